What follows belongs to an exercise in optimizing a design on an open flow for a short achievable clock period and few clock cycles; a production flow would make more cautious choices. RTL that was checked went through simulation tests only; none was proved equivalent to the original. The runs stand in the order in which they began. Some may have run side by side, so a run need not build on the results above it, and the first need not be the original design. The series may have gaps, and a smaller design here may also do less where the tests do not look. For runs 2 and 3, only the layout was checked, not whether the RTL still works. The clock port is modelled as an ideal driver; clocking choices that lean on that would not hold on a real chip. Power and IR drop assume default switching activity.

==> design.v <==
module mux4x1_4bit (
    input  wire [3:0] in0,
    input  wire [3:0] in1,
    input  wire [3:0] in2,
    input  wire [3:0] in3,
    input  wire [1:0] sel,
    output reg  [3:0] out
);
    always @(*) begin
        case (sel)
            2'b00: out = in0;
            2'b01: out = in1;
            2'b10: out = in2;
            2'b11: out = in3;
        endcase
    end
endmodule 
module mux4x1_32bit (
    input  [31:0] in0,
    input  [31:0] in1,
    input  [31:0] in2,
    input  [31:0] in3,
    input  [1:0]  sel,
    output reg [31:0] out
);
    always @(*) begin
        case (sel)
            2'b00: out = in0;
            2'b01: out = in1;
            2'b10: out = in2;
            2'b11: out = in3;
            default: out = 32'b0;
        endcase
    end
endmodule
module ALU(
    input [31:0] A, B,
    input [2:0] ALUOp, 
    output reg signed [31:0] ALU_result,
    output reg Zero, Negative, Positive    
);
    always @(*) begin
        case(ALUOp)
            3'b000: ALU_result = A | B;     
            3'b001: ALU_result = A + B;     
            3'b010: ALU_result = A - B;     
            3'b011: begin              
                if (A == B) ALU_result = 0;
                else if (A < B) ALU_result = -1;
                else ALU_result = 1;
            end
            default: ALU_result = 0;
        endcase
        Zero = (ALU_result == 0);  
    	Negative = (ALU_result < 0);
        Positive = (ALU_result > 0);
    end
endmodule    
module Comparator (
    input  [31:0] A,
    input  [31:0] B,
    output reg zero,
    output reg positive,
    output reg negative
);	
	always @(*) begin  
        if (A == B) begin
            zero     = 1;
            positive = 0;
            negative = 0;
        end
        else if ($signed(A) > $signed(B)) begin
            zero     = 0;
            positive = 1;
            negative = 0;
        end
        else begin
            zero     = 0;
            positive = 0;
            negative = 1;
        end
    end
endmodule
module Exception(
	input [5:0]opcode,
	input [3:0] IF_ID_RegDest,
	output reg exception
	);
always @ (*) 
	begin
		  exception =1'b0 ;
		if ((opcode == 6'd8 || opcode == 6'd9) && IF_ID_RegDest[0] == 1'b1) begin   
			exception = 1'b1;
		end
	end
endmodule
module control_unit( 
    input [5:0] opcode,
	input load_use,
	input second,
	input Exception,
    output reg  RegWr, ExtOp,
    output reg [2:0] ALUOp,
    output reg MemRd, MemWr,
    output reg WBdata ,
	output reg  [1:0]RegDst,
	output reg  [1:0]RegReadB,
	output reg Data_write,
	output reg [1:0]ALUSrc
);
always @(*)
begin
		RegReadB = 0;
		if (Exception == 0) begin
			if (opcode == 6'd7)
				RegReadB = 1;
			else if (opcode == 6'd9)
				RegReadB = second ? 2'd2 : 2'd1;
		end
end
always @(*)
begin
		ExtOp = !(opcode == 6'd0 || opcode == 6'd1 || opcode == 6'd2 ||
		          opcode == 6'd3 || opcode == 6'd4);
end
always @(*) 
begin
        RegDst = 0; RegWr = 0;
        ALUOp = 3'b000; ALUSrc = 0;
        MemRd = 0; MemWr = 0; WBdata = 0; Data_write=0;
		if (Exception == 1 || load_use == 1)
			begin
			end
		else if ((opcode == 6'd8) && !second) begin  
				    RegDst = 0;
		            ALUSrc = 1;
		            WBdata = 1;
		            RegWr = 1;
		            MemRd = 1;
		            ALUOp = 3'b001;
		end		
		else if ((opcode == 6'd9) && !second) begin
				    RegDst = 1;
		            ALUSrc = 1;
		            MemWr = 1;
		            ALUOp = 3'b001;
		end		
		else 
		begin
	        case (opcode) 
	            6'd0: 
				begin  
	                RegDst = 0; RegWr = 1; ALUOp = 3'b000;
	            end
	            6'd1: 
				begin  
	                RegDst = 0; RegWr = 1; ALUOp = 3'b001;
	            end
	            6'd2: 
				begin  
	                RegDst = 0; RegWr = 1; ALUOp = 3'b010;
	            end
	            6'd3: 
				begin  
	                RegDst = 0; RegWr = 1; ALUOp = 3'b011;
	            end
	            6'd4: 
				begin  
	                ALUSrc = 1; RegWr = 1; ALUOp = 3'b000;
	            end
	            6'd5: 
				begin  
	                ALUSrc = 1; RegWr = 1; ALUOp = 3'b001;
	            end
	            6'd6: 
				begin  
	                RegDst = 0; ALUSrc = 1; WBdata = 1; RegWr = 1; MemRd = 1; ALUOp = 3'b001;
	            end
	            6'd7: 
				begin  
	                 ALUSrc = 1; MemWr = 1; ALUOp = 3'b001;
	            end
				6'd8:   
				begin  
		            RegDst = 1;
		            ALUSrc = 2;
		            WBdata = 1;
		            RegWr = 1;
		            MemRd = 1;
		            ALUOp = 3'b001;
		        end	 
	            6'd9: 
				begin  
		            RegDst = 2;
		            ALUSrc = 2;
		            MemWr = 1;
		            ALUOp = 3'b001;
	            end	
	            6'd10,6'd11, 6'd12: 
				begin  
	            end
	            6'd13, 6'd14:
				begin  
	            end
				6'd15: 
				begin  
	                RegDst = 2; RegWr = 1; Data_write=1;
	            end
	            default: ;
	        endcase
			end
    end
endmodule    
module immediate_extender(
    input [13:0] imm_input,
    input Mostbit,
    output [31:0] imm_output
);
assign imm_output = (Mostbit == 1'b0) ? {18'b0, imm_input} :
                        {{18{imm_input[13]}}, imm_input};
endmodule
module forwarding_unit(	
	input ID_EX_MemRd,
    input [3:0] ID_EX_Rs,
    input [3:0] ID_EX_Rt,
	input [3:0] ID_EX_RegRd,
    input [3:0] EX_MEM_RegRd,
    input [3:0] MEM_WB_RegRd,
	input ID_EX_RegWrite,
    input EX_MEM_RegWrite,
    input MEM_WB_RegWrite,
    output reg [1:0] ForwardA,
    output reg [1:0] ForwardB,
	output reg load_use
);
    always @(*) begin
        ForwardA = 2'b00;
        ForwardB = 2'b00; 
		load_use = 1'b0;
        if (ID_EX_RegWrite && (ID_EX_RegRd != 0) && (ID_EX_RegRd == ID_EX_Rs) )
            ForwardA = 2'b01; 			
		else if (EX_MEM_RegWrite && (EX_MEM_RegRd != 0) &&(EX_MEM_RegRd == ID_EX_Rs))
            ForwardA = 2'b10;
		else if (MEM_WB_RegWrite && (MEM_WB_RegRd != 0) &&(MEM_WB_RegRd == ID_EX_Rs))
            ForwardA = 2'b11;
		else  
			ForwardA = 2'b00;
        if (ID_EX_RegWrite && (ID_EX_RegRd != 0) && (ID_EX_RegRd == ID_EX_Rt))
            ForwardB = 2'b01;
		else if(EX_MEM_RegWrite && (EX_MEM_RegRd != 0) &&(EX_MEM_RegRd  == ID_EX_Rt))
			ForwardB = 2'b10;
		else if (MEM_WB_RegWrite && (MEM_WB_RegRd != 0) &&(MEM_WB_RegRd == ID_EX_Rt))
            ForwardB = 2'b11;
		else  
			ForwardB = 2'b00;
		if ((ID_EX_MemRd == 1) && (ForwardA==1 || ForwardB==1))	begin
			load_use = 1'b1;											
			end
    end
endmodule
module RegisterFile(
    input clk,
    input RegWrite, RegWrite2,
    input [3:0] Rd, Rs, Rt,
    input [31:0] BusW, BusW2,
    output reg [31:0] BusA, BusB
);
    reg signed [31:0] Registers[1:15];
    always @(posedge clk) begin
        if (RegWrite2)
            Registers[15] <= BusW2;
        if (RegWrite && Rd != 4'd15 && Rd != 4'd0)
            Registers[Rd] <= BusW;
    end
	always @(*) begin
	    if (Rs == 4'd0)
	        BusA = 32'd0;
	    else if (RegWrite && Rs == Rd)     
	        BusA = BusW;          
	    else
	        BusA = Registers[Rs];      
	    if (Rt == 4'd0)
	        BusB = 32'd0;
	    else if (RegWrite && Rt == Rd)         
	        BusB = BusW;
	    else
	        BusB = Registers[Rt];
	end	 
endmodule
module PC_ctrl (
    input [5:0] OPcode,
    input zero,
    input positive,
    input negative,
	output reg kill1,
    output reg [1:0] PCSrc
);
    always @(*) begin
        kill1 = 0; 	   
		PCSrc = 2'b00;  
        case (OPcode)
            6'b001010: if (zero)   begin  PCSrc = 2'b10; kill1 =1; end  
            6'b001011: if (positive) begin PCSrc = 2'b10; kill1 =1; end 
            6'b001100: if (negative) begin PCSrc = 2'b10; kill1=1; end 
            6'b001101:            begin  PCSrc = 2'b01; kill1=1; end 
            6'b001110:            begin  PCSrc = 2'b10; kill1=1; end  
            6'b001111:            begin  PCSrc = 2'b10; kill1=1; end  
            default: PCSrc = 2'b00;
        endcase
    end
endmodule	  
module Program_Counter ( 
	input [31:0] IF_ID_PC,
	input [31:0] BTA,
    input clk, 
	input stall,
    input reset,
    input [1:0] PCSrc,
    input signed [31:0] imm_ext,
    input [31:0] reg_addr,
    output reg [31:0] PC
);
    always @(posedge clk or posedge reset) begin
        if (reset) begin
            PC <= 0;
        end 
	else if (!stall) begin
            case (PCSrc)
                2'b00: PC <= PC + 4;
                2'b01: PC <= reg_addr;
                2'b10: PC <= IF_ID_PC +(imm_ext <<2);
                2'b11: PC <= PC;  
            endcase
	end
    end
endmodule
module IF_ID (
    input clk,
    input reset,
	input stall,
	input kill1,
    input [31:0] PC_in,
    input [31:0] instruction_in,
    output reg [31:0] PC_out,
    output reg [31:0] instruction_out
);	
	parameter NOP = 32'b0;   
    always @(posedge clk or posedge reset) begin
        if (reset) begin
            PC_out <= 32'hFFFFFFFF;
            instruction_out <= NOP;
        end 
		else if (!stall) begin	 
            PC_out <= PC_in;  
			if (kill1)	  
            	instruction_out <=NOP;	
			else
				instruction_out <= instruction_in;	
        end	
    end	
endmodule
module ID_EX (
    input clk,
    input reset,
    input [2:0] ALUOp_in,
    input [1:0] ALUSrc_in,
    input       MemRead_in,
    input       MemWrite_in,
    input       WBdata_in,
    input       RegWrite_in,
    input       Data_write_in,
    input [31:0] BusA_in,
    input [31:0] BusB_in,
    input [31:0] imm_ext_in,
    input [3:0] Rd_in,
	input [31:0] PC,
	input [31:0] BTA_in,
    output reg [1:0] RegDst_out,
    output reg [2:0] ALUOp_out,
    output reg [1:0] ALUSrc_out,
    output reg       MemRead_out,
    output reg       MemWrite_out,
    output reg       WBdata_out,
    output reg       RegWrite_out,
    output reg       Data_write_out,
    output reg [31:0] BusA_out,
    output reg [31:0] BusB_out,
    output reg [31:0] imm_ext_out,
    output reg [3:0] Rd_out,
	output reg [31:0] PC_out,
	output reg [31:0] BTA_out
);
    always @(posedge clk or posedge reset) begin
        if (reset) begin
            {RegDst_out, ALUOp_out, ALUSrc_out, MemRead_out, MemWrite_out,
             WBdata_out, RegWrite_out, Data_write_out} <= 0;
            {BusA_out, BusB_out, imm_ext_out} <= 0;
            {Rd_out,BTA_out} <= 0; 
			PC_out <= 32'hFFFFFFFF;
        end else begin
            ALUOp_out      <= ALUOp_in;
            ALUSrc_out     <= ALUSrc_in;
            MemRead_out    <= MemRead_in;
            MemWrite_out   <= MemWrite_in;
            WBdata_out     <= WBdata_in;
            RegWrite_out   <= RegWrite_in;
            Data_write_out <= Data_write_in;
            BusA_out <= BusA_in;
            BusB_out <= BusB_in;
            imm_ext_out <= imm_ext_in;
            Rd_out <= Rd_in;
			PC_out <= PC ;
			BTA_out<=BTA_in; 
        end
    end
endmodule
module EX_MEM (
    input clk,
    input reset,
    input MemRead_in,
    input MemWrite_in,
    input WBdata_in,
    input RegWrite_in,
    input Data_write_in,
    input [31:0] ALU_result_in,
    input [31:0] BusB_in,
    input [3:0] dest_reg_in,
	input [31:0] PC,
    output reg MemRead_out,
    output reg MemWrite_out,
    output reg WBdata_out,
    output reg RegWrite_out,
    output reg Data_write_out,
    output reg [31:0] ALU_result_out,
    output reg [31:0] BusB_out,
    output reg [3:0] dest_reg_out,
	output reg [31:0] PC_out
);
    always @(posedge clk or posedge reset) begin
        if (reset) begin
            {MemRead_out, MemWrite_out, WBdata_out, RegWrite_out, Data_write_out} <= 0;
            ALU_result_out <= 0;
            BusB_out <= 0;
            dest_reg_out <= 0;
			PC_out <=32'hFFFFFFFF ;
        end else begin
            MemRead_out <= MemRead_in;
            MemWrite_out <= MemWrite_in;
            WBdata_out <= WBdata_in;
            RegWrite_out <= RegWrite_in;
            Data_write_out <= Data_write_in;
            ALU_result_out <= ALU_result_in;
            BusB_out <= BusB_in;
            dest_reg_out <= dest_reg_in;
			PC_out <= PC ;
        end
    end
endmodule
module MEM_WB (
    input clk,
    input reset,
    input RegWrite_in,
    input Data_write_in,
    input [31:0] Data_in,
    input [3:0] dest_reg_in,
	input [31:0] PC,
    output reg RegWrite_out,
    output reg Data_write_out,
    output reg [31:0] Data_out,
    output reg [3:0] dest_reg_out,
	output reg [31:0] PC_out
);
    always @(posedge clk or posedge reset) begin
        if (reset) begin
            {RegWrite_out, Data_write_out} <= 0;
            Data_out <= 0;
            dest_reg_out <= 0;
			PC_out<=32'hFFFFFFFF;
        end else begin
            RegWrite_out <= RegWrite_in;
            Data_write_out <= Data_write_in;
            Data_out <= Data_in;
            dest_reg_out <= dest_reg_in;
			PC_out<=PC;
        end
    end
endmodule
module pipline(    
    input clk,
    input reset,
    output [31:0] imem_addr,
    input  [31:0] imem_data,
    output [31:0] dmem_addr,
    output [31:0] dmem_wdata,
    output        dmem_we,
    input  [31:0] dmem_rdata
);
	wire stall;
	wire load_use;
	reg second;
    wire [31:0] PC;
    wire [31:0] instruction;
    assign imem_addr = PC;
    assign instruction = imem_data;
	wire [31:0] IF_ID_PC;
    wire [31:0] IF_ID_instruction ;
	IF_ID if_id ( 
	.kill1(kill1),
	.clk(clk),
	.reset(reset),
	.stall(stall),
	.PC_in(PC),
	.instruction_in(instruction),
	.PC_out(IF_ID_PC),
	.instruction_out(IF_ID_instruction)
	);
    wire [5:0] opcode = IF_ID_instruction[31:26];
    wire [3:0] Rd     = IF_ID_instruction[25:22];
    wire [3:0] Rs     = IF_ID_instruction[21:18];
    wire [3:0] Rt     = IF_ID_instruction[17:14];
    wire [13:0] imm   = IF_ID_instruction[13:0];
    wire ExtOp;
    wire [31:0] imm_ext;
    immediate_extender IMEXT (
        .imm_input(imm),
        .Mostbit(ExtOp),
        .imm_output(imm_ext)
    );
    wire RegWr, MemRd, MemWr, WBdata, Data_write;
    wire [1:0] RegDst, ALUSrc, PCSrc,RegReadB;  
	wire kill1;
    wire [2:0] ALUOp;
    control_unit CU (  
		.load_use(load_use),
		.second(second),
        .opcode(opcode),
        .RegDst(RegDst),
        .RegWr(RegWr),
        .ExtOp(ExtOp),
        .ALUOp(ALUOp),
        .ALUSrc(ALUSrc),
        .MemRd(MemRd),
        .MemWr(MemWr),
        .WBdata(WBdata),
        .Data_write(Data_write),
        .RegReadB(RegReadB),
		.Exception(Exception)
    );
    wire [3:0] real_Rt;
    wire [3:0] write_reg;
	mux4x1_4bit my_muxRB (
        .in0(Rt),
        .in1(Rd),
        .in2(Rd + 1),
        .in3(Rt),
        .sel(RegReadB),
        .out(real_Rt)
    	);
    mux4x1_4bit my_mux (
        .in0(Rd),
        .in1(Rd + 1),
        .in2(4'd14),
        .in3(Rt),
        .sel(RegDst),
        .out(write_reg)
    );
    wire [31:0] BusA, BusB;
	wire signed [31:0] BusW, BusW_temp;
	wire [31:0] R14_debug;
    RegisterFile RF (
        .clk(clk),
        .RegWrite(MEM_WB_RegWr),
        .Rd(MEM_WB_dest_reg),
        .Rs(Rs),
        .Rt(real_Rt),
        .BusW(BusW),
        .BusA(BusA),
        .BusB(BusB),
		.BusW2(BusW2),
		.RegWrite2(MEM_WB_RegWr || 1)
    );
	wire [31:0] BTA_in ; 
	assign BTA_in = IF_ID_PC + (imm_ext<< 2);
	wire zero, positive , negative;
Comparator comparator (
    .A(outForwardA),
    .B(outForwardB),
    .zero(zero),
    .positive(positive),
    .negative(negative)
);
	wire [31:0] ID_EX_PC;
	wire [31:0] BTA_out;
    wire [31:0] ID_EX_BusA, ID_EX_BusB;
    wire [31:0] ID_EX_imm_ext;
    wire [3:0] ID_EX_Rd;
    wire [1:0] ID_EX_RegDst, ID_EX_ALUSrc;
    wire ID_EX_RegWr, ID_EX_MemRd, ID_EX_MemWr, ID_EX_WBdata;
    wire [2:0] ID_EX_ALUOp;
    wire ID_EX_Data_write ; 
ID_EX id_ex(
    .clk(clk),
    .reset(reset),
    .ALUOp_in(ALUOp),
    .ALUSrc_in(ALUSrc),
    .MemRead_in(MemRd),
    .MemWrite_in(MemWr),
    .WBdata_in(WBdata),
    .RegWrite_in(RegWr),
    .Data_write_in(Data_write),
.PC(IF_ID_PC),
.BTA_in(BTA_in),
    .BusA_in(outForwardA),
    .BusB_in(outForwardB),
    .imm_ext_in(imm_ext),
    .Rd_in(write_reg),
.PC_out(ID_EX_PC),
.BTA_out(BTA_out),
    .RegDst_out(ID_EX_RegDst),
    .ALUOp_out(ID_EX_ALUOp),
    .ALUSrc_out(ID_EX_ALUSrc),
    .MemRead_out(ID_EX_MemRd),
    .MemWrite_out(ID_EX_MemWr),
    .WBdata_out(ID_EX_WBdata),
    .RegWrite_out(ID_EX_RegWr),
    .Data_write_out(ID_EX_Data_write),
    .BusA_out(ID_EX_BusA),
    .BusB_out(ID_EX_BusB),
    .imm_ext_out(ID_EX_imm_ext),
    .Rd_out(ID_EX_Rd)
);
    wire [31:0] ALU_inputB;
	wire [31:0] outForwardA;
	wire [31:0] outForwardB;
    mux4x1_32bit my_mux2 (
        .in0(ID_EX_BusB),
        .in1(ID_EX_imm_ext),
        .in2(ID_EX_imm_ext + 1),
        .in3(ID_EX_BusB),
        .sel(ID_EX_ALUSrc),
        .out(ALU_inputB)
    );
    wire signed [31:0] ALU_result;
    wire Zero, Negative, Positive;
    wire [31:0] EX_result = ID_EX_Data_write ? ID_EX_PC + 4 : ALU_result;
mux4x1_32bit my_mux4 (
    .in0(BusA),
    .in1(EX_result),
    .in2(BusW_temp),
    .in3(BusW),
    .sel(ForwardA),
    .out(outForwardA)
);
mux4x1_32bit my_mux3 (
    .in0(BusB),
    .in1(EX_result),
    .in2(BusW_temp),
    .in3(BusW),
    .sel(ForwardB),
    .out(outForwardB)
);
    ALU alu (
        .A(ID_EX_BusA),
        .B(ALU_inputB),
        .ALUOp(ID_EX_ALUOp),
        .ALU_result(ALU_result),
        .Zero(Zero),   
        .Negative(Negative),
        .Positive(Positive)
    );
	wire [1:0] ForwardA, ForwardB;
	wire Exception;
	forwarding_unit forward_unit ( 
		.ID_EX_MemRd(ID_EX_MemRd), 
		.ID_EX_Rs(Rs),
		.ID_EX_Rt(real_Rt),
		.ID_EX_RegRd(ID_EX_Rd),
		.EX_MEM_RegRd(EX_MEM_write_reg),
		.MEM_WB_RegRd(MEM_WB_dest_reg),
		.ID_EX_RegWrite(ID_EX_RegWr),
		.EX_MEM_RegWrite(EX_MEM_RegWr),
		.MEM_WB_RegWrite(MEM_WB_RegWr),
		.ForwardA(ForwardA),
		.ForwardB(ForwardB),
		.load_use(load_use)
		); 
	wire is_dw = (opcode == 6'd8 || opcode == 6'd9) && !Exception;
	assign stall = load_use || (is_dw && !second);
	always @(posedge clk or posedge reset) begin
		if (reset)
			second <= 1'b0;
		else if (!load_use)
			second <= is_dw && !second;
	end
	Exception try(
		.opcode(opcode),
		.IF_ID_RegDest(IF_ID_instruction[25:22]),
		.exception(Exception)
		);
    wire [31:0] EX_MEM_ALU_result;
    wire [31:0] EX_MEM_BusB;
    wire [3:0] EX_MEM_write_reg;
    wire EX_MEM_RegWr, EX_MEM_MemRd, EX_MEM_MemWr, EX_MEM_WBdata;
    wire EX_MEM_Data_write;
    wire [31:0] EX_MEM_PC ;
EX_MEM ex_mem(
    .clk(clk),
    .reset(reset),
    .MemRead_in(ID_EX_MemRd),
    .MemWrite_in(ID_EX_MemWr),
    .WBdata_in(ID_EX_WBdata),
    .RegWrite_in(ID_EX_RegWr),
    .Data_write_in(ID_EX_Data_write),
    .ALU_result_in(EX_result),
    .BusB_in(ID_EX_BusB),
    .dest_reg_in(ID_EX_Rd),
.PC(ID_EX_PC),
    .MemRead_out(EX_MEM_MemRd),
    .MemWrite_out(EX_MEM_MemWr),
    .WBdata_out(EX_MEM_WBdata),
    .RegWrite_out(EX_MEM_RegWr),
    .Data_write_out(EX_MEM_Data_write),
    .ALU_result_out(EX_MEM_ALU_result),
    .BusB_out(EX_MEM_BusB),
    .dest_reg_out(EX_MEM_write_reg),
.PC_out(EX_MEM_PC)
);
    wire [31:0] MemDataOut;
    assign dmem_addr  = EX_MEM_ALU_result;
    assign dmem_wdata = EX_MEM_BusB;
    assign dmem_we    = EX_MEM_MemWr;
    assign MemDataOut = dmem_rdata;
	assign BusW_temp = (EX_MEM_WBdata) ? MemDataOut : EX_MEM_ALU_result;
    wire [31:0] MEM_WB_DataOut;
    wire [3:0] MEM_WB_dest_reg;
    wire MEM_WB_RegWr, MEM_WB_WBdata;
    wire MEM_WB_Data_write;
    wire [31:0] MEM_WB_PC ;
MEM_WB mem_wb (
    .clk(clk),
    .reset(reset),
    .RegWrite_in(EX_MEM_RegWr),
    .Data_write_in(EX_MEM_Data_write),
    .Data_in(BusW_temp),
    .dest_reg_in(EX_MEM_write_reg),
.PC(EX_MEM_PC),
    .RegWrite_out(MEM_WB_RegWr),
    .Data_write_out(MEM_WB_Data_write),
    .Data_out(MEM_WB_DataOut),
    .dest_reg_out(MEM_WB_dest_reg),
.PC_out(MEM_WB_PC)
);
	assign BusW  = (MEM_WB_Data_write) ? MEM_WB_PC + 4 : MEM_WB_DataOut;
	wire [31:0] BusW2; 
	assign BusW2  = MEM_WB_PC; 
    PC_ctrl pc_control (
        .OPcode(opcode),
        .zero(zero),
        .positive(positive),
        .negative(negative),
        .PCSrc(PCSrc),
		.kill1(kill1)
    );
    Program_Counter pc (
		.IF_ID_PC(IF_ID_PC),
		.BTA(BTA_in),
		.stall(stall),
        .clk(clk),
        .reset(reset),
        .PCSrc(PCSrc),
        .imm_ext(imm_ext),
        .reg_addr(outForwardA),
        .PC(PC));
endmodule
==> run.sh <==
#!/bin/bash
# synth_recipe.tcl (not shown) runs the flow's synth.tcl, then flattens the netlist and writes it again
# the make line also repeats each setting of config.mk as NAME=value (left out here)
make -C /OpenROAD-flow-scripts/flow DESIGN_CONFIG=/design/flow/config.mk WORK_HOME=/design/flow/orfs CLKGATE_MAP_FILE= SYNTH_SCRIPT=/design/flow/synth_recipe.tcl finish
==> config.mk <==
export PLATFORM = sky130hd
export DESIGN_NAME = pipline
export DESIGN_NICKNAME = pipline
export VERILOG_FILES = /design/flow/design.v
export SDC_FILE = /design/flow/constraint.sdc
export NUM_CORES = 4
export LEC_CHECK = 0
export CAP_MARGIN = 20
export CORE_MARGIN = 2
export CORE_UTILIZATION = 40
export PLACE_DENSITY = 0.6
export SLEW_MARGIN = 20
==> constraint.sdc <==
create_clock -name core_clock -period 9.2 [get_ports {clk}]
set_input_delay 1.8400 -clock core_clock [delete_from_list [all_inputs] [get_ports {clk}]]
set_output_delay 1.8400 -clock core_clock [all_outputs]
set_load 0.01 [all_outputs]
==> results of run 1 <==
==> critical path, delay by kind of cell (launching register included) <==
kind	cells	cell delay [ns]
fa+ha+maj	4	0.94
buf+inv	4	0.53
flops	1	0.39
simple gates	18	4.06
compound gates	11	2.81
==> worst max-delay path by stage <==
stage | endpoint
global placement | pc.PC[22]
finish | pc.PC[31]
global route | pc.PC[30]
detailed placement | pc.PC[31]
floorplan | pc.PC[22]
CTS | pc.PC[31]
==> cell type report <==
| type | instances | area [µm²] |
|---|---|---|
| fill | 10614 | 62200 |
| clock buffer | 123 | 2610 |
| sequential | 874 | 24100 |
| antenna | 2 | 5.00 |
| clock inverter | 54 | 593 |
| inverter | 183 | 694 |
| multi-input combinational | 2711 | 21800 |
| tap | 1536 | 1920 |
| timing repair buffer | 396 | 3560 |
==> metrics by stage <==
step	power, mW	cell area [µm²]	hold WS, ns	util (%)
after floorplan	12.5	47300	0.331	-
after global placement	17.6	51700	0.336	44.0
after detailed placement	17.5	51700	0.347	44.0
after CTS	21.5	55000	0.343	46.7
after global routing	22.8	55400	0.357	47.1
final	21.9	55400	0.345	47.1
==> registers in the layout (all words and copies together), names as in the netlist, 2 cells and up <==
name and count:
RF.Registers 480, ex_mem.ALU_result_out 32, ex_mem.BusB_out 32, ex_mem.PC_out 32
ex_mem.dest_reg_out 4, id_ex.ALUOp_out 2, id_ex.ALUSrc_out 2, id_ex.BusA_out 32
id_ex.BusB_out 32, id_ex.PC_out 32, id_ex.Rd_out 4, id_ex.imm_ext_out 15
if_id.PC_out 32, if_id.instruction_out 32, mem_wb.Data_out 32, mem_wb.PC_out 32
mem_wb.dest_reg_out 4, pc.PC 32
==> power groups by stage <==
stage               clock network, mW  registers [mW]  logic [mW]
floorplan                           0            6.20        6.26
global placement                    0            6.78        10.8
detailed placement                  0            6.79        10.7
CTS                              3.96            6.72        10.8
global route                     4.13            6.81        11.9
finish                           3.92            6.74        11.3
==> cells by family after synthesis <==
logic type / count (synthesis)
adders and majority gates: 175
xor gates and xnor gates: 115
AOI/OAI and AO/OA: 1007
buffers and inverters: 462
DFF: 874
muxes: 353
and+or+nand+nor: 1061
==> per-layer routing <==
layer | vias up | wire (µm)
met5 | - | 88
met4 | 14 | 6240
met3 | 310 | 18500
met2 | 2028 | 77200
met1 | 18537 | 76600
li1 | 15628 | -
==> layout by cell type, fill, tap and decap left out, types with 50 or more instances in the layout <==
cell,count
sky130_fd_sc_hd__inv_1,180
sky130_fd_sc_hd__mux2i_1,93
sky130_fd_sc_hd__dfrtp_1,260
sky130_fd_sc_hd__buf_4,219
sky130_fd_sc_hd__xor2_1,50
sky130_fd_sc_hd__nand2_1,397
sky130_fd_sc_hd__nor2_1,242
sky130_fd_sc_hd__edfxtp_1,448
sky130_fd_sc_hd__nand3_1,102
sky130_fd_sc_hd__dfstp_2,128
sky130_fd_sc_hd__clkbuf_16,96
sky130_fd_sc_hd__clkdlybuf4s50_1,162
sky130_fd_sc_hd__a21o_1,68
sky130_fd_sc_hd__xnor2_1,65
sky130_fd_sc_hd__mux4_2,230
sky130_fd_sc_hd__o21ai_0,177
sky130_fd_sc_hd__ha_1,168
sky130_fd_sc_hd__a21oi_1,312
==> repair_timing <==
| action | 4_1_cts | 5_1_grt |
|---|---|---|
| endpoints found under the setup margin | 32 | 32 |
| pin swaps | 0 | 28 |
| setup buffers | 0 | 14 |
| hold endpoints to repair | 0 | 0 |
| gates resized for setup | 8 | 52 |
| gates cloned | 0 | 1 |
| hold buffers | 0 | 0 |
==> summary.txt, run 1 <==
=================================================================================
Compound-gate portion of the synthesized area                               14.2%
RR Startpoint                                                        id_ex.imm_ext_out[0]
Share of Yosys cell area claimed by the top area cell type                  28.5%
Post-synthesis simple-gate area fraction                                    10.4%
Worst slack after detailed placement                                    -0.327 ns
Crit share post-route                                                       96.2%
Number of remaining DRC errors                                                  0
Routability cong.                                                            1.01
Run status                                                           complete, no violations
Via count of the first global-routing pass                                 34,625
EDFF count, synth                                                             448
Max Cap Viol                                                                    0
Unique masters post-synth                                                     104
Arrival @ worst endpoint                                                  9.40 ns
Leading area contributor after synthesis                             sky130_fd_sc_hd__edfxtp_1
Router iterations before antenna repair                                         8
Half-perimeter wire length of the detailed placement result            131,000 µm
Clock tree from TritonCTS                                                   built
Horiz. Die Dim                                                             348 µm
Area Growth Syn to Fin                                                      17.1%
Buffer cell driving the clock tree root                              sky130_fd_sc_hd__clkbuf_16
Tmin final                                                                8.85 ns
Clock Power Share                                                           17.9%
Total of warnings raised by yosys                                              17
Setup TNS                                                                    0 ns
H-Tree Level Count                                                              3
Routing usage on met2                                                       42.5%
Seq/Total Area, Yosys                                                       51.0%
Required time reported for the critical path endpoint                     9.75 ns
Met3 track utilization from global routing                                  6.88%
Most Frequent Cell on Critical Path                                  sky130_fd_sc_hd__and3_1
Internal Power                                                            12.0 mW
Initial Utilization                                                         40.2%
Hold Crit Class                                                      flip-flop to flip-flop
Worst Clk Skew                                                          0.0663 ns
All-layer global routing usage                                              29.0%
Async set or reset register ratio after synthesis                           45.1%
Endpoint of the worst-slack reg-to-reg timing path                      pc.PC[31]
Count of antenna-violating nets left after detailed routing                     0
Main flop type after synthesis                                       sky130_fd_sc_hd__edfxtp_1
Largest vdd supply drop                                                0.000204 V
Dominant combinational cell family by area after synthesis           compound AO/OA/AOI/OAI gates
Final setup viols                                                               0
Leading post-synthesis cells by cell area                            sky130_fd_sc_hd__edfxtp_1 28%, sky130_fd_sc_hd__dfrtp_1 14%, sky130_fd_sc_hd__mux4_2 11%, sky130_fd_sc_hd__dfstp_2 7.1%, sky130_fd_sc_hd__ha_1 4.6%
Clock transition at the registers of the reported paths                   0.07 ns
Standard cell core area                                               118,000 µm²
Global-route wire length before repair                                 254,000 µm
Reported leakage power                                                    21.1 nW
FMAX                                                                      113 MHz
Cell Rows                                                                     126
Sort of element at the start of the critical path                       flip-flop
Adder-Cell Fraction of Synth Area                                           4.68%
Net Sw Power                                                              9.90 mW
Number of clock sinks seen by CTS                                             874
Power density relative to cell area                                    396 nW/µm²
Residual overflow from global routing                                           0
Normalized max-slew margin                                                  25.8%
Fin worst setup slack                                                    0.350 ns
Met1 Resource Use GR                                                        42.4%
Worst Setup End Kind                                                    flip-flop
Slowest cell delay on critical path                                       0.72 ns
Synth cell count leaders                                             448 x sky130_fd_sc_hd__edfxtp_1, 397 x sky130_fd_sc_hd__nand2_1, 324 x sky130_fd_sc_hd__a21oi_1, 266 x sky130_fd_sc_hd__dfrtp_1, 258 x sky130_fd_sc_hd__nor2_1
Routed via count divided by cell count                                       6.21
Max Transition Viols Final                                                      0
I/O Pins                                                                      163
Detail-routed net length per standard cell                                30.4 µm
Share of power burned in registers                                          30.7%
Start point of the critical path                                     id_ex.imm_ext_out[0]
Initial antenna violation count                                                14
Netlist Area Pre-Place                                                 47,300 µm²
Cell count after synthesis                                                  4,047
Number of clock buffers inserted by TritonCTS                                  94
Maximum root-to-sink buffer count                                               3
Wire length after detailed routing                                     179,000 µm
Count of final hold-check violations                                            0
Minimum setup slack among reg-to-reg paths                                0.35 ns
Least-Margin Pin Slew                                                     1.11 ns
Cell with the biggest individual delay on the critical path          sky130_fd_sc_hd__o41ai_4
Hold depth                                                                      0
Category of the critical setup timing path                           flip-flop to flip-flop
Most common cell in the synthesized netlist                          sky130_fd_sc_hd__edfxtp_1
Flip-flop and latch count after synthesis                                     874
Total number of vias                                                       36,517
Worst min-delay path endpoint                                        mem_wb.PC_out[13]
Cells after DPL                                                             5,685
Post-Synthesis Mean Instance Area                                        11.7 µm²
Clock latency of the later-clocked register in the worst-skew pair        0.72 ns
Gr busiest metal                                                             met2
Layout cell share with drive strength beyond 1                              21.0%
Worst R2R Path Depth                                                           37
Total Die Area                                                        121,000 µm²
Vertical die dimension                                                     348 µm
Port Buffer Count                                                             162
Total number of nets in the final design                                    4,501
Worst hold start                                                     ex_mem.PC_out[13]
Maximum number of pins on one net before global-route repair                  142
Initial detailed-routing violation count                                    4,755
Part of the power in combinational logic                                    51.4%
Share of cell area taken by muxes after synthesis                           13.6%
CP max FO                                                                      10
Post-synthesis xor/xnor area fraction                                       2.13%
Switching power share of the total                                          45.2%
Cell Count, Final, Fillers Out                                              5,879
=================================================================================
Testbench counts, summed over its fixed seeds: cycles 60,385.
==> inputs of run 2 (changes only) <==
==> design.v (replaced) <==
module pipline(
    input clk,
    input reset,
    output [31:0] imem_addr,
    input  [31:0] imem_data,
    output [31:0] dmem_addr,
    output [31:0] dmem_wdata,
    output        dmem_we,
    input  [31:0] dmem_rdata
);
    reg  [31:0] pc;
    reg         d_valid;
    reg  [31:0] d_ir;
    reg  [31:0] d_pc;
    reg         second;           
    reg         e_valid;
    reg  [31:0] e_a, e_b, e_imm, e_pc4, e_target;
    reg         e_fa_m, e_fa_w, e_fb_m, e_fb_w;
    reg         e_use_imm;
    reg         e_op_or, e_op_add, e_op_sub, e_op_cmp, e_op_link;
    reg         e_regwr, e_load, e_store;
    reg  [3:0]  e_dst;
    reg         e_bz, e_bgz, e_blz, e_jr;
    reg         e_pred_taken;     
    reg         e_ras_ok;         
    reg  [31:0] e_ras_pc;
    reg         m_regwr, m_load, m_we;
    reg  [3:0]  m_dst;
    reg  [31:0] m_res, m_wdata;
    reg         w_regwr;
    reg  [3:0]  w_dst;
    reg  [31:0] w_data;
    reg  [31:0] rf [1:14];
    assign imem_addr  = pc;
    assign dmem_addr  = m_res;
    assign dmem_wdata = m_wdata;
    assign dmem_we    = m_we;
    wire [5:0]  op  = d_ir[31:26];
    wire [3:0]  rd  = d_ir[25:22];
    wire [3:0]  rs  = d_ir[21:18];
    wire [3:0]  rt  = d_ir[17:14];
    wire [13:0] imm = d_ir[13:0];
    wire op_or   = op == 6'd0;
    wire op_add  = op == 6'd1;
    wire op_sub  = op == 6'd2;
    wire op_cmp  = op == 6'd3;
    wire op_ori  = op == 6'd4;
    wire op_addi = op == 6'd5;
    wire op_lw   = op == 6'd6;
    wire op_sw   = op == 6'd7;
    wire op_ldw  = op == 6'd8 && !rd[0];
    wire op_sdw  = op == 6'd9 && !rd[0];
    wire op_bz   = op == 6'd10;
    wire op_bgz  = op == 6'd11;
    wire op_blz  = op == 6'd12;
    wire op_jr   = op == 6'd13;
    wire op_j    = op == 6'd14;
    wire op_cll  = op == 6'd15;
    wire is_rtype = op_or | op_add | op_sub | op_cmp;
    wire is_cond  = op_bz | op_bgz | op_blz;
    wire is_dw    = op_ldw | op_sdw;
    wire use_a = is_rtype | op_ori | op_addi | op_lw | op_sw | op_ldw | op_sdw | is_cond | op_jr;
    wire use_b = is_rtype | op_sw | op_sdw | is_cond;
    wire [3:0] rb = (op_sw | op_sdw) ? {rd[3:1], rd[0] | second} : rt;
    wire       regwr = is_rtype | op_ori | op_addi | op_lw | op_ldw | op_cll;
    wire [3:0] dst   = op_cll ? 4'd14 : {rd[3:1], rd[0] | (op_ldw & second)};
    wire [31:0] sext  = {{18{imm[13]}}, imm};
    wire [31:0] imm_x = op_ori ? {18'd0, imm} : (second ? sext + 32'd1 : sext);
    wire [31:0] d_pc4    = d_pc + 32'd4;
    wire [31:0] d_target = d_pc + {sext[29:0], 2'b00};
    wire [31:0] rf_a = (rs == 4'd0 || rs == 4'd15) ? 32'd0 :
                       (w_regwr && w_dst == rs) ? w_data : rf[rs];
    wire [31:0] rf_b = (rb == 4'd0 || rb == 4'd15) ? 32'd0 :
                       (w_regwr && w_dst == rb) ? w_data : rf[rb];
    wire load_use = e_valid && e_load && (
                        (use_a && rs != 4'd0 && rs == e_dst) ||
                        (use_b && rb != 4'd0 && rb == e_dst));
    reg  [31:0] ras [0:3];
    reg  [1:0]  ras_sp;           
    reg  [2:0]  ras_cnt;
    wire [31:0] ras_top = ras[ras_sp];
    wire        e_mis;
    wire [31:0] e_redirect;
    wire issue    = d_valid && !load_use && !e_mis;
    wire dw_first = is_dw && !second;
    wire d_stall  = d_valid && (load_use || dw_first);
    wire pred_cond  = is_cond && imm[13];
    wire ras_hit    = op_jr && ras_cnt != 3'd0;
    wire d_redirect = issue && !dw_first && (op_j || op_cll || pred_cond || ras_hit);
    wire [31:0] d_redirect_pc = ras_hit ? ras_top : d_target;
    always @(posedge clk or posedge reset) begin
        if (reset) begin
            pc      <= 32'd0;
            d_valid <= 1'b0;
            d_ir    <= 32'd0;
            d_pc    <= 32'd0;
            second  <= 1'b0;
        end else begin
            if (e_mis) begin
                pc      <= e_redirect;
                d_valid <= 1'b0;
            end else if (d_stall) begin
                pc      <= pc;
            end else if (d_redirect) begin
                pc      <= d_redirect_pc;
                d_valid <= 1'b0;
            end else begin
                pc      <= pc + 32'd4;
                d_valid <= 1'b1;
                d_ir    <= imem_data;
                d_pc    <= pc;
            end
            if (e_mis)
                second <= 1'b0;
            else if (issue && is_dw)
                second <= !second;
        end
    end
    always @(posedge clk or posedge reset) begin
        if (reset) begin
            ras_sp  <= 2'd0;
            ras_cnt <= 3'd0;
        end else if (issue && op_cll) begin
            ras_sp  <= ras_sp + 2'd1;
            if (ras_cnt != 3'd4) ras_cnt <= ras_cnt + 3'd1;
        end else if (issue && op_jr && ras_cnt != 3'd0) begin
            ras_sp  <= ras_sp - 2'd1;
            ras_cnt <= ras_cnt - 3'd1;
        end
    end
    always @(posedge clk) begin
        if (issue && op_cll)
            ras[ras_sp + 2'd1] <= d_pc4;
    end
    always @(posedge clk or posedge reset) begin
        if (reset) begin
            e_valid <= 1'b0;
        end else begin
            e_valid <= issue;
        end
    end
    always @(posedge clk) begin
        e_a       <= rf_a;
        e_b       <= rf_b;
        e_imm     <= imm_x;
        e_pc4     <= d_pc4;
        e_target  <= d_target;
        e_fa_m    <= e_valid && e_regwr && e_dst == rs && rs != 4'd0;
        e_fa_w    <= m_regwr && m_dst == rs && rs != 4'd0;
        e_fb_m    <= e_valid && e_regwr && e_dst == rb && rb != 4'd0;
        e_fb_w    <= m_regwr && m_dst == rb && rb != 4'd0;
        e_use_imm <= !(is_rtype || is_cond);
        e_op_or   <= op_or | op_ori;
        e_op_add  <= op_add | op_addi | op_lw | op_sw | op_ldw | op_sdw;
        e_op_sub  <= op_sub;
        e_op_cmp  <= op_cmp;
        e_op_link <= op_cll;
        e_regwr   <= regwr;
        e_load    <= op_lw | op_ldw;
        e_store   <= op_sw | op_sdw;
        e_dst     <= dst;
        e_bz      <= op_bz;
        e_bgz     <= op_bgz;
        e_blz     <= op_blz;
        e_jr      <= op_jr;
        e_pred_taken <= pred_cond;
        e_ras_ok  <= ras_hit;
        e_ras_pc  <= ras_top;
    end
    wire [31:0] fa = e_fa_m ? m_res : e_fa_w ? w_data : e_a;
    wire [31:0] fb = e_fb_m ? m_res : e_fb_w ? w_data : e_b;
    wire [31:0] bop = e_use_imm ? e_imm : fb;
    wire [31:0] sum  = fa + bop;
    wire [31:0] diff = fa - fb;
    wire        eq   = fa == fb;
    wire        ltu  = fa < fb;
    wire        lts  = $signed(fa) < $signed(fb);
    wire        gts  = $signed(fa) > $signed(fb);
    wire [31:0] cmpv = eq ? 32'd0 : ltu ? 32'hFFFFFFFF : 32'd1;
    wire [31:0] result = ({32{e_op_or}}   & (fa | bop)) |
                         ({32{e_op_add}}  & sum) |
                         ({32{e_op_sub}}  & diff) |
                         ({32{e_op_cmp}}  & cmpv) |
                         ({32{e_op_link}} & e_pc4);
    wire taken   = (e_bz & eq) | (e_bgz & gts) | (e_blz & lts);
    wire cond_mis = (e_bz | e_bgz | e_blz) & (taken ^ e_pred_taken);
    wire jr_mis   = e_jr & !(e_ras_ok && fa == e_ras_pc);
    assign e_mis      = e_valid && (cond_mis || jr_mis);
    assign e_redirect = e_jr ? fa : e_pred_taken ? e_pc4 : e_target;
    always @(posedge clk or posedge reset) begin
        if (reset) begin
            m_regwr <= 1'b0;
            m_load  <= 1'b0;
            m_we    <= 1'b0;
        end else begin
            m_regwr <= e_valid && e_regwr;
            m_load  <= e_valid && e_load;
            m_we    <= e_valid && e_store;
        end
    end
    always @(posedge clk) begin
        m_dst   <= e_dst;
        m_res   <= result;
        m_wdata <= fb;
    end
    always @(posedge clk or posedge reset) begin
        if (reset)
            w_regwr <= 1'b0;
        else
            w_regwr <= m_regwr && m_dst != 4'd0 && m_dst != 4'd15;
    end
    always @(posedge clk) begin
        w_dst  <= m_dst;
        w_data <= m_load ? dmem_rdata : m_res;
    end
    always @(posedge clk) begin
        if (w_regwr)
            rf[w_dst] <= w_data;
    end
endmodule
--- a/config.mk
+++ b/config.mk
@@ -6,7 +6,9 @@
 export NUM_CORES = 4
 export LEC_CHECK = 0
+export ABC_CLOCK_PERIOD_IN_PS = 2500
 export CAP_MARGIN = 20
 export CORE_MARGIN = 2
 export CORE_UTILIZATION = 40
 export PLACE_DENSITY = 0.6
+export SETUP_SLACK_MARGIN = 5
 export SLEW_MARGIN = 20
==> run 2 against run 1 <==
Wire length fell by 3.7%. Cell area rose by 5.2%. Sequential share of layout area rose by 1.2 points. Die area rose by 3.6%. Clock-buffer cell count rose by 19. Worst setup slack improved by 4.2 ns. First-iteration DRC count fell by 1.8%. Clock skew fell by 0.0064 ns. Fmax rose by 90%. Global-route usage fell by 2.9 points. Final cell count rose by 8.5%. Non-clock buffer count fell by 67. Highest routed layer unchanged.
==> summary.txt, run 2 <==
=====================================================================================
Worst Clk Skew                                                              0.0599 ns
Power density relative to cell area                                        296 nW/µm²
Cell type group with the largest total delay on the critical path        compound AO/OA/AOI/OAI gates
Setup TNS                                                                        0 ns
Met1 Resource Use GR                                                            36.1%
H-Tree Level Count                                                                  3
Standard cell core area                                                   122,000 µm²
Slowest cell delay on critical path                                           0.41 ns
Required time reported for the critical path endpoint                         9.57 ns
Crit share post-route                                                           50.7%
Adder-Cell Fraction of Synth Area                                               3.51%
Max Transition Viols Final                                                          0
Routed via count divided by cell count                                           5.97
PnR Total Power                                                               17.2 mW
Least-Margin Pin Slew                                                         1.22 ns
Critical-path cell list                                                  buf_12, buf_16, mux2_4, nor2_1, a21o_1, inv_2, ha_4, a211o_1, a21oi_4, a21boi_4, o211ai_1, a21oi_2, mux2i_2, mux2i_4, buf_12, buf_4, nand2_4, nor2_4, buf_6, and3_4, buf_12
FMAX                                                                          214 MHz
Post-route standard cell area excluding fillers                            58,200 µm²
Seq/Total Area, Yosys                                                           53.1%
Layout cell share with drive strength beyond 1                                  16.4%
Max Cap Viol                                                                        0
Main flop type after synthesis                                           sky130_fd_sc_hd__edfxtp_1
DP Area                                                                    52,300 µm²
Buffer cell driving the clock tree root                                  sky130_fd_sc_hd__clkbuf_16
Post-Synthesis Mean Instance Area                                            10.9 µm²
Port Buffer Count                                                                 162
Cell Rows                                                                         128
Sort of element at the start of the critical path                           flip-flop
Router iterations before antenna repair                                             8
Post-synthesis simple-gate area fraction                                        12.5%
Cells after DPL                                                                 6,071
Met3 track utilization from global routing                                      4.69%
Cell Count, Final, Fillers Out                                                  6,380
Cell with the biggest individual delay on the critical path              sky130_fd_sc_hd__dfxtp_4
Final Util                                                                      47.8%
Initial antenna violation count                                                     9
Hold Crit Class                                                          flip-flop to flip-flop
Initial detailed-routing violation count                                        4,668
Normalized max-slew margin                                                      18.4%
Count of antenna-violating nets left after detailed routing                         0
Gr busiest metal                                                                 met2
Cell count after synthesis                                                      4,497
Routability cong.                                                               0.925
Run status                                                               complete, no violations
Via count of the first global-routing pass                                     36,469
Share of cell area taken by muxes after synthesis                               10.5%
Maximum number of pins on one net before global-route repair                      141
Detail-routed net length per standard cell                                    27.0 µm
EDFF count, synth                                                                 576
Clock latency of the later-clocked register in the worst-skew pair            0.72 ns
Horiz. Die Dim                                                                 354 µm
Share of Yosys cell area claimed by the top area cell type                      35.3%
Reported leakage power                                                        21.5 nW
Area Growth Syn to Fin                                                          18.9%
Most common cell in the synthesized netlist                              sky130_fd_sc_hd__nand2_1
Number of clock buffers inserted by TritonCTS                                     107
Routing usage on met2                                                           41.2%
Synth cell count leaders                                                 677 x sky130_fd_sc_hd__nand2_1, 576 x sky130_fd_sc_hd__edfxtp_1, 310 x sky130_fd_sc_hd__nor2_1, 300 x sky130_fd_sc_hd__dfxtp_1, 235 x sky130_fd_sc_hd__a21oi_1
Clock transition at the registers of the reported paths                       0.06 ns
Leading area contributor after synthesis                                 sky130_fd_sc_hd__edfxtp_1
Compound-gate portion of the synthesized area                                   13.9%
I/O Pins                                                                          163
Number of remaining DRC errors                                                      0
Maximum root-to-sink buffer count                                                   3
Unique masters post-synth                                                          92
Vertical die dimension                                                         354 µm
Most frequent standard cell in the layout excluding fill and tap cells   sky130_fd_sc_hd__nand2_1
Residual overflow from global routing                                               0
Post-synthesis xor/xnor area fraction                                           2.97%
Global-route wire length before repair                                     245,000 µm
Largest vdd supply drop                                                    0.000174 V
Total number of vias                                                           38,113
Tmin final                                                                    4.66 ns
Dominant combinational cell family by area after synthesis               compound AO/OA/AOI/OAI gates
Worst Setup End Kind                                                        flip-flop
Count of final hold-check violations                                                0
Total Die Area                                                            125,000 µm²
CP max FO                                                                           8
Unrepaired setup endpoints after global routing                                   yes
Total number of nets in the final design                                        4,861
Number of clock sinks seen by CTS                                                 984
Number of hold buffers added after CTS                                              0
All-layer global routing usage                                                  26.2%
Critical path buffers and inverters                                                 7
Category of the critical setup timing path                               flip-flop to flip-flop
Flip-flop and latch count after synthesis                                         984
Half-perimeter wire length of the detailed placement result                107,000 µm
Leading post-synthesis cells by cell area                                sky130_fd_sc_hd__edfxtp_1 35%, sky130_fd_sc_hd__dfxtp_1 12%, sky130_fd_sc_hd__dfrtp_1 5.5%, sky130_fd_sc_hd__nand2_1 5.2%, sky130_fd_sc_hd__mux4_2 4.4%
Netlist Area Pre-Place                                                     49,000 µm²
Total of warnings raised by yosys                                                   1
Arrival @ worst endpoint                                                      5.04 ns
Wire length after detailed routing                                         172,000 µm
Initial Utilization                                                             40.2%
Final setup viols                                                                   0
Clock tree from TritonCTS                                                       built
Max reg flops                                                                     448
Async set or reset register ratio after synthesis                               11.0%
Leading cell types in the layout, fill and taps excluded                 670 x sky130_fd_sc_hd__nand2_1, 576 x sky130_fd_sc_hd__edfxtp_1, 294 x sky130_fd_sc_hd__nor2_1
Most Frequent Cell on Critical Path                                      sky130_fd_sc_hd__buf_12
=====================================================================================
run 2: cell count changes after synthesis, moves of 52 or more:
cell	change
sky130_fd_sc_hd__a211oi_1	+89
sky130_fd_sc_hd__mux4_2	-134
sky130_fd_sc_hd__mux2_2	+60
sky130_fd_sc_hd__dfxtp_1	+268
sky130_fd_sc_hd__dfstp_2	-128
sky130_fd_sc_hd__nor2_1	+52
sky130_fd_sc_hd__a21oi_1	-89
sky130_fd_sc_hd__mux2i_1	+79
sky130_fd_sc_hd__dfrtp_1	-158
sky130_fd_sc_hd__edfxtp_1	+128
sky130_fd_sc_hd__nand2_1	+280
sky130_fd_sc_hd__a311oi_1	+98
run 2: routing by layer:
| metal | up-vias | wire, µm |
|---|---|---|
| met5 | - | 13 |
| met2 | 1929 | 78200 |
| li1 | 16949 | - |
| met3 | 350 | 16500 |
| met4 | 2 | 6740 |
| met1 | 18883 | 70500 |
run 2: cell families (layout without fill, tap and decap cells):
kind of cell	count (synthesis)	count (layout)
AOI/OAI and AO/OA	1007	1009
adders and majority gates	135	135
DFF	984	984
other	0	2
xor gates and xnor gates	166	166
and+or+nand+nor	1392	1398
muxes	374	374
buffers and inverters	439	687
run 2: timing repair:
item | 4_1_cts | 5_1_grt
pin swaps | 22 | 31
gates resized for setup | 132 | 112
setup endpoints to repair | 295 | 272
cloned | 9 | 14
setup buffers | 53 | 29
run 2: final timing paths:
kind | from | to | slack [ns] | depth (start not counted)
max reg2reg | e_fa_w | ras[1][27] | 4.54 | 21
max | e_fa_w | ras[1][27] | 4.54 | 21
min | m_dst[3] | w_dst[3] | 0.43 | 0
min in group asynchronous | reset | d_ir[1] | 1.70 | 2
min reg2reg | m_dst[3] | w_dst[3] | 0.43 | 0
max in group asynchronous | reset | d_ir[21] | 5.84 | 3
run 2: report_power, final:
group          switching, mW  internal, mW
Sequential             0.977          5.58
Combinational           3.60          2.59
Clock                   1.88          2.62
run 2: metrics by stage:
| stage | setup slack, ns | hold WS, ns |
|---|---|---|
| 2_1_floorplan | 5.00 | 0.329 |
| 3_3_place_gp | 3.37 | 0.417 |
| 3_5_place_dp | 3.31 | 0.418 |
| 4_1_cts | 4.68 | 0.427 |
| 5_1_grt | 4.43 | 0.439 |
| 6_report | 4.54 | 0.431 |
run 2: layout make-up:
| type | instances | area [µm²] |
|---|---|---|
| flip-flops and latches | 984 | 26100 |
| well taps | 1625 | 2030 |
| repair buffers | 329 | 3540 |
| multi-input cells | 3082 | 22300 |
| clock buffers | 142 | 3040 |
| inverters | 156 | 599 |
| fillers | 10932 | 63500 |
| clock inverters | 60 | 643 |
| diodes | 2 | 5.00 |
run 2: worst register-to-register path, cell delays in order (launching register included):
cell                       delay (ns)
sky130_fd_sc_hd__dfxtp_4         0.41
sky130_fd_sc_hd__buf_12          0.14
sky130_fd_sc_hd__buf_16          0.14
sky130_fd_sc_hd__mux2_4          0.32
sky130_fd_sc_hd__nor2_1          0.09
sky130_fd_sc_hd__a21o_1          0.16
sky130_fd_sc_hd__inv_2           0.07
sky130_fd_sc_hd__ha_4            0.24
sky130_fd_sc_hd__a211o_1         0.30
sky130_fd_sc_hd__a21oi_4         0.21
sky130_fd_sc_hd__a21boi_4        0.09
sky130_fd_sc_hd__o211ai_1        0.30
sky130_fd_sc_hd__a21oi_2         0.11
sky130_fd_sc_hd__mux2i_2         0.30
sky130_fd_sc_hd__mux2i_4         0.31
sky130_fd_sc_hd__buf_12          0.14
sky130_fd_sc_hd__buf_4           0.11
sky130_fd_sc_hd__nand2_4         0.13
sky130_fd_sc_hd__nor2_4          0.20
sky130_fd_sc_hd__buf_6           0.13
sky130_fd_sc_hd__and3_4          0.27
sky130_fd_sc_hd__buf_12          0.17
==> inputs of run 3 (changes only) <==
==> design.v (replaced) <==
module pipline(
    input clk,
    input reset,
    output [31:0] imem_addr,
    input  [31:0] imem_data,
    output [31:0] dmem_addr,
    output [31:0] dmem_wdata,
    output        dmem_we,
    input  [31:0] dmem_rdata
);
    reg  [31:0] pc;
    reg         d_valid;
    reg  [31:0] d_ir;
    reg  [31:0] d_pc;
    reg         second;           
    reg         d_fhit;           
    reg         d_fp;             
    reg  [31:0] d_fpc;            
    reg         e_valid;
    reg  [31:0] e_a, e_b, e_bop, e_pc4, e_target, e_alt;
    reg         e_op_or, e_op_add, e_op_sub, e_op_cmp, e_op_link;
    reg         e_regwr, e_load, e_store;
    reg  [3:0]  e_dst;
    reg         e_bz, e_bgz, e_blz, e_jr, e_j;
    reg         e_pred_taken;     
    reg         e_ras_ok;         
    reg  [31:0] e_ras_pc;
    reg  [9:0]  e_pcidx;          
    reg         m_regwr, m_load, m_we;
    reg  [3:0]  m_dst;
    reg  [31:0] m_res, m_wdata;
    reg         w_regwr;
    reg  [3:0]  w_dst;
    reg  [31:0] w_data;
    reg  [31:0] rf [1:14];
    assign imem_addr  = pc;
    assign dmem_addr  = m_res;
    assign dmem_wdata = m_wdata;
    assign dmem_we    = m_we;
    wire [5:0]  op  = d_ir[31:26];
    wire [3:0]  rd  = d_ir[25:22];
    wire [3:0]  rs  = d_ir[21:18];
    wire [3:0]  rt  = d_ir[17:14];
    wire [13:0] imm = d_ir[13:0];
    wire op_or   = op == 6'd0;
    wire op_add  = op == 6'd1;
    wire op_sub  = op == 6'd2;
    wire op_cmp  = op == 6'd3;
    wire op_ori  = op == 6'd4;
    wire op_addi = op == 6'd5;
    wire op_lw   = op == 6'd6;
    wire op_sw   = op == 6'd7;
    wire op_ldw  = op == 6'd8 && !rd[0];
    wire op_sdw  = op == 6'd9 && !rd[0];
    wire op_bz   = op == 6'd10;
    wire op_bgz  = op == 6'd11;
    wire op_blz  = op == 6'd12;
    wire op_jr   = op == 6'd13;
    wire op_j    = op == 6'd14;
    wire op_cll  = op == 6'd15;
    wire is_rtype = op_or | op_add | op_sub | op_cmp;
    wire is_cond  = op_bz | op_bgz | op_blz;
    wire is_dw    = op_ldw | op_sdw;
    wire is_ctrl  = is_cond | op_jr | op_j | op_cll;
    wire use_a = is_rtype | op_ori | op_addi | op_lw | op_sw | op_ldw | op_sdw | is_cond | op_jr;
    wire use_b = is_rtype | op_sw | op_sdw | is_cond;
    wire [3:0] rb = (op_sw | op_sdw) ? {rd[3:1], rd[0] | second} : rt;
    wire       regwr = is_rtype | op_ori | op_addi | op_lw | op_ldw | op_cll;
    wire [3:0] dst   = op_cll ? 4'd14 : {rd[3:1], rd[0] | (op_ldw & second)};
    wire [31:0] sext  = {{18{imm[13]}}, imm};
    wire [31:0] imm_x = op_ori ? {18'd0, imm} : (second ? sext + 32'd1 : sext);
    wire [31:0] d_pc4    = d_pc + 32'd4;
    wire [31:0] d_target = d_pc + {sext[29:0], 2'b00};
    wire [31:0] e_result;
    wire [31:0] m_value = m_load ? dmem_rdata : m_res;
    wire a_e = e_valid && e_regwr && e_dst == rs;
    wire a_m = m_regwr && m_dst == rs;
    wire a_w = w_regwr && w_dst == rs;
    wire b_e = e_valid && e_regwr && e_dst == rb;
    wire b_m = m_regwr && m_dst == rb;
    wire b_w = w_regwr && w_dst == rb;
    wire [31:0] rf_a = (rs == 4'd0 || rs == 4'd15) ? 32'd0 : rf[rs];
    wire [31:0] rf_b = (rb == 4'd0 || rb == 4'd15) ? 32'd0 : rf[rb];
    wire a_z = rs == 4'd0;
    wire b_z = rb == 4'd0;
    wire [31:0] opa = a_z ? 32'd0 : a_e ? e_result : a_m ? m_value : a_w ? w_data : rf_a;
    wire [31:0] opb = b_z ? 32'd0 : b_e ? e_result : b_m ? m_value : b_w ? w_data : rf_b;
    wire load_use = e_valid && e_load && (
                        (use_a && !a_z && rs == e_dst) ||
                        (use_b && !b_z && rb == e_dst));
    reg  [31:0] ras [0:3];
    reg  [1:0]  ras_sp;           
    reg  [2:0]  ras_cnt;
    wire [31:0] ras_top = ras[ras_sp];
    wire        e_mis;
    wire [31:0] e_redirect;
    wire dw_first = is_dw && !second;
    wire d_stall  = d_valid && (load_use || dw_first);
    wire d_go     = d_valid && !load_use;
    wire pred_cond  = is_cond && (d_fhit ? d_fp : imm[13]);
    wire ras_hit    = op_jr && !d_fp && ras_cnt != 3'd0;
    wire need_tgt   = ((op_j || op_cll) && !d_fp) || (is_cond && !d_fhit && imm[13]);
    wire d_redirect = d_go && !dw_first && (need_tgt || ras_hit || (!is_ctrl && d_fp));
    wire [31:0] d_redirect_pc = ras_hit ? ras_top : is_ctrl ? d_target : d_pc4;
    reg  [15:0] btb_v;
    reg  [5:0]  btb_tag [0:15];
    reg  [29:0] btb_tgt [0:15];
    reg         btb_tk  [0:15];
    reg         btb_jr  [0:15];
    wire [3:0]  f_idx  = pc[5:2];
    wire        f_hit  = btb_v[f_idx] && btb_tag[f_idx] == pc[11:6] && pc[31:12] == 20'd0;
    wire        f_jr   = btb_jr[f_idx];
    wire        f_pred = f_hit && btb_tk[f_idx] && (!f_jr || ras_cnt != 3'd0);
    wire [31:0] f_pc   = f_jr ? ras_top : {btb_tgt[f_idx], 2'b00};
    wire        e_btb_we = e_valid && (e_bz || e_bgz || e_blz || e_jr || e_j);
    wire        e_taken;
    always @(posedge clk or posedge reset) begin
        if (reset)
            btb_v <= 16'd0;
        else if (e_btb_we)
            btb_v[e_pcidx[3:0]] <= 1'b1;
    end
    always @(posedge clk) begin
        if (e_btb_we) begin
            btb_tag[e_pcidx[3:0]] <= e_pcidx[9:4];
            btb_tgt[e_pcidx[3:0]] <= e_target[31:2];
            btb_tk[e_pcidx[3:0]]  <= e_taken;
            btb_jr[e_pcidx[3:0]]  <= e_jr;
        end
    end
    wire [31:0] f_next = d_stall ? pc : d_redirect ? d_redirect_pc : f_pred ? f_pc : pc + 32'd4;
    always @(posedge clk or posedge reset) begin
        if (reset) begin
            pc      <= 32'd0;
            d_valid <= 1'b0;
        end else begin
            pc      <= e_mis ? e_redirect : f_next;
            d_valid <= !e_mis && (d_stall ? d_valid : !d_redirect);
        end
    end
    always @(posedge clk or posedge reset) begin
        if (reset) begin
            d_ir    <= 32'd0;
            d_pc    <= 32'd0;
            d_fhit  <= 1'b0;
            d_fp    <= 1'b0;
            d_fpc   <= 32'd0;
        end else if (!d_stall) begin
            d_ir    <= imem_data;
            d_pc    <= pc;
            d_fhit  <= f_hit;
            d_fp    <= f_pred;
            d_fpc   <= f_pc;
        end
    end
    always @(posedge clk or posedge reset) begin
        if (reset)
            second <= 1'b0;
        else if (e_mis)
            second <= 1'b0;
        else if (d_go && is_dw)
            second <= !second;
    end
    always @(posedge clk or posedge reset) begin
        if (reset) begin
            ras_sp  <= 2'd0;
            ras_cnt <= 3'd0;
        end else if (e_valid && e_op_link) begin
            ras_sp  <= ras_sp + 2'd1;
            if (ras_cnt != 3'd4) ras_cnt <= ras_cnt + 3'd1;
        end else if (e_valid && e_jr && ras_cnt != 3'd0) begin
            ras_sp  <= ras_sp - 2'd1;
            ras_cnt <= ras_cnt - 3'd1;
        end
    end
    always @(posedge clk) begin
        if (e_valid && e_op_link)
            ras[ras_sp + 2'd1] <= e_pc4;
    end
    always @(posedge clk or posedge reset) begin
        if (reset)
            e_valid <= 1'b0;
        else
            e_valid <= d_go && !e_mis;
    end
    always @(posedge clk) begin
        e_a       <= opa;
        e_b       <= opb;
        e_bop     <= (is_rtype || is_cond) ? opb : imm_x;
        e_pc4     <= d_pc4;
        e_target  <= d_target;
        e_alt     <= pred_cond ? d_pc4 : d_target;
        e_op_or   <= op_or | op_ori;
        e_op_add  <= op_add | op_addi | op_lw | op_sw | op_ldw | op_sdw;
        e_op_sub  <= op_sub;
        e_op_cmp  <= op_cmp;
        e_op_link <= op_cll;
        e_regwr   <= regwr;
        e_load    <= op_lw | op_ldw;
        e_store   <= op_sw | op_sdw;
        e_dst     <= dst;
        e_bz      <= op_bz;
        e_bgz     <= op_bgz;
        e_blz     <= op_blz;
        e_jr      <= op_jr;
        e_j       <= op_j | op_cll;
        e_pred_taken <= pred_cond;
        e_ras_ok  <= ras_hit || (op_jr && d_fp);
        e_ras_pc  <= d_fp ? d_fpc : ras_top;
        e_pcidx   <= d_pc[11:2];
    end
    wire [31:0] sum  = e_a + e_bop;
    wire [31:0] diff = e_a - e_b;
    wire        eq   = e_a == e_b;
    wire        ltu  = e_a < e_b;
    wire        lts  = $signed(e_a) < $signed(e_b);
    wire        gts  = $signed(e_a) > $signed(e_b);
    wire [31:0] cmpv = eq ? 32'd0 : ltu ? 32'hFFFFFFFF : 32'd1;
    assign e_result = ({32{e_op_or}}   & (e_a | e_bop)) |
                      ({32{e_op_add}}  & sum) |
                      ({32{e_op_sub}}  & diff) |
                      ({32{e_op_cmp}}  & cmpv) |
                      ({32{e_op_link}} & e_pc4);
    wire taken    = (e_bz & eq) | (e_bgz & gts) | (e_blz & lts);
    assign e_taken = taken | e_jr | e_j;
    wire cond_mis = (e_bz | e_bgz | e_blz) & (taken ^ e_pred_taken);
    wire jr_mis   = e_jr & !(e_ras_ok && e_a == e_ras_pc);
    assign e_mis      = e_valid && (cond_mis || jr_mis);
    assign e_redirect = e_jr ? e_a : e_alt;
    always @(posedge clk or posedge reset) begin
        if (reset) begin
            m_regwr <= 1'b0;
            m_load  <= 1'b0;
            m_we    <= 1'b0;
        end else begin
            m_regwr <= e_valid && e_regwr && e_dst != 4'd0 && e_dst != 4'd15;
            m_load  <= e_valid && e_load;
            m_we    <= e_valid && e_store;
        end
    end
    always @(posedge clk) begin
        m_dst   <= e_dst;
        m_res   <= e_result;
        m_wdata <= e_b;
    end
    always @(posedge clk or posedge reset) begin
        if (reset)
            w_regwr <= 1'b0;
        else
            w_regwr <= m_regwr;
    end
    always @(posedge clk) begin
        w_dst  <= m_dst;
        w_data <= m_value;
    end
    always @(posedge clk) begin
        if (w_regwr)
            rf[w_dst] <= w_data;
    end
endmodule
--- a/config.mk
+++ b/config.mk
@@ -6,5 +6,5 @@
 export NUM_CORES = 4
 export LEC_CHECK = 0
-export ABC_CLOCK_PERIOD_IN_PS = 2500
+export ABC_CLOCK_PERIOD_IN_PS = 2000
 export CAP_MARGIN = 20
 export CORE_MARGIN = 2
@@ -13,2 +13,3 @@
 export SETUP_SLACK_MARGIN = 5
 export SLEW_MARGIN = 20
+export TNS_END_PERCENT = 100
==> run 3 against run 2 <==
Final cell count is 40% higher. Core utilization is 1.6 points lower. Critical path depth is 12 lower. Sequential power is 65% higher. Global-route usage is 0.46 points higher. Via count is 43% higher. Synthesized cell count is 37% higher. Die area is 57% higher. Critical path type unchanged. Critical endpoint is now e_a[26]. Largest cell class unchanged.
==> summary.txt, run 3 <==
=====================================================================================
Run status                                                               complete, no violations
Maximum root-to-sink buffer count                                                   3
Fin worst setup slack                                                         5.01 ns
Final Util                                                                      46.2%
Global-route wire length before repair                                     380,000 µm
Tmin final                                                                    4.19 ns
Hold Crit Class                                                          flip-flop to flip-flop
Clock latency of the later-clocked register in the worst-skew pair            0.87 ns
Number of clock buffers inserted by TritonCTS                                     178
Netlist Area Pre-Place                                                     77,100 µm²
Number of remaining DRC errors                                                      0
Crit share post-route                                                           45.5%
Layout cell share with drive strength beyond 1                                  14.1%
Maximum number of pins on one net before global-route repair                      141
PnR Total Power                                                               25.3 mW
I/O Pins                                                                          163
Async set or reset register ratio after synthesis                               9.32%
EDFF count, synth                                                               1,184
Max reg flops                                                                     480
Total number of nets in the final design                                        6,458
Power density relative to cell area                                        285 nW/µm²
Share of power burned in registers                                              42.5%
Clock tree from TritonCTS                                                       built
Leading area contributor after synthesis                                 sky130_fd_sc_hd__edfxtp_1
Post-Synthesis Mean Instance Area                                            12.5 µm²
Slowest cell delay on critical path                                           1.07 ns
Detail-routed net length per standard cell                                    29.9 µm
Half-perimeter wire length of the detailed placement result                170,000 µm
Critical-path cell list                                                  buf_4, xnor2_1, nand3_1, nor3_2, buf_4, nor2_4, buf_4, a221oi_1, o31ai_1
Leading post-synthesis cells by cell area                                sky130_fd_sc_hd__edfxtp_1 46%, sky130_fd_sc_hd__dfxtp_1 9.2%, sky130_fd_sc_hd__mux4_2 8.0%, sky130_fd_sc_hd__dfrtp_1 5.1%, sky130_fd_sc_hd__nand2_1 4.4%
Initial detailed-routing violation count                                        7,273
Worst slack after detailed placement                                          4.14 ns
Routability cong.                                                               0.933
Internal Power                                                                16.6 mW
Cell count after synthesis                                                      6,147
FMAX                                                                          239 MHz
Horiz. Die Dim                                                                 443 µm
Required time reported for the critical path endpoint                         9.88 ns
Normalized max-slew margin                                                      14.1%
Most Frequent Cell on Critical Path                                      sky130_fd_sc_hd__buf_4
Router iterations before antenna repair                                             8
Total number of vias                                                           54,498
Routed via count divided by cell count                                           6.09
Least-Margin Pin Slew                                                         1.28 ns
Vertical die dimension                                                         443 µm
Largest vdd supply drop                                                    0.000227 V
Seq/Total Area, Yosys                                                           60.4%
Number of clock sinks seen by CTS                                               1,695
Count of final hold-check violations                                                0
Residual overflow from global routing                                               0
Clock transition at the registers of the reported paths                       0.06 ns
Reported leakage power                                                        32.2 nW
Standard cell core area                                                   192,000 µm²
Switching power share of the total                                              34.6%
Unique masters post-synth                                                         103
Worst Setup End Kind                                                        flip-flop
Cell Rows                                                                         161
All-layer global routing usage                                                  26.6%
WHS                                                                          0.352 ns
Buffer cell driving the clock tree root                                  sky130_fd_sc_hd__clkbuf_16
Final setup viols                                                                   0
Via count of the first global-routing pass                                     52,097
Share of Yosys cell area claimed by the top area cell type                      46.1%
Count of antenna-violating nets left after detailed routing                         0
Category of the critical setup timing path                               flip-flop to flip-flop
Unrepaired setup endpoints after global routing                                    no
CP max FO                                                                          44
Setup TNS                                                                        0 ns
Area Growth Syn to Fin                                                          15.1%
Minimum setup slack among reg-to-reg paths                                    5.01 ns
Synth cell count leaders                                                 1,184 x sky130_fd_sc_hd__edfxtp_1, 907 x sky130_fd_sc_hd__nand2_1, 379 x sky130_fd_sc_hd__nor2_1, 353 x sky130_fd_sc_hd__dfxtp_1, 274 x sky130_fd_sc_hd__mux4_2
Port Buffer Count                                                                 162
Sort of element at the start of the critical path                           flip-flop
Net Sw Power                                                                  8.75 mW
Main flop type after synthesis                                           sky130_fd_sc_hd__edfxtp_1
H-Tree Level Count                                                                  4
Most frequent standard cell in the layout excluding fill and tap cells   sky130_fd_sc_hd__edfxtp_1
Max Transition Viols Final                                                          0
Total of warnings raised by yosys                                                   1
Clock Power Share                                                               29.9%
Max Cap Viol                                                                        0
Flip-flop and latch count after synthesis                                       1,695
Initial Utilization                                                             40.1%
Most common cell in the synthesized netlist                              sky130_fd_sc_hd__edfxtp_1
Cell with the biggest individual delay on the critical path              sky130_fd_sc_hd__a221oi_1
Wire length after detailed routing                                         267,000 µm
Part of the power in combinational logic                                        27.5%
Total Die Area                                                            196,000 µm²
Arrival @ worst endpoint                                                      4.87 ns
Initial antenna violation count                                                    20
Worst Clk Skew                                                              0.0677 ns
Leading cell types in the layout, fill and taps excluded                 1,184 x sky130_fd_sc_hd__edfxtp_1, 907 x sky130_fd_sc_hd__nand2_1, 352 x sky130_fd_sc_hd__nor2_1
=====================================================================================
[run 3: cells by family after synthesis]
kind of cell | count (synthesis) | share of synthesized area, %
simple gates | 1833 | 10.4
mux | 505 | 11.1
compound gates | 1192 | 10.3
flops | 1695 | 60.4
fa+ha+maj | 140 | 2.31
xor+xnor | 196 | 2.23
buf+inv | 586 | 3.22
[run 3: path summary, 6_finish.rpt]
path,startpoint,to,cells after the start
min in group asynchronous,reset,d_ir[24],2
max reg2reg,d_ir[20],e_a[26],9
max,d_ir[20],e_a[26],9
min,e_b[29],m_wdata[29],0
min reg2reg,e_b[29],m_wdata[29],0
max in group asynchronous,reset,ras_sp[0],3
[run 3: area by class of cell]
| class | instances | area (µm²) |
|---|---|---|
| fillers | 16948 | 103000 |
| flip-flops and latches | 1695 | 46600 |
| multi-input cells | 3870 | 28700 |
| clock buffers | 249 | 5130 |
| repair buffers | 313 | 3240 |
| well taps | 2526 | 3160 |
| clock inverters | 87 | 1140 |
| inverters | 194 | 734 |
| diodes | 8 | 20.0 |
[run 3: power by group through the flow]
| stage | logic (mW) | registers (mW) | clock network [mW] |
|---|---|---|---|
| final | 6.97 | 10.8 | 7.57 |
| after global routing | 7.35 | 10.9 | 7.95 |
| after CTS | 6.85 | 10.7 | 7.63 |
| after detailed placement | 6.57 | 11.0 | 0 |
| after global placement | 6.56 | 10.9 | 0 |
| after floorplan | 4.25 | 10.2 | 0 |
[run 3: metrics by stage]
step           std cells  cell area (µm²)
2_1_floorplan       6147            77100
3_3_place_gp        8563            81500
3_5_place_dp        8563            81500
4_1_cts             8926            88500
5_1_grt             8935            88700
6_report            8942            88700
[run 3: layer usage]
metal	up-vias	part of all wire, %	wire, µm	track usage, %
li1	23283	-	-	-
met1	27563	40	107000	36.4
met2	3076	45	120000	40.8
met3	568	9.4	25100	4.74
met4	8	5.7	15300	13.3
met5	-	0.019	50	0
[run 3: repair_timing]
action	CTS	global route
hold buffers	0	0
cloned	11	2
pin swaps	5	2
resized for setup	61	22
buffers inserted	16	6
endpoints found under the setup margin	120	83
[run 3: worst max-delay path: cells and delay by family (launching register included)]
kind	cells	cell delay (ns)
DFF	1	0.73
and+or+nand+nor	3	0.40
xor gates and xnor gates	1	0.19
buffers and inverters	3	1.44
AOI/OAI and AO/OA	2	1.22
==> inputs of run 4 (changes only) <==
--- a/design.v
+++ b/design.v
@@ -53,7 +53,8 @@
     wire op_ldw  = op == 6'd8 && !rd[0];
     wire op_sdw  = op == 6'd9 && !rd[0];
-    wire op_bz   = op == 6'd10;
-    wire op_bgz  = op == 6'd11;
-    wire op_blz  = op == 6'd12;
+    wire br_far  = imm != 14'd1;
+    wire op_bz   = op == 6'd10 && br_far;
+    wire op_bgz  = op == 6'd11 && br_far;
+    wire op_blz  = op == 6'd12 && br_far;
     wire op_jr   = op == 6'd13;
     wire op_j    = op == 6'd14;
==> flow/run.sh (new file) <==
#!/bin/bash
# Standard ORFS layout (standard.sh) with a larger setup margin for
# timing repair, so the resizer keeps optimising below the design's period.
# The design, constraints and clock period are the design's, unchanged.
set -euo pipefail
MARGIN=$(cat flow/margin.txt)
bash standard.sh SETUP_SLACK_MARGIN=$MARGIN TNS_END_PERCENT=100 finish > flow_make.log 2>&1
==> flow/margin.txt (new file) <==
6.2
==> standard.sh (new file) <==
#!/bin/bash
# synth_recipe.tcl (not shown) runs the flow's synth.tcl, then flattens the netlist and writes it again
# the make line also repeats each setting of config.mk as NAME=value (left out here)
make -C /OpenROAD-flow-scripts/flow DESIGN_CONFIG=/design/flow/config.mk WORK_HOME=/design/flow/orfs CLKGATE_MAP_FILE= SYNTH_SCRIPT=/design/flow/synth_recipe.tcl "${@:-finish}"
removed: run.sh
==> run 4 against run 3 <==
Still clean. Total power up 6.8%. Global-route usage grew 1.5 points. Area after synthesis hardly changed. Combinational power rose by 28%. Core utilization is 4.4 points higher. Register-to-register slack improved by 0.49 ns. Cell area rose by 9.5%. Fmax is 13% higher. Via count grew 5.3%. Non-clock buffer count is 376 higher. Critical path depth grew 6. Largest cell class unchanged. Largest power group unchanged. Highest routed layer unchanged.
==> summary.txt, run 4 <==
=====================================================================================
Total number of nets in the final design                                        6,763
Max reg flops                                                                     480
Port Buffer Count                                                                 162
Leading area contributor after synthesis                                 sky130_fd_sc_hd__edfxtp_1
Global-route wire length before repair                                     400,000 µm
I/O Pins                                                                          163
H-Tree Level Count                                                                  4
Worst slack after detailed placement                                          4.47 ns
Max Transition Viols Final                                                          0
Largest vdd supply drop                                                    0.000215 V
Cell Rows                                                                         161
Synth cell count leaders                                                 1,184 x sky130_fd_sc_hd__edfxtp_1, 885 x sky130_fd_sc_hd__nand2_1, 401 x sky130_fd_sc_hd__nor2_1, 353 x sky130_fd_sc_hd__dfxtp_1, 279 x sky130_fd_sc_hd__mux4_2
Via count of the first global-routing pass                                     55,063
Async set or reset register ratio after synthesis                               9.32%
Total of warnings raised by yosys                                                   1
Residual overflow from global routing                                               0
Tmin final                                                                    3.70 ns
Clock latency of the later-clocked register in the worst-skew pair            0.85 ns
Flip-flop and latch count after synthesis                                       1,695
Routed via count divided by cell count                                           6.21
Main flop type after synthesis                                           sky130_fd_sc_hd__edfxtp_1
Unrepaired setup endpoints after global routing                                   yes
Area Growth Syn to Fin                                                          26.0%
Post-Synthesis Mean Instance Area                                            12.7 µm²
Layout cell share with drive strength beyond 1                                  29.3%
Number of clock buffers inserted by TritonCTS                                     172
Fin worst setup slack                                                         5.50 ns
Clock transition at the registers of the reported paths                       0.06 ns
Required time reported for the critical path endpoint                         9.93 ns
Sequential cell area                                                       46,900 µm²
PnR Total Power                                                               27.0 mW
Cells after DPL                                                                 8,485
WHS                                                                          0.343 ns
Buffer cell driving the clock tree root                                  sky130_fd_sc_hd__clkbuf_16
Power density relative to cell area                                        278 nW/µm²
Filler Cell Count                                                              16,031
Vertical die dimension                                                         443 µm
Hold Crit Class                                                          flip-flop to flip-flop
Worst Clk Skew                                                              0.0288 ns
All-layer global routing usage                                                  28.1%
FMAX                                                                          270 MHz
Wire length after detailed routing                                         286,000 µm
Crit share post-route                                                           40.2%
Most common cell in the synthesized netlist                              sky130_fd_sc_hd__edfxtp_1
EDFF count, synth                                                               1,184
CP max FO                                                                           6
Share of Yosys cell area claimed by the top area cell type                      46.1%
Total number of vias                                                           57,368
Reported leakage power                                                        35.8 nW
Run status                                                               complete, no violations
Most frequent standard cell in the layout excluding fill and tap cells   sky130_fd_sc_hd__edfxtp_1
Detail-routed net length per standard cell                                    31.0 µm
Normalized max-slew margin                                                      24.7%
Netlist Area Pre-Place                                                     77,100 µm²
Standard cell core area                                                   192,000 µm²
Initial Utilization                                                             40.1%
Number of hold buffers added after CTS                                              0
Count of final hold-check violations                                                0
Minimum setup slack among reg-to-reg paths                                    5.50 ns
Sort of element at the start of the critical path                           flip-flop
Number of clock sinks seen by CTS                                               1,695
Number of remaining DRC errors                                                      0
Count of antenna-violating nets left after detailed routing                         0
Horiz. Die Dim                                                                 443 µm
Initial antenna violation count                                                    15
Half-perimeter wire length of the detailed placement result                160,000 µm
Leading cell types in the layout, fill and taps excluded                 1,184 x sky130_fd_sc_hd__edfxtp_1, 845 x sky130_fd_sc_hd__nand2_1, 318 x sky130_fd_sc_hd__nor2_1
Seq/Total Area, Yosys                                                           60.4%
Cell Count, Final, Fillers Out                                                  9,235
Area taken by multi-input logic gates                                      31,900 µm²
Maximum number of pins on one net before global-route repair                       73
Arrival @ worst endpoint                                                      4.44 ns
Maximum root-to-sink buffer count                                                   3
Category of the critical setup timing path                               flip-flop to flip-flop
Leading post-synthesis cells by cell area                                sky130_fd_sc_hd__edfxtp_1 46%, sky130_fd_sc_hd__dfxtp_1 9.2%, sky130_fd_sc_hd__mux4_2 8.2%, sky130_fd_sc_hd__dfrtp_1 5.1%, sky130_fd_sc_hd__nand2_1 4.3%
Max Cap Viol                                                                        0
Initial detailed-routing violation count                                        7,708
Routability cong.                                                               0.904
Total Die Area                                                            196,000 µm²
Worst Setup End Kind                                                        flip-flop
Clock tree from TritonCTS                                                       built
Router iterations before antenna repair                                             6
Setup TNS                                                                        0 ns
Cell count after synthesis                                                      6,064
Final setup viols                                                                   0
Least-Margin Pin Slew                                                         1.13 ns
Unique masters post-synth                                                          93
=====================================================================================
==> run 4: cell count changes after synthesis, sizes merged, moves of 23 or more <==
cell | before | now
a21oi | 269 | 233
buf | 194 | 114
clkbuf | 198 | 266
mux2i | 180 | 224
nand2 | 909 | 886
o21ai | 251 | 180
==> run 4: layout make-up <==
| type | instances | share of cell area, % |
|---|---|---|
| sequential | 1695 | 48.3 |
| multi-input combinational | 3809 | 32.9 |
| timing repair buffer | 689 | 8.61 |
| clock buffer | 235 | 5.17 |
| tap | 2526 | 3.25 |
| clock inverter | 90 | 1.00 |
| inverter | 189 | 0.755 |
| antenna | 2 | 0.00515 |
==> run 4: cells by family after synthesis <==
group | synth area share [%]
simple gates | 10.2
flops | 60.4
compound gates | 9.74
mux | 12.1
buf+inv | 2.92
xor+xnor | 2.23
fa+ha+maj | 2.33
==> run 4: what timing repair did <==
item,4_1_cts,5_1_grt
endpoints found under the hold margin,0,0
setup buffers,271,87
pin swaps,157,147
cloned,47,18
setup endpoints to repair,550,412
gates resized for setup,1302,324
==> run 4: critical path, cell delays in order, from the launching register on <==
cell and delay [ns]:
sky130_fd_sc_hd__dfrtp_2 0.46, sky130_fd_sc_hd__or4b_4 0.61, sky130_fd_sc_hd__a211oi_4 0.30, sky130_fd_sc_hd__buf_6 0.14
sky130_fd_sc_hd__a21oi_4 0.03, sky130_fd_sc_hd__clkbuf_16 0.17, sky130_fd_sc_hd__xnor2_4 0.14, sky130_fd_sc_hd__or4_4 0.46
sky130_fd_sc_hd__buf_6 0.15, sky130_fd_sc_hd__nand3_4 0.11, sky130_fd_sc_hd__buf_12 0.14, sky130_fd_sc_hd__buf_16 0.16
sky130_fd_sc_hd__nor2_4 0.05, sky130_fd_sc_hd__a2111oi_4 0.31, sky130_fd_sc_hd__nor4_2 0.09, sky130_fd_sc_hd__mux2_4 0.29
==> run 4: through the flow <==
step | cell area, µm² | util, %
after floorplan | 77500 | -
after global placement | 81900 | 42.7
after detailed placement | 81900 | 42.7
after CTS | 94800 | 49.4
after global routing | 97100 | 50.6
final | 97100 | 50.6
==> run 4: path summary, 6_finish.rpt <==
path	startpoint	end	depth (start not counted)
worst max-delay path	d_ir[28]	e_bop[3]	15
worst min-delay path	e_b[22]	m_wdata[22]	0
worst max register to register	d_ir[28]	e_bop[3]	15
worst min register to register	e_b[22]	m_wdata[22]	0
max in group asynchronous	reset	d_ir[19]	3
min in group asynchronous	reset	d_pc[30]	2
==> run 4: power breakdown <==
part | switching [mW] | internal [mW] | leakage, nW
Clock | 3.12 | 4.25 | 2.93
Combinational | 4.94 | 3.95 | 17.3
Sequential | 1.25 | 9.53 | 15.6
Total | 9.31 | 17.7 | 35.8
==> run 4: layer usage <==
metal	track usage, %	vias up	part of all wire (%)
li1	-	23825	-
met1	37.7	29195	39
met2	42.8	3501	44
met3	5.77	837	10
met4	15.3	10	6.4
met5	0	-	0.018
Testbench counts for the RTL of run 4, summed over its fixed seeds: cycles 60,274.
==> inputs of run 5 (changes only) <==
==> design.v (replaced) <==
module pipline(
    input clk,
    input reset,
    output [31:0] imem_addr,
    input  [31:0] imem_data,
    output [31:0] dmem_addr,
    output [31:0] dmem_wdata,
    output        dmem_we,
    input  [31:0] dmem_rdata
);
    function [15:0] onehot;
        input [3:0] r;
        begin
            onehot = 16'd1 << r;
            onehot[0]  = 1'b0;
            onehot[15] = 1'b0;
        end
    endfunction
    function [32:0] ksadd;
        input [31:0] a, b;
        input        cin;
        reg   [31:0] p, g, pp, gg;
        integer      n, d;
        begin
            p  = a ^ b;
            g  = a & b;
            pp = p;
            gg = g;
            gg[0] = g[0] | (p[0] & cin);
            for (d = 1; d < 32; d = d * 2)
                for (n = 31; n >= d; n = n - 1) begin
                    gg[n] = gg[n] | (pp[n] & gg[n - d]);
                    pp[n] = pp[n] & pp[n - d];
                end
            ksadd[0] = p[0] ^ cin;
            for (n = 1; n < 32; n = n + 1)
                ksadd[n] = p[n] ^ gg[n - 1];
            ksadd[32] = gg[31];
        end
    endfunction
    reg  [9:0]  pc;               
    reg         second;           
    reg         e_valid;
    reg  [31:0] e_a, e_b, e_imm;
    reg         e_fa_m, e_fa_w, e_fa_r;       
    reg         e_fb_m, e_fb_w, e_fb_r;       
    reg         e_bi_m, e_bi_w, e_bi_r, e_bi_i;  
    reg  [9:0]  e_pc1;            
    reg  [9:0]  e_alt;            
    reg         e_op_or, e_op_add, e_op_sub, e_op_cmp, e_op_link;
    reg         e_regwr, e_load, e_store;
    reg  [15:0] e_dst_oh;
    reg  [15:0] e_ld_oh;          
    reg         e_st_ld;          
    reg         e_bz, e_bgz, e_blz, e_jr, e_cll;
    reg         e_pred_taken;     
    reg         e_ras_ok;         
    reg  [9:0]  e_ras_pc;
    reg         m_load, m_we;
    reg  [15:0] m_dst_oh;
    reg  [31:0] m_res, m_wdata;
    reg  [15:0] w_dst_oh;
    reg  [31:0] w_data;
    reg  [31:0] rf [1:14];
    reg  [9:0]  ras [0:3];
    reg  [1:0]  ras_sp;           
    reg  [2:0]  ras_cnt;
    assign imem_addr  = {20'd0, pc, 2'b00};
    assign dmem_addr  = m_res;
    assign dmem_wdata = m_wdata;
    assign dmem_we    = m_we;
    wire [5:0]  op  = imem_data[31:26];
    wire [3:0]  rd  = imem_data[25:22];
    wire [3:0]  rs  = imem_data[21:18];
    wire [3:0]  rt  = imem_data[17:14];
    wire [13:0] imm = imem_data[13:0];
    wire op_or   = op == 6'd0;
    wire op_add  = op == 6'd1;
    wire op_sub  = op == 6'd2;
    wire op_cmp  = op == 6'd3;
    wire op_ori  = op == 6'd4;
    wire op_addi = op == 6'd5;
    wire op_lw   = op == 6'd6;
    wire op_sw   = op == 6'd7;
    wire op_ldw  = op == 6'd8 && !rd[0];
    wire op_sdw  = op == 6'd9 && !rd[0];
    wire br_far  = imm != 14'd1;
    wire op_bz   = op == 6'd10 && br_far;
    wire op_bgz  = op == 6'd11 && br_far;
    wire op_blz  = op == 6'd12 && br_far;
    wire op_jr   = op == 6'd13;
    wire op_j    = op == 6'd14;
    wire op_cll  = op == 6'd15;
    wire is_rtype = op_or | op_add | op_sub | op_cmp;
    wire is_cond  = op_bz | op_bgz | op_blz;
    wire is_dw    = op_ldw | op_sdw;
    wire is_st = op_sw | op_sdw;
    wire use_a = is_rtype | op_ori | op_addi | op_lw | op_sw | op_ldw | op_sdw | is_cond | op_jr;
    wire use_t = is_rtype | is_cond;
    wire [15:0] rs_oh  = onehot(rs);
    wire [15:0] rt_oh  = onehot(rt);
    wire [15:0] rx_oh  = onehot({rd[3:1], rd[0] | second});
    wire        regwr  = is_rtype | op_ori | op_addi | op_lw | op_ldw | op_cll;
    wire [15:0] dst_oh = regwr ? onehot(op_cll ? 4'd14 : {rd[3:1], rd[0] | (op_ldw & second)})
                               : 16'd0;
    wire [31:0] sext  = {{18{imm[13]}}, imm};
    wire [31:0] imm_x = op_ori ? {18'd0, imm} : (second ? sext + 32'd1 : sext);
    reg  [31:0] rf_s, rf_t, rf_x;
    integer i;
    always @(*) begin
        rf_s = 32'd0;
        rf_t = 32'd0;
        rf_x = 32'd0;
        for (i = 1; i <= 14; i = i + 1) begin
            rf_s = rf_s | ({32{rs_oh[i]}} & rf[i]);
            rf_t = rf_t | ({32{rt_oh[i]}} & rf[i]);
            rf_x = rf_x | ({32{rx_oh[i]}} & rf[i]);
        end
    end
    wire s_w = |(rs_oh & w_dst_oh);
    wire t_w = |(rt_oh & w_dst_oh);
    wire x_w = |(rx_oh & w_dst_oh);
    wire [31:0] rd_a = s_w ? w_data : rf_s;
    wire [31:0] rd_t = t_w ? w_data : rf_t;
    wire [31:0] rd_x = x_w ? w_data : rf_x;
    wire [31:0] rd_b = is_st ? rd_x : rd_t;
    wire [15:0] e_wr = e_valid ? e_dst_oh : 16'd0;
    wire a_e = |(rs_oh & e_wr);
    wire a_m = |(rs_oh & m_dst_oh);
    wire t_e = |(rt_oh & e_wr);
    wire t_m = |(rt_oh & m_dst_oh);
    wire x_e = |(rx_oh & e_wr);
    wire x_m = |(rx_oh & m_dst_oh);
    wire b_e = is_st ? x_e : t_e;
    wire b_m = is_st ? x_m : t_m;
    wire [15:0] e_ld = e_valid ? e_ld_oh : 16'd0;
    wire load_use = (use_a && |(rs_oh & e_ld)) || (use_t && |(rt_oh & e_ld));
    wire st_ld    = is_st && |(rx_oh & e_ld);
    wire        e_mis;
    wire [9:0]  e_redirect;
    wire [9:0]  ras_top;
    wire [9:0]  pc1     = pc + 10'd1;
    wire [9:0]  ftarget = pc + imm[9:0];
    wire        pred_cond = (op == 6'd10 || op == 6'd11 || op == 6'd12) && imm[13];
    wire        ras_hit   = op_jr && ras_cnt != 3'd0;
    wire        dw_first  = is_dw && !second;
    wire        f_hold    = load_use || dw_first;
    wire        take      = op_j || op_cll || pred_cond;
    wire        s_tgt     = !f_hold && take;
    wire        s_ras     = !f_hold && !take && ras_hit;
    wire        s_pc1     = !f_hold && !take && !ras_hit;
    wire [9:0]  f_next = ({10{f_hold}} & pc) | ({10{s_tgt}} & ftarget) |
                         ({10{s_ras}} & ras_top) | ({10{s_pc1}} & pc1);
    always @(posedge clk or posedge reset) begin
        if (reset) begin
            pc     <= 10'd0;
            second <= 1'b0;
        end else begin
            pc     <= e_mis ? e_redirect : f_next;
            if (e_mis)
                second <= 1'b0;
            else if (!load_use && is_dw)
                second <= !second;
        end
    end
    always @(posedge clk or posedge reset) begin
        if (reset)
            e_valid <= 1'b0;
        else
            e_valid <= !load_use && !e_mis;
    end
    wire ub = use_t;
    always @(posedge clk) begin
        e_a       <= rd_a;
        e_b       <= rd_b;
        e_imm     <= imm_x;
        e_fa_m    <= a_e;
        e_fa_w    <= !a_e && a_m;
        e_fa_r    <= !a_e && !a_m;
        e_fb_m    <= b_e;
        e_fb_w    <= !b_e && b_m;
        e_fb_r    <= !b_e && !b_m;
        e_bi_m    <= ub && b_e;
        e_bi_w    <= ub && !b_e && b_m;
        e_bi_r    <= ub && !b_e && !b_m;
        e_bi_i    <= !ub;
        e_pc1     <= pc1;
        e_alt     <= pred_cond ? pc1 : ftarget;
        e_op_or   <= op_or | op_ori;
        e_op_add  <= op_add | op_addi | op_lw | op_sw | op_ldw | op_sdw;
        e_op_sub  <= op_sub;
        e_op_cmp  <= op_cmp;
        e_op_link <= op_cll;
        e_regwr   <= regwr;
        e_load    <= op_lw | op_ldw;
        e_store   <= op_sw | op_sdw;
        e_dst_oh  <= dst_oh;
        e_ld_oh   <= (op_lw | op_ldw) ? dst_oh : 16'd0;
        e_st_ld   <= st_ld;
        e_bz      <= op_bz;
        e_bgz     <= op_bgz;
        e_blz     <= op_blz;
        e_jr      <= op_jr;
        e_cll     <= op_cll;
        e_pred_taken <= pred_cond;
        e_ras_ok  <= ras_hit;
        e_ras_pc  <= ras_top;
    end
    wire [31:0] fa  = ({32{e_fa_m}} & m_res) | ({32{e_fa_w}} & w_data) | ({32{e_fa_r}} & e_a);
    wire [31:0] fb  = ({32{e_fb_m}} & m_res) | ({32{e_fb_w}} & w_data) | ({32{e_fb_r}} & e_b);
    wire [31:0] bop = ({32{e_bi_m}} & m_res) | ({32{e_bi_w}} & w_data) | ({32{e_bi_r}} & e_b) |
                      ({32{e_bi_i}} & e_imm);
    wire [32:0] sum33  = ksadd(fa, bop, 1'b0);
    wire [32:0] diff33 = ksadd(fa, ~fb, 1'b1);
    wire [31:0] sum  = sum33[31:0];
    wire [31:0] diff = diff33[31:0];
    wire [31:0] ca0 = m_res, ca1 = w_data, ca2 = e_a;
    wire [31:0] cb0 = m_res, cb1 = w_data, cb2 = e_b;
    wire [2:0]  csa = {e_fa_r, e_fa_w, e_fa_m};
    wire [2:0]  csb = {e_fb_r, e_fb_w, e_fb_m};
    wire [8:0]  ceq = {ca2 == cb2, ca2 == cb1, ca2 == cb0,
                       ca1 == cb2, 1'b1,       ca1 == cb0,
                       ca0 == cb2, ca0 == cb1, 1'b1};
    wire [8:0]  clt = {ca2 < cb2,  ca2 < cb1,  ca2 < cb0,
                       ca1 < cb2,  1'b0,       ca1 < cb0,
                       ca0 < cb2,  ca0 < cb1,  1'b0};
    wire [8:0]  cpair = {csa[2] & csb[2], csa[2] & csb[1], csa[2] & csb[0],
                         csa[1] & csb[2], csa[1] & csb[1], csa[1] & csb[0],
                         csa[0] & csb[2], csa[0] & csb[1], csa[0] & csb[0]};
    wire        eq   = |(cpair & ceq);
    wire        ltu  = |(cpair & clt);
    wire        lts  = (fa[31] ^ fb[31]) ? fa[31] : ltu;
    wire [2:0]  cjr  = {ca2[11:2] == e_ras_pc, ca1[11:2] == e_ras_pc, ca0[11:2] == e_ras_pc};
    wire        jr_ok = |(csa & cjr);
    wire        gts  = !lts && !eq;
    wire [31:0] cmpv = {{31{ltu}}, !eq};
    wire [31:0] link = {19'd0, e_pc1 == 10'd0 && e_cll, e_pc1, 2'b00};
    wire [31:0] result = ({32{e_op_or}}   & (fa | bop)) |
                         ({32{e_op_add}}  & sum) |
                         ({32{e_op_sub}}  & diff) |
                         ({32{e_op_cmp}}  & cmpv) |
                         ({32{e_op_link}} & link);
    wire taken    = (e_bz & eq) | (e_bgz & gts) | (e_blz & lts);
    wire cond_mis = (e_bz | e_bgz | e_blz) & (taken ^ e_pred_taken);
    wire jr_mis   = e_jr & !(e_ras_ok && jr_ok);
    assign e_mis      = e_valid && (cond_mis || jr_mis);
    assign e_redirect = e_jr ? fa[11:2] : e_alt;
    assign ras_top = ras[ras_sp];
    always @(posedge clk or posedge reset) begin
        if (reset) begin
            ras_sp  <= 2'd0;
            ras_cnt <= 3'd0;
        end else if (e_valid && e_cll) begin
            ras_sp  <= ras_sp + 2'd1;
            if (ras_cnt != 3'd4) ras_cnt <= ras_cnt + 3'd1;
        end else if (e_valid && e_jr && ras_cnt != 3'd0) begin
            ras_sp  <= ras_sp - 2'd1;
            ras_cnt <= ras_cnt - 3'd1;
        end
    end
    always @(posedge clk) begin
        if (e_valid && e_cll)
            ras[ras_sp + 2'd1] <= e_pc1;
    end
    always @(posedge clk or posedge reset) begin
        if (reset) begin
            m_dst_oh <= 16'd0;
            m_load   <= 1'b0;
            m_we     <= 1'b0;
        end else begin
            m_dst_oh <= e_wr;
            m_load   <= e_valid && e_load;
            m_we     <= e_valid && e_store;
        end
    end
    always @(posedge clk) begin
        m_res   <= result;
        m_wdata <= e_st_ld ? dmem_rdata : fb;
    end
    always @(posedge clk or posedge reset) begin
        if (reset)
            w_dst_oh <= 16'd0;
        else
            w_dst_oh <= m_dst_oh;
    end
    always @(posedge clk) begin
        w_data <= m_load ? dmem_rdata : m_res;
    end
    integer k;
    always @(posedge clk) begin
        for (k = 1; k <= 14; k = k + 1)
            if (w_dst_oh[k])
                rf[k] <= w_data;
    end
endmodule
==> flow/run.sh (replaced) <==
#!/bin/bash
# Standard ORFS layout (standard.sh), run in two parts:
#  1. the standard synthesis, unchanged;
#  2. floorplan to finish with a larger setup margin for timing repair, sizing
#     not limited to same-footprint cells, and the delay cells kept out of
#     port buffering and repair (added to the platform's don't-use list).
# The design, constraints and clock period are the design's, unchanged.
set -euo pipefail
MARGIN=$(cat flow/margin.txt)
DU=" sky130_fd_sc_hd__probe_p_8 sky130_fd_sc_hd__probec_p_8 sky130_fd_sc_hd__lpflow_bleeder_1 sky130_fd_sc_hd__lpflow_clkbufkapwr_1 sky130_fd_sc_hd__lpflow_clkbufkapwr_16 sky130_fd_sc_hd__lpflow_clkbufkapwr_2 sky130_fd_sc_hd__lpflow_clkbufkapwr_4 sky130_fd_sc_hd__lpflow_clkbufkapwr_8 sky130_fd_sc_hd__lpflow_clkinvkapwr_1 sky130_fd_sc_hd__lpflow_clkinvkapwr_16 sky130_fd_sc_hd__lpflow_clkinvkapwr_2 sky130_fd_sc_hd__lpflow_clkinvkapwr_4 sky130_fd_sc_hd__lpflow_clkinvkapwr_8 sky130_fd_sc_hd__lpflow_decapkapwr_12 sky130_fd_sc_hd__lpflow_decapkapwr_3 sky130_fd_sc_hd__lpflow_decapkapwr_4 sky130_fd_sc_hd__lpflow_decapkapwr_6 sky130_fd_sc_hd__lpflow_decapkapwr_8 sky130_fd_sc_hd__lpflow_inputiso0n_1 sky130_fd_sc_hd__lpflow_inputiso0p_1 sky130_fd_sc_hd__lpflow_inputiso1n_1 sky130_fd_sc_hd__lpflow_inputiso1p_1 sky130_fd_sc_hd__lpflow_inputisolatch_1 sky130_fd_sc_hd__lpflow_isobufsrc_1 sky130_fd_sc_hd__lpflow_isobufsrc_16 sky130_fd_sc_hd__lpflow_isobufsrc_2 sky130_fd_sc_hd__lpflow_isobufsrc_4 sky130_fd_sc_hd__lpflow_isobufsrc_8 sky130_fd_sc_hd__lpflow_isobufsrckapwr_16 sky130_fd_sc_hd__lpflow_lsbuf_lh_hl_isowell_tap_1 sky130_fd_sc_hd__lpflow_lsbuf_lh_hl_isowell_tap_2 sky130_fd_sc_hd__lpflow_lsbuf_lh_hl_isowell_tap_4 sky130_fd_sc_hd__lpflow_lsbuf_lh_isowell_4 sky130_fd_sc_hd__lpflow_lsbuf_lh_isowell_tap_1 sky130_fd_sc_hd__lpflow_lsbuf_lh_isowell_tap_2 sky130_fd_sc_hd__lpflow_lsbuf_lh_isowell_tap_4  sky130_fd_sc_hd__clkdlybuf4s* sky130_fd_sc_hd__dlygate4sd* sky130_fd_sc_hd__dlymetal6s*"
bash standard.sh synth > flow_synth.log 2>&1
bash standard.sh "DONT_USE_CELLS=$DU" MATCH_CELL_FOOTPRINT=0 SETUP_SLACK_MARGIN=$MARGIN TNS_END_PERCENT=100 finish > flow_make.log 2>&1
--- a/config.mk
+++ b/config.mk
@@ -9,6 +9,6 @@
 export CAP_MARGIN = 20
 export CORE_MARGIN = 2
-export CORE_UTILIZATION = 40
-export PLACE_DENSITY = 0.6
+export CORE_UTILIZATION = 45
+export PLACE_DENSITY = 0.62
 export SETUP_SLACK_MARGIN = 5
 export SLEW_MARGIN = 20
==> run 5 against run 4 <==
Still clean on timing, DRC and antenna. Via count down 21%. Fmax fell by 4.4%. Synthesized cell count down 31%. Worst setup slack got worse by 0.17 ns. Clock skew decreased by 0.011 ns. Final cell count down 33%. Cell area decreased by 41%. Clock power is 51% lower. Largest power group unchanged.
==> summary.txt, run 5 <==
=====================================================================================
Most common cell in the synthesized netlist                              sky130_fd_sc_hd__a22oi_1
Normalized max-slew margin                                                      14.9%
FMAX                                                                          258 MHz
Highest metal layer used by the detailed router                                  met5
Number of clock buffers inserted by TritonCTS                                      86
Maximum number of pins on one net before global-route repair                       44
Most frequent standard cell in the layout excluding fill and tap cells   sky130_fd_sc_hd__edfxtp_1
EDFF count, synth                                                                 488
Synth cell count leaders                                                 491 x sky130_fd_sc_hd__a22oi_1, 488 x sky130_fd_sc_hd__edfxtp_1, 302 x sky130_fd_sc_hd__ha_1, 297 x sky130_fd_sc_hd__nand2_1, 257 x sky130_fd_sc_hd__dfxtp_1
Area taken by multi-input logic gates                                      24,000 µm²
Port Buffer Count                                                                 140
Switching power share of the total                                              33.8%
Main flop type after synthesis                                           sky130_fd_sc_hd__edfxtp_1
Hold depth                                                                          1
Share of power burned in registers                                              39.5%
Total number of nets in the final design                                        5,253
Max reg flops                                                                     448
Max Transition Viols Final                                                          0
Count of antenna-violating nets left after detailed routing                         0
Clock tree from TritonCTS                                                       built
I/O Pins                                                                          163
Routed via count divided by cell count                                           7.27
Part of the power in combinational logic                                        28.5%
Wire length after detailed routing                                         222,000 µm
Count of final hold-check violations                                                0
Global-route wire length before repair                                     306,000 µm
Run status                                                               complete, no violations
DP Area                                                                    46,500 µm²
Area Growth Syn to Fin                                                          29.6%
Met2 routed WL                                                              89,800 µm
Leading post-synthesis cells by cell area                                sky130_fd_sc_hd__edfxtp_1 33%, sky130_fd_sc_hd__dfxtp_1 12%, sky130_fd_sc_hd__ha_1 8.6%, sky130_fd_sc_hd__a22oi_1 8.4%, sky130_fd_sc_hd__a221oi_1 3.2%
Detail-routed net length per standard cell                                    35.6 µm
Clock Power Share                                                               32.0%
Setup TNS                                                                        0 ns
Final setup viols                                                                   0
Sort of element at the start of the critical path                           flip-flop
H-Tree Level Count                                                                  3
Worst Setup End Kind                                                        flip-flop
Largest vdd supply drop                                                    0.000180 V
Reported leakage power                                                        21.8 nW
Half-perimeter wire length of the detailed placement result                123,000 µm
Cell Rows                                                                         114
Number of hold buffers added after CTS                                              0
Worst R2R Path Depth                                                               18
Vertical die dimension                                                         317 µm
Buffer cell driving the clock tree root                                  sky130_fd_sc_hd__clkbuf_16
Seq/Total Area, Yosys                                                           47.6%
Number of remaining DRC errors                                                      0
CP max FO                                                                           6
Total Die Area                                                            100,000 µm²
Share of Yosys cell area claimed by the top area cell type                      33.2%
Worst Clk Skew                                                              0.0175 ns
Filler Cell Count                                                               7,750
Crit share post-route                                                           42.1%
Least-Margin Pin Slew                                                         1.28 ns
Post-Synthesis Mean Instance Area                                            10.5 µm²
Category of the critical setup timing path                               flip-flop to flip-flop
Leading cell types in the layout, fill and taps excluded                 488 x sky130_fd_sc_hd__edfxtp_1, 477 x sky130_fd_sc_hd__a22oi_1, 279 x sky130_fd_sc_hd__nand2_1
Cell count after synthesis                                                      4,202
Routed length on met1                                                       75,300 µm
Internal Power                                                                7.45 mW
Layout cell share with drive strength beyond 1                                  25.7%
Unrepaired setup endpoints after global routing                                   yes
Initial antenna violation count                                                    10
Power density relative to cell area                                        197 nW/µm²
Router iterations before antenna repair                                            15
Clock transition at the registers of the reported paths                       0.06 ns
All-layer global routing usage                                                  42.6%
Async set or reset register ratio after synthesis                               5.93%
Sequential cell area                                                       21,300 µm²
Standard cell core area                                                    96,900 µm²
Flip-flop and latch count after synthesis                                         792
Residual overflow from global routing                                               0
Required time reported for the critical path endpoint                         9.75 ns
Netlist Area Pre-Place                                                     44,100 µm²
Post-route standard cell area excluding fillers                            57,100 µm²
Hold Crit Class                                                          flip-flop to flip-flop
Total of warnings raised by yosys                                                   2
Tmin final                                                                    3.87 ns
Clock latency of the later-clocked register in the worst-skew pair            0.68 ns
Max Cap Viol                                                                        0
WL met3                                                                     36,100 µm
Initial detailed-routing violation count                                        9,872
Leading area contributor after synthesis                                 sky130_fd_sc_hd__edfxtp_1
Maximum root-to-sink buffer count                                                   3
Via count of the first global-routing pass                                     42,458
Initial Utilization                                                             45.5%
Routability cong.                                                               0.995
Total number of vias                                                           45,327
Horiz. Die Dim                                                                 317 µm
Number of clock sinks seen by CTS                                                 792
Net Sw Power                                                                  3.80 mW
Arrival @ worst endpoint                                                      4.42 ns
Unique masters post-synth                                                          84
=====================================================================================
[run 5: changes by cell type in the layout (fill, tap and decap cells not counted), moves of 83 or more]
cell and delta:
sky130_fd_sc_hd__mux4_2 -269, sky130_fd_sc_hd__mux2i_1 -155, sky130_fd_sc_hd__nor2_1 -208, sky130_fd_sc_hd__clkbuf_16 -93
sky130_fd_sc_hd__dfxtp_1 -83, sky130_fd_sc_hd__a22oi_1 +470, sky130_fd_sc_hd__buf_1 +271, sky130_fd_sc_hd__ha_1 +175
sky130_fd_sc_hd__edfxtp_1 -696, sky130_fd_sc_hd__buf_4 -215, sky130_fd_sc_hd__a221oi_1 +104, sky130_fd_sc_hd__a22o_1 +110
sky130_fd_sc_hd__buf_2 +159, sky130_fd_sc_hd__nand2_1 -566
[run 5: worst paths after layout]
kind                         start            to  slack [ns]
max                         e_fa_m     m_res[30]        5.33
min                        e_store          m_we        0.44
max reg2reg                 e_fa_m     m_res[30]        5.33
min reg2reg                e_store          m_we        0.44
max in group asynchronous    reset         pc[7]        6.91
min in group asynchronous    reset  m_dst_oh[13]        1.29
[run 5: repair_timing]
action,4_1_cts,5_1_grt
pin swaps,166,129
endpoints found under the setup margin,179,180
gates cloned,34,4
setup buffers,430,127
gates resized for setup,1022,424
[run 5: kinds of logic after synthesis]
group | share of synthesized area, %
flops | 47.6
mux | 1.84
xor+xnor | 2.42
other cells | 0.00851
buf+inv | 4.56
fa+ha+maj | 8.75
compound gates | 24.6
simple gates | 10.2
[run 5: per-layer routing]
layer,vias up,GRT usage [%]
met5,-,0.568
met4,21,27.7
met3,1471,18.1
met2,4603,61.5
met1,21266,52.2
li1,17966,-
[run 5: metrics by stage]
stage / hold WS, ns / total power, mW / instances / setup WS [ns] / util [%]
floorplan: 0.395 / 6.02 / 4223 / 5.39 / -
global placement: 0.429 / 6.80 / 5467 / 2.98 / 47.9
detailed placement: 0.422 / 6.83 / 5474 / 2.85 / 48.0
CTS: 0.444 / 10.9 / 6099 / 5.39 / 56.8
global route: 0.453 / 11.6 / 6230 / 5.20 / 59.0
finish: 0.442 / 11.3 / 6232 / 5.33 / 59.0
[run 5: layout make-up]
class | count | share of cell area (%)
clock buffers | 102 | 3.96
diodes | 2 | 0.00876
clock inverters | 59 | 1.11
well taps | 1276 | 2.79
flip-flops and latches | 792 | 37.3
multi-input cells | 2940 | 42.1
inverters | 228 | 1.51
repair buffers | 833 | 11.3
[run 5: power groups by stage]
stage	clock network [mW]	logic, mW	registers (mW)
floorplan	0	1.68	4.34
global placement	0	2.28	4.52
detailed placement	0	2.32	4.51
CTS	3.60	2.84	4.42
global route	3.73	3.42	4.45
finish	3.60	3.21	4.44
[run 5: worst max-delay path, stage by stage, from the launching register on]
cell                       delay (ns)
sky130_fd_sc_hd__dfxtp_4         0.39
sky130_fd_sc_hd__buf_1           0.12
sky130_fd_sc_hd__a222oi_1        0.31
sky130_fd_sc_hd__buf_2           0.20
sky130_fd_sc_hd__buf_1           0.12
sky130_fd_sc_hd__buf_6           0.11
sky130_fd_sc_hd__ha_4            0.15
sky130_fd_sc_hd__fa_2            0.21
sky130_fd_sc_hd__nor2b_1         0.05
sky130_fd_sc_hd__o21a_1          0.21
sky130_fd_sc_hd__o21ai_2         0.17
sky130_fd_sc_hd__a21oi_2         0.09
sky130_fd_sc_hd__o31ai_4         0.38
sky130_fd_sc_hd__a31oi_4         0.20
sky130_fd_sc_hd__o21ai_0         0.31
sky130_fd_sc_hd__a21oi_2         0.16
sky130_fd_sc_hd__a21oi_1         0.21
sky130_fd_sc_hd__mux2i_1         0.11
sky130_fd_sc_hd__a211o_1         0.24
Testbench counts for the RTL of run 5, summed over its fixed seeds: cycles 55,664.
==> inputs of run 6 (changes only) <==
--- a/design.v
+++ b/design.v
@@ -42,7 +42,9 @@
     reg         second;           
     reg         e_valid;
-    reg  [31:0] e_a, e_b, e_imm;
+    reg  [31:0] e_a, e_b, e_imm;   
+    reg  [15:0] e_rx_oh;          
     reg         e_fa_m, e_fa_w, e_fa_r;       
     reg         e_fb_m, e_fb_w, e_fb_r;       
+    reg         e_fx_m, e_fx_w, e_fx_r;       
     reg         e_bi_m, e_bi_w, e_bi_r, e_bi_i;  
     reg  [9:0]  e_pc1;            
@@ -106,23 +108,18 @@
     wire [31:0] sext  = {{18{imm[13]}}, imm};
     wire [31:0] imm_x = op_ori ? {18'd0, imm} : (second ? sext + 32'd1 : sext);
-    reg  [31:0] rf_s, rf_t, rf_x;
+    reg  [31:0] rf_s, rf_t;
     integer i;
     always @(*) begin
         rf_s = 32'd0;
         rf_t = 32'd0;
-        rf_x = 32'd0;
         for (i = 1; i <= 14; i = i + 1) begin
             rf_s = rf_s | ({32{rs_oh[i]}} & rf[i]);
             rf_t = rf_t | ({32{rt_oh[i]}} & rf[i]);
-            rf_x = rf_x | ({32{rx_oh[i]}} & rf[i]);
         end
     end
     wire s_w = |(rs_oh & w_dst_oh);
     wire t_w = |(rt_oh & w_dst_oh);
-    wire x_w = |(rx_oh & w_dst_oh);
     wire [31:0] rd_a = s_w ? w_data : rf_s;
     wire [31:0] rd_t = t_w ? w_data : rf_t;
-    wire [31:0] rd_x = x_w ? w_data : rf_x;
-    wire [31:0] rd_b = is_st ? rd_x : rd_t;
     wire [15:0] e_wr = e_valid ? e_dst_oh : 16'd0;
     wire a_e = |(rs_oh & e_wr);
@@ -132,6 +129,4 @@
     wire x_e = |(rx_oh & e_wr);
     wire x_m = |(rx_oh & m_dst_oh);
-    wire b_e = is_st ? x_e : t_e;
-    wire b_m = is_st ? x_m : t_m;
     wire [15:0] e_ld = e_valid ? e_ld_oh : 16'd0;
     wire load_use = (use_a && |(rs_oh & e_ld)) || (use_t && |(rt_oh & e_ld));
@@ -173,15 +168,19 @@
     always @(posedge clk) begin
         e_a       <= rd_a;
-        e_b       <= rd_b;
+        e_b       <= rd_t;
+        e_rx_oh   <= rx_oh;
         e_imm     <= imm_x;
         e_fa_m    <= a_e;
         e_fa_w    <= !a_e && a_m;
         e_fa_r    <= !a_e && !a_m;
-        e_fb_m    <= b_e;
-        e_fb_w    <= !b_e && b_m;
-        e_fb_r    <= !b_e && !b_m;
-        e_bi_m    <= ub && b_e;
-        e_bi_w    <= ub && !b_e && b_m;
-        e_bi_r    <= ub && !b_e && !b_m;
+        e_fb_m    <= t_e;
+        e_fb_w    <= !t_e && t_m;
+        e_fb_r    <= !t_e && !t_m;
+        e_fx_m    <= x_e;
+        e_fx_w    <= !x_e && x_m;
+        e_fx_r    <= !x_e && !x_m;
+        e_bi_m    <= ub && t_e;
+        e_bi_w    <= ub && !t_e && t_m;
+        e_bi_r    <= ub && !t_e && !t_m;
         e_bi_i    <= !ub;
         e_pc1     <= pc1;
@@ -209,4 +208,12 @@
     wire [31:0] fa  = ({32{e_fa_m}} & m_res) | ({32{e_fa_w}} & w_data) | ({32{e_fa_r}} & e_a);
     wire [31:0] fb  = ({32{e_fb_m}} & m_res) | ({32{e_fb_w}} & w_data) | ({32{e_fb_r}} & e_b);
+    reg  [31:0] rf_xe;
+    integer j;
+    always @(*) begin
+        rf_xe = 32'd0;
+        for (j = 1; j <= 14; j = j + 1)
+            rf_xe = rf_xe | ({32{e_rx_oh[j]}} & rf[j]);
+    end
+    wire [31:0] fx  = ({32{e_fx_m}} & m_res) | ({32{e_fx_w}} & w_data) | ({32{e_fx_r}} & rf_xe);
     wire [31:0] bop = ({32{e_bi_m}} & m_res) | ({32{e_bi_w}} & w_data) | ({32{e_bi_r}} & e_b) |
                       ({32{e_bi_i}} & e_imm);
@@ -276,5 +283,5 @@
     always @(posedge clk) begin
         m_res   <= result;
-        m_wdata <= e_st_ld ? dmem_rdata : fb;
+        m_wdata <= e_st_ld ? dmem_rdata : fx;
     end
     always @(posedge clk or posedge reset) begin
==> run 6 against run 5 <==
Still clean. Final cell count shrank 0.47%. Fmax shrank 2.1%. Area after synthesis grew 0.45%. Non-clock buffer count shrank 116. Core utilization shrank 1.9 points. Critical path depth shrank 4. Wire length shrank 1.1%. Cell area shrank 2.1%. Die area grew 0.44%. Register-to-register slack lost 0.08 ns. Largest power group unchanged.
==> summary.txt, run 6 <==
=====================================================================================
Run status                                                               complete, no violations
Post-route standard cell area excluding fillers                            56,000 µm²
Sort of element at the start of the critical path                           flip-flop
Buffer cell driving the clock tree root                                  sky130_fd_sc_hd__clkbuf_16
Cells after DPL                                                                 5,552
Power density relative to cell area                                        203 nW/µm²
Layout cell share with drive strength beyond 1                                  22.7%
Total Die Area                                                            101,000 µm²
Initial antenna violation count                                                     5
Synth cell count leaders                                                 577 x sky130_fd_sc_hd__a22oi_1, 488 x sky130_fd_sc_hd__edfxtp_1, 303 x sky130_fd_sc_hd__o21ai_0, 302 x sky130_fd_sc_hd__ha_1, 279 x sky130_fd_sc_hd__nand2_1
Share of Yosys cell area claimed by the top area cell type                      33.1%
Worst R2R Path Depth                                                               14
Leading post-synthesis cells by cell area                                sky130_fd_sc_hd__edfxtp_1 33%, sky130_fd_sc_hd__dfxtp_1 12%, sky130_fd_sc_hd__a22oi_1 9.8%, sky130_fd_sc_hd__ha_1 8.5%, sky130_fd_sc_hd__o21ai_0 3.4%
Minimum setup slack among reg-to-reg paths                                    5.24 ns
Unrepaired setup endpoints after global routing                                   yes
Number of hold buffers added after CTS                                              0
Clock transition at the registers of the reported paths                       0.06 ns
Via count of the first global-routing pass                                     41,356
Routability cong.                                                                1.00
Max Transition Viols Final                                                          0
Tmin final                                                                    3.96 ns
Number of remaining DRC errors                                                      0
H-Tree Level Count                                                                  3
Netlist Area Pre-Place                                                     44,300 µm²
Most frequent standard cell in the layout excluding fill and tap cells   sky130_fd_sc_hd__a22oi_1
Final setup viols                                                                   0
Main flop type after synthesis                                           sky130_fd_sc_hd__edfxtp_1
Reported leakage power                                                        21.0 nW
Count of final hold-check violations                                                0
Initial Utilization                                                             45.2%
FMAX                                                                          253 MHz
Router iterations before antenna repair                                            13
Vertical die dimension                                                         318 µm
Residual overflow from global routing                                               0
Most Frequent Cell on Critical Path                                      sky130_fd_sc_hd__a21o_1
Routed via count divided by cell count                                           7.29
All-layer global routing usage                                                  41.0%
Worst Setup End Kind                                                        flip-flop
Global-route wire length before repair                                     300,000 µm
Fin worst setup slack                                                         5.24 ns
Area Growth Syn to Fin                                                          26.4%
Most common cell in the synthesized netlist                              sky130_fd_sc_hd__a22oi_1
Capture point of the worst path                                             m_res[30]
Seq/Total Area, Yosys                                                           48.1%
I/O Pins                                                                          163
Count of antenna-violating nets left after detailed routing                         0
Max reg flops                                                                     448
Total of warnings raised by yosys                                                   2
Slowest cell delay on critical path                                           0.50 ns
Cell Count, Final, Fillers Out                                                  6,203
Port Buffer Count                                                                 140
Cell Rows                                                                         115
Cell with the biggest individual delay on the critical path              sky130_fd_sc_hd__a222oi_1
Critical-path cell list                                                  buf_12, a222oi_1, ha_1, a21o_1, a21o_1, a221oi_2, o21ai_4, a31oi_4, o21ai_2, o41a_1, a221o_1, a2111oi_2, a21oi_1, nand2_1
Start point of the critical path                                               e_fb_m
Flip-flop and latch count after synthesis                                         809
Horiz. Die Dim                                                                 318 µm
Clock latency of the later-clocked register in the worst-skew pair            0.68 ns
WHS                                                                          0.455 ns
Worst slack after detailed placement                                          3.48 ns
Number of clock buffers inserted by TritonCTS                                      85
Hold Crit Class                                                          flip-flop to flip-flop
Leading cell types in the layout, fill and taps excluded                 571 x sky130_fd_sc_hd__a22oi_1, 488 x sky130_fd_sc_hd__edfxtp_1, 275 x sky130_fd_sc_hd__buf_1
Arrival @ worst endpoint                                                      4.55 ns
Least-Margin Pin Slew                                                         1.24 ns
Detail-routed net length per standard cell                                    35.4 µm
Maximum root-to-sink buffer count                                                   3
Maximum number of pins on one net before global-route repair                       37
Worst Clk Skew                                                              0.0289 ns
Wire length after detailed routing                                         220,000 µm
Leading area contributor after synthesis                                 sky130_fd_sc_hd__edfxtp_1
Total number of nets in the final design                                        5,210
Normalized max-slew margin                                                      16.5%
Max Cap Viol                                                                        0
Category of the critical setup timing path                               flip-flop to flip-flop
Post-Synthesis Mean Instance Area                                            10.4 µm²
Half-perimeter wire length of the detailed placement result                128,000 µm
Unique masters post-synth                                                          81
Cell count after synthesis                                                      4,266
Required time reported for the critical path endpoint                         9.80 ns
DP Area                                                                    46,400 µm²
EDFF count, synth                                                                 488
Final Util                                                                      57.1%
Initial detailed-routing violation count                                        9,618
Largest vdd supply drop                                                    0.000182 V
RR Startpoint                                                                  e_fb_m
Endpoint of the worst-slack reg-to-reg timing path                          m_res[30]
Clock tree from TritonCTS                                                       built
Number of clock sinks seen by CTS                                                 809
Async set or reset register ratio after synthesis                               5.81%
Standard cell core area                                                    98,000 µm²
Total number of vias                                                           45,205
PnR Total Power                                                               11.4 mW
Setup TNS                                                                        0 ns
Crit share post-route                                                           43.0%
CP max FO                                                                          18
=====================================================================================
-- run 6: cell count changes in the layout (fill, tap and decap cells not counted), moves of 26 or more --
| cell | before | now |
|---|---|---|
| sky130_fd_sc_hd__nor2b_1 | 23 | 57 |
| sky130_fd_sc_hd__o21ai_0 | 102 | 136 |
| sky130_fd_sc_hd__o21ai_1 | 52 | 99 |
| sky130_fd_sc_hd__buf_4 | 62 | 35 |
| sky130_fd_sc_hd__buf_2 | 160 | 128 |
| sky130_fd_sc_hd__a31oi_1 | 33 | 7 |
| sky130_fd_sc_hd__a22oi_1 | 477 | 571 |
| sky130_fd_sc_hd__a21oi_1 | 117 | 156 |
| sky130_fd_sc_hd__nand3_1 | 135 | 238 |
| sky130_fd_sc_hd__buf_6 | 137 | 104 |
| sky130_fd_sc_hd__inv_1 | 203 | 175 |
| sky130_fd_sc_hd__nand4_1 | 114 | 84 |
| sky130_fd_sc_hd__mux2i_1 | 55 | 24 |
| sky130_fd_sc_hd__a22o_1 | 123 | 95 |
-- run 6: logic make-up after synthesis --
kind of cell	Yosys count	synth area share (%)
xor+xnor	118	2.33
flops	809	48.1
other cells	1	0.00847
compound gates	1532	24.4
simple gates	1001	11.0
buf+inv	459	4.16
mux	40	1.20
fa+ha+maj	306	8.71
-- run 6: worst min-delay path by stage --
stage / slack [ns] / endpoint / from / depth (start not counted)
after floorplan: 0.40 / w_dst_oh[13] / m_dst_oh[13] / 0
after global placement: 0.43 / m_we / e_store / 1
after detailed placement: 0.44 / m_load / e_load / 1
after CTS: 0.45 / m_load / e_load / 1
after global routing: 0.47 / m_load / e_load / 1
final: 0.46 / m_load / e_load / 1
-- run 6: area by class of cell --
type,instances,area (µm²)
Antenna cell,6,15.0
Sequential cell,809,21600
Fill cell,8088,42000
Clock inverter,43,551
Tap cell,1287,1610
Timing Repair Buffer,717,5230
Inverter,190,729
Multi-Input combinational cell,3035,23800
Clock buffer,116,2420
-- run 6: power breakdown --
| group | total (mW) | internal (mW) | switching [mW] |
|---|---|---|---|
| combinational | 3.03 | 1.25 | 1.77 |
| sequential | 4.60 | 4.14 | 0.463 |
| clock | 3.73 | 2.16 | 1.57 |
| total | 11.4 | 7.56 | 3.80 |
-- run 6: critical path, delay by kind of cell, from the launching register on --
kind / cells / cell delay, ns
compound gates: 11 / 2.95
fa+ha+maj: 1 / 0.34
buf+inv: 1 / 0.15
flops: 1 / 0.35
simple gates: 1 / 0.07
-- run 6: what timing repair did --
| action | 4_1_cts | 5_1_grt |
|---|---|---|
| setup endpoints to repair | 188 | 214 |
| setup buffers | 307 | 138 |
| pin swaps | 136 | 140 |
| gates cloned | 33 | 7 |
| resized for setup | 841 | 413 |
-- run 6: metal layers --
layer,wire (µm),up-vias,global-route usage (%)
li1,-,17893,-
met1,74300,21334,50.2
met2,87600,4527,58.5
met3,35900,1447,16.8
met4,21800,4,28.8
met5,18,-,0.236
Testbench counts for the RTL of run 6, summed over its fixed seeds: cycles 55,664.
==> inputs of run 7 (changes only) <==
--- a/design.v
+++ b/design.v
@@ -39,4 +39,23 @@
         end
     endfunction
+    function [9:0] ksadd10;
+        input [9:0] a, b;
+        reg   [9:0] p, g, pp, gg;
+        integer     n, d;
+        begin
+            p  = a ^ b;
+            g  = a & b;
+            pp = p;
+            gg = g;
+            for (d = 1; d < 10; d = d * 2)
+                for (n = 9; n >= d; n = n - 1) begin
+                    gg[n] = gg[n] | (pp[n] & gg[n - d]);
+                    pp[n] = pp[n] & pp[n - d];
+                end
+            ksadd10[0] = p[0];
+            for (n = 1; n < 10; n = n + 1)
+                ksadd10[n] = p[n] ^ gg[n - 1];
+        end
+    endfunction
     reg  [9:0]  pc;               
     reg         second;           
@@ -44,22 +63,28 @@
     reg  [31:0] e_a, e_b, e_imm;   
     reg  [15:0] e_rx_oh;          
+    reg  [15:0] e_ry_oh;          
     reg         e_fa_m, e_fa_w, e_fa_r;       
     reg         e_fb_m, e_fb_w, e_fb_r;       
     reg         e_fx_m, e_fx_w, e_fx_r;       
+    reg         e_fy_m, e_fy_w, e_fy_r;       
     reg         e_bi_m, e_bi_w, e_bi_r, e_bi_i;  
     reg  [9:0]  e_pc1;            
     reg  [9:0]  e_alt;            
     reg         e_op_or, e_op_add, e_op_sub, e_op_cmp, e_op_link;
-    reg         e_regwr, e_load, e_store;
+    reg         e_regwr, e_load, e_store, e_sdw;
     reg  [15:0] e_dst_oh;
     reg  [15:0] e_ld_oh;          
     reg         e_st_ld;          
+    reg         e_st_ld2;         
     reg         e_bz, e_bgz, e_blz, e_jr, e_cll;
     reg         e_pred_taken;     
+    reg  [5:0]  e_bidx;           
     reg         e_ras_ok;         
     reg  [9:0]  e_ras_pc;
-    reg         m_load, m_we;
+    reg         m_load;
+    reg  [31:0] o_addr, o_wdata, p_data;
+    reg         o_we, pend;
     reg  [15:0] m_dst_oh;
-    reg  [31:0] m_res, m_wdata;
+    reg  [31:0] m_res;
     reg  [15:0] w_dst_oh;
     reg  [31:0] w_data;
@@ -69,7 +94,7 @@
     reg  [2:0]  ras_cnt;
     assign imem_addr  = {20'd0, pc, 2'b00};
-    assign dmem_addr  = m_res;
-    assign dmem_wdata = m_wdata;
-    assign dmem_we    = m_we;
+    assign dmem_addr  = o_addr;
+    assign dmem_wdata = o_wdata;
+    assign dmem_we    = o_we;
     wire [5:0]  op  = imem_data[31:26];
     wire [3:0]  rd  = imem_data[25:22];
@@ -96,5 +121,6 @@
     wire is_rtype = op_or | op_add | op_sub | op_cmp;
     wire is_cond  = op_bz | op_bgz | op_blz;
-    wire is_dw    = op_ldw | op_sdw;
+    wire is_dw    = op_ldw;         
+    wire is_mem   = op_lw | op_sw | op_ldw | op_sdw;
     wire is_st = op_sw | op_sdw;
     wire use_a = is_rtype | op_ori | op_addi | op_lw | op_sw | op_ldw | op_sdw | is_cond | op_jr;
@@ -102,5 +128,6 @@
     wire [15:0] rs_oh  = onehot(rs);
     wire [15:0] rt_oh  = onehot(rt);
-    wire [15:0] rx_oh  = onehot({rd[3:1], rd[0] | second});
+    wire [15:0] rx_oh  = onehot(rd);
+    wire [15:0] ry_oh  = onehot({rd[3:1], 1'b1});
     wire        regwr  = is_rtype | op_ori | op_addi | op_lw | op_ldw | op_cll;
     wire [15:0] dst_oh = regwr ? onehot(op_cll ? 4'd14 : {rd[3:1], rd[0] | (op_ldw & second)})
@@ -129,16 +156,25 @@
     wire x_e = |(rx_oh & e_wr);
     wire x_m = |(rx_oh & m_dst_oh);
+    wire y_e = |(ry_oh & e_wr);
+    wire y_m = |(ry_oh & m_dst_oh);
     wire [15:0] e_ld = e_valid ? e_ld_oh : 16'd0;
     wire load_use = (use_a && |(rs_oh & e_ld)) || (use_t && |(rt_oh & e_ld));
     wire st_ld    = is_st && |(rx_oh & e_ld);
+    wire st_ld2   = op_sdw && |(ry_oh & e_ld);
+    wire mem_hold = e_valid && e_sdw && is_mem;
     wire        e_mis;
     wire [9:0]  e_redirect;
     wire [9:0]  ras_top;
     wire [9:0]  pc1     = pc + 10'd1;
-    wire [9:0]  ftarget = pc + imm[9:0];
-    wire        pred_cond = (op == 6'd10 || op == 6'd11 || op == 6'd12) && imm[13];
+    wire [9:0]  ftarget = ksadd10(pc, imm[9:0]);
+    reg  [63:0] bh_v, bh_t;       
+    wire        bh_hit    = bh_v[pc[5:0]];
+    wire        bh_tk     = bh_t[pc[5:0]];
+    wire        pred_cond = (op == 6'd10 || op == 6'd11 || op == 6'd12) &&
+                            (bh_hit ? bh_tk : imm[13]);
     wire        ras_hit   = op_jr && ras_cnt != 3'd0;
     wire        dw_first  = is_dw && !second;
-    wire        f_hold    = load_use || dw_first;
+    wire        f_stall   = load_use || mem_hold;
+    wire        f_hold    = f_stall || dw_first;
     wire        take      = op_j || op_cll || pred_cond;
     wire        s_tgt     = !f_hold && take;
@@ -155,5 +191,5 @@
             if (e_mis)
                 second <= 1'b0;
-            else if (!load_use && is_dw)
+            else if (!f_stall && is_dw)
                 second <= !second;
         end
@@ -163,5 +199,5 @@
             e_valid <= 1'b0;
         else
-            e_valid <= !load_use && !e_mis;
+            e_valid <= !f_stall && !e_mis;
     end
     wire ub = use_t;
@@ -170,4 +206,5 @@
         e_b       <= rd_t;
         e_rx_oh   <= rx_oh;
+        e_ry_oh   <= ry_oh;
         e_imm     <= imm_x;
         e_fa_m    <= a_e;
@@ -180,4 +217,7 @@
         e_fx_w    <= !x_e && x_m;
         e_fx_r    <= !x_e && !x_m;
+        e_fy_m    <= y_e;
+        e_fy_w    <= !y_e && y_m;
+        e_fy_r    <= !y_e && !y_m;
         e_bi_m    <= ub && t_e;
         e_bi_w    <= ub && !t_e && t_m;
@@ -194,7 +234,9 @@
         e_load    <= op_lw | op_ldw;
         e_store   <= op_sw | op_sdw;
+        e_sdw     <= op_sdw;
         e_dst_oh  <= dst_oh;
         e_ld_oh   <= (op_lw | op_ldw) ? dst_oh : 16'd0;
         e_st_ld   <= st_ld;
+        e_st_ld2  <= st_ld2;
         e_bz      <= op_bz;
         e_bgz     <= op_bgz;
@@ -203,4 +245,5 @@
         e_cll     <= op_cll;
         e_pred_taken <= pred_cond;
+        e_bidx    <= pc[5:0];
         e_ras_ok  <= ras_hit;
         e_ras_pc  <= ras_top;
@@ -208,11 +251,15 @@
     wire [31:0] fa  = ({32{e_fa_m}} & m_res) | ({32{e_fa_w}} & w_data) | ({32{e_fa_r}} & e_a);
     wire [31:0] fb  = ({32{e_fb_m}} & m_res) | ({32{e_fb_w}} & w_data) | ({32{e_fb_r}} & e_b);
-    reg  [31:0] rf_xe;
+    reg  [31:0] rf_xe, rf_ye;
     integer j;
     always @(*) begin
         rf_xe = 32'd0;
-        for (j = 1; j <= 14; j = j + 1)
+        rf_ye = 32'd0;
+        for (j = 1; j <= 14; j = j + 1) begin
             rf_xe = rf_xe | ({32{e_rx_oh[j]}} & rf[j]);
+            rf_ye = rf_ye | ({32{e_ry_oh[j]}} & rf[j]);
+        end
     end
+    wire [31:0] fy  = ({32{e_fy_m}} & m_res) | ({32{e_fy_w}} & w_data) | ({32{e_fy_r}} & rf_ye);
     wire [31:0] fx  = ({32{e_fx_m}} & m_res) | ({32{e_fx_w}} & w_data) | ({32{e_fx_r}} & rf_xe);
     wire [31:0] bop = ({32{e_bi_m}} & m_res) | ({32{e_bi_w}} & w_data) | ({32{e_bi_r}} & e_b) |
@@ -250,4 +297,14 @@
     wire taken    = (e_bz & eq) | (e_bgz & gts) | (e_blz & lts);
     wire cond_mis = (e_bz | e_bgz | e_blz) & (taken ^ e_pred_taken);
+    always @(posedge clk or posedge reset) begin
+        if (reset)
+            bh_v <= 64'd0;
+        else if (e_valid && (e_bz || e_bgz || e_blz))
+            bh_v[e_bidx] <= 1'b1;
+    end
+    always @(posedge clk) begin
+        if (e_valid && (e_bz || e_bgz || e_blz))
+            bh_t[e_bidx] <= taken;
+    end
     wire jr_mis   = e_jr & !(e_ras_ok && jr_ok);
     assign e_mis      = e_valid && (cond_mis || jr_mis);
@@ -274,14 +331,18 @@
             m_dst_oh <= 16'd0;
             m_load   <= 1'b0;
-            m_we     <= 1'b0;
+            o_we     <= 1'b0;
+            pend     <= 1'b0;
         end else begin
             m_dst_oh <= e_wr;
             m_load   <= e_valid && e_load;
-            m_we     <= e_valid && e_store;
+            o_we     <= pend || (e_valid && e_store);
+            pend     <= e_valid && e_sdw;
         end
     end
     always @(posedge clk) begin
         m_res   <= result;
-        m_wdata <= e_st_ld ? dmem_rdata : fx;
+        o_addr  <= pend ? o_addr + 32'd1 : result;
+        o_wdata <= pend ? p_data : e_st_ld ? dmem_rdata : fx;
+        p_data  <= e_st_ld2 ? dmem_rdata : fy;
     end
     always @(posedge clk or posedge reset) begin
--- a/config.mk
+++ b/config.mk
@@ -9,6 +9,6 @@
 export CAP_MARGIN = 20
 export CORE_MARGIN = 2
-export CORE_UTILIZATION = 45
-export PLACE_DENSITY = 0.62
+export CORE_UTILIZATION = 40
+export PLACE_DENSITY = 0.6
 export SETUP_SLACK_MARGIN = 5
 export SLEW_MARGIN = 20
==> run 7 against run 6 <==
Sequential power increased by 24%. Sequential share of layout area decreased by 0.97 points. Total power increased by 32%. Global-route usage decreased by 3.4 points. Critical path depth increased by 16. Core utilization decreased by 5.8 points. Cell area increased by 28%. Non-clock buffer count increased by 256. Worst setup slack got worse by 0.30 ns. Synthesized cell count increased by 27%. Critical endpoint is now o_addr[6]. Largest power group unchanged.
==> summary.txt, run 7 <==
=====================================================================================
Run status                                                               complete, no violations
Cell count after synthesis                                                      5,404
Count of antenna-violating nets left after detailed routing                         0
Global-route wire length before repair                                     388,000 µm
Power density relative to cell area                                        210 nW/µm²
Sequential cell area                                                       26,900 µm²
Total of warnings raised by yosys                                                   2
Total number of vias                                                           57,716
Routed length on met1                                                       97,500 µm
Net Sw Power                                                                  5.38 mW
WL met3                                                                     45,100 µm
Leading area contributor after synthesis                                 sky130_fd_sc_hd__edfxtp_1
Highest metal layer used by the detailed router                                  met5
Synth cell count leaders                                                 648 x sky130_fd_sc_hd__a22oi_1, 552 x sky130_fd_sc_hd__edfxtp_1, 372 x sky130_fd_sc_hd__nand2_1, 356 x sky130_fd_sc_hd__dfxtp_1, 325 x sky130_fd_sc_hd__clkbuf_1
Most frequent standard cell in the layout excluding fill and tap cells   sky130_fd_sc_hd__a22oi_1
Adder-Cell Fraction of Synth Area                                               7.01%
Unrepaired setup endpoints after global routing                                   yes
Share of cell area taken by muxes after synthesis                               3.08%
Horiz. Die Dim                                                                 378 µm
Number of clock sinks seen by CTS                                               1,020
Standard cell core area                                                   139,000 µm²
Cell with the biggest individual delay on the critical path              sky130_fd_sc_hd__dfxtp_4
Max Cap Viol                                                                        0
Total number of nets in the final design                                        6,518
Compound-gate portion of the synthesized area                                   25.2%
Vertical die dimension                                                         378 µm
Async set or reset register ratio after synthesis                               11.0%
Worst Setup End Kind                                                        flip-flop
All-layer global routing usage                                                  37.6%
Initial antenna violation count                                                    28
Slowest cell delay on critical path                                           0.39 ns
Category of the critical setup timing path                               flip-flop to flip-flop
Cell type group with the largest total delay on the critical path        buffers and inverters
CP max FO                                                                           4
Normalized max-slew margin                                                      6.13%
Switching power share of the total                                              35.9%
Share of power burned in registers                                              38.1%
Number of hold buffers added after CTS                                              0
Hold Crit Class                                                          flip-flop to flip-flop
Count of final hold-check violations                                                0
Port Buffer Count                                                                 140
Sort of element at the start of the critical path                           flip-flop
Arrival @ worst endpoint                                                      4.86 ns
Routed via count divided by cell count                                           7.10
Dominant combinational cell family by area after synthesis               compound AO/OA/AOI/OAI gates
Tmin final                                                                    4.25 ns
PnR Total Power                                                               15.0 mW
Main flop type after synthesis                                           sky130_fd_sc_hd__edfxtp_1
Post-synthesis simple-gate area fraction                                        10.4%
Most common cell in the synthesized netlist                              sky130_fd_sc_hd__a22oi_1
Netlist Area Pre-Place                                                     55,900 µm²
Number of clock buffers inserted by TritonCTS                                     110
Half-perimeter wire length of the detailed placement result                163,000 µm
H-Tree Level Count                                                                  3
Clock latency of the later-clocked register in the worst-skew pair            0.80 ns
Met2 routed WL                                                             113,000 µm
Buffer cell driving the clock tree root                                  sky130_fd_sc_hd__clkbuf_16
Max Transition Viols Final                                                          0
Clock Power Share                                                               30.8%
Initial Utilization                                                             40.2%
Seq/Total Area, Yosys                                                           47.4%
Final Util                                                                      51.3%
Max reg flops                                                                     448
Detail-routed net length per standard cell                                    34.8 µm
Maximum root-to-sink buffer count                                                   3
Total Die Area                                                            143,000 µm²
I/O Pins                                                                          163
Leading post-synthesis cells by cell area                                sky130_fd_sc_hd__edfxtp_1 30%, sky130_fd_sc_hd__dfxtp_1 13%, sky130_fd_sc_hd__a22oi_1 8.7%, sky130_fd_sc_hd__ha_1 6.9%, sky130_fd_sc_hd__dfrtp_1 5.0%
Leading cell types in the layout, fill and taps excluded                 632 x sky130_fd_sc_hd__a22oi_1, 552 x sky130_fd_sc_hd__edfxtp_1, 369 x sky130_fd_sc_hd__buf_1
Final setup viols                                                                   0
EDFF count, synth                                                                 552
Share of Yosys cell area claimed by the top area cell type                      29.6%
Reported leakage power                                                        27.1 nW
Routability cong.                                                                1.02
Critical path buffers and inverters                                                23
Wire length after detailed routing                                         283,000 µm
Number of remaining DRC errors                                                      0
Router iterations before antenna repair                                            22
Post-Synthesis Mean Instance Area                                            10.3 µm²
Area taken by multi-input logic gates                                      30,300 µm²
Flip-flop and latch count after synthesis                                       1,020
Post-synthesis xor/xnor area fraction                                           2.47%
Least-Margin Pin Slew                                                         1.41 ns
Area Growth Syn to Fin                                                          27.7%
Largest vdd supply drop                                                    0.000292 V
Initial detailed-routing violation count                                       13,016
Clock transition at the registers of the reported paths                       0.06 ns
Internal Power                                                                9.61 mW
Worst Clk Skew                                                              0.0754 ns
Most Frequent Cell on Critical Path                                      sky130_fd_sc_hd__buf_1
Layout cell share with drive strength beyond 1                                  25.3%
Maximum number of pins on one net before global-route repair                       99
Residual overflow from global routing                                               0
Crit share post-route                                                           46.2%
Cell Rows                                                                         137
Required time reported for the critical path endpoint                         9.81 ns
Clock tree from TritonCTS                                                       built
Via count of the first global-routing pass                                     53,623
Setup TNS                                                                        0 ns
FMAX                                                                          235 MHz
Part of the power in combinational logic                                        31.1%
Filler Cell Count                                                              12,260
Unique masters post-synth                                                          82
=====================================================================================
## run 7: cell types whose count changed after synthesis, sizes merged, moves of 49 or more
cell | before | now
clkbuf | 216 | 325
nand2 | 279 | 372
dfxtp | 274 | 356
a22oi | 577 | 648
nor2 | 150 | 219
dfrtp | 47 | 112
edfxtp | 488 | 552
a21oi | 188 | 251
inv | 190 | 245
a31o | 2 | 51
## run 7: through the flow
step / cells / setup WS (ns) / hold WS [ns] / cell area, µm²
final: 8130 / 4.95 / 0.438 / 71400
after global routing: 8118 / 4.89 / 0.459 / 71400
after CTS: 7921 / 5.46 / 0.436 / 68500
after detailed placement: 7164 / 3.29 / 0.422 / 58900
after global placement: 7160 / 3.42 / 0.418 / 58800
after floorplan: 5425 / 5.44 / 0.391 / 57400
## run 7: layout make-up
class | count | area share, %
antenna | 16 | 0.0561
clock buffer | 147 | 4.32
clock inverter | 62 | 0.857
inverter | 248 | 1.35
multi-input combinational | 3788 | 42.5
sequential | 1020 | 37.7
tap | 1876 | 3.29
timing repair buffer | 973 | 9.96
## run 7: repair_timing
| item | CTS | global route |
|---|---|---|
| cloned | 37 | 14 |
| buffers inserted | 511 | 177 |
| endpoints found under the setup margin | 403 | 380 |
| pin swaps | 155 | 152 |
| gates resized for setup | 1017 | 476 |
## run 7: power groups by stage
stage | logic [mW] | registers (mW) | clock network (mW)
2_1_floorplan | 2.47 | 5.59 | 0
3_3_place_gp | 3.35 | 5.84 | 0
3_5_place_dp | 3.40 | 5.86 | 0
4_1_cts | 4.19 | 5.68 | 4.61
5_1_grt | 4.92 | 5.73 | 4.81
6_report | 4.66 | 5.71 | 4.62
## run 7: path summary, 6_finish.rpt
check	startpoint	end	slack, ns	cells after the start
worst max-delay path	e_fa_m	o_addr[6]	4.95	30
worst min-delay path	p_data[29]	o_wdata[29]	0.44	1
worst max register to register	e_fa_m	o_addr[6]	4.95	30
worst min register to register	p_data[29]	o_wdata[29]	0.44	1
max in group asynchronous	reset	pend	6.73	3
min in group asynchronous	reset	bh_v[25]	1.04	2
## run 7: logic make-up (layout without fill, tap and decap cells)
group / Yosys count / count (layout)
mux: 121 / 121
other cells: 1 / 38
fa+ha+maj: 311 / 311
simple gates: 1215 / 1234
compound gates: 1941 / 1942
xor+xnor: 158 / 158
buf+inv: 637 / 1430
flops: 1020 / 1020
## run 7: layer usage
| layer | GRT usage [%] | up-vias |
|---|---|---|
| met5 | 0.206 | - |
| li1 | - | 22719 |
| met2 | 53.1 | 5559 |
| met3 | 16.8 | 1793 |
| met4 | 25.7 | 36 |
| met1 | 45.7 | 27609 |
Testbench counts for the RTL of run 7, summed over its fixed seeds: cycles 54,113.
==> inputs of run 8 (changes only) <==
==> flow/run.sh (replaced) <==
#!/bin/bash
# Standard ORFS layout (standard.sh), run in parts:
#  1. the standard synthesis, unchanged;
#  2. floorplan to clock tree synthesis, with a larger setup margin for
#     timing repair, sizing not limited to same-footprint cells, and the delay
#     cells kept out of port buffering and repair (added to the platform's
#     don't-use list);
#  3. flow/fix_chains.tcl on the clock-tree result: bypasses repair buffers
#     that only drive another repair buffer (chains the setup repair leaves on
#     critical paths), then resizes gates for setup and legalizes;
#  4. global routing to finish, with the same settings.
# The design, constraints and clock period are the design's, unchanged.
set -euo pipefail
MARGIN=$(cat flow/margin.txt)
DU=" sky130_fd_sc_hd__probe_p_8 sky130_fd_sc_hd__probec_p_8 sky130_fd_sc_hd__lpflow_bleeder_1 sky130_fd_sc_hd__lpflow_clkbufkapwr_1 sky130_fd_sc_hd__lpflow_clkbufkapwr_16 sky130_fd_sc_hd__lpflow_clkbufkapwr_2 sky130_fd_sc_hd__lpflow_clkbufkapwr_4 sky130_fd_sc_hd__lpflow_clkbufkapwr_8 sky130_fd_sc_hd__lpflow_clkinvkapwr_1 sky130_fd_sc_hd__lpflow_clkinvkapwr_16 sky130_fd_sc_hd__lpflow_clkinvkapwr_2 sky130_fd_sc_hd__lpflow_clkinvkapwr_4 sky130_fd_sc_hd__lpflow_clkinvkapwr_8 sky130_fd_sc_hd__lpflow_decapkapwr_12 sky130_fd_sc_hd__lpflow_decapkapwr_3 sky130_fd_sc_hd__lpflow_decapkapwr_4 sky130_fd_sc_hd__lpflow_decapkapwr_6 sky130_fd_sc_hd__lpflow_decapkapwr_8 sky130_fd_sc_hd__lpflow_inputiso0n_1 sky130_fd_sc_hd__lpflow_inputiso0p_1 sky130_fd_sc_hd__lpflow_inputiso1n_1 sky130_fd_sc_hd__lpflow_inputiso1p_1 sky130_fd_sc_hd__lpflow_inputisolatch_1 sky130_fd_sc_hd__lpflow_isobufsrc_1 sky130_fd_sc_hd__lpflow_isobufsrc_16 sky130_fd_sc_hd__lpflow_isobufsrc_2 sky130_fd_sc_hd__lpflow_isobufsrc_4 sky130_fd_sc_hd__lpflow_isobufsrc_8 sky130_fd_sc_hd__lpflow_isobufsrckapwr_16 sky130_fd_sc_hd__lpflow_lsbuf_lh_hl_isowell_tap_1 sky130_fd_sc_hd__lpflow_lsbuf_lh_hl_isowell_tap_2 sky130_fd_sc_hd__lpflow_lsbuf_lh_hl_isowell_tap_4 sky130_fd_sc_hd__lpflow_lsbuf_lh_isowell_4 sky130_fd_sc_hd__lpflow_lsbuf_lh_isowell_tap_1 sky130_fd_sc_hd__lpflow_lsbuf_lh_isowell_tap_2 sky130_fd_sc_hd__lpflow_lsbuf_lh_isowell_tap_4  sky130_fd_sc_hd__clkdlybuf4s* sky130_fd_sc_hd__dlygate4sd* sky130_fd_sc_hd__dlymetal6s*"
R=orfs/results/$FLOW_PLATFORM/pipline/base
bash standard.sh synth > flow_synth.log 2>&1
bash standard.sh "DONT_USE_CELLS=$DU" MATCH_CELL_FOOTPRINT=0 SETUP_SLACK_MARGIN=$MARGIN TNS_END_PERCENT=100 cts > flow_cts.log 2>&1
PLATFORM_DIR=$FLOW_HOME/platforms/$FLOW_PLATFORM IN_ODB=$R/4_cts.odb IN_SDC=$R/4_cts.sdc OUT_ODB=$R/4_cts.odb \
  DONT_USE_CELLS="$DU" MARGIN=$MARGIN openroad -no_init -exit flow/fix_chains.tcl > flow_fix_chains.log 2>&1
bash standard.sh "DONT_USE_CELLS=$DU" MATCH_CELL_FOOTPRINT=0 SETUP_SLACK_MARGIN=$MARGIN TNS_END_PERCENT=100 finish > flow_make.log 2>&1
==> flow/fix_chains.tcl (new file) <==
# remove chains of repair buffers (a buffer driving only another buffer),
# then resize for setup
set P $::env(PLATFORM_DIR)
read_db $::env(IN_ODB)
read_liberty $P/lib/sky130_fd_sc_hd__tt_025C_1v80.lib
read_sdc $::env(IN_SDC)
source $P/setRC.tcl
set_propagated_clock [all_clocks]
set_dont_use $::env(DONT_USE_CELLS)
estimate_parasitics -placement
puts "FIX before WS [worst_slack -max]"
set block [ord::get_db_block]
set removed 0
set changed 1
while {$changed} {
  set changed 0
  foreach inst [$block getInsts] {
    set name [$inst getName]
    if {![string match rebuffer* $name]} continue
    set in [$inst findITerm A]
    set out [$inst findITerm X]
    if {$in eq "NULL" || $out eq "NULL"} continue
    set innet [$in getNet]
    set net [$out getNet]
    if {$net eq "NULL" || $innet eq "NULL"} continue
    if {[llength [$net getBTerms]] > 0} continue
    set loads {}
    foreach it [$net getITerms] {
      if {[$it isOutputSignal]} continue
      lappend loads $it
    }
    if {[llength $loads] != 1} continue
    set li [[lindex $loads 0] getInst]
    if {![string match rebuffer* [$li getName]]} continue
    # bypass this buffer: its load takes the buffer's input net
    set ld [lindex $loads 0]
    $ld disconnect
    $in disconnect
    $out disconnect
    $ld connect $innet
    odb::dbInst_destroy $inst
    odb::dbNet_destroy $net
    incr removed
    set changed 1
  }
}
puts "FIX removed $removed chained buffers"
estimate_parasitics -placement
puts "FIX after removal WS [worst_slack -max]"
repair_timing -setup -setup_margin $::env(MARGIN) -sequence "sizeup,swap" -repair_tns 100 -skip_last_gasp
detailed_placement
estimate_parasitics -placement
puts "FIX after repair WS [worst_slack -max] hold [worst_slack -min]"
if {[info exists ::env(OUT_ODB)]} { write_db $::env(OUT_ODB) }
==> run 8 against run 7 <==
Cell area decreased by 0.64%. Fmax grew 9.9%. Worst setup slack gained 0.38 ns. Total power shrank 0.48%. Synthesized cell count is the same. Area after synthesis stayed put. Final cell count down 1.9%. Global-route usage down 0.12 points. Clock-buffer cell count did not move. Critical path type unchanged.
==> summary.txt, run 8 <==
=====================================================================================
Run status                                                               complete, no violations
Total number of vias                                                           56,497
Area taken by multi-input logic gates                                      30,500 µm²
Seq/Total Area, Yosys                                                           47.4%
Residual overflow from global routing                                               0
Least-Margin Pin Slew                                                         1.45 ns
Total Die Area                                                            143,000 µm²
Arrival @ worst endpoint                                                      4.45 ns
Sort of element at the start of the critical path                           flip-flop
Horiz. Die Dim                                                                 378 µm
Maximum root-to-sink buffer count                                                   3
CP max FO                                                                           4
Initial antenna violation count                                                    26
Leading cell types in the layout, fill and taps excluded                 637 x sky130_fd_sc_hd__a22oi_1, 552 x sky130_fd_sc_hd__edfxtp_1, 354 x sky130_fd_sc_hd__nand2_1
Category of the critical setup timing path                               flip-flop to flip-flop
Routability cong.                                                                1.02
Max reg flops                                                                     448
Largest vdd supply drop                                                    0.000288 V
Reported leakage power                                                        26.8 nW
PnR Total Power                                                               14.9 mW
Global-route wire length before repair                                     386,000 µm
Unrepaired setup endpoints after global routing                                   yes
Netlist Area Pre-Place                                                     55,900 µm²
Final setup viols                                                                   0
Slowest cell delay on critical path                                           0.53 ns
Critical-path cell list                                                  inv_1, ha_1, nand4_1, or4_1, a21oi_2, a211o_1, a211oi_2, a211oi_4, buf_6, a31oi_4, a211o_4, a21oi_4, nand3b_4, clkbuf_16, o31ai_2
Initial Utilization                                                             40.2%
Port Buffer Count                                                                 140
H-Tree Level Count                                                                  3
Standard cell core area                                                   139,000 µm²
Worst Clk Skew                                                              0.0725 ns
Number of remaining DRC errors                                                      0
Total of warnings raised by yosys                                                   2
Max Transition Viols Final                                                          0
Crit share post-route                                                           42.0%
Max Cap Viol                                                                        0
Clock latency of the later-clocked register in the worst-skew pair            0.78 ns
Detail-routed net length per standard cell                                    35.0 µm
Most frequent standard cell in the layout excluding fill and tap cells   sky130_fd_sc_hd__a22oi_1
Initial detailed-routing violation count                                       12,609
Required time reported for the critical path endpoint                         9.79 ns
Number of clock sinks seen by CTS                                               1,020
Async set or reset register ratio after synthesis                               11.0%
Hold Crit Class                                                          flip-flop to flip-flop
Final Util                                                                      51.0%
Power density relative to cell area                                        210 nW/µm²
All-layer global routing usage                                                  37.5%
Total number of nets in the final design                                        6,367
Leading area contributor after synthesis                                 sky130_fd_sc_hd__edfxtp_1
Number of clock buffers inserted by TritonCTS                                     110
Vertical die dimension                                                         378 µm
Layout cell share with drive strength beyond 1                                  26.1%
Area Growth Syn to Fin                                                          26.9%
Worst Setup End Kind                                                        flip-flop
Share of Yosys cell area claimed by the top area cell type                      29.6%
Clock transition at the registers of the reported paths                       0.06 ns
Filler Cell Count                                                              12,363
Flip-flop and latch count after synthesis                                       1,020
Tmin final                                                                    3.87 ns
Wire length after detailed routing                                         279,000 µm
Count of final hold-check violations                                                0
Clock tree from TritonCTS                                                       built
Post-Synthesis Mean Instance Area                                            10.3 µm²
Normalized max-slew margin                                                      3.64%
Half-perimeter wire length of the detailed placement result                163,000 µm
EDFF count, synth                                                                 552
Count of antenna-violating nets left after detailed routing                         0
Most common cell in the synthesized netlist                              sky130_fd_sc_hd__a22oi_1
Cell with the biggest individual delay on the critical path              sky130_fd_sc_hd__or4_1
Cell Rows                                                                         137
Router iterations before antenna repair                                            22
Main flop type after synthesis                                           sky130_fd_sc_hd__edfxtp_1
Cell count after synthesis                                                      5,404
Sequential cell area                                                       26,900 µm²
Via count of the first global-routing pass                                     53,083
Unique masters post-synth                                                          82
Leading post-synthesis cells by cell area                                sky130_fd_sc_hd__edfxtp_1 30%, sky130_fd_sc_hd__dfxtp_1 13%, sky130_fd_sc_hd__a22oi_1 8.7%, sky130_fd_sc_hd__ha_1 6.9%, sky130_fd_sc_hd__dfrtp_1 5.0%
Setup TNS                                                                        0 ns
Buffer cell driving the clock tree root                                  sky130_fd_sc_hd__clkbuf_16
FMAX                                                                          259 MHz
Synth cell count leaders                                                 648 x sky130_fd_sc_hd__a22oi_1, 552 x sky130_fd_sc_hd__edfxtp_1, 372 x sky130_fd_sc_hd__nand2_1, 356 x sky130_fd_sc_hd__dfxtp_1, 325 x sky130_fd_sc_hd__clkbuf_1
Routed via count divided by cell count                                           7.08
Maximum number of pins on one net before global-route repair                       99
I/O Pins                                                                          163
=====================================================================================
-- run 8: cell counts after synthesis --
Identical to the previous run, type by type.
-- run 8: where the power goes --
group | switching (mW) | internal, mW | total, mW
sequential | 0.483 | 5.22 | 5.71
clock | 2.04 | 2.57 | 4.61
combinational | 2.81 | 1.79 | 4.60
-- run 8: worst max-delay path: cells and delay by family, from the launching register on --
kind / cells / cell delay, ns
DFF: 1 / 0.42
AOI/OAI and AO/OA: 8 / 1.59
adders and majority gates: 1 / 0.28
and+or+nand+nor: 3 / 0.90
buffers and inverters: 3 / 0.49
-- run 8: layout make-up --
cell class,instances,area share [%]
clock inverter,62,0.862
timing repair buffer,822,9.03
inverter,248,1.37
sequential,1020,38.0
tap,1876,3.31
antenna,15,0.0529
clock buffer,147,4.35
multi-input combinational,3788,43.1
-- run 8: cell families (layout without fill, tap and decap cells) --
kind of cell / count (synthesis) / count (layout) / share of synthesized area, %
and+or+nand+nor: 1215 / 1234 / 10.4
AOI/OAI and AO/OA: 1941 / 1942 / 25.2
DFF: 1020 / 1020 / 47.4
adders and majority gates: 311 / 311 / 7.01
muxes: 121 / 121 / 3.08
other: 1 / 37 / 0.00670
xor gates and xnor gates: 158 / 158 / 2.47
buffers and inverters: 637 / 1279 / 4.49
-- run 8: worst paths after layout --
path                                 to       start  slack [ns]  cells past startpoint
max                            bh_t[31]     e_b[12]        5.33                     15
min                         o_wdata[29]  p_data[29]        0.44                      1
max reg2reg                    bh_t[31]     e_b[12]        5.33                     15
min reg2reg                 o_wdata[29]  p_data[29]        0.44                      1
max in group asynchronous  w_dst_oh[10]       reset        6.73                      3
min in group asynchronous      bh_v[25]       reset        1.05                      2
-- run 8: per-layer routing --
| metal | up-vias | track usage, % | wire length (µm) |
|---|---|---|---|
| li1 | 22456 | - | - |
| met1 | 26901 | 45.5 | 96800 |
| met2 | 5364 | 53.0 | 112000 |
| met3 | 1743 | 16.9 | 44900 |
| met4 | 33 | 25.0 | 25400 |
| met5 | - | 0.652 | 495 |
-- run 8: repair_timing --
| action | in CTS | in global routing |
|---|---|---|
| gates resized for setup | 1017 | 363 |
| buffers inserted | 511 | 152 |
| endpoints found under the setup margin | 403 | 382 |
| gates cloned | 37 | 11 |
| pin swaps | 155 | 130 |
| hold buffers | 0 | 0 |
-- run 8: per-stage QoR --
stage	area [µm²]	hold slack (ns)	worst slack (ns)	instances
floorplan	57400	0.391	5.44	5425
global placement	58800	0.418	3.42	7160
detailed placement	58900	0.422	3.29	7164
CTS	68500	0.436	5.46	7921
global route	70900	0.459	5.28	7965
finish	71000	0.437	5.33	7978
==> inputs of run 9 (changes only) <==
--- a/design.v
+++ b/design.v
@@ -297,13 +297,21 @@
     wire taken    = (e_bz & eq) | (e_bgz & gts) | (e_blz & lts);
     wire cond_mis = (e_bz | e_bgz | e_blz) & (taken ^ e_pred_taken);
+    reg         u_we, u_tk;
+    reg  [5:0]  u_idx;
     always @(posedge clk or posedge reset) begin
-        if (reset)
+        if (reset) begin
+            u_we <= 1'b0;
             bh_v <= 64'd0;
-        else if (e_valid && (e_bz || e_bgz || e_blz))
-            bh_v[e_bidx] <= 1'b1;
+        end else begin
+            u_we <= e_valid && (e_bz || e_bgz || e_blz);
+            if (u_we)
+                bh_v[u_idx] <= 1'b1;
+        end
     end
     always @(posedge clk) begin
-        if (e_valid && (e_bz || e_bgz || e_blz))
-            bh_t[e_bidx] <= taken;
+        u_tk  <= taken;
+        u_idx <= e_bidx;
+        if (u_we)
+            bh_t[u_idx] <= u_tk;
     end
     wire jr_mis   = e_jr & !(e_ras_ok && jr_ok);
==> run 9 against run 8 <==
Register-to-register slack lost 0.08 ns. Final cell count shrank 2.1%. Worst hold slack got worse by 0.11 ns. Global-route usage shrank 0.18 points. Area after synthesis down 0.62%. Fmax is 2.1% lower. Cell area shrank 0.79%. First-iteration DRC count down 6.6%. Wire length shrank 0.57%. Non-clock buffer count down 11. Die area decreased by 0.62%. Critical endpoint is now pc[1]. Largest power group unchanged.
==> summary.txt, run 9 <==
=====================================================================================
Run status                                                               complete, no violations
Clock transition at the registers of the reported paths                       0.07 ns
Number of hold buffers added after CTS                                              0
Required time reported for the critical path endpoint                         9.83 ns
Largest vdd supply drop                                                    0.000177 V
Port Buffer Count                                                                 140
Sort of element at the start of the critical path                           flip-flop
Part of the power in combinational logic                                        27.5%
Total Die Area                                                            142,000 µm²
Arrival @ worst endpoint                                                      4.58 ns
Reported leakage power                                                        26.5 nW
Share of power burned in registers                                              39.1%
Category of the critical setup timing path                               flip-flop to flip-flop
H-Tree Level Count                                                                  3
Final Util                                                                      51.1%
Standard cell core area                                                   138,000 µm²
Clock tree from TritonCTS                                                       built
Leading cell types in the layout, fill and taps excluded                 649 x sky130_fd_sc_hd__a22oi_1, 552 x sky130_fd_sc_hd__edfxtp_1, 296 x sky130_fd_sc_hd__nand2_1
Number of remaining DRC errors                                                      0
Clock latency of the later-clocked register in the worst-skew pair            0.78 ns
Internal Power                                                                9.77 mW
Tmin final                                                                    3.95 ns
Total of warnings raised by yosys                                                   2
Critical-path cell list                                                  inv_2, ha_4, nand4_1, nor4_4, nand2_1, a21oi_2, nor4_2, nor4_2, buf_4, a31oi_4, o21a_1, or3_4, a31oi_4, buf_8, mux2_2
Max reg flops                                                                     448
Routed via count divided by cell count                                           7.07
Sequential cell area                                                       27,200 µm²
Clock Power Share                                                               33.4%
Initial Utilization                                                             40.4%
Vertical die dimension                                                         377 µm
PnR Total Power                                                               14.7 mW
Initial detailed-routing violation count                                       11,772
Leading post-synthesis cells by cell area                                sky130_fd_sc_hd__edfxtp_1 30%, sky130_fd_sc_hd__dfxtp_1 13%, sky130_fd_sc_hd__a22oi_1 8.9%, sky130_fd_sc_hd__ha_1 6.9%, sky130_fd_sc_hd__dfrtp_1 5.1%
Hold Crit Class                                                          flip-flop to flip-flop
Half-perimeter wire length of the detailed placement result                163,000 µm
Worst Clk Skew                                                              0.0591 ns
Share of Yosys cell area claimed by the top area cell type                      29.8%
Synth cell count leaders                                                 660 x sky130_fd_sc_hd__a22oi_1, 552 x sky130_fd_sc_hd__edfxtp_1, 386 x sky130_fd_sc_hd__o21ai_0, 363 x sky130_fd_sc_hd__dfxtp_1, 322 x sky130_fd_sc_hd__nand2_1
Via count of the first global-routing pass                                     51,988
Final setup viols                                                                   0
Post-Synthesis Mean Instance Area                                            10.4 µm²
Residual overflow from global routing                                               0
Filler Cell Count                                                              12,092
Max Cap Viol                                                                        0
Main flop type after synthesis                                           sky130_fd_sc_hd__edfxtp_1
Flip-flop and latch count after synthesis                                       1,028
Area taken by multi-input logic gates                                      29,600 µm²
Cell with the biggest individual delay on the critical path              sky130_fd_sc_hd__nor4_4
Worst Setup End Kind                                                        flip-flop
Net Sw Power                                                                  4.91 mW
CP max FO                                                                           5
WHS                                                                          0.327 ns
Cells after DPL                                                                 7,024
Wire length after detailed routing                                         278,000 µm
Async set or reset register ratio after synthesis                               11.0%
Normalized max-slew margin                                                      10.5%
Horiz. Die Dim                                                                 377 µm
Layout cell share with drive strength beyond 1                                  25.1%
Crit share post-route                                                           43.0%
Most frequent standard cell in the layout excluding fill and tap cells   sky130_fd_sc_hd__a22oi_1
Number of clock sinks seen by CTS                                               1,028
Slowest cell delay on critical path                                           0.44 ns
Seq/Total Area, Yosys                                                           48.0%
Detail-routed net length per standard cell                                    35.5 µm
Most common cell in the synthesized netlist                              sky130_fd_sc_hd__a22oi_1
Count of final hold-check violations                                                0
Initial antenna violation count                                                    28
Total number of nets in the final design                                        6,283
Leading area contributor after synthesis                                 sky130_fd_sc_hd__edfxtp_1
Count of antenna-violating nets left after detailed routing                         0
EDFF count, synth                                                                 552
Router iterations before antenna repair                                            19
Max Transition Viols Final                                                          0
Global-route wire length before repair                                     382,000 µm
Cell Count, Final, Fillers Out                                                  7,814
Least-Margin Pin Slew                                                         1.34 ns
I/O Pins                                                                          163
Cell Rows                                                                         136
Area Growth Syn to Fin                                                          26.6%
All-layer global routing usage                                                  37.3%
Routability cong.                                                                1.01
Maximum root-to-sink buffer count                                                   3
Netlist Area Pre-Place                                                     55,600 µm²
Number of clock buffers inserted by TritonCTS                                     113
Setup TNS                                                                        0 ns
Unrepaired setup endpoints after global routing                                   yes
Power density relative to cell area                                        209 nW/µm²
Switching power share of the total                                              33.4%
Buffer cell driving the clock tree root                                  sky130_fd_sc_hd__clkbuf_16
FMAX                                                                          253 MHz
Unique masters post-synth                                                          77
Maximum number of pins on one net before global-route repair                       66
Cell count after synthesis                                                      5,322
Total number of vias                                                           55,239
=====================================================================================
==> run 9: cell count changes after synthesis, sizes merged, moves of 32 or more <==
cell	before	now
a31o	51	4
mux2i	53	21
nand2	372	322
nor2	219	177
o21ai	299	403
o21bai	25	74
==> run 9: worst max-delay path, delay by kind of cell (launching register included) <==
kind,cells,cell delay [ns]
buf+inv,3,0.41
fa+ha+maj,1,0.27
simple gates,6,1.53
flops,1,0.41
compound gates,4,0.83
mux,1,0.33
==> run 9: cells by family (layout without fill, tap and decap cells) <==
kind of cell	count (synthesis)	after routing	synth area share [%]
compound gates	1972	1973	25.0
xor+xnor	151	151	2.38
flops	1028	1028	48.0
simple gates	1127	1134	9.82
fa+ha+maj	311	311	7.06
buf+inv	615	1271	4.34
mux	117	117	3.38
other cells	1	35	0.00675
==> run 9: layout make-up <==
| cell class | instances | area share (%) |
|---|---|---|
| inverter | 244 | 1.36 |
| multi-input combinational | 3708 | 42.0 |
| timing repair buffer | 811 | 9.17 |
| clock buffer | 141 | 4.42 |
| sequential | 1028 | 38.6 |
| clock inverter | 75 | 1.22 |
| antenna | 13 | 0.0462 |
| tap | 1794 | 3.19 |
==> run 9: worst paths after layout <==
kind | end | slack (ns) | cells past startpoint | from
max | pc[1] | 5.25 | 15 | e_b[17]
min | u_idx[5] | 0.33 | 0 | e_bidx[5]
max reg2reg | pc[1] | 5.25 | 15 | e_b[17]
min reg2reg | u_idx[5] | 0.33 | 0 | e_bidx[5]
max in group asynchronous | w_dst_oh[14] | 6.48 | 3 | reset
min in group asynchronous | o_we | 1.27 | 2 | reset
==> run 9: repair_timing <==
item / 4_1_cts / 5_1_grt
setup buffers: 455 / 146
cloned: 30 / 12
endpoints found under the setup margin: 290 / 284
pin swaps: 152 / 118
gates resized for setup: 1162 / 354
==> run 9: power groups by stage <==
| stage | Combinational, mW | Sequential, mW | Clock (mW) |
|---|---|---|---|
| after global placement | 2.94 | 5.90 | 0 |
| after floorplan | 2.20 | 5.61 | 0 |
| after global routing | 4.29 | 5.76 | 5.10 |
| after CTS | 3.67 | 5.71 | 4.91 |
| final | 4.04 | 5.74 | 4.90 |
| after detailed placement | 2.98 | 5.91 | 0 |
==> run 9: through the flow <==
step	cell area (µm²)	setup WS, ns
after detailed placement	58400	3.60
after CTS	68000	5.39
final	70400	5.25
after global placement	58400	3.51
after floorplan	56700	5.39
after global routing	70400	5.20
==> run 9: routing by layer <==
layer / wire (µm) / vias up / global-route usage [%]
met5: 422 / - / 0.892
met4: 25700 / 46 / 24.7
met3: 41700 / 1518 / 15.2
met2: 113000 / 5028 / 53.9
met1: 96900 / 26542 / 45.4
li1: - / 22105 / -
Testbench counts for the RTL of run 9, summed over its fixed seeds: cycles 54,113.

-- afterwards: timing with drivers on the ports --
The results above use ideal ports. As a check the final layouts listed here were re-extracted and re-timed, cells and wires unchanged.
Step 1: set_driving_cell puts a clkbuf_16 on clk and a buf_2 on each other input, an assumption about the parent block.
Step 2 adds t to the input delays and takes it off the output delays; t is the mean of the earliest and latest rising clock arrival at the registers after step 1. Input paths then give back, and output paths get back, about the clock's delay inside the block.
Three values: no drivers, after step 1, after step 2; two values: the first two.
| run | t (ns) | setup WS [ns] | hold WS [ns] | worst setup path at the end |
|---|---|---|---|---|
| run 1 | 0.759 | 0.350 / 0.350 / 0.350 | 0.345 / 0.345 / 0.345 | register to register |
| run 2 | 0.758 | 4.535 / 4.535 / 4.535 | 0.431 / 0.431 / 0.431 | register to register |
| run 3 | 0.911 | 5.010 / 4.980 / 5.010 | 0.352 / 0.352 / 0.352 | register to register |
| run 4 | 0.924 | 5.498 / 5.498 / 5.330 | 0.343 / 0.343 / 0.343 | input to register |
| run 5 | 0.744 | 5.329 / 5.329 / 4.789 | 0.442 / 0.442 / 0.442 | input to register |
| run 6 | 0.751 | 5.245 / 5.245 / 4.713 | 0.455 / 0.455 / 0.455 | input to register |
| run 7 | 0.845 | 4.948 / 4.948 / 4.598 | 0.438 / 0.438 / 0.438 | input to register |
| run 8 | 0.833 | 5.332 / 5.332 / 4.540 | 0.437 / 0.437 / 0.437 | input to register |
| run 9 | 0.831 | 5.248 / 5.248 / 4.589 | 0.327 / 0.327 / 0.327 | input to register |
After both steps every run listed still meets setup and hold. The setup slack of run 8, which loses most, moves by 0.000 ns with the drivers and by -0.792 ns with both steps.
